This design comes from an exercise in tuning for small area on the open sky130 flow, not from production work.
Where RTL was checked, it was by simulation tests only, not by an equivalence proof against the original.
The runs stand in the order in which they began. Some may have run side by side, so a run need not build on the results above it, and the first need not be the original design.
Not every run is shown, and edits may drop behaviour that the tests do not exercise.
Function not checked in run 5: the RTL went through the layout flow alone.
No activity file was given, so power comes from the tool's default toggle rates.

File: design.v
`timescale 1ns / 1ps
`default_nettype none
module rv32i_alu (
    i_clk,
    i_rst_n,
    i_alu,
    i_rs1_addr,
    i_rs1,
    i_rs2,
    i_imm,
    i_funct3,
    i_opcode,
    i_exception,
    i_pc,
    i_rd_addr,
    i_ce,
    i_stall,
    i_force_stall,
    i_flush,
    o_rs1_addr,
    o_rs1,
    o_rs2,
    o_imm,
    o_funct3,
    o_opcode,
    o_exception,
    o_y,
    o_pc,
    o_next_pc,
    o_change_pc,
    o_wr_rd,
    o_rd_addr,
    o_rd,
    o_rd_valid,
    o_stall_from_alu,
    o_ce,
    o_stall,
    o_flush
);
    input logic i_clk, i_rst_n;
    input logic [14-1:0] i_alu;   
    input logic [4:0] i_rs1_addr;   
    input logic [31:0] i_rs1;   
    input logic [31:0] i_rs2;   
    input logic [31:0] i_imm;   
    input logic [2:0] i_funct3;   
    input logic [11-1:0] i_opcode;   
    input logic [4-1:0] i_exception;   
    input logic [31:0] i_pc;   
    input logic [4:0] i_rd_addr;   
    input logic i_ce;   
    input logic i_stall;   
    input logic i_force_stall;   
    input logic i_flush;   
    output logic [4:0] o_rs1_addr;   
    output logic [31:0] o_rs1;   
    output logic [31:0] o_rs2;   
    output logic [11:0] o_imm;   
    output logic [2:0] o_funct3;   
    output logic [11-1:0] o_opcode;   
    output logic [4-1:0] o_exception;   
    output logic [31:0] o_y;   
    output logic [31:0] o_pc;   
    output logic [31:0] o_next_pc;   
    output logic o_change_pc;   
    output logic o_wr_rd;   
    output logic [4:0] o_rd_addr;   
    output logic [31:0] o_rd;   
    output logic o_rd_valid;   
    output logic o_stall_from_alu;  
    output logic o_ce;   
    output logic o_stall;   
    output logic o_flush;   
    logic alu_add;
    logic alu_sub;
    logic alu_slt;
    logic alu_sltu;
    logic alu_xor;
    logic alu_or;
    logic alu_and;
    logic alu_sll;
    logic alu_srl;
    logic alu_sra;
    logic alu_eq;
    logic alu_neq;
    logic alu_ge;
    logic alu_geu;
    logic opcode_rtype;
    logic opcode_itype;
    logic opcode_load;
    logic opcode_store;
    logic opcode_branch;
    logic opcode_jal;
    logic opcode_jalr;
    logic opcode_lui;
    logic opcode_auipc;
    logic opcode_system;
    logic opcode_fence;
    logic [31:0] a;   
    logic [31:0] b;   
    logic [31:0] y_d;   
    logic [31:0] rd_d;   
    logic wr_rd_d;   
    logic rd_valid_d;   
    logic [31:0] a_pc;
    logic [31:0] sum;
    logic stall_bit;
    always_ff @(posedge i_clk, negedge i_rst_n) begin
        if (!i_rst_n) begin
            o_exception      <= 0;
            o_ce             <= 0;
            o_stall_from_alu <= 0;
        end else begin
            if (i_ce && !stall_bit) begin   
                o_opcode <= i_opcode;
                o_exception <= i_exception;
                o_y <= y_d;
                o_rs1_addr <= i_rs1_addr;
                o_rs1 <= i_rs1;
                o_rs2 <= i_rs2;
                o_rd_addr <= i_rd_addr;
                o_imm <= i_imm[11:0];
                o_funct3 <= i_funct3;
                o_rd <= rd_d;
                o_rd_valid <= rd_valid_d;
                o_wr_rd <= wr_rd_d;
                o_stall_from_alu <= i_opcode[3] || i_opcode[2];  
                o_pc <= i_pc;   
            end
            if(i_flush && !stall_bit) begin  
                o_ce <= 0;
            end else if (!stall_bit) begin   
                o_ce <= i_ce;
            end else if (stall_bit && !i_stall)
                o_ce <= 0;   
        end
    end
    always_comb begin
        y_d = 0;
        a   = (opcode_jal || opcode_auipc) ? i_pc : i_rs1;   
        b   = (opcode_rtype || opcode_branch) ? i_rs2 : i_imm;   
        if (alu_add) y_d = a + b;
        if (alu_sub) y_d = a - b;
        if (alu_slt || alu_sltu) begin
            y_d = {31'b0, (a < b)};
            if (alu_slt) y_d = (a[31] ^ b[31]) ? {31'b0, a[31]} : y_d;
        end
        if (alu_xor) y_d = a ^ b;
        if (alu_or) y_d = a | b;
        if (alu_and) y_d = a & b;
        if (alu_sll) y_d = a << b[4:0];
        if (alu_srl) y_d = a >> b[4:0];
        if (alu_sra) y_d = $signed(a) >>> b[4:0];
        if (alu_eq || alu_neq) begin
            y_d = {31'b0, (a == b)};
            if (alu_neq) y_d = {31'b0, !y_d[0]};
        end
        if (alu_ge || alu_geu) begin
            y_d = {31'b0, (a >= b)};
            if (alu_ge) y_d = (a[31] ^ b[31]) ? {31'b0, b[31]} : y_d;
        end
    end
    always_comb begin
        o_flush = i_flush;   
        rd_d = 0;
        rd_valid_d = 0;
        o_change_pc = 0;
        o_next_pc = 0;
        wr_rd_d = 0;
        a_pc = i_pc;
        if (!i_flush) begin
            if (opcode_rtype || opcode_itype) rd_d = y_d;
            if (opcode_branch && y_d[0]) begin
                o_next_pc = sum;   
                o_change_pc = i_ce;   
                o_flush = i_ce;
            end
            if (opcode_jal || opcode_jalr) begin
                if (opcode_jalr) a_pc = i_rs1;
                o_next_pc = sum;   
                o_change_pc = i_ce;   
                o_flush = i_ce;
                rd_d = i_pc + 4;   
            end
        end
        if (opcode_lui) rd_d = i_imm;
        if (opcode_auipc) rd_d = sum;
        if (opcode_branch || opcode_store || (opcode_system && i_funct3 == 0) || opcode_fence)
            wr_rd_d = 0;   
        else
            wr_rd_d = 1;  
        if (opcode_load || (opcode_system && i_funct3 != 0))
            rd_valid_d = 0;   
        else rd_valid_d = 1;
        o_stall = (i_stall || i_force_stall) && !i_flush;   
    end
    assign sum = a_pc + i_imm;   
    assign stall_bit = o_stall || i_stall;
    assign alu_add = i_alu[0];
    assign alu_sub = i_alu[1];
    assign alu_slt = i_alu[2];
    assign alu_sltu = i_alu[3];
    assign alu_xor = i_alu[4];
    assign alu_or = i_alu[5];
    assign alu_and = i_alu[6];
    assign alu_sll = i_alu[7];
    assign alu_srl = i_alu[8];
    assign alu_sra = i_alu[9];
    assign alu_eq = i_alu[10];
    assign alu_neq = i_alu[11];
    assign alu_ge = i_alu[12];
    assign alu_geu = i_alu[13];
    assign opcode_rtype = i_opcode[0];
    assign opcode_itype = i_opcode[1];
    assign opcode_load = i_opcode[2];
    assign opcode_store = i_opcode[3];
    assign opcode_branch = i_opcode[4];
    assign opcode_jal = i_opcode[5];
    assign opcode_jalr = i_opcode[6];
    assign opcode_lui = i_opcode[7];
    assign opcode_auipc = i_opcode[8];
    assign opcode_system = i_opcode[9];
    assign opcode_fence = i_opcode[10];
endmodule
File: run.sh
#!/bin/bash
# synth_recipe.tcl (not shown) runs the flow's synth.tcl, then flattens the netlist and writes it again
# the make line also repeats each setting of config.mk as NAME=value (left out here)
make -C /OpenROAD-flow-scripts/flow DESIGN_CONFIG=/design/flow/config.mk WORK_HOME=/design/flow/orfs CLKGATE_MAP_FILE= SYNTH_SCRIPT=/design/flow/synth_recipe.tcl finish
File: config.mk
export PLATFORM = sky130hd
export DESIGN_NAME = rv32i_alu
export DESIGN_NICKNAME = rv32i_alu
export VERILOG_FILES = /design/flow/design.v
export SDC_FILE = /design/flow/constraint.sdc
export NUM_CORES = 4
export LEC_CHECK = 0
export CAP_MARGIN = 20
export CORE_MARGIN = 2
export CORE_UTILIZATION = 40
export SLEW_MARGIN = 20
File: constraint.sdc
create_clock -name core_clock -period 9.0 [get_ports {i_clk}]
set_input_delay 1.8000 -clock core_clock [delete_from_list [all_inputs] [get_ports {i_clk}]]
set_output_delay 1.8000 -clock core_clock [all_outputs]
set_load 0.01 [all_outputs]
==> results of run 1 <==
==> flip-flops by register name, summed over array words and instances (netlist names), 3 cells and up <==
name,count
o_imm,12
o_opcode,11
o_funct3,3
o_rs1,32
o_rd_addr,5
o_rs2,32
o_rd,32
o_rs1_addr,5
o_pc,32
o_y,32
o_exception,4
==> metrics by stage <==
step                total power [uW]  area [sq um]  TNS [ns]  setup WS (ns)  util, %
floorplan                       2130         21300         0          0.736        -
global placement                2960         26900         0          0.143     51.3
detailed placement              2950         26900         0         0.0143     51.3
CTS                             3790         27600         0         0.0219     52.5
global route                    3970         27700  -0.00467       -0.00467     52.6
finish                          3870         27700         0          0.225     52.6
==> cells in the final DEF (no fill, tap or decap), drive strengths merged, types with 18 or more instances in the layout <==
| cell type | count |
|---|---|
| o21ai | 139 |
| buf | 181 |
| o21a | 34 |
| a21oi | 194 |
| edfxtp | 198 |
| inv | 137 |
| clkbuf | 27 |
| a211oi | 40 |
| mux2i | 129 |
| clkdlybuf4s50 | 410 |
| nor2 | 264 |
| a221oi | 33 |
| o211ai | 42 |
| and2 | 18 |
| nand2 | 187 |
| a21o | 32 |
| xor2 | 31 |
| ha | 129 |
| nor3 | 72 |
| a211o | 18 |
| o31ai | 28 |
| xnor2 | 46 |
| nor2b | 30 |
| nand3 | 55 |
| nand4 | 28 |
| o21bai | 18 |
| a31oi | 36 |
| nor4 | 19 |
| mux2 | 110 |
==> power groups by stage <==
stage / combinational [uW] / sequential [uW] / clock (uW)
finish: 1920 / 1100 / 840
global route: 1990 / 1110 / 874
CTS: 1840 / 1100 / 845
detailed placement: 1830 / 1130 / 0
global placement: 1830 / 1120 / 0
floorplan: 983 / 1150 / 0
==> repair_timing <==
action / CTS / global route
resized for setup: 0 / 5
buffers inserted: 0 / 5
gates cloned: 0 / 1
endpoints found under the setup margin: 1 / 34
pin swaps: 1 / 3
==> kinds of logic (layout without fill, tap and decap cells) <==
family,after synthesis,in the layout
AOI/OAI and AO/OA,780,780
xor gates and xnor gates,77,77
adders and majority gates,130,130
buffers and inverters,298,767
DFF,204,204
muxes,251,251
other,0,2
and+or+nand+nor,761,762
==> worst paths after layout <==
kind / cells past startpoint / slack, ns / start / endpoint
setup / recovery: 19 / 0.22 / i_opcode[4] / o_next_pc[4]
hold reg to reg: 2 / 0.49 / o_ce / o_ce
min in group asynchronous: 1 / 1.54 / i_rst_n / o_exception[3]
hold / removal: 2 / 0.49 / o_ce / o_ce
max in group asynchronous: 1 / 7.21 / i_rst_n / o_ce
setup reg to reg: 1 / 8.23 / o_exception[0] / o_exception[0]
==> layout make-up <==
| class | instances | area share [%] |
|---|---|---|
| multi-input combinational | 2000 | 50.8 |
| sequential | 204 | 22.0 |
| timing repair buffer | 592 | 19.9 |
| tap | 688 | 3.11 |
| clock buffer | 27 | 2.09 |
| inverter | 137 | 1.86 |
| clock inverter | 11 | 0.208 |
| antenna | 2 | 0.0181 |
==> worst max-delay path, cell delays in order <==
cell and delay (ns):
clkdlybuf4s50_1 0.44, buf_4 0.22, nor2_2 0.26, buf_4 0.23
mux2i_4 0.44, ha_1 0.40, inv_1 0.13, or4_1 0.71
nor4_2 0.24, buf_4 0.20, nor3b_1 0.05, a2111oi_1 0.36
inv_1 0.13, a211oi_2 0.24, nor3_4 0.07, buf_12 0.16
buf_12 0.16, nor2_1 0.15, clkdlybuf4s50_1 0.55
==> layer usage <==
metal | vias up | global-route usage, % | share of wire [%]
met5 | - | 0 | 0.052
met4 | 10 | 21.9 | 6.4
met3 | 402 | 9.68 | 12
met2 | 1890 | 67.5 | 44
met1 | 11800 | 54.8 | 38
li1 | 10300 | - | -
==> impl_metrics.py, run 1 <==
metrics = {
    "status": {
        "outcome": "finished clean",
    },
    "synth": {
        "yosys_warnings": 1,
        "synth_area_sq_um": 21300,
        "synth_simple_gate_area_share_pct": 16.8,
        "netlist_instances": 2501,
        "yosys_most_used_dff": "edfxtp_1",
        "syn_area_per_cell_sq_um": 8.50,
        "synthXorXnorAreaFrac_pct": 3.17,
        "synth_compound_area_share_pct": 24.8,
        "synth_edf_count": 198,
        "synthMuxAreaShare_pct": 13.2,
        "yosysTopAreaCellShare_pct": 28.0,
        "synth_area_leaders": "edfxtp_1, ha_1, mux2i_1",
        "synth_top_family_by_area": "compound AO/OA/AOI/OAI gates",
        "synth.distinct_cells": 92,
        "synth_seq_area_share_pct": 28.7,
        "synth-adder-area-share_pct": 7.69,
        "ys_seq_elements": 204,
        "synth_commonest_cells": "nor2_1, edfxtp_1, a21oi_1, nand2_1, o21ai_0",
        "syn_nets": 2807,
        "synthArstFlopShare_pct": 2.94,
        "yosysMostFrequentCell": "nor2_1",
        "yosysTopAreaCell": "edfxtp_1",
    },
    "power": {
        "seqPwrFrac_pct": 28.6,
        "peakVddDrop_mv": 0.0985,
        "internal_power_uw": 2260,
        "pwr_density_cell_nw_per_um2": 140,
        "p_comb_share_pct": 49.7,
        "p_leak_uw": 0.0106,
        "power_switching_uw": 1600,
        "switching_share_pct": 41.5,
        "pwr-share-clk_pct": 21.7,
    },
    "placed_design": {
        "place.port_buffers": 414,
        "place_congestion": 1.10,
        "post-dp-hpwl_mm": 99.7,
        "place_inst": 3615,
    },
    "global_route": {
        "grt_pass1_vias": 22800,
        "antenna_found_initial": 12,
        "grt_overflow": 0,
        "grt_usage_pct": 42.8,
        "grt_first_pass_wirelength_mm": 168,
        "grt_max_degree": 81,
    },
    "routing": {
        "wl_per_cell_um": 33.6,
        "drt-total-wl_mm": 123,
        "vias": 24400,
        "postRouteAntennaNets": 0,
        "firstDrtPassIters": 8,
        "first_iter_violations": 3543,
        "routed_via_density": 6.66,
        "drc": 0,
    },
    "setup_path": {
        "crit_path_end_kind": "primary output",
        "crit_path_start_kind": "input pin",
        "required_ns": 7.20,
        "crit_arrival_ns": 6.98,
        "crit_fanout": 27,
        "critPathKind": "input pin to primary output",
    },
    "final_layout": {
        "stdcell_count": 3661,
        "n_fill_cell": 4942,
        "nets": 3262,
        "seqCellArea_sq_um": 6100,
        "multiInputGateArea_sq_um": 14100,
        "drive_gt1_share_pct": 12.9,
        "syn2layout_area_growth_pct": 30.1,
    },
    "sta": {
        "setup_viol": 0,
        "fmax_mhz": 114,
        "tightest_slew_ns": 1.19,
        "hold_ws_ns": 0.489,
        "skew_ns": 0,
        "min_period_over_period_pct": 97.5,
        "hold_viol_final": 0,
        "fin_crit_ns": 8.78,
        "slew_headroom_pct": 20.2,
        "drv_slew": 0,
    },
    "cts": {
        "cts_tree": "done",
        "cts.sinks": 204,
        "hold_buffers": 0,
        "clkLatencyLatePin_ns": 0.52,
        "cts_max_level": 1,
        "cts_buffer_depth": 3,
        "cts_buffers": 21,
        "cts-root-buf": "clkbuf_16",
        "cts.clk_slew.worst_paths_ns": 0.06,
    },
    "flow_run": {
        "drv_cap": 0,
    },
    "floorplanning": {
        "start_util_pct": 40.5,
        "die_h_um": 235,
        "rows": 84,
        "chipWidth_um": 235,
        "dieArea_sq_um": 55000,
        "io_pins": 415,
        "core_area_sq_um": 52600,
    },
    "worst_hold_path": {
        "hold_class": "flip-flop to flip-flop",
    },
}
==> run 2: changes to the inputs <==
==> design.v (replaced) <==
`timescale 1ns / 1ps
`default_nettype none
module rv32i_alu (
    input  logic                        i_clk,
    input  logic                        i_rst_n,
    input  logic [14-1:0]       i_alu,
    input  logic [4:0]                  i_rs1_addr,
    input  logic [31:0]                 i_rs1,
    input  logic [31:0]                 i_rs2,
    input  logic [31:0]                 i_imm,
    input  logic [2:0]                  i_funct3,
    input  logic [11-1:0]    i_opcode,
    input  logic [4-1:0] i_exception,
    input  logic [31:0]                 i_pc,
    input  logic [4:0]                  i_rd_addr,
    input  logic                        i_ce,
    input  logic                        i_stall,
    input  logic                        i_force_stall,
    input  logic                        i_flush,
    output logic [4:0]                  o_rs1_addr,
    output logic [31:0]                 o_rs1,
    output logic [31:0]                 o_rs2,
    output logic [11:0]                 o_imm,
    output logic [2:0]                  o_funct3,
    output logic [11-1:0]    o_opcode,
    output logic [4-1:0] o_exception,
    output logic [31:0]                 o_y,
    output logic [31:0]                 o_pc,
    output logic [31:0]                 o_next_pc,
    output logic                        o_change_pc,
    output logic                        o_wr_rd,
    output logic [4:0]                  o_rd_addr,
    output logic [31:0]                 o_rd,
    output logic                        o_rd_valid,
    output logic                        o_stall_from_alu,
    output logic                        o_ce,
    output logic                        o_stall,
    output logic                        o_flush
);
    logic op_rtype, op_itype, op_load, op_store, op_branch, op_jal, op_jalr;
    logic op_lui, op_auipc, op_system, op_fence;
    assign op_rtype  = i_opcode[0];
    assign op_itype  = i_opcode[1];
    assign op_load   = i_opcode[2];
    assign op_store  = i_opcode[3];
    assign op_branch = i_opcode[4];
    assign op_jal    = i_opcode[5];
    assign op_jalr   = i_opcode[6];
    assign op_lui    = i_opcode[7];
    assign op_auipc  = i_opcode[8];
    assign op_system = i_opcode[9];
    assign op_fence  = i_opcode[10];
    logic [31:0] a, b;
    assign a = (op_jal | op_auipc) ? i_pc : i_rs1;
    assign b = (op_rtype | op_branch) ? i_rs2 : i_imm;
    logic        do_sub;
    logic [31:0] bx, sum;
    logic        cout;
    assign do_sub = i_alu[1] | i_alu[2] | i_alu[3] | i_alu[12] | i_alu[13];
    assign bx = b ^ {32{do_sub}};
    logic [31:0] a_p, a_g; logic [32:0] a_c;
    assign a_p = a ^ bx; assign a_g = a & bx; assign a_c[0] = do_sub;
    logic a_G0, a_P0; assign a_G0 = (a_g[3] | (a_p[3] & (a_g[2] | (a_p[2] & (a_g[1] | (a_p[1] & a_g[0])))))); assign a_P0 = (a_p[3] & (a_p[2] & (a_p[1] & a_p[0])));
    assign sum[0] = a_p[0] ^ a_c[0];
    assign a_c[1] = a_g[0] | (a_p[0] & a_c[0]);
    assign sum[1] = a_p[1] ^ a_c[1];
    assign a_c[2] = a_g[1] | (a_p[1] & a_c[1]);
    assign sum[2] = a_p[2] ^ a_c[2];
    assign a_c[3] = a_g[2] | (a_p[2] & a_c[2]);
    assign sum[3] = a_p[3] ^ a_c[3];
    assign a_c[4] = a_G0 | (a_P0 & a_c[0]);
    logic a_G1, a_P1; assign a_G1 = (a_g[7] | (a_p[7] & (a_g[6] | (a_p[6] & (a_g[5] | (a_p[5] & a_g[4])))))); assign a_P1 = (a_p[7] & (a_p[6] & (a_p[5] & a_p[4])));
    assign sum[4] = a_p[4] ^ a_c[4];
    assign a_c[5] = a_g[4] | (a_p[4] & a_c[4]);
    assign sum[5] = a_p[5] ^ a_c[5];
    assign a_c[6] = a_g[5] | (a_p[5] & a_c[5]);
    assign sum[6] = a_p[6] ^ a_c[6];
    assign a_c[7] = a_g[6] | (a_p[6] & a_c[6]);
    assign sum[7] = a_p[7] ^ a_c[7];
    assign a_c[8] = a_G1 | (a_P1 & a_c[4]);
    logic a_G2, a_P2; assign a_G2 = (a_g[11] | (a_p[11] & (a_g[10] | (a_p[10] & (a_g[9] | (a_p[9] & a_g[8])))))); assign a_P2 = (a_p[11] & (a_p[10] & (a_p[9] & a_p[8])));
    assign sum[8] = a_p[8] ^ a_c[8];
    assign a_c[9] = a_g[8] | (a_p[8] & a_c[8]);
    assign sum[9] = a_p[9] ^ a_c[9];
    assign a_c[10] = a_g[9] | (a_p[9] & a_c[9]);
    assign sum[10] = a_p[10] ^ a_c[10];
    assign a_c[11] = a_g[10] | (a_p[10] & a_c[10]);
    assign sum[11] = a_p[11] ^ a_c[11];
    assign a_c[12] = a_G2 | (a_P2 & a_c[8]);
    logic a_G3, a_P3; assign a_G3 = (a_g[15] | (a_p[15] & (a_g[14] | (a_p[14] & (a_g[13] | (a_p[13] & a_g[12])))))); assign a_P3 = (a_p[15] & (a_p[14] & (a_p[13] & a_p[12])));
    assign sum[12] = a_p[12] ^ a_c[12];
    assign a_c[13] = a_g[12] | (a_p[12] & a_c[12]);
    assign sum[13] = a_p[13] ^ a_c[13];
    assign a_c[14] = a_g[13] | (a_p[13] & a_c[13]);
    assign sum[14] = a_p[14] ^ a_c[14];
    assign a_c[15] = a_g[14] | (a_p[14] & a_c[14]);
    assign sum[15] = a_p[15] ^ a_c[15];
    assign a_c[16] = a_G3 | (a_P3 & a_c[12]);
    logic a_G4, a_P4; assign a_G4 = (a_g[19] | (a_p[19] & (a_g[18] | (a_p[18] & (a_g[17] | (a_p[17] & a_g[16])))))); assign a_P4 = (a_p[19] & (a_p[18] & (a_p[17] & a_p[16])));
    assign sum[16] = a_p[16] ^ a_c[16];
    assign a_c[17] = a_g[16] | (a_p[16] & a_c[16]);
    assign sum[17] = a_p[17] ^ a_c[17];
    assign a_c[18] = a_g[17] | (a_p[17] & a_c[17]);
    assign sum[18] = a_p[18] ^ a_c[18];
    assign a_c[19] = a_g[18] | (a_p[18] & a_c[18]);
    assign sum[19] = a_p[19] ^ a_c[19];
    assign a_c[20] = a_G4 | (a_P4 & a_c[16]);
    logic a_G5, a_P5; assign a_G5 = (a_g[23] | (a_p[23] & (a_g[22] | (a_p[22] & (a_g[21] | (a_p[21] & a_g[20])))))); assign a_P5 = (a_p[23] & (a_p[22] & (a_p[21] & a_p[20])));
    assign sum[20] = a_p[20] ^ a_c[20];
    assign a_c[21] = a_g[20] | (a_p[20] & a_c[20]);
    assign sum[21] = a_p[21] ^ a_c[21];
    assign a_c[22] = a_g[21] | (a_p[21] & a_c[21]);
    assign sum[22] = a_p[22] ^ a_c[22];
    assign a_c[23] = a_g[22] | (a_p[22] & a_c[22]);
    assign sum[23] = a_p[23] ^ a_c[23];
    assign a_c[24] = a_G5 | (a_P5 & a_c[20]);
    logic a_G6, a_P6; assign a_G6 = (a_g[27] | (a_p[27] & (a_g[26] | (a_p[26] & (a_g[25] | (a_p[25] & a_g[24])))))); assign a_P6 = (a_p[27] & (a_p[26] & (a_p[25] & a_p[24])));
    assign sum[24] = a_p[24] ^ a_c[24];
    assign a_c[25] = a_g[24] | (a_p[24] & a_c[24]);
    assign sum[25] = a_p[25] ^ a_c[25];
    assign a_c[26] = a_g[25] | (a_p[25] & a_c[25]);
    assign sum[26] = a_p[26] ^ a_c[26];
    assign a_c[27] = a_g[26] | (a_p[26] & a_c[26]);
    assign sum[27] = a_p[27] ^ a_c[27];
    assign a_c[28] = a_G6 | (a_P6 & a_c[24]);
    logic a_G7, a_P7; assign a_G7 = (a_g[31] | (a_p[31] & (a_g[30] | (a_p[30] & (a_g[29] | (a_p[29] & a_g[28])))))); assign a_P7 = (a_p[31] & (a_p[30] & (a_p[29] & a_p[28])));
    assign sum[28] = a_p[28] ^ a_c[28];
    assign a_c[29] = a_g[28] | (a_p[28] & a_c[28]);
    assign sum[29] = a_p[29] ^ a_c[29];
    assign a_c[30] = a_g[29] | (a_p[29] & a_c[29]);
    assign sum[30] = a_p[30] ^ a_c[30];
    assign a_c[31] = a_g[30] | (a_p[30] & a_c[30]);
    assign sum[31] = a_p[31] ^ a_c[31];
    assign a_c[32] = a_G7 | (a_P7 & a_c[28]);
    assign cout = a_c[32];
    logic ltu, lt, eq;
    assign ltu = ~cout;
    assign lt  = (a[31] ^ b[31]) ? a[31] : ltu;
    assign eq  = ~|a_p;   
    logic [31:0] a_rev, sh_in, sh_out, sh_rev;
    logic        fill;
    always_comb for (int i = 0; i < 32; i++) a_rev[i] = a[31-i];
    assign sh_in  = i_alu[7] ? a_rev : a;
    assign fill   = i_alu[9] & a[31];
    assign sh_out = 32'($signed({fill, sh_in}) >>> b[4:0]);
    always_comb for (int i = 0; i < 32; i++) sh_rev[i] = sh_out[31-i];
    logic cmp;
    assign cmp = (i_alu[2] & lt) | (i_alu[3] & ltu) | (i_alu[12] & ~lt) |
                 (i_alu[13] & ~ltu) | (i_alu[10] & eq) | (i_alu[11] & ~eq);
    logic [31:0] y;
    assign y = ({32{i_alu[0] | i_alu[1]}} & sum) |
               ({32{i_alu[4] | i_alu[5]}} & a_p) |
               ({32{i_alu[6] | i_alu[5]}} & a_g) |
               ({32{i_alu[7]}} & sh_rev) |
               ({32{i_alu[8] | i_alu[9]}} & sh_out) |
               {31'b0, cmp};
    logic [31:0] ta, target;
    assign ta = op_jalr ? i_rs1 : i_pc;
    logic [31:0] t_p, t_g; logic [32:0] t_c;
    assign t_p = ta ^ i_imm; assign t_g = ta & i_imm; assign t_c[0] = 1'b0;
    logic t_G0, t_P0; assign t_G0 = (t_g[3] | (t_p[3] & (t_g[2] | (t_p[2] & (t_g[1] | (t_p[1] & t_g[0])))))); assign t_P0 = (t_p[3] & (t_p[2] & (t_p[1] & t_p[0])));
    assign target[0] = t_p[0] ^ t_c[0];
    assign t_c[1] = t_g[0] | (t_p[0] & t_c[0]);
    assign target[1] = t_p[1] ^ t_c[1];
    assign t_c[2] = t_g[1] | (t_p[1] & t_c[1]);
    assign target[2] = t_p[2] ^ t_c[2];
    assign t_c[3] = t_g[2] | (t_p[2] & t_c[2]);
    assign target[3] = t_p[3] ^ t_c[3];
    assign t_c[4] = t_G0 | (t_P0 & t_c[0]);
    logic t_G1, t_P1; assign t_G1 = (t_g[7] | (t_p[7] & (t_g[6] | (t_p[6] & (t_g[5] | (t_p[5] & t_g[4])))))); assign t_P1 = (t_p[7] & (t_p[6] & (t_p[5] & t_p[4])));
    assign target[4] = t_p[4] ^ t_c[4];
    assign t_c[5] = t_g[4] | (t_p[4] & t_c[4]);
    assign target[5] = t_p[5] ^ t_c[5];
    assign t_c[6] = t_g[5] | (t_p[5] & t_c[5]);
    assign target[6] = t_p[6] ^ t_c[6];
    assign t_c[7] = t_g[6] | (t_p[6] & t_c[6]);
    assign target[7] = t_p[7] ^ t_c[7];
    assign t_c[8] = t_G1 | (t_P1 & t_c[4]);
    logic t_G2, t_P2; assign t_G2 = (t_g[11] | (t_p[11] & (t_g[10] | (t_p[10] & (t_g[9] | (t_p[9] & t_g[8])))))); assign t_P2 = (t_p[11] & (t_p[10] & (t_p[9] & t_p[8])));
    assign target[8] = t_p[8] ^ t_c[8];
    assign t_c[9] = t_g[8] | (t_p[8] & t_c[8]);
    assign target[9] = t_p[9] ^ t_c[9];
    assign t_c[10] = t_g[9] | (t_p[9] & t_c[9]);
    assign target[10] = t_p[10] ^ t_c[10];
    assign t_c[11] = t_g[10] | (t_p[10] & t_c[10]);
    assign target[11] = t_p[11] ^ t_c[11];
    assign t_c[12] = t_G2 | (t_P2 & t_c[8]);
    logic t_G3, t_P3; assign t_G3 = (t_g[15] | (t_p[15] & (t_g[14] | (t_p[14] & (t_g[13] | (t_p[13] & t_g[12])))))); assign t_P3 = (t_p[15] & (t_p[14] & (t_p[13] & t_p[12])));
    assign target[12] = t_p[12] ^ t_c[12];
    assign t_c[13] = t_g[12] | (t_p[12] & t_c[12]);
    assign target[13] = t_p[13] ^ t_c[13];
    assign t_c[14] = t_g[13] | (t_p[13] & t_c[13]);
    assign target[14] = t_p[14] ^ t_c[14];
    assign t_c[15] = t_g[14] | (t_p[14] & t_c[14]);
    assign target[15] = t_p[15] ^ t_c[15];
    assign t_c[16] = t_G3 | (t_P3 & t_c[12]);
    logic t_G4, t_P4; assign t_G4 = (t_g[19] | (t_p[19] & (t_g[18] | (t_p[18] & (t_g[17] | (t_p[17] & t_g[16])))))); assign t_P4 = (t_p[19] & (t_p[18] & (t_p[17] & t_p[16])));
    assign target[16] = t_p[16] ^ t_c[16];
    assign t_c[17] = t_g[16] | (t_p[16] & t_c[16]);
    assign target[17] = t_p[17] ^ t_c[17];
    assign t_c[18] = t_g[17] | (t_p[17] & t_c[17]);
    assign target[18] = t_p[18] ^ t_c[18];
    assign t_c[19] = t_g[18] | (t_p[18] & t_c[18]);
    assign target[19] = t_p[19] ^ t_c[19];
    assign t_c[20] = t_G4 | (t_P4 & t_c[16]);
    logic t_G5, t_P5; assign t_G5 = (t_g[23] | (t_p[23] & (t_g[22] | (t_p[22] & (t_g[21] | (t_p[21] & t_g[20])))))); assign t_P5 = (t_p[23] & (t_p[22] & (t_p[21] & t_p[20])));
    assign target[20] = t_p[20] ^ t_c[20];
    assign t_c[21] = t_g[20] | (t_p[20] & t_c[20]);
    assign target[21] = t_p[21] ^ t_c[21];
    assign t_c[22] = t_g[21] | (t_p[21] & t_c[21]);
    assign target[22] = t_p[22] ^ t_c[22];
    assign t_c[23] = t_g[22] | (t_p[22] & t_c[22]);
    assign target[23] = t_p[23] ^ t_c[23];
    assign t_c[24] = t_G5 | (t_P5 & t_c[20]);
    logic t_G6, t_P6; assign t_G6 = (t_g[27] | (t_p[27] & (t_g[26] | (t_p[26] & (t_g[25] | (t_p[25] & t_g[24])))))); assign t_P6 = (t_p[27] & (t_p[26] & (t_p[25] & t_p[24])));
    assign target[24] = t_p[24] ^ t_c[24];
    assign t_c[25] = t_g[24] | (t_p[24] & t_c[24]);
    assign target[25] = t_p[25] ^ t_c[25];
    assign t_c[26] = t_g[25] | (t_p[25] & t_c[25]);
    assign target[26] = t_p[26] ^ t_c[26];
    assign t_c[27] = t_g[26] | (t_p[26] & t_c[26]);
    assign target[27] = t_p[27] ^ t_c[27];
    assign t_c[28] = t_G6 | (t_P6 & t_c[24]);
    logic t_G7, t_P7; assign t_G7 = (t_g[31] | (t_p[31] & (t_g[30] | (t_p[30] & (t_g[29] | (t_p[29] & t_g[28])))))); assign t_P7 = (t_p[31] & (t_p[30] & (t_p[29] & t_p[28])));
    assign target[28] = t_p[28] ^ t_c[28];
    assign t_c[29] = t_g[28] | (t_p[28] & t_c[28]);
    assign target[29] = t_p[29] ^ t_c[29];
    assign t_c[30] = t_g[29] | (t_p[29] & t_c[29]);
    assign target[30] = t_p[30] ^ t_c[30];
    assign t_c[31] = t_g[30] | (t_p[30] & t_c[30]);
    assign target[31] = t_p[31] ^ t_c[31];
    assign t_c[32] = t_G7 | (t_P7 & t_c[28]);
    logic take;
    assign take = ~i_flush & ((op_branch & y[0]) | op_jal | op_jalr);
    assign o_next_pc   = take ? target : 32'b0;
    assign o_change_pc = take & i_ce;
    assign o_flush     = i_flush | (take & i_ce);
    assign o_stall     = (i_stall | i_force_stall) & ~i_flush;
    logic [31:0] pc4, ic;
    assign pc4[1:0] = i_pc[1:0];
    assign ic[2] = 1'b1;
    for (genvar i = 2; i < 32; i++) begin : g_inc
        assign pc4[i] = i_pc[i] ^ ic[i];
        if (i < 31) assign ic[i+1] = ic[i] & i_pc[i];
    end
    logic [31:0] rd;
    always_comb begin
        rd = 32'b0;
        if (~i_flush & (op_rtype | op_itype)) rd = y;
        if (~i_flush & (op_jal | op_jalr)) rd = pc4;
        if (op_lui) rd = i_imm;
        if (op_auipc) rd = target;
    end
    logic stall, capture;
    assign stall   = i_stall | o_stall;
    assign capture = i_ce & ~stall;
    always_ff @(posedge i_clk, negedge i_rst_n) begin
        if (!i_rst_n) begin
            o_exception      <= 0;
            o_ce             <= 0;
            o_stall_from_alu <= 0;
        end else begin
            if (capture) begin
                o_exception      <= i_exception;
                o_stall_from_alu <= op_store | op_load;
            end
            if (!stall) o_ce <= i_ce & ~i_flush;
            else if (!i_stall) o_ce <= 0;
        end
    end
    always_ff @(posedge i_clk) begin
        if (i_rst_n && capture) begin
            o_opcode   <= i_opcode;
            o_y        <= y;
            o_rs1_addr <= i_rs1_addr;
            o_rs1      <= i_rs1;
            o_rs2      <= i_rs2;
            o_rd_addr  <= i_rd_addr;
            o_imm      <= i_imm[11:0];
            o_funct3   <= i_funct3;
            o_rd       <= rd;
            o_pc       <= i_pc;
        end
    end
    assign o_wr_rd    = ~(o_opcode[4] | o_opcode[3] | o_opcode[10] |
                          (o_opcode[9] & (o_funct3 == 3'd0)));
    assign o_rd_valid = ~(o_opcode[2] | (o_opcode[9] & (o_funct3 != 3'd0)));
endmodule
==> run 2 against run 1 <==
Setup slack worse by 0.037 ns. Cell count down 29%. Sequential share of layout area up 4.5 points. Sequential power about the same. Fmax down 0.42%. Worst hold slack better by 0.012 ns. Final area down 18%.
==> impl_metrics.py, run 2 <==
metrics = {
    "status": {
        "outcome": "finished clean",
    },
    "setup_path": {
        "required_ns": 7.20,
        "crit_fanout": 2,
        "r2r_cells": 1,
        "critPathKind": "input pin to primary output",
        "crit_path_start_kind": "input pin",
        "crit_arrival_ns": 7.01,
        "crit_path_end_kind": "primary output",
    },
    "global_route": {
        "grt_first_pass_wirelength_mm": 113,
        "grt_pass1_vias": 15900,
        "antenna_found_initial": 5,
        "grt_usage_pct": 37.6,
        "grt_overflow": 0,
        "grt_max_degree": 180,
    },
    "cts": {
        "cts-root-buf": "clkbuf_16",
        "clkLatencyLatePin_ns": 0.54,
        "cts.sinks": 202,
        "cts_buffers": 24,
        "cts.clk_slew.worst_paths_ns": 0.06,
        "cts_buffer_depth": 3,
        "hold_buffers": 0,
        "cts_tree": "done",
        "cts_max_level": 1,
    },
    "synth": {
        "synth_seq_area_share_pct": 37.0,
        "yosys_warnings": 1,
        "synth_commonest_cells": "edfxtp_1, nand2_1, nor2_1, a21oi_1, mux2i_1",
        "yosysMostFrequentCell": "edfxtp_1",
        "syn_nets": 1864,
        "netlist_instances": 1556,
        "syn_area_per_cell_sq_um": 10.5,
        "yosys_most_used_dff": "edfxtp_1",
        "synth_area_sq_um": 16300,
        "synth.distinct_cells": 75,
        "ys_seq_elements": 202,
        "yosysTopAreaCellShare_pct": 36.1,
        "yosysTopAreaCell": "edfxtp_1",
        "synth_area_leaders": "edfxtp_1, ha_1, fa_1",
        "synth_edf_count": 196,
        "synthArstFlopShare_pct": 2.97,
    },
    "placed_design": {
        "place_congestion": 1.07,
        "post-dp-hpwl_mm": 65.7,
        "place.port_buffers": 414,
        "place_inst": 2552,
        "pre_cts_ws_ns": -0.863,
    },
    "final_layout": {
        "n_fill_cell": 3564,
        "stdcell_count": 2602,
        "final_util_pct": 56.9,
        "syn2layout_area_growth_pct": 39.7,
        "layout_common_cells": "clkdlybuf4s50_1, edfxtp_1, buf_4, nand2_1, nor2_1",
        "seqCellArea_sq_um": 6040,
        "multiInputGateArea_sq_um": 9740,
        "nets": 2366,
        "drive_gt1_share_pct": 16.6,
        "final_common_cell": "clkdlybuf4s50_1",
    },
    "worst_hold_path": {
        "holdPathStages": 2,
        "hold_class": "flip-flop to flip-flop",
    },
    "sta": {
        "skew_ns": 0,
        "fin_crit_ns": 8.81,
        "drv_slew": 0,
        "min_period_over_period_pct": 97.9,
        "tightest_slew_ns": 1.23,
        "hold_viol_final": 0,
        "slew_headroom_pct": 17.6,
        "setup_ws_ns": 0.188,
        "setup_viol": 0,
        "fmax_mhz": 113,
    },
    "routing": {
        "drt-total-wl_mm": 80.4,
        "firstDrtPassIters": 9,
        "wl_per_cell_um": 30.9,
        "postRouteAntennaNets": 0,
        "routed_via_density": 6.27,
        "drc": 0,
        "vias": 16300,
        "first_iter_violations": 2185,
    },
    "floorplanning": {
        "io_pins": 415,
        "die_h_um": 206,
        "core_area_sq_um": 40000,
        "dieArea_sq_um": 42400,
        "rows": 73,
        "chipWidth_um": 206,
        "start_util_pct": 40.8,
    },
    "power": {
        "pwr_density_cell_nw_per_um2": 154,
        "p_leak_uw": 0.00892,
        "peakVddDrop_mv": 0.159,
    },
    "flow_run": {
        "drv_cap": 0,
    },
}
[run 2: cell types whose count changed after synthesis, sizes merged, moves of 44 or more]
cell,previous run,this run
mux2,110,53
clkbuf,113,65
fa,1,47
nor3,72,20
inv,135,61
nand2,187,130
ha,129,85
o21ai,139,79
nor2,263,128
a21oi,194,95
[run 2: routing by layer]
layer	track usage, %	up-vias	part of all wire (%)
met1	48.4	8012	38
met3	8.34	177	11
met5	0	-	0
li1	-	6987	-
met4	18.2	0	5.5
met2	60.0	1147	45
[run 2: worst paths after layout]
check | slack [ns] | startpoint | endpoint
setup / recovery | 0.19 | i_pc[0] | o_next_pc[31]
hold / removal | 0.50 | o_ce | o_ce
setup reg to reg | 8.23 | o_exception[2] | o_exception[2]
hold reg to reg | 0.50 | o_ce | o_ce
max in group asynchronous | 7.23 | i_rst_n | o_stall_from_alu
min in group asynchronous | 1.52 | i_rst_n | o_exception[1]
[run 2: critical path, cell delays in order]
cell,delay (ns)
clkdlybuf4s50_1,0.42
mux2_2,0.27
ha_1,0.18
inv_1,0.08
fa_1,0.16
inv_1,0.06
fa_2,0.36
fa_2,0.35
a21o_1,0.20
a21o_1,0.17
a21o_1,0.17
a21o_1,0.21
a31o_2,0.28
nand3_2,0.09
a31oi_4,0.09
a41oi_2,0.18
buf_4,0.15
o31ai_2,0.09
fa_2,0.37
fa_2,0.36
fa_2,0.36
xnor2_2,0.16
xnor2_2,0.15
nor2b_1,0.14
buf_2,0.15
[run 2: what timing repair did]
| action | 4_1_cts | 5_1_grt |
|---|---|---|
| endpoints found under the setup margin | 12 | 11 |
| gates cloned | 0 | 0 |
| setup buffers | 2 | 3 |
| pin swaps | 5 | 5 |
| hold endpoints to repair | 0 | 0 |
| gates resized for setup | 27 | 10 |
[run 2: area by class of cell]
class | count | share of cell area (%)
multi-input cells | 1197 | 42.7
flip-flops and latches | 202 | 26.5
repair buffers | 572 | 23.6
well taps | 525 | 2.88
clock buffers | 25 | 2.65
inverters | 61 | 1.01
clock inverters | 15 | 0.577
diodes | 5 | 0.0549
[run 2: cell families (layout without fill, tap and decap cells)]
kind of cell / Yosys count / in the layout / share of synthesized area [%]
AO/OA/AOI/OAI: 422 / 422 / 17.9
AND/OR/NAND/NOR: 410 / 410 / 11.6
flip-flops: 202 / 202 / 37.0
multiplexers: 188 / 188 / 14.7
buffers and inverters: 157 / 673 / 4.01
adder cells (fa/ha/maj): 134 / 134 / 12.4
XOR/XNOR: 43 / 43 / 2.31
other: 0 / 5 / 0
[run 2: where the power goes]
part	total, uW	leakage [uW]	internal (uW)	switching (uW)
clock	924	0.000363	518	406
combinational	1470	0.00665	612	860
sequential	1110	0.00191	1090	13.1
total	3500	0.00892	2220	1280
[run 2: stage by stage]
step	hold slack [ns]	power, uW	setup TNS, ns	area (sq um)
6_report	0.500	3500	0	22800
5_1_grt	0.527	3630	-0.00477	22800
4_1_cts	0.501	3470	0	22700
3_5_place_dp	0.486	2540	-4.74	21900
3_3_place_gp	0.471	2540	-4.51	21900
2_1_floorplan	0.514	1840	0	16300
==> run 3: changes to the inputs <==
==> flow/run.sh (new file) <==
#!/bin/bash
# The standard layout (standard.sh: standard synthesis, ORFS from floorplan to finish),
# with one change: the buffer that global placement puts on every input and output port is
# sky130_fd_sc_hd__buf_1 instead of the one OpenROAD picks by default.
set -euo pipefail
cd "$(dirname "$0")/.."
bash standard.sh "BUFFER_PORTS_ARGS=-buffer_cell sky130_fd_sc_hd__buf_1" finish > flow_make.log 2>&1
==> standard.sh (new file) <==
#!/bin/bash
# synth_recipe.tcl (not shown) runs the flow's synth.tcl, then flattens the netlist and writes it again
# the make line also repeats each setting of config.mk as NAME=value (left out here)
make -C /OpenROAD-flow-scripts/flow DESIGN_CONFIG=/design/flow/config.mk WORK_HOME=/design/flow/orfs CLKGATE_MAP_FILE= SYNTH_SCRIPT=/design/flow/synth_recipe.tcl "${@:-finish}"
removed: run.sh
==> run 3 against run 2 <==
Still clean on timing, DRC and antenna. Clock skew stayed put. Wire length is 3.0% lower. Sequential cell count stayed put. Sequential power hardly changed. Sequential share of layout area is 4.4 points higher. Via count is 2.6% lower. Non-clock buffer count is 76 lower. Clock power is 4.7% lower. Global-route usage is 1.3 points lower. Register-to-register slack better by 0.02 ns. Fmax is 0.71% higher. Critical endpoint unchanged.
==> impl_metrics.py, run 3 <==
metrics = {
    "status": {
        "outcome": "finished clean",
    },
    "global_route": {
        "use_met2_pct": 57.9,
        "antenna_found_initial": 3,
        "grt_first_pass_wirelength_mm": 110,
        "grt_pass1_vias": 15500,
        "use_met3_pct": 7.76,
        "grt_overflow": 0,
        "grt_max_degree": 80,
        "met1_usage_pct": 46.6,
        "grt-busiest-layer": "met2",
        "grt_usage_pct": 36.2,
    },
    "sta": {
        "tightest_slew_ns": 1.04,
        "drv_slew": 0,
        "skew_ns": 0,
        "slew_headroom_pct": 30.6,
        "fmax_mhz": 114,
        "hold_viol_final": 0,
        "rsz0062_at_grt": "no",
        "setup_viol": 0,
        "fin_crit_ns": 8.75,
        "setup_ws_ns": 0.250,
        "min_period_over_period_pct": 97.2,
    },
    "setup_path": {
        "crit_path_top_delay_cell": "fa_1",
        "cp_num_buf_inv": 5,
        "crit_fanout": 2,
        "slowest_delay_ns": 0.42,
        "crit_arrival_ns": 6.95,
        "crit_family": "adder cells",
        "crit_path_end_kind": "primary output",
        "crit_path_start_kind": "input pin",
        "required_ns": 7.20,
        "critPathKind": "input pin to primary output",
    },
    "cts": {
        "cts_tree": "done",
        "cts_max_level": 1,
        "cts.clk_slew.worst_paths_ns": 0.06,
        "clkLatencyLatePin_ns": 0.53,
        "cts_buffer_depth": 3,
        "hold_buffers": 0,
        "cts_buffers": 22,
        "cts.sinks": 202,
        "cts-root-buf": "clkbuf_16",
    },
    "synth": {
        "synth_commonest_cells": "edfxtp_1, nand2_1, nor2_1, a21oi_1, mux2i_1",
        "synth.distinct_cells": 75,
        "synth_area_leaders": "edfxtp_1, ha_1, fa_1",
        "syn_nets": 1864,
        "netlist_instances": 1556,
        "synth_seq_area_share_pct": 37.0,
        "yosys_warnings": 1,
        "syn_area_per_cell_sq_um": 10.5,
        "ys_seq_elements": 202,
        "synth_area_sq_um": 16300,
        "yosys_most_used_dff": "edfxtp_1",
        "yosysTopAreaCell": "edfxtp_1",
        "synth_edf_count": 196,
        "yosysTopAreaCellShare_pct": 36.1,
        "yosysMostFrequentCell": "edfxtp_1",
        "synthArstFlopShare_pct": 2.97,
    },
    "routing": {
        "wl_per_cell_um": 30.9,
        "first_iter_violations": 1792,
        "routed_via_density": 6.30,
        "drt-total-wl_mm": 78.0,
        "postRouteAntennaNets": 0,
        "drc": 0,
        "vias": 15900,
        "firstDrtPassIters": 8,
    },
    "floorplanning": {
        "dieArea_sq_um": 42400,
        "io_pins": 415,
        "core_area_sq_um": 40000,
        "rows": 73,
        "start_util_pct": 40.8,
        "chipWidth_um": 206,
        "die_h_um": 206,
    },
    "final_layout": {
        "syn2layout_area_growth_pct": 19.8,
        "layout_common_cells": "buf_1, edfxtp_1, nand2_1, nor2_1, a21oi_1",
        "final_util_pct": 48.8,
        "nets": 2288,
        "drive_gt1_share_pct": 12.9,
        "final_common_cell": "buf_1",
    },
    "flow_run": {
        "drv_cap": 0,
    },
    "placed_design": {
        "place_congestion": 1.02,
        "pre_cts_ws_ns": -0.0507,
        "post-dp-hpwl_mm": 63.3,
        "place.port_buffers": 414,
    },
    "power": {
        "p_leak_uw": 0.00740,
        "peakVddDrop_mv": 0.135,
        "total_power_uw": 3280,
        "pwr_density_cell_nw_per_um2": 168,
    },
    "worst_hold_path": {
        "hold_class": "flip-flop to flip-flop",
    },
}
run 3: power by group:
part	leakage (uW)	switching [uW]	internal [uW]	total, uW
sequential	0.00191	13.1	1090	1110
clock	0.000335	391	490	881
combinational	0.00516	841	448	1290
run 3: worst paths after layout:
check | start | to | slack (ns) | depth (start not counted)
setup / recovery | i_opcode[6] | o_next_pc[31] | 0.25 | 25
hold / removal | o_stall_from_alu | o_stall_from_alu | 0.48 | 2
setup reg to reg | o_exception[1] | o_exception[1] | 8.25 | 1
hold reg to reg | o_stall_from_alu | o_stall_from_alu | 0.48 | 2
max in group asynchronous | i_rst_n | o_stall_from_alu | 7.58 | 1
min in group asynchronous | i_rst_n | o_exception[3] | 1.15 | 1
run 3: final cells by class:
class	instances	area (sq um)
fillers	3889	20500
flip-flops and latches	202	6040
well taps	525	657
multi-input cells	1197	9710
clock buffers	27	579
clock inverters	13	119
repair buffers	496	2200
inverters	61	229
diodes	2	5.00
run 3: metal layers:
metal | up-vias | routed length, um
met1 | 7879 | 30000
li1 | 6812 | -
met3 | 200 | 7990
met4 | 6 | 4540
met5 | - | 49
met2 | 1002 | 35400
run 3: cells by family after synthesis:
family | Yosys count | share of synthesized area (%)
compound gates | 422 | 17.9
buf+inv | 157 | 4.01
fa+ha+maj | 134 | 12.4
simple gates | 410 | 11.6
flops | 202 | 37.0
mux | 188 | 14.7
xor+xnor | 43 | 2.31
run 3: per-stage QoR:
step	area, sq um	TNS [ns]	hold slack, ns	cells
after floorplan	16300	0	0.514	1556
final	19500	0	0.484	2523
after global routing	19500	0	0.519	2522
after detailed placement	18800	-0.0507	0.476	2480
after global placement	18800	0	0.472	2480
after CTS	19500	0	0.489	2521
run 3: repair_timing:
item,in CTS,in global routing
buffers inserted,1,0
gates cloned,0,0
gates resized for setup,1,10
setup endpoints to repair,1,3
pin swaps,2,1
hold endpoints to repair,0,0
==> run 4: changes to the inputs <==
--- a/design.v
+++ b/design.v
@@ -156,5 +156,5 @@
                {31'b0, cmp};
     logic [31:0] ta, target;
-    assign ta = op_jalr ? i_rs1 : i_pc;
+    assign ta = op_jalr ? i_rs1 : (op_lui ? 32'b0 : i_pc);
     logic [31:0] t_p, t_g; logic [32:0] t_c;
     assign t_p = ta ^ i_imm; assign t_g = ta & i_imm; assign t_c[0] = 1'b0;
@@ -249,6 +249,5 @@
         if (~i_flush & (op_rtype | op_itype)) rd = y;
         if (~i_flush & (op_jal | op_jalr)) rd = pc4;
-        if (op_lui) rd = i_imm;
-        if (op_auipc) rd = target;
+        if (op_lui | op_auipc) rd = target;
     end
     logic stall, capture;
--- a/config.mk
+++ b/config.mk
@@ -6,6 +6,9 @@
 export NUM_CORES = 4
 export LEC_CHECK = 0
+export ABC_AREA = 1
 export CAP_MARGIN = 20
 export CORE_MARGIN = 2
 export CORE_UTILIZATION = 40
+export CTS_CLUSTER_DIAMETER = 150
+export CTS_CLUSTER_SIZE = 25
 export SLEW_MARGIN = 20
==> run 4 against run 3 <==
First-iteration DRC count down 20%. Non-clock buffer count decreased by 47. Count of clock-buffer cells in the layout shrank 11. Clock skew unchanged. Setup slack improved by 0.046 ns. Die area shrank 8.1%. Sequential share of layout area grew 3.8 points. Critical path depth decreased by 1. Power shrank 18%. Critical endpoint unchanged. Largest cell class unchanged.
==> impl_metrics.py, run 4 <==
metrics = {
    "sta": {
        "tightest_slew_ns": 1.03,
        "slew_headroom_pct": 31.0,
        "hold_viol_final": 0,
        "rsz0062_at_grt": "no",
        "skew_ns": 0,
        "fmax_mhz": 115,
        "tns_ns": 0,
        "min_period_over_period_pct": 96.7,
        "hold_ws_ns": 0.482,
        "fin_crit_ns": 8.70,
        "setup_viol": 0,
        "drv_slew": 0,
    },
    "flow_run": {
        "drv_cap": 0,
    },
    "power": {
        "p_leak_uw": 0.00704,
        "switching_share_pct": 37.2,
        "p_comb_share_pct": 37.0,
        "seqPwrFrac_pct": 41.2,
        "pwr_density_cell_nw_per_um2": 154,
        "pwr-share-clk_pct": 21.8,
        "peakVddDrop_mv": 0.103,
        "power_switching_uw": 999,
        "internal_power_uw": 1680,
    },
    "setup_path": {
        "r2r_cells": 2,
        "critPathKind": "input pin to primary output",
        "rr_endpoint": "o_ce",
        "crit_path_start_kind": "input pin",
        "crit_end": "o_next_pc[31]",
        "setup.worst_path.start": "i_opcode[7]",
        "required_ns": 7.20,
        "crit_arrival_ns": 6.90,
        "crit_path_end_kind": "primary output",
        "crit_fanout": 7,
        "reg2reg_from": "o_ce",
        "reg2reg_slack_ns": 8.32,
    },
    "final_layout": {
        "nets": 2427,
        "final_common_cell": "buf_1",
        "final_util_pct": 47.4,
        "layout_common_cells": "buf_1, nand2_1, inv_1, edfxtp_1, o21ai_0",
        "syn2layout_area_growth_pct": 16.1,
        "design_area_sq_um": 17400,
        "drive_gt1_share_pct": 5.94,
    },
    "synth": {
        "yosys_most_used_dff": "edfxtp_1",
        "synth_commonest_cells": "nand2_1, inv_1, edfxtp_1, o21ai_0, nand3_1",
        "synth_area_leaders": "edfxtp_1, nand2_1, ha_1",
        "synthArstFlopShare_pct": 2.97,
        "synth_area_sq_um": 15000,
        "netlist_instances": 1745,
        "synth_edf_count": 196,
        "ys_seq_elements": 202,
        "yosysTopAreaCell": "edfxtp_1",
        "syn_area_per_cell_sq_um": 8.58,
        "yosys_warnings": 1,
        "syn_nets": 2053,
        "yosysMostFrequentCell": "nand2_1",
        "synth.distinct_cells": 57,
        "yosysTopAreaCellShare_pct": 39.3,
        "synth_seq_area_share_pct": 40.3,
    },
    "cts": {
        "cts_buffers": 12,
        "cts.clk_slew.worst_paths_ns": 0.07,
        "cts_buffer_depth": 3,
        "cts_max_level": 1,
        "cts_tree": "done",
        "post-cts-setup-buffer-count": 0,
        "cts.sinks": 202,
        "cts-root-buf": "clkbuf_16",
        "hold_buffers": 0,
        "clkLatencyLatePin_ns": 0.48,
    },
    "global_route": {
        "grt_pass1_vias": 13400,
        "use_met3_pct": 5.04,
        "grt_first_pass_wirelength_mm": 84.0,
        "antenna_found_initial": 4,
        "grt-busiest-layer": "met2",
        "grt_usage_pct": 29.1,
        "use_met2_pct": 46.8,
        "grt_max_degree": 79,
        "grt_overflow": 0,
        "met1_usage_pct": 40.2,
    },
    "routing": {
        "first_iter_violations": 1433,
        "drt-total-wl_mm": 58.7,
        "postRouteAntennaNets": 0,
        "wl_per_cell_um": 22.6,
        "firstDrtPassIters": 6,
        "routed_via_density": 5.55,
        "drc": 0,
        "vias": 14400,
    },
    "floorplanning": {
        "core_area_sq_um": 36700,
        "die_h_um": 197,
        "chipWidth_um": 197,
        "dieArea_sq_um": 39000,
        "start_util_pct": 40.8,
        "io_pins": 415,
        "rows": 70,
    },
    "placed_design": {
        "place.port_buffers": 414,
        "placed_cell_area_sq_um": 17000,
        "post-dp-hpwl_mm": 47.6,
        "place_congestion": 0.969,
    },
    "status": {
        "outcome": "finished clean",
    },
    "worst_hold_path": {
        "hold_class": "flip-flop to flip-flop",
    },
}
[run 4: kinds of logic (layout without fill, tap and decap cells)]
logic type | count (synthesis) | in the layout | synth area share (%)
and+or+nand+nor | 592 | 592 | 16.4
AOI/OAI and AO/OA | 450 | 450 | 18.0
buffers and inverters | 307 | 684 | 8.21
DFF | 202 | 202 | 40.3
adders and majority gates | 132 | 132 | 13.4
xor gates and xnor gates | 48 | 48 | 2.81
muxes | 14 | 14 | 0.936
other | 0 | 3 | 0
[run 4: critical path: stages]
cell and delay (ns):
clkbuf_2 0.22, o31ai_1 0.31, ha_1 0.23, fa_1 0.18, inv_1 0.05, fa_1 0.41
fa_1 0.44, nand3b_1 0.18, nand3_1 0.14, a221o_1 0.21, nand3_1 0.08, nand2_1 0.09
nand3_1 0.07, nand3_1 0.11, nand3_1 0.08, nand3_1 0.18, a31oi_1 0.16, fa_1 0.44
fa_1 0.43, fa_1 0.41, xor2_1 0.16, xor2_1 0.19, a21oi_2 0.11, buf_1 0.19
[run 4: how the worst min path moves through the flow]
stage                         from        endpoint  slack [ns]  cells after the start
floorplan           o_exception[0]  o_exception[0]        0.51                      2
global placement    o_exception[2]  o_exception[2]        0.45                      2
detailed placement  o_exception[3]  o_exception[3]        0.46                      2
CTS                 o_exception[3]  o_exception[3]        0.48                      2
global route        o_exception[2]  o_exception[2]        0.51                      2
finish              o_exception[0]  o_exception[0]        0.48                      2
[run 4: area by class of cell]
class	instances	area, sq um
Fill cell	3678	19300
Multi-Input combinational cell	1236	7720
Sequential cell	202	6040
Timing Repair Buffer	449	1840
Inverter	218	818
Tap cell	468	586
Clock buffer	16	337
Clock inverter	1	30.0
Antenna cell	3	7.51
[run 4: power by group through the flow]
stage                     combinational [uW]  sequential (uW)  clock [uW]
after global routing                    1090             1110         620
after detailed placement                 973             1130           0
final                                    993             1100         585
after global placement                   965             1130           0
after CTS                                978             1110         596
after floorplan                          600             1150           0
[run 4: repair_timing]
action | CTS | global route
endpoints found under the hold margin | 0 | 0
gates resized for setup | 0 | 1
endpoints found under the setup margin | 0 | 1
[run 4: routing by layer]
layer  wire, um  part of all wire [%]
met2      26900                    46
met4       1550                   2.6
met5         26                 0.044
met1      24700                    42
met3       5550                   9.4
[run 4: stage by stage]
stage                     power (uW)  setup WS [ns]  instances
after floorplan                 1750          0.832       1745
after global placement          2090          0.301       2572
after detailed placement        2100          0.196       2572
after CTS                       2680          0.210       2589
after global routing            2820         0.0571       2591
final                           2680          0.297       2593
==> run 5: changes to the inputs <==
--- a/design.v
+++ b/design.v
@@ -69,5 +69,4 @@
     assign a_c[3] = a_g[2] | (a_p[2] & a_c[2]);
     assign sum[3] = a_p[3] ^ a_c[3];
-    assign a_c[4] = a_G0 | (a_P0 & a_c[0]);
     logic a_G1, a_P1; assign a_G1 = (a_g[7] | (a_p[7] & (a_g[6] | (a_p[6] & (a_g[5] | (a_p[5] & a_g[4])))))); assign a_P1 = (a_p[7] & (a_p[6] & (a_p[5] & a_p[4])));
     assign sum[4] = a_p[4] ^ a_c[4];
@@ -78,5 +77,4 @@
     assign a_c[7] = a_g[6] | (a_p[6] & a_c[6]);
     assign sum[7] = a_p[7] ^ a_c[7];
-    assign a_c[8] = a_G1 | (a_P1 & a_c[4]);
     logic a_G2, a_P2; assign a_G2 = (a_g[11] | (a_p[11] & (a_g[10] | (a_p[10] & (a_g[9] | (a_p[9] & a_g[8])))))); assign a_P2 = (a_p[11] & (a_p[10] & (a_p[9] & a_p[8])));
     assign sum[8] = a_p[8] ^ a_c[8];
@@ -87,5 +85,4 @@
     assign a_c[11] = a_g[10] | (a_p[10] & a_c[10]);
     assign sum[11] = a_p[11] ^ a_c[11];
-    assign a_c[12] = a_G2 | (a_P2 & a_c[8]);
     logic a_G3, a_P3; assign a_G3 = (a_g[15] | (a_p[15] & (a_g[14] | (a_p[14] & (a_g[13] | (a_p[13] & a_g[12])))))); assign a_P3 = (a_p[15] & (a_p[14] & (a_p[13] & a_p[12])));
     assign sum[12] = a_p[12] ^ a_c[12];
@@ -96,5 +93,4 @@
     assign a_c[15] = a_g[14] | (a_p[14] & a_c[14]);
     assign sum[15] = a_p[15] ^ a_c[15];
-    assign a_c[16] = a_G3 | (a_P3 & a_c[12]);
     logic a_G4, a_P4; assign a_G4 = (a_g[19] | (a_p[19] & (a_g[18] | (a_p[18] & (a_g[17] | (a_p[17] & a_g[16])))))); assign a_P4 = (a_p[19] & (a_p[18] & (a_p[17] & a_p[16])));
     assign sum[16] = a_p[16] ^ a_c[16];
@@ -105,5 +101,4 @@
     assign a_c[19] = a_g[18] | (a_p[18] & a_c[18]);
     assign sum[19] = a_p[19] ^ a_c[19];
-    assign a_c[20] = a_G4 | (a_P4 & a_c[16]);
     logic a_G5, a_P5; assign a_G5 = (a_g[23] | (a_p[23] & (a_g[22] | (a_p[22] & (a_g[21] | (a_p[21] & a_g[20])))))); assign a_P5 = (a_p[23] & (a_p[22] & (a_p[21] & a_p[20])));
     assign sum[20] = a_p[20] ^ a_c[20];
@@ -114,5 +109,4 @@
     assign a_c[23] = a_g[22] | (a_p[22] & a_c[22]);
     assign sum[23] = a_p[23] ^ a_c[23];
-    assign a_c[24] = a_G5 | (a_P5 & a_c[20]);
     logic a_G6, a_P6; assign a_G6 = (a_g[27] | (a_p[27] & (a_g[26] | (a_p[26] & (a_g[25] | (a_p[25] & a_g[24])))))); assign a_P6 = (a_p[27] & (a_p[26] & (a_p[25] & a_p[24])));
     assign sum[24] = a_p[24] ^ a_c[24];
@@ -123,5 +117,4 @@
     assign a_c[27] = a_g[26] | (a_p[26] & a_c[26]);
     assign sum[27] = a_p[27] ^ a_c[27];
-    assign a_c[28] = a_G6 | (a_P6 & a_c[24]);
     logic a_G7, a_P7; assign a_G7 = (a_g[31] | (a_p[31] & (a_g[30] | (a_p[30] & (a_g[29] | (a_p[29] & a_g[28])))))); assign a_P7 = (a_p[31] & (a_p[30] & (a_p[29] & a_p[28])));
     assign sum[28] = a_p[28] ^ a_c[28];
@@ -132,5 +125,40 @@
     assign a_c[31] = a_g[30] | (a_p[30] & a_c[30]);
     assign sum[31] = a_p[31] ^ a_c[31];
-    assign a_c[32] = a_G7 | (a_P7 & a_c[28]);
+    logic a_X0; assign a_X0 = a_G0 | (a_P0 & a_c[0]);
+    logic a_G1_0; assign a_G1_0 = a_G1 | (a_P1 & a_X0);
+    logic a_G2_0; assign a_G2_0 = a_G2 | (a_P2 & a_G1);
+    logic a_P2_0; assign a_P2_0 = a_P2 & a_P1;
+    logic a_G3_0; assign a_G3_0 = a_G3 | (a_P3 & a_G2);
+    logic a_P3_0; assign a_P3_0 = a_P3 & a_P2;
+    logic a_G4_0; assign a_G4_0 = a_G4 | (a_P4 & a_G3);
+    logic a_P4_0; assign a_P4_0 = a_P4 & a_P3;
+    logic a_G5_0; assign a_G5_0 = a_G5 | (a_P5 & a_G4);
+    logic a_P5_0; assign a_P5_0 = a_P5 & a_P4;
+    logic a_G6_0; assign a_G6_0 = a_G6 | (a_P6 & a_G5);
+    logic a_P6_0; assign a_P6_0 = a_P6 & a_P5;
+    logic a_G7_0; assign a_G7_0 = a_G7 | (a_P7 & a_G6);
+    logic a_P7_0; assign a_P7_0 = a_P7 & a_P6;
+    logic a_G2_1; assign a_G2_1 = a_G2_0 | (a_P2_0 & a_X0);
+    logic a_G3_1; assign a_G3_1 = a_G3_0 | (a_P3_0 & a_G1_0);
+    logic a_G4_1; assign a_G4_1 = a_G4_0 | (a_P4_0 & a_G2_0);
+    logic a_P4_1; assign a_P4_1 = a_P4_0 & a_P2_0;
+    logic a_G5_1; assign a_G5_1 = a_G5_0 | (a_P5_0 & a_G3_0);
+    logic a_P5_1; assign a_P5_1 = a_P5_0 & a_P3_0;
+    logic a_G6_1; assign a_G6_1 = a_G6_0 | (a_P6_0 & a_G4_0);
+    logic a_P6_1; assign a_P6_1 = a_P6_0 & a_P4_0;
+    logic a_G7_1; assign a_G7_1 = a_G7_0 | (a_P7_0 & a_G5_0);
+    logic a_P7_1; assign a_P7_1 = a_P7_0 & a_P5_0;
+    logic a_G4_2; assign a_G4_2 = a_G4_1 | (a_P4_1 & a_X0);
+    logic a_G5_2; assign a_G5_2 = a_G5_1 | (a_P5_1 & a_G1_0);
+    logic a_G6_2; assign a_G6_2 = a_G6_1 | (a_P6_1 & a_G2_1);
+    logic a_G7_2; assign a_G7_2 = a_G7_1 | (a_P7_1 & a_G3_1);
+    assign a_c[4] = a_X0;
+    assign a_c[8] = a_G1_0;
+    assign a_c[12] = a_G2_1;
+    assign a_c[16] = a_G3_1;
+    assign a_c[20] = a_G4_2;
+    assign a_c[24] = a_G5_2;
+    assign a_c[28] = a_G6_2;
+    assign a_c[32] = a_G7_2;
     assign cout = a_c[32];
     logic ltu, lt, eq;
@@ -148,11 +176,24 @@
     assign cmp = (i_alu[2] & lt) | (i_alu[3] & ltu) | (i_alu[12] & ~lt) |
                  (i_alu[13] & ~ltu) | (i_alu[10] & eq) | (i_alu[11] & ~eq);
-    logic [31:0] y;
-    assign y = ({32{i_alu[0] | i_alu[1]}} & sum) |
-               ({32{i_alu[4] | i_alu[5]}} & a_p) |
-               ({32{i_alu[6] | i_alu[5]}} & a_g) |
-               ({32{i_alu[7]}} & sh_rev) |
-               ({32{i_alu[8] | i_alu[9]}} & sh_out) |
-               {31'b0, cmp};
+    logic stall, capture, cap;
+    assign stall   = i_stall | o_stall;
+    assign capture = i_ce & ~stall;
+    assign cap     = i_rst_n & capture;
+    logic s_sum, s_p, s_g, s_sll, s_sr;
+    assign s_sum = i_alu[0] | i_alu[1];
+    assign s_p   = i_alu[4] | i_alu[5];
+    assign s_g   = i_alu[6] | i_alu[5];
+    assign s_sll = i_alu[7];
+    assign s_sr  = i_alu[8] | i_alu[9];
+    logic [31:0] yc;
+    assign yc = ({32{cap & s_sum}} & sum) |
+                ({32{cap & s_p}} & a_p) |
+                ({32{cap & s_g}} & a_g) |
+                ({32{cap & s_sll}} & sh_rev) |
+                ({32{cap & s_sr}} & sh_out) |
+                {31'b0, cap & cmp};
+    logic y0;
+    assign y0 = (s_sum & sum[0]) | (s_p & a_p[0]) | (s_g & a_g[0]) | (s_sll & sh_rev[0]) |
+                (s_sr & sh_out[0]) | cmp;
     logic [31:0] ta, target;
     assign ta = op_jalr ? i_rs1 : (op_lui ? 32'b0 : i_pc);
@@ -167,5 +208,4 @@
     assign t_c[3] = t_g[2] | (t_p[2] & t_c[2]);
     assign target[3] = t_p[3] ^ t_c[3];
-    assign t_c[4] = t_G0 | (t_P0 & t_c[0]);
     logic t_G1, t_P1; assign t_G1 = (t_g[7] | (t_p[7] & (t_g[6] | (t_p[6] & (t_g[5] | (t_p[5] & t_g[4])))))); assign t_P1 = (t_p[7] & (t_p[6] & (t_p[5] & t_p[4])));
     assign target[4] = t_p[4] ^ t_c[4];
@@ -176,5 +216,4 @@
     assign t_c[7] = t_g[6] | (t_p[6] & t_c[6]);
     assign target[7] = t_p[7] ^ t_c[7];
-    assign t_c[8] = t_G1 | (t_P1 & t_c[4]);
     logic t_G2, t_P2; assign t_G2 = (t_g[11] | (t_p[11] & (t_g[10] | (t_p[10] & (t_g[9] | (t_p[9] & t_g[8])))))); assign t_P2 = (t_p[11] & (t_p[10] & (t_p[9] & t_p[8])));
     assign target[8] = t_p[8] ^ t_c[8];
@@ -185,5 +224,4 @@
     assign t_c[11] = t_g[10] | (t_p[10] & t_c[10]);
     assign target[11] = t_p[11] ^ t_c[11];
-    assign t_c[12] = t_G2 | (t_P2 & t_c[8]);
     logic t_G3, t_P3; assign t_G3 = (t_g[15] | (t_p[15] & (t_g[14] | (t_p[14] & (t_g[13] | (t_p[13] & t_g[12])))))); assign t_P3 = (t_p[15] & (t_p[14] & (t_p[13] & t_p[12])));
     assign target[12] = t_p[12] ^ t_c[12];
@@ -194,5 +232,4 @@
     assign t_c[15] = t_g[14] | (t_p[14] & t_c[14]);
     assign target[15] = t_p[15] ^ t_c[15];
-    assign t_c[16] = t_G3 | (t_P3 & t_c[12]);
     logic t_G4, t_P4; assign t_G4 = (t_g[19] | (t_p[19] & (t_g[18] | (t_p[18] & (t_g[17] | (t_p[17] & t_g[16])))))); assign t_P4 = (t_p[19] & (t_p[18] & (t_p[17] & t_p[16])));
     assign target[16] = t_p[16] ^ t_c[16];
@@ -203,5 +240,4 @@
     assign t_c[19] = t_g[18] | (t_p[18] & t_c[18]);
     assign target[19] = t_p[19] ^ t_c[19];
-    assign t_c[20] = t_G4 | (t_P4 & t_c[16]);
     logic t_G5, t_P5; assign t_G5 = (t_g[23] | (t_p[23] & (t_g[22] | (t_p[22] & (t_g[21] | (t_p[21] & t_g[20])))))); assign t_P5 = (t_p[23] & (t_p[22] & (t_p[21] & t_p[20])));
     assign target[20] = t_p[20] ^ t_c[20];
@@ -212,5 +248,4 @@
     assign t_c[23] = t_g[22] | (t_p[22] & t_c[22]);
     assign target[23] = t_p[23] ^ t_c[23];
-    assign t_c[24] = t_G5 | (t_P5 & t_c[20]);
     logic t_G6, t_P6; assign t_G6 = (t_g[27] | (t_p[27] & (t_g[26] | (t_p[26] & (t_g[25] | (t_p[25] & t_g[24])))))); assign t_P6 = (t_p[27] & (t_p[26] & (t_p[25] & t_p[24])));
     assign target[24] = t_p[24] ^ t_c[24];
@@ -221,5 +256,4 @@
     assign t_c[27] = t_g[26] | (t_p[26] & t_c[26]);
     assign target[27] = t_p[27] ^ t_c[27];
-    assign t_c[28] = t_G6 | (t_P6 & t_c[24]);
     logic t_G7, t_P7; assign t_G7 = (t_g[31] | (t_p[31] & (t_g[30] | (t_p[30] & (t_g[29] | (t_p[29] & t_g[28])))))); assign t_P7 = (t_p[31] & (t_p[30] & (t_p[29] & t_p[28])));
     assign target[28] = t_p[28] ^ t_c[28];
@@ -230,7 +264,42 @@
     assign t_c[31] = t_g[30] | (t_p[30] & t_c[30]);
     assign target[31] = t_p[31] ^ t_c[31];
-    assign t_c[32] = t_G7 | (t_P7 & t_c[28]);
+    logic t_X0; assign t_X0 = t_G0 | (t_P0 & t_c[0]);
+    logic t_G1_0; assign t_G1_0 = t_G1 | (t_P1 & t_X0);
+    logic t_G2_0; assign t_G2_0 = t_G2 | (t_P2 & t_G1);
+    logic t_P2_0; assign t_P2_0 = t_P2 & t_P1;
+    logic t_G3_0; assign t_G3_0 = t_G3 | (t_P3 & t_G2);
+    logic t_P3_0; assign t_P3_0 = t_P3 & t_P2;
+    logic t_G4_0; assign t_G4_0 = t_G4 | (t_P4 & t_G3);
+    logic t_P4_0; assign t_P4_0 = t_P4 & t_P3;
+    logic t_G5_0; assign t_G5_0 = t_G5 | (t_P5 & t_G4);
+    logic t_P5_0; assign t_P5_0 = t_P5 & t_P4;
+    logic t_G6_0; assign t_G6_0 = t_G6 | (t_P6 & t_G5);
+    logic t_P6_0; assign t_P6_0 = t_P6 & t_P5;
+    logic t_G7_0; assign t_G7_0 = t_G7 | (t_P7 & t_G6);
+    logic t_P7_0; assign t_P7_0 = t_P7 & t_P6;
+    logic t_G2_1; assign t_G2_1 = t_G2_0 | (t_P2_0 & t_X0);
+    logic t_G3_1; assign t_G3_1 = t_G3_0 | (t_P3_0 & t_G1_0);
+    logic t_G4_1; assign t_G4_1 = t_G4_0 | (t_P4_0 & t_G2_0);
+    logic t_P4_1; assign t_P4_1 = t_P4_0 & t_P2_0;
+    logic t_G5_1; assign t_G5_1 = t_G5_0 | (t_P5_0 & t_G3_0);
+    logic t_P5_1; assign t_P5_1 = t_P5_0 & t_P3_0;
+    logic t_G6_1; assign t_G6_1 = t_G6_0 | (t_P6_0 & t_G4_0);
+    logic t_P6_1; assign t_P6_1 = t_P6_0 & t_P4_0;
+    logic t_G7_1; assign t_G7_1 = t_G7_0 | (t_P7_0 & t_G5_0);
+    logic t_P7_1; assign t_P7_1 = t_P7_0 & t_P5_0;
+    logic t_G4_2; assign t_G4_2 = t_G4_1 | (t_P4_1 & t_X0);
+    logic t_G5_2; assign t_G5_2 = t_G5_1 | (t_P5_1 & t_G1_0);
+    logic t_G6_2; assign t_G6_2 = t_G6_1 | (t_P6_1 & t_G2_1);
+    logic t_G7_2; assign t_G7_2 = t_G7_1 | (t_P7_1 & t_G3_1);
+    assign t_c[4] = t_X0;
+    assign t_c[8] = t_G1_0;
+    assign t_c[12] = t_G2_1;
+    assign t_c[16] = t_G3_1;
+    assign t_c[20] = t_G4_2;
+    assign t_c[24] = t_G5_2;
+    assign t_c[28] = t_G6_2;
+    assign t_c[32] = t_G7_2;
     logic take;
-    assign take = ~i_flush & ((op_branch & y[0]) | op_jal | op_jalr);
+    assign take = ~i_flush & ((op_branch & y0) | op_jal | op_jalr);
     assign o_next_pc   = take ? target : 32'b0;
     assign o_change_pc = take & i_ce;
@@ -244,14 +313,12 @@
         if (i < 31) assign ic[i+1] = ic[i] & i_pc[i];
     end
-    logic [31:0] rd;
-    always_comb begin
-        rd = 32'b0;
-        if (~i_flush & (op_rtype | op_itype)) rd = y;
-        if (~i_flush & (op_jal | op_jalr)) rd = pc4;
-        if (op_lui | op_auipc) rd = target;
-    end
-    logic stall, capture;
-    assign stall   = i_stall | o_stall;
-    assign capture = i_ce & ~stall;
+    logic s_rdy, s_rdt, s_rdp;
+    assign s_rdy = ~i_flush & (op_rtype | op_itype);
+    assign s_rdt = op_lui | op_auipc;
+    assign s_rdp = ~i_flush & (op_jal | op_jalr);
+    logic [31:0] y_d, rd_d;
+    assign y_d  = yc | ({32{~cap}} & o_y);
+    assign rd_d = ({32{s_rdy}} & yc) | ({32{cap & s_rdt}} & target) |
+                  ({32{cap & s_rdp}} & pc4) | ({32{~cap}} & o_rd);
     always_ff @(posedge i_clk, negedge i_rst_n) begin
         if (!i_rst_n) begin
@@ -271,5 +338,4 @@
         if (i_rst_n && capture) begin
             o_opcode   <= i_opcode;
-            o_y        <= y;
             o_rs1_addr <= i_rs1_addr;
             o_rs1      <= i_rs1;
@@ -278,8 +344,11 @@
             o_imm      <= i_imm[11:0];
             o_funct3   <= i_funct3;
-            o_rd       <= rd;
             o_pc       <= i_pc;
         end
     end
+    always_ff @(posedge i_clk) begin
+        o_y  <= y_d;
+        o_rd <= rd_d;
+    end
     assign o_wr_rd    = ~(o_opcode[4] | o_opcode[3] | o_opcode[10] |
                           (o_opcode[9] & (o_funct3 == 3'd0)));
==> flow/run.sh (replaced) <==
#!/bin/bash
# The standard layout (standard.sh), with two changes:
#  - synthesis runs flow/synth.tcl: the standard synthesis script with an area-oriented ABC script;
#  - the buffer that global placement puts on every input and output port is
#    sky130_fd_sc_hd__buf_1 instead of the one OpenROAD picks by default.
# The make output goes to flow_make.log; each ORFS step logs to orfs/logs/.
set -euo pipefail
cd "$(dirname "$0")/.."
bash standard.sh "SYNTH_SCRIPT=$PWD/flow/synth.tcl" \
  "BUFFER_PORTS_ARGS=-buffer_cell sky130_fd_sc_hd__buf_1" finish > flow_make.log 2>&1
==> flow/area.abc (new file) <==
strash
dch
amap
topo
stime -c
buffer -c
upsize -c
dnsize -c
==> flow/synth.tcl (new file) <==
# The standard synthesis script (synth_recipe.tcl in the work folder), with one change: the
# ABC pass maps the logic with flow/area.abc, an area-oriented script, instead of ORFS's own.
# Flip-flops are mapped before ABC runs, so the registers are those of the standard synthesis.
set my_flow_dir [file dirname [file normalize [info script]]]
proc abc {args} {
  set i [lsearch -exact $args -script]
  if {$i >= 0} { lset args [expr {$i + 1}] [file join $::my_flow_dir area.abc] }
  yosys abc {*}$args
}
source [file join [file dirname $my_flow_dir] synth_recipe.tcl]
==> run 5 against run 4 <==
Synthesized area is 10% lower. Final area is 7.4% lower. Critical path depth increased by 4. Critical path type unchanged. Largest cell class unchanged. Largest power group unchanged. Highest routed layer unchanged.
==> impl_metrics.py, run 5 <==
metrics = {
    "routing": {
        "drc": 0,
        "drt-total-wl_mm": 50.8,
        "wl_per_cell_um": 22.9,
        "routed_via_density": 5.86,
        "first_iter_violations": 1320,
        "postRouteAntennaNets": 0,
        "vias": 13000,
        "firstDrtPassIters": 7,
    },
    "cts": {
        "clkLatencyLatePin_ns": 0.48,
        "cts.clk_slew.worst_paths_ns": 0.10,
        "cts_buffer_depth": 3,
        "cts.sinks": 202,
        "cts_tree": "done",
        "cts_buffers": 12,
        "cts_max_level": 1,
        "cts-root-buf": "clkbuf_16",
    },
    "global_route": {
        "antenna_found_initial": 2,
        "grt_pass1_vias": 12500,
        "grt_usage_pct": 27.9,
        "grt_first_pass_wirelength_mm": 75.9,
        "grt_overflow": 0,
        "grt_max_degree": 66,
    },
    "power": {
        "p_leak_uw": 0.00622,
        "power_switching_uw": 1030,
        "switching_share_pct": 36.6,
        "pwr-share-clk_pct": 21.3,
        "internal_power_uw": 1780,
        "total_power_uw": 2810,
        "pwr_density_cell_nw_per_um2": 175,
        "seqPwrFrac_pct": 41.9,
        "p_comb_share_pct": 36.9,
        "peakVddDrop_mv": 0.102,
    },
    "worst_hold_path": {
        "hold_class": "flip-flop to flip-flop",
    },
    "synth": {
        "yosysTopAreaCellShare_pct": 29.6,
        "synth_area_leaders": "edfxtp_1, dfxtp_1, ha_1",
        "yosysMostFrequentCell": "inv_1",
        "syn_nets": 1678,
        "synth_seq_area_share_pct": 40.2,
        "syn_area_per_cell_sq_um": 9.78,
        "synth.distinct_cells": 52,
        "yosysTopAreaCell": "edfxtp_1",
        "ys_seq_elements": 202,
        "yosys_warnings": 1,
        "synthArstFlopShare_pct": 2.97,
        "synth_edf_count": 132,
        "synth_area_sq_um": 13400,
        "yosys_most_used_dff": "edfxtp_1",
        "synth_commonest_cells": "inv_1, o22ai_1, edfxtp_1, nor2_1, o21ai_0",
        "netlist_instances": 1370,
    },
    "floorplanning": {
        "rows": 67,
        "chipWidth_um": 187,
        "core_area_sq_um": 33300,
        "die_h_um": 187,
        "io_pins": 415,
        "start_util_pct": 40.3,
        "dieArea_sq_um": 35000,
    },
    "sta": {
        "hold_viol_final": 0,
        "fin_crit_ns": 8.78,
        "setup_viol": 0,
        "slew_headroom_pct": 18.0,
        "min_period_over_period_pct": 97.6,
        "tightest_slew_ns": 1.23,
        "fmax_mhz": 114,
        "skew_ns": 0,
        "drv_slew": 0,
    },
    "placed_design": {
        "post-dp-hpwl_mm": 39.9,
        "place.port_buffers": 414,
        "placed_cell_area_sq_um": 15700,
        "place_congestion": 0.943,
    },
    "final_layout": {
        "syn2layout_area_growth_pct": 20.0,
        "layout_common_cells": "buf_1, inv_1, o22ai_1, edfxtp_1, nor2_1",
        "final_common_cell": "buf_1",
        "drive_gt1_share_pct": 8.61,
        "seqCellArea_sq_um": 5400,
        "nets": 2068,
        "design_area_sq_um": 16100,
        "multiInputGateArea_sq_um": 7110,
        "n_fill_cell": 3277,
    },
    "setup_path": {
        "crit_arrival_ns": 6.98,
        "crit_path_end_kind": "primary output",
        "slowest_delay_ns": 0.53,
        "cp_common_cell": "inv_1",
        "crit_path_top_delay_cell": "fa_2",
        "crit_fanout": 4,
        "required_ns": 7.20,
        "critPathKind": "input pin to primary output",
        "crit_path_start_kind": "input pin",
    },
    "flow_run": {
        "drv_cap": 0,
    },
    "status": {
        "outcome": "finished clean",
    },
}
## run 5: cell types whose count changed after synthesis, moves of 50 or more
cell / delta
nor2_1: +59
nand3_1: -88
edfxtp_1: -64
nand2_1: -358
inv_1: -50
dfxtp_1: +64
o22ai_1: +134
o22a_1: +76
o21ai_0: -88
## run 5: logic make-up after synthesis
kind of cell,count (synthesis),share of synthesized area (%)
AO/OA/AOI/OAI,563,30.6
buffers and inverters,261,7.40
AND/OR/NAND/NOR,212,6.79
flip-flops,202,40.2
adder cells (fa/ha/maj),132,15.0
## run 5: path summary, 6_finish.rpt
path | startpoint | to | slack (ns) | depth (start not counted)
max | i_opcode[6] | o_next_pc[30] | 0.22 | 28
min | o_y[20] | o_y[20] | 0.48 | 2
max reg2reg | o_rd[21] | o_rd[21] | 8.26 | 1
min reg2reg | o_y[20] | o_y[20] | 0.48 | 2
max in group asynchronous | i_rst_n | o_exception[1] | 7.54 | 1
min in group asynchronous | i_rst_n | o_exception[2] | 1.19 | 1
## run 5: final cells by class
cell class,instances,area share (%)
well taps,448,3.48
diodes,1,0.0156
repair buffers,472,12.6
inverters,165,3.88
flip-flops and latches,202,33.5
multi-input cells,907,44.2
clock inverters,1,0.187
clock buffers,19,2.16
## run 5: worst max-delay path, delay by kind of cell
kind / cells / cell delay, ns
AO/OA/AOI/OAI: 12 / 1.90
adder cells (fa/ha/maj): 7 / 2.41
buffers and inverters: 8 / 0.78
AND/OR/NAND/NOR: 1 / 0.09
## run 5: what timing repair did
| item | CTS | global route |
|---|---|---|
| pin swaps | 1 | 4 |
| gates cloned | 0 | 0 |
| resized for setup | 11 | 11 |
| setup endpoints to repair | 6 | 6 |
| setup buffers | 0 | 1 |
| hold buffers | 0 | 0 |
## run 5: through the flow
stage	setup slack [ns]	hold WS, ns	TNS, ns	instances	util [%]
after floorplan	0.0386	0.489	0	1370	-
after global placement	-0.327	0.455	-1.30	2193	47.0
after detailed placement	-0.382	0.458	-1.61	2193	47.0
after CTS	0.0676	0.477	0	2213	48.2
after global routing	-0.0150	0.492	-0.0217	2215	48.4
final	0.215	0.479	0	2215	48.4
## run 5: layer usage
metal  share of wire (%)  vias to the layer above  global-route usage [%]  wire, um
li1                    -                     6043                       -         -
met1                  43                     6262                    37.4     21600
met2                  47                      579                    45.4     23700
met3                 7.4                       87                    5.20      3770
met4                 3.3                        2                    9.77      1660
met5               0.026                        -                       0        13
## run 5: power by group through the flow
stage,clock network (uW),registers [uW],logic [uW]
2_1_floorplan,0,1250,565
3_3_place_gp,0,1190,1010
3_5_place_dp,0,1200,1010
4_1_cts,611,1180,1020
5_1_grt,637,1190,1130
6_report,599,1180,1040
==> run 6: changes to the inputs <==
--- a/design.v
+++ b/design.v
@@ -321,4 +321,10 @@
     assign rd_d = ({32{s_rdy}} & yc) | ({32{cap & s_rdt}} & target) |
                   ({32{cap & s_rdp}} & pc4) | ({32{~cap}} & o_rd);
+    logic [3:0] op_enc, op_code;
+    always_comb begin
+        op_enc = 4'd0;
+        for (int j = 0; j < 11; j++) op_enc = op_enc | (i_opcode[j] ? 4'(j + 1) : 4'd0);
+    end
+    always_comb for (int j = 0; j < 11; j++) o_opcode[j] = (op_code == 4'(j + 1));
     always_ff @(posedge i_clk, negedge i_rst_n) begin
         if (!i_rst_n) begin
@@ -337,5 +343,5 @@
     always_ff @(posedge i_clk) begin
         if (i_rst_n && capture) begin
-            o_opcode   <= i_opcode;
+            op_code    <= op_enc;
             o_rs1_addr <= i_rs1_addr;
             o_rs1      <= i_rs1;
==> run 6 against run 5 <==
Setup slack lost 0.041 ns. Sequential cell count down 7. Wire length grew 9.9%. Critical endpoint is now o_next_pc[26]. Synthesized area shrank 0.67%. Sequential share of layout area fell by 1.4 points. Via count increased by 4.4%. Still clean on timing, DRC and antenna. Die area is 0.66% lower. Power up 6.9%. Non-clock buffer count fell by 6. Critical path type unchanged. Final area rose by 0.29%.
==> impl_metrics.py, run 6 <==
metrics = {
    "status": {
        "outcome": "finished clean",
    },
    "power": {
        "peakVddDrop_mv": 0.114,
        "seqPwrFrac_pct": 38.0,
        "p_comb_share_pct": 35.8,
        "internal_power_uw": 1880,
        "pwr_density_cell_nw_per_um2": 186,
        "pwr-share-clk_pct": 26.3,
        "p_leak_uw": 0.00626,
        "switching_share_pct": 37.6,
        "power_switching_uw": 1130,
    },
    "placed_design": {
        "place_congestion": 0.975,
        "place_inst": 2204,
        "place.port_buffers": 414,
        "post-dp-hpwl_mm": 44.2,
    },
    "sta": {
        "fmax_mhz": 113,
        "rsz0062_at_grt": "yes",
        "fin_crit_ns": 8.83,
        "hold_viol_final": 0,
        "tightest_slew_ns": 1.11,
        "setup_viol": 0,
        "slew_headroom_pct": 25.4,
        "drv_slew": 0,
        "skew_ns": 0,
        "min_period_over_period_pct": 98.1,
        "tns_ns": 0,
    },
    "setup_path": {
        "crit_arrival_ns": 7.03,
        "r2r_cells": 1,
        "required_ns": 7.20,
        "rr_endpoint": "o_rd[24]",
        "crit_path_end_kind": "primary output",
        "crit_path_start_kind": "input pin",
        "reg2reg_from": "o_rd[24]",
        "critPathKind": "input pin to primary output",
        "reg2reg_slack_ns": 8.25,
        "crit_fanout": 4,
    },
    "worst_hold_path": {
        "min_to": "o_y[17]",
        "hold_class": "flip-flop to flip-flop",
        "hp-start": "o_y[17]",
        "holdPathStages": 2,
    },
    "routing": {
        "first_iter_violations": 1539,
        "vias": 13500,
        "routed_via_density": 6.06,
        "firstDrtPassIters": 6,
        "drc": 0,
        "wl_per_cell_um": 25.0,
        "postRouteAntennaNets": 0,
        "drt-total-wl_mm": 55.8,
    },
    "final_layout": {
        "syn2layout_area_growth_pct": 21.2,
        "final_util_pct": 49.5,
        "drive_gt1_share_pct": 9.08,
        "n_fill_cell": 3120,
        "stdcell_count": 2237,
        "nets": 2090,
        "final_common_cell": "buf_1",
        "layout_common_cells": "buf_1, inv_1, o22ai_1, nor2_1, edfxtp_1",
        "num_antenna_cells": 0,
    },
    "floorplanning": {
        "core_area_sq_um": 32600,
        "dieArea_sq_um": 34800,
        "start_util_pct": 40.8,
        "chipWidth_um": 186,
        "die_h_um": 186,
        "io_pins": 415,
        "rows": 66,
    },
    "flow_run": {
        "drv_cap": 0,
    },
    "synth": {
        "synth.distinct_cells": 53,
        "syn_nets": 1700,
        "synth_area_sq_um": 13300,
        "yosys_warnings": 1,
        "yosysMostFrequentCell": "inv_1",
        "yosysTopAreaCellShare_pct": 28.2,
        "ys_seq_elements": 195,
        "syn_area_per_cell_sq_um": 9.57,
        "synth_edf_count": 125,
        "synth_seq_area_share_pct": 38.9,
        "synth_area_leaders": "edfxtp_1, dfxtp_1, ha_1",
        "synthArstFlopShare_pct": 3.08,
        "yosysTopAreaCell": "edfxtp_1",
        "yosys_most_used_dff": "edfxtp_1",
        "synth_commonest_cells": "inv_1, o22ai_1, nor2_1, edfxtp_1, o21ai_0",
        "netlist_instances": 1392,
    },
    "cts": {
        "cts_buffer_depth": 2,
        "cts-root-buf": "clkbuf_16",
        "cts.clk_slew.worst_paths_ns": 0.08,
        "cts_buffers": 17,
        "cts.sinks": 195,
        "cts_tree": "done",
        "cts_max_level": 4,
        "clkLatencyLatePin_ns": 0.45,
    },
    "global_route": {
        "grt_first_pass_wirelength_mm": 82.2,
        "antenna_found_initial": 1,
        "grt_usage_pct": 31.1,
        "grt_pass1_vias": 12800,
        "grt_overflow": 0,
        "grt_max_degree": 86,
    },
}
-- run 6: cell types whose count changed after synthesis, sizes merged, moves of 4 or more --
cell    change
buf         +4
clkbuf      -5
edfxtp      -7
nor2       +11
nor3        +4
o221a       -4
o22ai       +6
or2         +5
-- run 6: timing repair --
| action | CTS | global route |
|---|---|---|
| hold buffers | 0 | 0 |
| pin swaps | 1 | 4 |
| setup endpoints to repair | 6 | 6 |
| setup buffers | 0 | 1 |
| gates resized for setup | 11 | 10 |
-- run 6: worst max path at each step --
stage	start	to	slack, ns
detailed placement	i_opcode[7]	o_next_pc[31]	-0.27
floorplan	i_opcode[7]	o_next_pc[27]	0.05
global route	i_opcode[6]	o_next_pc[26]	-0.01
finish	i_opcode[6]	o_next_pc[26]	0.17
CTS	i_opcode[6]	o_next_pc[27]	0.03
global placement	i_opcode[7]	o_next_pc[31]	-0.25
-- run 6: kinds of logic after synthesis --
logic type / Yosys count / share of synthesized area, %
adders and majority gates: 132 / 15.1
DFF: 195 / 38.9
AOI/OAI and AO/OA: 563 / 30.7
buffers and inverters: 262 / 7.56
and+or+nand+nor: 240 / 7.79
-- run 6: cell type report --
class                   count  area [sq um]  area share, %
clock buffers              19           453           2.81
clock inverters            13           139          0.861
inverters                 167           632           3.92
multi-input cells         935          7190           44.5
flip-flops and latches    195          5180           32.1
well taps                 442           553           3.43
repair buffers            466          1990           12.3
-- run 6: critical path: stages --
cell	delay, ns
clkbuf_2	0.14
inv_1	0.07
a32o_1	0.26
ha_1	0.18
inv_1	0.08
fa_1	0.17
inv_1	0.06
fa_2	0.37
fa_2	0.41
a21o_1	0.19
a21oi_2	0.14
o21bai_1	0.08
a21o_1	0.19
a21oi_1	0.15
o21bai_1	0.08
a21oi_1	0.15
o21bai_1	0.09
a311oi_1	0.24
buf_4	0.17
o21ai_1	0.13
inv_1	0.13
o21ai_1	0.10
fa_2	0.40
fa_2	0.38
fa_2	0.54
inv_1	0.05
nor2_1	0.10
buf_1	0.17
-- run 6: power by group through the flow --
stage | sequential [uW] | combinational (uW) | clock [uW]
after global placement | 1160 | 1040 | 0
after CTS | 1140 | 1050 | 795
after global routing | 1150 | 1160 | 826
after detailed placement | 1160 | 1050 | 0
after floorplan | 1210 | 565 | 0
final | 1140 | 1070 | 789
-- run 6: routing by layer --
metal | vias up | share of wire, % | global-route usage (%)
met5 | - | 0 | 0
met4 | 0 | 3.3 | 10.9
met3 | 100 | 9.3 | 6.23
met2 | 774 | 46 | 49.6
met1 | 6557 | 41 | 42.3
li1 | 6118 | - | -
-- run 6: stage by stage --
stage	instance area [sq um]	hold WS, ns	setup WS [ns]	power, uW
floorplan	13300	0.489	0.0494	1780
global placement	15500	0.456	-0.247	2190
detailed placement	15500	0.458	-0.269	2200
CTS	16100	0.472	0.0308	2990
global route	16100	0.485	-0.0131	3140
finish	16100	0.470	0.174	3000
==> run 7: changes to the inputs <==
==> flow/area.abc (replaced) <==
strash
dch -f
amap
topo
stime -c
buffer -c
upsize -c
dnsize -c
--- a/config.mk
+++ b/config.mk
@@ -10,5 +10,4 @@
 export CORE_MARGIN = 2
 export CORE_UTILIZATION = 40
-export CTS_CLUSTER_DIAMETER = 150
-export CTS_CLUSTER_SIZE = 25
+export CTS_BUF_LIST = sky130_fd_sc_hd__clkbuf_8
 export SLEW_MARGIN = 20
==> run 7 against run 6 <==
Cell count down 0.45%. Sequential power is essentially flat. Count of clock-buffer cells in the layout is the same. Final area shrank 0.79%. Sequential share of layout area rose by 0.26 points. Clock power is 27% lower. Sequential cell count unchanged. Fmax rose by 0.65%. Via count fell by 1.5%. Non-clock buffer count grew 20. Largest power group unchanged.
==> impl_metrics.py, run 7 <==
metrics = {
    "status": {
        "outcome": "finished clean",
    },
    "setup_path": {
        "crit_arrival_ns": 6.97,
        "cp_num_buf_inv": 6,
        "crit_path_end_kind": "primary output",
        "critPathKind": "input pin to primary output",
        "crit_path_top_delay_cell": "fa_1",
        "crit_path_start_kind": "input pin",
        "cp_common_cell": "fa_2",
        "crit_fanout": 4,
        "required_ns": 7.20,
        "crit_family": "adder cells",
        "slowest_delay_ns": 0.40,
    },
    "synth": {
        "syn_nets": 1670,
        "yosysTopAreaCell": "edfxtp_1",
        "synth_edf_count": 125,
        "yosys_warnings": 1,
        "synth_seq_area_share_pct": 39.3,
        "yosys_most_used_dff": "edfxtp_1",
        "synth_commonest_cells": "o22ai_1, inv_1, edfxtp_1, nor2_1, clkbuf_1",
        "ys_seq_elements": 195,
        "synthArstFlopShare_pct": 3.08,
        "synth_area_leaders": "edfxtp_1, dfxtp_1, o22ai_1",
        "synth_area_sq_um": 13200,
        "syn_area_per_cell_sq_um": 9.70,
        "synth.distinct_cells": 54,
        "netlist_instances": 1362,
        "yosysTopAreaCellShare_pct": 28.4,
        "yosysMostFrequentCell": "o22ai_1",
    },
    "flow_run": {
        "drv_cap": 0,
    },
    "global_route": {
        "grt_first_pass_wirelength_mm": 77.1,
        "grt_usage_pct": 30.1,
        "grt_max_degree": 85,
        "antenna_found_initial": 1,
        "grt_pass1_vias": 12600,
        "grt_overflow": 0,
    },
    "cts": {
        "cts_max_level": 4,
        "hold_buffers": 0,
        "cts_buffers": 17,
        "cts.clk_slew.worst_paths_ns": 0.09,
        "cts_tree": "done",
        "cts.sinks": 195,
        "cts-root-buf": "clkbuf_8",
        "cts_buffer_depth": 2,
        "clkLatencyLatePin_ns": 0.51,
    },
    "floorplanning": {
        "rows": 66,
        "chipWidth_um": 186,
        "die_h_um": 186,
        "core_area_sq_um": 32500,
        "io_pins": 415,
        "start_util_pct": 40.6,
        "dieArea_sq_um": 34500,
    },
    "final_layout": {
        "n_fill_cell": 3178,
        "final_util_pct": 49.2,
        "num_antenna_cells": 0,
        "nets": 2080,
        "drive_gt1_share_pct": 9.58,
        "layout_common_cells": "buf_1, o22ai_1, inv_1, edfxtp_1, nor2_1",
        "syn2layout_area_growth_pct": 21.2,
        "design_area_sq_um": 16000,
        "final_common_cell": "buf_1",
    },
    "sta": {
        "drv_slew": 0,
        "fin_crit_ns": 8.77,
        "skew_ns": 0,
        "slew_headroom_pct": 29.1,
        "min_period_over_period_pct": 97.4,
        "tightest_slew_ns": 1.06,
        "setup_ws_ns": 0.232,
        "hold_viol_final": 0,
        "setup_viol": 0,
        "fmax_mhz": 114,
    },
    "routing": {
        "drt-total-wl_mm": 53.4,
        "wl_per_cell_um": 24.0,
        "drc": 0,
        "vias": 13300,
        "postRouteAntennaNets": 0,
        "firstDrtPassIters": 5,
        "routed_via_density": 5.99,
        "first_iter_violations": 1274,
    },
    "power": {
        "peakVddDrop_mv": 0.0853,
        "p_leak_uw": 0.00615,
        "pwr_density_cell_nw_per_um2": 174,
    },
    "placed_design": {
        "place.port_buffers": 414,
        "pre_cts_ws_ns": -0.469,
        "placed_cell_area_sq_um": 15500,
        "post-dp-hpwl_mm": 41.3,
        "place_congestion": 0.971,
    },
    "worst_hold_path": {
        "hold_class": "flip-flop to flip-flop",
    },
}
run 7: final cells by class:
class / instances / area (sq um) / area share [%]
clock buffer: 19 / 262 / 1.63
clock inverter: 13 / 110 / 0.688
timing repair buffer: 486 / 2120 / 13.2
tap: 442 / 553 / 3.45
sequential: 195 / 5180 / 32.4
inverter: 159 / 602 / 3.76
multi-input combinational: 913 / 7180 / 44.9
run 7: stage by stage:
step	total power, uW	TNS [ns]	std cells	hold WS [ns]
after floorplan	1790	0	1362	0.488
after global placement	2200	-0.828	2191	0.454
after detailed placement	2200	-1.66	2191	0.460
after CTS	2770	0	2223	0.477
after global routing	2930	-0.000930	2227	0.498
final	2790	0	2227	0.473
run 7: worst min-delay path: cells and delay by family, from the launching register on:
family,cells,cell delay [ns]
flip-flops,1,0.32
AO/OA/AOI/OAI,1,0.07
buffers and inverters,1,0.04
run 7: repair_timing:
item,CTS,global route
resized for setup,10,16
setup buffers,0,4
hold endpoints to repair,0,0
pin swaps,1,9
endpoints found under the setup margin,6,34
run 7: layer usage:
layer | track usage, % | vias to the layer above | wire length, um
met4 | 8.85 | 0 | 1340
met5 | 0 | - | 0
met2 | 49.0 | 667 | 25000
li1 | - | 6085 | -
met3 | 5.32 | 81 | 4300
met1 | 41.0 | 6509 | 22800
run 7: final timing paths:
path,from,end,slack [ns],cells past startpoint
max,i_opcode[7],o_next_pc[31],0.23,29
min,o_y[13],o_y[13],0.47,2
max reg2reg,o_rd[16],o_rd[16],8.26,1
min reg2reg,o_y[13],o_y[13],0.47,2
max in group asynchronous,i_rst_n,o_stall_from_alu,7.60,1
min in group asynchronous,i_rst_n,o_exception[3],1.14,1
run 7: kinds of logic after synthesis:
family,Yosys count,share of synthesized area (%)
xor gates and xnor gates,5,0.332
AOI/OAI and AO/OA,554,30.7
buffers and inverters,254,7.31
and+or+nand+nor,222,7.23
adders and majority gates,132,15.2
DFF,195,39.3
run 7: report_power, final:
group,switching (uW),internal (uW)
clock network,343,234
logic,669,402
registers,62.9,1080
==> run 8: changes to the inputs <==
--- a/flow/run.sh
+++ b/flow/run.sh
@@ -1,5 +1,6 @@
 #!/bin/bash
 # The standard layout (standard.sh), with two changes:
-#  - synthesis runs flow/synth.tcl: the standard synthesis script with an area-oriented ABC script;
+#  - synthesis runs flow/synth.tcl: the standard synthesis script without extract_fa and with an
+#    area-oriented ABC script;
 #  - the buffer that global placement puts on every input and output port is
 #    sky130_fd_sc_hd__buf_1 instead of the one OpenROAD picks by default.
==> flow/area.abc (replaced) <==
strash
dch
amap
topo
stime -c
buffer -c
upsize -c
dnsize -c
==> flow/synth.tcl (replaced) <==
# The standard synthesis script (synth_recipe.tcl in the work folder), with two changes to the
# mapping of the logic: Yosys's extract_fa pass is skipped, so ABC maps the adders together with
# the rest of the logic, and the ABC pass uses flow/area.abc, an area-oriented script, instead of
# ORFS's own. Flip-flops are mapped before ABC runs and extract_fa never touches them, so the
# registers (names, count and cell types) are those of the standard synthesis.
set my_flow_dir [file dirname [file normalize [info script]]]
proc extract_fa {args} { puts "extract_fa skipped by flow/synth.tcl" }
proc abc {args} {
  set i [lsearch -exact $args -script]
  if {$i >= 0} { lset args [expr {$i + 1}] [file join $::my_flow_dir area.abc] }
  yosys abc {*}$args
}
source [file join [file dirname $my_flow_dir] synth_recipe.tcl]
==> run 8 against run 7 <==
Worst hold slack improved by 0.00075 ns. Register-to-register slack barely moved. Power fell by 5.8%. Die area fell by 2.6%. Setup slack improved by 0.16 ns. Global-route usage rose by 0.45 points. Cell count rose by 7.6%. First-iteration DRC count rose by 29%. Final area fell by 5.1%. Sequential power barely moved. Critical path type unchanged. Largest cell class unchanged.
==> impl_metrics.py, run 8 <==
metrics = {
    "setup_path": {
        "crit_fanout": 34,
        "crit_path_end_kind": "primary output",
        "required_ns": 7.20,
        "critPathKind": "input pin to primary output",
        "slowest_delay_ns": 0.40,
        "crit_path_top_delay_cell": "a221oi_2",
        "cp_num_buf_inv": 10,
        "crit_family": "compound AO/OA/AOI/OAI gates",
        "crit_path_start_kind": "input pin",
        "crit_arrival_ns": 6.81,
    },
    "flow_run": {
        "drv_cap": 0,
    },
    "synth": {
        "synth_seq_area_share_pct": 40.3,
        "synth_area_sq_um": 12900,
        "yosysTopAreaCellShare_pct": 29.2,
        "synth_edf_count": 125,
        "yosysTopAreaCell": "edfxtp_1",
        "yosys_warnings": 1,
        "synth.distinct_cells": 61,
        "synth_commonest_cells": "nor2_1, o22ai_1, o21ai_0, edfxtp_1",
        "synthArstFlopShare_pct": 3.08,
        "yosys_most_used_dff": "edfxtp_1",
        "synth_area_leaders": "edfxtp_1, dfxtp_1, nor2_1",
        "yosysMostFrequentCell": "nor2_1",
        "syn_nets": 1786,
        "netlist_instances": 1610,
        "ys_seq_elements": 195,
        "syn_area_per_cell_sq_um": 7.98,
    },
    "sta": {
        "fin_crit_ns": 8.61,
        "tightest_slew_ns": 1.11,
        "hold_viol_final": 0,
        "drv_slew": 0,
        "slew_headroom_pct": 25.1,
        "min_period_over_period_pct": 95.6,
        "skew_ns": 0,
        "setup_viol": 0,
        "tns_ns": 0,
        "rsz0062_at_grt": "no",
        "fmax_mhz": 116,
    },
    "placed_design": {
        "post-dp-hpwl_mm": 42.6,
        "place.port_buffers": 414,
        "place_congestion": 1.01,
        "placed_cell_area_sq_um": 14800,
    },
    "global_route": {
        "antenna_found_initial": 0,
        "grt_usage_pct": 30.6,
        "grt_pass1_vias": 12700,
        "grt_max_degree": 90,
        "grt_overflow": 0,
        "grt_first_pass_wirelength_mm": 77.4,
    },
    "power": {
        "peakVddDrop_mv": 0.0913,
        "total_power_uw": 2630,
        "p_leak_uw": 0.00544,
        "pwr_density_cell_nw_per_um2": 173,
    },
    "floorplanning": {
        "die_h_um": 183,
        "rows": 65,
        "chipWidth_um": 183,
        "io_pins": 415,
        "core_area_sq_um": 31600,
        "start_util_pct": 40.6,
        "dieArea_sq_um": 33600,
    },
    "final_layout": {
        "n_fill_cell": 3265,
        "final_util_pct": 48.0,
        "seqCellArea_sq_um": 5180,
        "num_antenna_cells": 0,
        "syn2layout_area_growth_pct": 18.2,
        "nets": 2157,
        "multiInputGateArea_sq_um": 6830,
        "final_common_cell": "buf_1",
        "layout_common_cells": "buf_1, nor2_1, o22ai_1, o21ai_0, edfxtp_1",
        "design_area_sq_um": 15200,
        "drive_gt1_share_pct": 6.37,
    },
    "cts": {
        "cts-root-buf": "clkbuf_8",
        "cts_max_level": 4,
        "cts_buffers": 17,
        "cts.clk_slew.worst_paths_ns": 0.09,
        "post-cts-setup-buffer-count": 0,
        "clkLatencyLatePin_ns": 0.50,
        "cts_buffer_depth": 2,
        "cts.sinks": 195,
        "cts_tree": "done",
    },
    "routing": {
        "postRouteAntennaNets": 0,
        "first_iter_violations": 1641,
        "wl_per_cell_um": 22.3,
        "firstDrtPassIters": 6,
        "drt-total-wl_mm": 53.3,
        "vias": 14500,
        "drc": 0,
        "routed_via_density": 6.04,
    },
    "worst_hold_path": {
        "hold_class": "flip-flop to flip-flop",
    },
    "status": {
        "outcome": "finished clean",
    },
}
run 8: metal layers:
layer / up-vias / GRT usage [%] / part of all wire [%] / routed length (um)
met5: - / 0 / 0 / 0
met4: 0 / 8.10 / 2.1 / 1140
met3: 76 / 5.32 / 9.4 / 5010
met2: 777 / 49.6 / 46 / 24600
met1: 6781 / 42.1 / 42 / 22600
li1: 6839 / - / - / -
run 8: kinds of logic (layout without fill, tap and decap cells):
group | Yosys count | in the layout | synth area share (%)
simple gates | 514 | 514 | 17.0
flops | 195 | 195 | 40.3
buf+inv | 224 | 608 | 6.89
compound gates | 677 | 677 | 35.7
run 8: repair_timing:
| action | CTS | global route |
|---|---|---|
| hold buffers | 0 | 0 |
| endpoints found under the setup margin | 0 | 30 |
| gates resized for setup | 0 | 1 |
run 8: cell type report:
type / count / share of cell area, %
Timing Repair Buffer: 449 / 12.0
Sequential cell: 195 / 34.1
Multi-Input combinational cell: 1191 / 45.0
Inverter: 127 / 3.19
Clock inverter: 15 / 0.807
Clock buffer: 17 / 1.54
Tap cell: 402 / 3.31
run 8: per-stage QoR:
step                hold slack (ns)  cells  worst slack, ns
floorplan                     0.489   1610             1.74
global placement              0.456   2364            0.561
detailed placement            0.457   2364            0.485
CTS                           0.478   2396            0.472
global route                  0.490   2396           0.0105
finish                        0.474   2396            0.392
run 8: report_power, final:
group | total, uW | internal (uW) | switching (uW)
Clock | 544 | 216 | 327
Sequential | 1130 | 1070 | 57.0
Combinational | 957 | 316 | 641
run 8: path summary, 6_finish.rpt:
path,cells after the start,to,slack [ns],startpoint
max,31,o_next_pc[21],0.39,i_opcode[4]
min,2,o_y[12],0.47,o_y[12]
max reg2reg,1,o_rd[11],8.26,o_rd[11]
min reg2reg,2,o_y[12],0.47,o_y[12]
max in group asynchronous,1,o_ce,7.57,i_rst_n
min in group asynchronous,1,o_exception[1],1.17,i_rst_n
==> run 9: changes to the inputs <==
--- a/design.v
+++ b/design.v
@@ -61,5 +61,5 @@
     logic [31:0] a_p, a_g; logic [32:0] a_c;
     assign a_p = a ^ bx; assign a_g = a & bx; assign a_c[0] = do_sub;
-    logic a_G0, a_P0; assign a_G0 = (a_g[3] | (a_p[3] & (a_g[2] | (a_p[2] & (a_g[1] | (a_p[1] & a_g[0])))))); assign a_P0 = (a_p[3] & (a_p[2] & (a_p[1] & a_p[0])));
+    logic a_G0, a_P0; assign a_G0 = (a_g[7] | (a_p[7] & (a_g[6] | (a_p[6] & (a_g[5] | (a_p[5] & (a_g[4] | (a_p[4] & (a_g[3] | (a_p[3] & (a_g[2] | (a_p[2] & (a_g[1] | (a_p[1] & a_g[0])))))))))))))); assign a_P0 = (a_p[7] & (a_p[6] & (a_p[5] & (a_p[4] & (a_p[3] & (a_p[2] & (a_p[1] & a_p[0])))))));
     assign sum[0] = a_p[0] ^ a_c[0];
     assign a_c[1] = a_g[0] | (a_p[0] & a_c[0]);
@@ -69,5 +69,5 @@
     assign a_c[3] = a_g[2] | (a_p[2] & a_c[2]);
     assign sum[3] = a_p[3] ^ a_c[3];
-    logic a_G1, a_P1; assign a_G1 = (a_g[7] | (a_p[7] & (a_g[6] | (a_p[6] & (a_g[5] | (a_p[5] & a_g[4])))))); assign a_P1 = (a_p[7] & (a_p[6] & (a_p[5] & a_p[4])));
+    assign a_c[4] = a_g[3] | (a_p[3] & a_c[3]);
     assign sum[4] = a_p[4] ^ a_c[4];
     assign a_c[5] = a_g[4] | (a_p[4] & a_c[4]);
@@ -77,5 +77,5 @@
     assign a_c[7] = a_g[6] | (a_p[6] & a_c[6]);
     assign sum[7] = a_p[7] ^ a_c[7];
-    logic a_G2, a_P2; assign a_G2 = (a_g[11] | (a_p[11] & (a_g[10] | (a_p[10] & (a_g[9] | (a_p[9] & a_g[8])))))); assign a_P2 = (a_p[11] & (a_p[10] & (a_p[9] & a_p[8])));
+    logic a_G1, a_P1; assign a_G1 = (a_g[15] | (a_p[15] & (a_g[14] | (a_p[14] & (a_g[13] | (a_p[13] & (a_g[12] | (a_p[12] & (a_g[11] | (a_p[11] & (a_g[10] | (a_p[10] & (a_g[9] | (a_p[9] & a_g[8])))))))))))))); assign a_P1 = (a_p[15] & (a_p[14] & (a_p[13] & (a_p[12] & (a_p[11] & (a_p[10] & (a_p[9] & a_p[8])))))));
     assign sum[8] = a_p[8] ^ a_c[8];
     assign a_c[9] = a_g[8] | (a_p[8] & a_c[8]);
@@ -85,5 +85,5 @@
     assign a_c[11] = a_g[10] | (a_p[10] & a_c[10]);
     assign sum[11] = a_p[11] ^ a_c[11];
-    logic a_G3, a_P3; assign a_G3 = (a_g[15] | (a_p[15] & (a_g[14] | (a_p[14] & (a_g[13] | (a_p[13] & a_g[12])))))); assign a_P3 = (a_p[15] & (a_p[14] & (a_p[13] & a_p[12])));
+    assign a_c[12] = a_g[11] | (a_p[11] & a_c[11]);
     assign sum[12] = a_p[12] ^ a_c[12];
     assign a_c[13] = a_g[12] | (a_p[12] & a_c[12]);
@@ -93,5 +93,5 @@
     assign a_c[15] = a_g[14] | (a_p[14] & a_c[14]);
     assign sum[15] = a_p[15] ^ a_c[15];
-    logic a_G4, a_P4; assign a_G4 = (a_g[19] | (a_p[19] & (a_g[18] | (a_p[18] & (a_g[17] | (a_p[17] & a_g[16])))))); assign a_P4 = (a_p[19] & (a_p[18] & (a_p[17] & a_p[16])));
+    logic a_G2, a_P2; assign a_G2 = (a_g[23] | (a_p[23] & (a_g[22] | (a_p[22] & (a_g[21] | (a_p[21] & (a_g[20] | (a_p[20] & (a_g[19] | (a_p[19] & (a_g[18] | (a_p[18] & (a_g[17] | (a_p[17] & a_g[16])))))))))))))); assign a_P2 = (a_p[23] & (a_p[22] & (a_p[21] & (a_p[20] & (a_p[19] & (a_p[18] & (a_p[17] & a_p[16])))))));
     assign sum[16] = a_p[16] ^ a_c[16];
     assign a_c[17] = a_g[16] | (a_p[16] & a_c[16]);
@@ -101,5 +101,5 @@
     assign a_c[19] = a_g[18] | (a_p[18] & a_c[18]);
     assign sum[19] = a_p[19] ^ a_c[19];
-    logic a_G5, a_P5; assign a_G5 = (a_g[23] | (a_p[23] & (a_g[22] | (a_p[22] & (a_g[21] | (a_p[21] & a_g[20])))))); assign a_P5 = (a_p[23] & (a_p[22] & (a_p[21] & a_p[20])));
+    assign a_c[20] = a_g[19] | (a_p[19] & a_c[19]);
     assign sum[20] = a_p[20] ^ a_c[20];
     assign a_c[21] = a_g[20] | (a_p[20] & a_c[20]);
@@ -109,5 +109,5 @@
     assign a_c[23] = a_g[22] | (a_p[22] & a_c[22]);
     assign sum[23] = a_p[23] ^ a_c[23];
-    logic a_G6, a_P6; assign a_G6 = (a_g[27] | (a_p[27] & (a_g[26] | (a_p[26] & (a_g[25] | (a_p[25] & a_g[24])))))); assign a_P6 = (a_p[27] & (a_p[26] & (a_p[25] & a_p[24])));
+    logic a_G3, a_P3; assign a_G3 = (a_g[31] | (a_p[31] & (a_g[30] | (a_p[30] & (a_g[29] | (a_p[29] & (a_g[28] | (a_p[28] & (a_g[27] | (a_p[27] & (a_g[26] | (a_p[26] & (a_g[25] | (a_p[25] & a_g[24])))))))))))))); assign a_P3 = (a_p[31] & (a_p[30] & (a_p[29] & (a_p[28] & (a_p[27] & (a_p[26] & (a_p[25] & a_p[24])))))));
     assign sum[24] = a_p[24] ^ a_c[24];
     assign a_c[25] = a_g[24] | (a_p[24] & a_c[24]);
@@ -117,5 +117,5 @@
     assign a_c[27] = a_g[26] | (a_p[26] & a_c[26]);
     assign sum[27] = a_p[27] ^ a_c[27];
-    logic a_G7, a_P7; assign a_G7 = (a_g[31] | (a_p[31] & (a_g[30] | (a_p[30] & (a_g[29] | (a_p[29] & a_g[28])))))); assign a_P7 = (a_p[31] & (a_p[30] & (a_p[29] & a_p[28])));
+    assign a_c[28] = a_g[27] | (a_p[27] & a_c[27]);
     assign sum[28] = a_p[28] ^ a_c[28];
     assign a_c[29] = a_g[28] | (a_p[28] & a_c[28]);
@@ -131,34 +131,10 @@
     logic a_G3_0; assign a_G3_0 = a_G3 | (a_P3 & a_G2);
     logic a_P3_0; assign a_P3_0 = a_P3 & a_P2;
-    logic a_G4_0; assign a_G4_0 = a_G4 | (a_P4 & a_G3);
-    logic a_P4_0; assign a_P4_0 = a_P4 & a_P3;
-    logic a_G5_0; assign a_G5_0 = a_G5 | (a_P5 & a_G4);
-    logic a_P5_0; assign a_P5_0 = a_P5 & a_P4;
-    logic a_G6_0; assign a_G6_0 = a_G6 | (a_P6 & a_G5);
-    logic a_P6_0; assign a_P6_0 = a_P6 & a_P5;
-    logic a_G7_0; assign a_G7_0 = a_G7 | (a_P7 & a_G6);
-    logic a_P7_0; assign a_P7_0 = a_P7 & a_P6;
     logic a_G2_1; assign a_G2_1 = a_G2_0 | (a_P2_0 & a_X0);
     logic a_G3_1; assign a_G3_1 = a_G3_0 | (a_P3_0 & a_G1_0);
-    logic a_G4_1; assign a_G4_1 = a_G4_0 | (a_P4_0 & a_G2_0);
-    logic a_P4_1; assign a_P4_1 = a_P4_0 & a_P2_0;
-    logic a_G5_1; assign a_G5_1 = a_G5_0 | (a_P5_0 & a_G3_0);
-    logic a_P5_1; assign a_P5_1 = a_P5_0 & a_P3_0;
-    logic a_G6_1; assign a_G6_1 = a_G6_0 | (a_P6_0 & a_G4_0);
-    logic a_P6_1; assign a_P6_1 = a_P6_0 & a_P4_0;
-    logic a_G7_1; assign a_G7_1 = a_G7_0 | (a_P7_0 & a_G5_0);
-    logic a_P7_1; assign a_P7_1 = a_P7_0 & a_P5_0;
-    logic a_G4_2; assign a_G4_2 = a_G4_1 | (a_P4_1 & a_X0);
-    logic a_G5_2; assign a_G5_2 = a_G5_1 | (a_P5_1 & a_G1_0);
-    logic a_G6_2; assign a_G6_2 = a_G6_1 | (a_P6_1 & a_G2_1);
-    logic a_G7_2; assign a_G7_2 = a_G7_1 | (a_P7_1 & a_G3_1);
-    assign a_c[4] = a_X0;
-    assign a_c[8] = a_G1_0;
-    assign a_c[12] = a_G2_1;
-    assign a_c[16] = a_G3_1;
-    assign a_c[20] = a_G4_2;
-    assign a_c[24] = a_G5_2;
-    assign a_c[28] = a_G6_2;
-    assign a_c[32] = a_G7_2;
+    assign a_c[8] = a_X0;
+    assign a_c[16] = a_G1_0;
+    assign a_c[24] = a_G2_1;
+    assign a_c[32] = a_G3_1;
     assign cout = a_c[32];
     logic ltu, lt, eq;
==> flow/area.abc (replaced) <==
strash
dch -f
amap
topo
stime -c
buffer -c
dnsize -c
==> run 9 against run 8 <==
Synthesized area decreased by 2.6%. Final area increased by 1.3%. Clock skew unchanged. Critical path type unchanged. Highest routed layer unchanged. Clock power increased by 2%. First-iteration DRC count increased by 13%. Still clean.
==> impl_metrics.py, run 9 <==
metrics = {
    "synth": {
        "synth_commonest_cells": "nor2_1, o21ai_0, nand2_1, a21oi_1",
        "yosys_warnings": 1,
        "yosysTopAreaCell": "edfxtp_1",
        "synth.distinct_cells": 45,
        "yosysMostFrequentCell": "nor2_1",
        "synth_area_leaders": "edfxtp_1, dfxtp_1, nor2_1",
        "synth_seq_area_share_pct": 41.4,
        "syn_area_per_cell_sq_um": 7.94,
        "synth_edf_count": 125,
        "yosysTopAreaCellShare_pct": 30.0,
        "netlist_instances": 1576,
        "synthArstFlopShare_pct": 3.08,
        "syn_nets": 1752,
        "yosys_most_used_dff": "edfxtp_1",
        "synth_area_sq_um": 12500,
        "ys_seq_elements": 195,
    },
    "sta": {
        "min_period_over_period_pct": 97.2,
        "fmax_mhz": 114,
        "fin_crit_ns": 8.75,
        "drv_slew": 0,
        "skew_ns": 0,
        "hold_viol_final": 0,
        "hold_ws_ns": 0.476,
        "setup_viol": 0,
        "setup_ws_ns": 0.248,
        "slew_headroom_pct": 21.8,
        "tightest_slew_ns": 1.17,
    },
    "placed_design": {
        "place.port_buffers": 414,
        "post-dp-hpwl_mm": 44.3,
        "place_congestion": 0.990,
        "pre_cts_ws_ns": 0.115,
    },
    "cts": {
        "cts.clk_slew.worst_paths_ns": 0.09,
        "cts_buffers": 17,
        "cts.sinks": 195,
        "cts_tree": "done",
        "hold_buffers": 0,
        "cts_max_level": 4,
        "cts-root-buf": "clkbuf_8",
        "clkLatencyLatePin_ns": 0.51,
        "cts_buffer_depth": 2,
    },
    "final_layout": {
        "nets": 2167,
        "n_fill_cell": 3120,
        "drive_gt1_share_pct": 7.58,
        "final_common_cell": "buf_1",
        "layout_common_cells": "buf_1, nor2_1, nand2_1, o21ai_0, a21oi_1",
        "syn2layout_area_growth_pct": 23.0,
    },
    "routing": {
        "postRouteAntennaNets": 0,
        "drc": 0,
        "routed_via_density": 6.12,
        "top_layer": "met4",
        "wl_met2_mm": 26.0,
        "wl_per_cell_um": 23.9,
        "route.met3.wl_mm": 5.51,
        "met1_length_mm": 23.7,
        "first_iter_violations": 1848,
        "vias": 14700,
        "drt-total-wl_mm": 57.3,
        "firstDrtPassIters": 6,
    },
    "global_route": {
        "grt_max_degree": 82,
        "antenna_found_initial": 1,
        "grt_first_pass_wirelength_mm": 82.8,
        "grt_usage_pct": 33.2,
        "grt_overflow": 0,
        "grt_pass1_vias": 13400,
    },
    "status": {
        "outcome": "finished clean",
    },
    "power": {
        "p_leak_uw": 0.00559,
        "pwr_density_cell_nw_per_um2": 175,
        "peakVddDrop_mv": 0.0955,
        "total_power_uw": 2690,
    },
    "floorplanning": {
        "die_h_um": 181,
        "core_area_sq_um": 30700,
        "dieArea_sq_um": 32700,
        "io_pins": 415,
        "start_util_pct": 40.8,
        "rows": 64,
        "chipWidth_um": 181,
    },
    "flow_run": {
        "drv_cap": 0,
    },
    "setup_path": {
        "crit_family": "compound AO/OA/AOI/OAI gates",
        "crit_path_end_kind": "primary output",
        "required_ns": 7.20,
        "cp_num_buf_inv": 5,
        "crit_fanout": 8,
        "crit_arrival_ns": 6.95,
        "crit_path_start_kind": "input pin",
        "critPathKind": "input pin to primary output",
        "slowest_delay_ns": 0.53,
        "crit_path_top_delay_cell": "or4_1",
    },
    "worst_hold_path": {
        "hold_class": "flip-flop to flip-flop",
    },
}
[run 9: changes by cell type after synthesis, moves of 13 or more]
cell / before / now
a32oi_1: 0 / 24
a2111oi_0: 1 / 19
nand2_1: 110 / 169
buf_2: 13 / 0
o22ai_1: 152 / 125
a211oi_1: 34 / 7
a21oi_1: 117 / 136
clkbuf_1: 74 / 89
nor2_1: 301 / 236
o21ai_0: 142 / 171
[run 9: timing repair]
item,CTS,global route
buffers inserted,0,2
resized for setup,0,28
setup endpoints to repair,0,34
[run 9: worst paths after layout]
path | from | end | slack, ns | depth (start not counted)
setup / recovery | i_opcode[5] | o_next_pc[11] | 0.25 | 29
hold / removal | o_y[18] | o_y[18] | 0.48 | 2
setup reg to reg | o_rd[10] | o_rd[10] | 8.24 | 2
max in group asynchronous | i_rst_n | o_exception[0] | 7.57 | 1
min in group asynchronous | i_rst_n | o_stall_from_alu | 1.16 | 1
hold reg to reg | o_y[18] | o_y[18] | 0.48 | 2
[run 9: cell families after synthesis]
kind of cell | share of synthesized area (%)
buffers and inverters | 6.21
AOI/OAI and AO/OA | 36.4
xor gates and xnor gates | 0.0700
and+or+nand+nor | 15.8
DFF | 41.4
[run 9: report_power, final]
group	internal (uW)	switching, uW
sequential	1070	62.7
clock	207	349
combinational	339	660
[run 9: layout make-up]
cell class	count	area [sq um]	area share, %
repair buffers	491	2220	14.5
clock inverters	14	120	0.780
inverters	112	425	2.76
diodes	1	2.50	0.0163
flip-flops and latches	195	5180	33.7
clock buffers	18	248	1.61
well taps	396	495	3.22
multi-input cells	1174	6690	43.5
[run 9: layer usage]
| metal | vias up | track usage, % |
|---|---|---|
| met5 | - | 0 |
| li1 | 6815 | - |
| met3 | 97 | 6.03 |
| met2 | 839 | 53.3 |
| met4 | 0 | 12.2 |
| met1 | 6945 | 44.8 |
[run 9: tightest hold or removal path, delay by kind of cell, from the launching register on]
| family | cells | cell delay (ns) |
|---|---|---|
| buf+inv | 1 | 0.04 |
| flops | 1 | 0.32 |
| compound gates | 1 | 0.07 |
[run 9: metrics by stage]
step	instances	TNS, ns	util [%]	instance area, sq um
3_5_place_dp	2363	0	48.4	14800
6_report	2401	0	50.2	15400
5_1_grt	2401	-0.00565	50.2	15400
4_1_cts	2395	0	49.6	15200
2_1_floorplan	1576	0	-	12500
3_3_place_gp	2363	0	48.4	14800
==> run 10: changes to the inputs <==
==> design.v: back to that of run 6 <==
==> run 10 against run 9 <==
First-iteration DRC count is 17% lower. Sequential power is essentially flat. Final area down 1.3%. Clock skew is the same. Register-to-register slack about the same. Cell count rose by 0.96%. Core utilization down 1.7 points. Die area grew 1.1%. Power decreased by 0.93%. Fmax increased by 1.7%. Largest cell class unchanged.
==> impl_metrics.py, run 10 <==
metrics = {
    "sta": {
        "slew_headroom_pct": 19.1,
        "tightest_slew_ns": 1.20,
        "hold_ws_ns": 0.472,
        "fin_crit_ns": 8.61,
        "rsz0062_at_grt": "no",
        "tns_ns": 0,
        "setup_viol": 0,
        "min_period_over_period_pct": 95.7,
        "fmax_mhz": 116,
        "drv_slew": 0,
        "hold_viol_final": 0,
        "skew_ns": 0,
    },
    "routing": {
        "routed_via_density": 6.02,
        "wl_met2_mm": 24.2,
        "first_iter_violations": 1534,
        "postRouteAntennaNets": 0,
        "met1_length_mm": 23.6,
        "drt-total-wl_mm": 53.5,
        "firstDrtPassIters": 6,
        "route.met3.wl_mm": 4.70,
        "drc": 0,
        "vias": 14600,
        "wl_per_cell_um": 22.1,
        "top_layer": "met4",
    },
    "synth": {
        "yosys_most_used_dff": "edfxtp_1",
        "synth_area_sq_um": 12600,
        "synth_seq_area_share_pct": 41.0,
        "synthArstFlopShare_pct": 3.08,
        "netlist_instances": 1632,
        "yosysTopAreaCell": "edfxtp_1",
        "yosysMostFrequentCell": "nor2_1",
        "synth_edf_count": 125,
        "yosys_warnings": 1,
        "synth.distinct_cells": 46,
        "synth_area_leaders": "edfxtp_1, dfxtp_1, o22ai_1",
        "syn_area_per_cell_sq_um": 7.75,
        "synth_commonest_cells": "nor2_1, o22ai_1, inv_1, o21ai_0, nand2_1",
        "syn_nets": 1808,
        "ys_seq_elements": 195,
        "yosysTopAreaCellShare_pct": 29.7,
    },
    "flow_run": {
        "drv_cap": 0,
    },
    "global_route": {
        "grt_first_pass_wirelength_mm": 78.9,
        "antenna_found_initial": 0,
        "grt_overflow": 0,
        "grt_pass1_vias": 12800,
        "grt_max_degree": 68,
        "grt_usage_pct": 31.1,
    },
    "final_layout": {
        "final_common_cell": "buf_1",
        "layout_common_cells": "buf_1, nor2_1, o22ai_1, inv_1, o21ai_0",
        "syn2layout_area_growth_pct": 20.1,
        "num_antenna_cells": 0,
        "drive_gt1_share_pct": 5.04,
        "n_fill_cell": 3220,
        "nets": 2186,
    },
    "cts": {
        "cts_max_level": 4,
        "clkLatencyLatePin_ns": 0.51,
        "cts_tree": "done",
        "cts_buffer_depth": 2,
        "post-cts-setup-buffer-count": 0,
        "hold_buffers": 0,
        "cts-root-buf": "clkbuf_8",
        "cts_buffers": 17,
        "cts.sinks": 195,
        "cts.clk_slew.worst_paths_ns": 0.09,
    },
    "status": {
        "outcome": "finished clean",
    },
    "setup_path": {
        "required_ns": 7.20,
        "crit_arrival_ns": 6.81,
        "critPathKind": "input pin to primary output",
        "crit_fanout": 31,
        "crit_path_end_kind": "primary output",
        "crit_path_start_kind": "input pin",
        "reg2reg_slack_ns": 8.25,
    },
    "power": {
        "p_leak_uw": 0.00562,
        "total_power_uw": 2670,
        "peakVddDrop_mv": 0.0867,
        "pwr_density_cell_nw_per_um2": 175,
    },
    "placed_design": {
        "place_congestion": 0.958,
        "place.port_buffers": 414,
        "post-dp-hpwl_mm": 41.9,
    },
    "floorplanning": {
        "core_area_sq_um": 31300,
        "rows": 65,
        "chipWidth_um": 182,
        "die_h_um": 182,
        "dieArea_sq_um": 33100,
        "io_pins": 415,
        "start_util_pct": 40.4,
    },
    "worst_hold_path": {
        "hold_class": "flip-flop to flip-flop",
    },
}
-- run 10: area by class of cell --
| cell class | instances | area (sq um) | area share (%) |
|---|---|---|---|
| clock inverter | 13 | 138 | 0.906 |
| timing repair buffer | 457 | 1890 | 12.4 |
| multi-input combinational | 1170 | 6590 | 43.4 |
| inverter | 169 | 639 | 4.21 |
| tap | 402 | 503 | 3.31 |
| clock buffer | 18 | 248 | 1.63 |
| sequential | 195 | 5180 | 34.1 |
-- run 10: power breakdown --
part	internal, uW	total [uW]	switching (uW)
clock	253	588	335
combinational	308	952	644
sequential	1070	1130	53.5
total	1630	2670	1030
-- run 10: kinds of logic (layout without fill, tap and decap cells) --
kind of cell	Yosys count	after routing	synth area share (%)
and+or+nand+nor	494	494	16.3
DFF	195	195	41.0
buffers and inverters	267	657	7.92
AOI/OAI and AO/OA	676	676	34.7
-- run 10: stage by stage --
step / utilization [%] / area, sq um / std cells / worst slack [ns]
after global routing: 48.5 / 15200 / 2424 / 0.000469
final: 48.5 / 15200 / 2424 / 0.391
after detailed placement: 47.1 / 14800 / 2393 / -0.0246
after global placement: 47.1 / 14800 / 2393 / 0.258
after CTS: 48.4 / 15100 / 2424 / 0.0860
after floorplan: - / 12600 / 1632 / 0.879
-- run 10: critical path, stage by stage --
cell and delay (ns):
buf_1 0.15, nor2_4 0.26, clkinv_1 0.18, buf_4 0.29
o22ai_2 0.18, inv_1 0.08, o22ai_1 0.20, nand2_1 0.10
o21ai_0 0.18, nor2b_1 0.12, a21oi_1 0.25, o21ai_1 0.18
a311oi_2 0.35, buf_4 0.18, o221ai_1 0.13, inv_1 0.14
o21a_1 0.19, nor3_2 0.07, a221oi_2 0.31, inv_1 0.09
o22ai_1 0.13, o211ai_1 0.13, a221oi_2 0.34, nor2b_1 0.10
o21ai_2 0.18, buf_8 0.23, nor2_1 0.09, buf_1 0.15
-- run 10: final timing paths --
check                                       to        start  cells after the start
worst max-delay path             o_next_pc[10]  i_opcode[4]                     28
worst min-delay path                    o_y[3]       o_y[3]                      2
worst max register to register        o_rd[30]     o_rd[30]                      2
worst min register to register          o_y[3]       o_y[3]                      2
max in group asynchronous       o_exception[0]      i_rst_n                      1
min in group asynchronous                 o_ce      i_rst_n                      1
-- run 10: metal layers --
| layer | track usage [%] | vias to the layer above |
|---|---|---|
| met3 | 4.19 | 61 |
| met4 | 7.90 | 0 |
| met5 | 0 | - |
| li1 | - | 6870 |
| met1 | 45.2 | 6885 |
| met2 | 48.8 | 770 |
-- run 10: repair_timing --
action / in CTS / in global routing
pin swaps: 0 / 0
gates resized for setup: 1 / 11
setup endpoints to repair: 10 / 34
==> run 11: changes to the inputs <==
--- a/design.v
+++ b/design.v
@@ -61,5 +61,5 @@
     logic [31:0] a_p, a_g; logic [32:0] a_c;
     assign a_p = a ^ bx; assign a_g = a & bx; assign a_c[0] = do_sub;
-    logic a_G0, a_P0; assign a_G0 = (a_g[3] | (a_p[3] & (a_g[2] | (a_p[2] & (a_g[1] | (a_p[1] & a_g[0])))))); assign a_P0 = (a_p[3] & (a_p[2] & (a_p[1] & a_p[0])));
+    logic a_G0, a_P0; assign a_G0 = (a_g[7] | (a_p[7] & (a_g[6] | (a_p[6] & (a_g[5] | (a_p[5] & (a_g[4] | (a_p[4] & (a_g[3] | (a_p[3] & (a_g[2] | (a_p[2] & (a_g[1] | (a_p[1] & a_g[0])))))))))))))); assign a_P0 = (a_p[7] & (a_p[6] & (a_p[5] & (a_p[4] & (a_p[3] & (a_p[2] & (a_p[1] & a_p[0])))))));
     assign sum[0] = a_p[0] ^ a_c[0];
     assign a_c[1] = a_g[0] | (a_p[0] & a_c[0]);
@@ -69,5 +69,5 @@
     assign a_c[3] = a_g[2] | (a_p[2] & a_c[2]);
     assign sum[3] = a_p[3] ^ a_c[3];
-    logic a_G1, a_P1; assign a_G1 = (a_g[7] | (a_p[7] & (a_g[6] | (a_p[6] & (a_g[5] | (a_p[5] & a_g[4])))))); assign a_P1 = (a_p[7] & (a_p[6] & (a_p[5] & a_p[4])));
+    assign a_c[4] = a_g[3] | (a_p[3] & a_c[3]);
     assign sum[4] = a_p[4] ^ a_c[4];
     assign a_c[5] = a_g[4] | (a_p[4] & a_c[4]);
@@ -77,5 +77,6 @@
     assign a_c[7] = a_g[6] | (a_p[6] & a_c[6]);
     assign sum[7] = a_p[7] ^ a_c[7];
-    logic a_G2, a_P2; assign a_G2 = (a_g[11] | (a_p[11] & (a_g[10] | (a_p[10] & (a_g[9] | (a_p[9] & a_g[8])))))); assign a_P2 = (a_p[11] & (a_p[10] & (a_p[9] & a_p[8])));
+    assign a_c[8] = a_G0 | (a_P0 & a_c[0]);
+    logic a_G1, a_P1; assign a_G1 = (a_g[15] | (a_p[15] & (a_g[14] | (a_p[14] & (a_g[13] | (a_p[13] & (a_g[12] | (a_p[12] & (a_g[11] | (a_p[11] & (a_g[10] | (a_p[10] & (a_g[9] | (a_p[9] & a_g[8])))))))))))))); assign a_P1 = (a_p[15] & (a_p[14] & (a_p[13] & (a_p[12] & (a_p[11] & (a_p[10] & (a_p[9] & a_p[8])))))));
     assign sum[8] = a_p[8] ^ a_c[8];
     assign a_c[9] = a_g[8] | (a_p[8] & a_c[8]);
@@ -85,5 +86,5 @@
     assign a_c[11] = a_g[10] | (a_p[10] & a_c[10]);
     assign sum[11] = a_p[11] ^ a_c[11];
-    logic a_G3, a_P3; assign a_G3 = (a_g[15] | (a_p[15] & (a_g[14] | (a_p[14] & (a_g[13] | (a_p[13] & a_g[12])))))); assign a_P3 = (a_p[15] & (a_p[14] & (a_p[13] & a_p[12])));
+    assign a_c[12] = a_g[11] | (a_p[11] & a_c[11]);
     assign sum[12] = a_p[12] ^ a_c[12];
     assign a_c[13] = a_g[12] | (a_p[12] & a_c[12]);
@@ -93,5 +94,6 @@
     assign a_c[15] = a_g[14] | (a_p[14] & a_c[14]);
     assign sum[15] = a_p[15] ^ a_c[15];
-    logic a_G4, a_P4; assign a_G4 = (a_g[19] | (a_p[19] & (a_g[18] | (a_p[18] & (a_g[17] | (a_p[17] & a_g[16])))))); assign a_P4 = (a_p[19] & (a_p[18] & (a_p[17] & a_p[16])));
+    assign a_c[16] = a_G1 | (a_P1 & a_c[8]);
+    logic a_G2, a_P2; assign a_G2 = (a_g[23] | (a_p[23] & (a_g[22] | (a_p[22] & (a_g[21] | (a_p[21] & (a_g[20] | (a_p[20] & (a_g[19] | (a_p[19] & (a_g[18] | (a_p[18] & (a_g[17] | (a_p[17] & a_g[16])))))))))))))); assign a_P2 = (a_p[23] & (a_p[22] & (a_p[21] & (a_p[20] & (a_p[19] & (a_p[18] & (a_p[17] & a_p[16])))))));
     assign sum[16] = a_p[16] ^ a_c[16];
     assign a_c[17] = a_g[16] | (a_p[16] & a_c[16]);
@@ -101,5 +103,5 @@
     assign a_c[19] = a_g[18] | (a_p[18] & a_c[18]);
     assign sum[19] = a_p[19] ^ a_c[19];
-    logic a_G5, a_P5; assign a_G5 = (a_g[23] | (a_p[23] & (a_g[22] | (a_p[22] & (a_g[21] | (a_p[21] & a_g[20])))))); assign a_P5 = (a_p[23] & (a_p[22] & (a_p[21] & a_p[20])));
+    assign a_c[20] = a_g[19] | (a_p[19] & a_c[19]);
     assign sum[20] = a_p[20] ^ a_c[20];
     assign a_c[21] = a_g[20] | (a_p[20] & a_c[20]);
@@ -109,5 +111,6 @@
     assign a_c[23] = a_g[22] | (a_p[22] & a_c[22]);
     assign sum[23] = a_p[23] ^ a_c[23];
-    logic a_G6, a_P6; assign a_G6 = (a_g[27] | (a_p[27] & (a_g[26] | (a_p[26] & (a_g[25] | (a_p[25] & a_g[24])))))); assign a_P6 = (a_p[27] & (a_p[26] & (a_p[25] & a_p[24])));
+    assign a_c[24] = a_G2 | (a_P2 & a_c[16]);
+    logic a_G3, a_P3; assign a_G3 = (a_g[31] | (a_p[31] & (a_g[30] | (a_p[30] & (a_g[29] | (a_p[29] & (a_g[28] | (a_p[28] & (a_g[27] | (a_p[27] & (a_g[26] | (a_p[26] & (a_g[25] | (a_p[25] & a_g[24])))))))))))))); assign a_P3 = (a_p[31] & (a_p[30] & (a_p[29] & (a_p[28] & (a_p[27] & (a_p[26] & (a_p[25] & a_p[24])))))));
     assign sum[24] = a_p[24] ^ a_c[24];
     assign a_c[25] = a_g[24] | (a_p[24] & a_c[24]);
@@ -117,5 +120,5 @@
     assign a_c[27] = a_g[26] | (a_p[26] & a_c[26]);
     assign sum[27] = a_p[27] ^ a_c[27];
-    logic a_G7, a_P7; assign a_G7 = (a_g[31] | (a_p[31] & (a_g[30] | (a_p[30] & (a_g[29] | (a_p[29] & a_g[28])))))); assign a_P7 = (a_p[31] & (a_p[30] & (a_p[29] & a_p[28])));
+    assign a_c[28] = a_g[27] | (a_p[27] & a_c[27]);
     assign sum[28] = a_p[28] ^ a_c[28];
     assign a_c[29] = a_g[28] | (a_p[28] & a_c[28]);
@@ -125,40 +128,5 @@
     assign a_c[31] = a_g[30] | (a_p[30] & a_c[30]);
     assign sum[31] = a_p[31] ^ a_c[31];
-    logic a_X0; assign a_X0 = a_G0 | (a_P0 & a_c[0]);
-    logic a_G1_0; assign a_G1_0 = a_G1 | (a_P1 & a_X0);
-    logic a_G2_0; assign a_G2_0 = a_G2 | (a_P2 & a_G1);
-    logic a_P2_0; assign a_P2_0 = a_P2 & a_P1;
-    logic a_G3_0; assign a_G3_0 = a_G3 | (a_P3 & a_G2);
-    logic a_P3_0; assign a_P3_0 = a_P3 & a_P2;
-    logic a_G4_0; assign a_G4_0 = a_G4 | (a_P4 & a_G3);
-    logic a_P4_0; assign a_P4_0 = a_P4 & a_P3;
-    logic a_G5_0; assign a_G5_0 = a_G5 | (a_P5 & a_G4);
-    logic a_P5_0; assign a_P5_0 = a_P5 & a_P4;
-    logic a_G6_0; assign a_G6_0 = a_G6 | (a_P6 & a_G5);
-    logic a_P6_0; assign a_P6_0 = a_P6 & a_P5;
-    logic a_G7_0; assign a_G7_0 = a_G7 | (a_P7 & a_G6);
-    logic a_P7_0; assign a_P7_0 = a_P7 & a_P6;
-    logic a_G2_1; assign a_G2_1 = a_G2_0 | (a_P2_0 & a_X0);
-    logic a_G3_1; assign a_G3_1 = a_G3_0 | (a_P3_0 & a_G1_0);
-    logic a_G4_1; assign a_G4_1 = a_G4_0 | (a_P4_0 & a_G2_0);
-    logic a_P4_1; assign a_P4_1 = a_P4_0 & a_P2_0;
-    logic a_G5_1; assign a_G5_1 = a_G5_0 | (a_P5_0 & a_G3_0);
-    logic a_P5_1; assign a_P5_1 = a_P5_0 & a_P3_0;
-    logic a_G6_1; assign a_G6_1 = a_G6_0 | (a_P6_0 & a_G4_0);
-    logic a_P6_1; assign a_P6_1 = a_P6_0 & a_P4_0;
-    logic a_G7_1; assign a_G7_1 = a_G7_0 | (a_P7_0 & a_G5_0);
-    logic a_P7_1; assign a_P7_1 = a_P7_0 & a_P5_0;
-    logic a_G4_2; assign a_G4_2 = a_G4_1 | (a_P4_1 & a_X0);
-    logic a_G5_2; assign a_G5_2 = a_G5_1 | (a_P5_1 & a_G1_0);
-    logic a_G6_2; assign a_G6_2 = a_G6_1 | (a_P6_1 & a_G2_1);
-    logic a_G7_2; assign a_G7_2 = a_G7_1 | (a_P7_1 & a_G3_1);
-    assign a_c[4] = a_X0;
-    assign a_c[8] = a_G1_0;
-    assign a_c[12] = a_G2_1;
-    assign a_c[16] = a_G3_1;
-    assign a_c[20] = a_G4_2;
-    assign a_c[24] = a_G5_2;
-    assign a_c[28] = a_G6_2;
-    assign a_c[32] = a_G7_2;
+    assign a_c[32] = a_G3 | (a_P3 & a_c[24]);
     assign cout = a_c[32];
     logic ltu, lt, eq;
@@ -200,5 +168,5 @@
     logic [31:0] t_p, t_g; logic [32:0] t_c;
     assign t_p = ta ^ i_imm; assign t_g = ta & i_imm; assign t_c[0] = 1'b0;
-    logic t_G0, t_P0; assign t_G0 = (t_g[3] | (t_p[3] & (t_g[2] | (t_p[2] & (t_g[1] | (t_p[1] & t_g[0])))))); assign t_P0 = (t_p[3] & (t_p[2] & (t_p[1] & t_p[0])));
+    logic t_G0, t_P0; assign t_G0 = (t_g[7] | (t_p[7] & (t_g[6] | (t_p[6] & (t_g[5] | (t_p[5] & (t_g[4] | (t_p[4] & (t_g[3] | (t_p[3] & (t_g[2] | (t_p[2] & (t_g[1] | (t_p[1] & t_g[0])))))))))))))); assign t_P0 = (t_p[7] & (t_p[6] & (t_p[5] & (t_p[4] & (t_p[3] & (t_p[2] & (t_p[1] & t_p[0])))))));
     assign target[0] = t_p[0] ^ t_c[0];
     assign t_c[1] = t_g[0] | (t_p[0] & t_c[0]);
@@ -208,5 +176,5 @@
     assign t_c[3] = t_g[2] | (t_p[2] & t_c[2]);
     assign target[3] = t_p[3] ^ t_c[3];
-    logic t_G1, t_P1; assign t_G1 = (t_g[7] | (t_p[7] & (t_g[6] | (t_p[6] & (t_g[5] | (t_p[5] & t_g[4])))))); assign t_P1 = (t_p[7] & (t_p[6] & (t_p[5] & t_p[4])));
+    assign t_c[4] = t_g[3] | (t_p[3] & t_c[3]);
     assign target[4] = t_p[4] ^ t_c[4];
     assign t_c[5] = t_g[4] | (t_p[4] & t_c[4]);
@@ -216,5 +184,5 @@
     assign t_c[7] = t_g[6] | (t_p[6] & t_c[6]);
     assign target[7] = t_p[7] ^ t_c[7];
-    logic t_G2, t_P2; assign t_G2 = (t_g[11] | (t_p[11] & (t_g[10] | (t_p[10] & (t_g[9] | (t_p[9] & t_g[8])))))); assign t_P2 = (t_p[11] & (t_p[10] & (t_p[9] & t_p[8])));
+    logic t_G1, t_P1; assign t_G1 = (t_g[15] | (t_p[15] & (t_g[14] | (t_p[14] & (t_g[13] | (t_p[13] & (t_g[12] | (t_p[12] & (t_g[11] | (t_p[11] & (t_g[10] | (t_p[10] & (t_g[9] | (t_p[9] & t_g[8])))))))))))))); assign t_P1 = (t_p[15] & (t_p[14] & (t_p[13] & (t_p[12] & (t_p[11] & (t_p[10] & (t_p[9] & t_p[8])))))));
     assign target[8] = t_p[8] ^ t_c[8];
     assign t_c[9] = t_g[8] | (t_p[8] & t_c[8]);
@@ -224,5 +192,5 @@
     assign t_c[11] = t_g[10] | (t_p[10] & t_c[10]);
     assign target[11] = t_p[11] ^ t_c[11];
-    logic t_G3, t_P3; assign t_G3 = (t_g[15] | (t_p[15] & (t_g[14] | (t_p[14] & (t_g[13] | (t_p[13] & t_g[12])))))); assign t_P3 = (t_p[15] & (t_p[14] & (t_p[13] & t_p[12])));
+    assign t_c[12] = t_g[11] | (t_p[11] & t_c[11]);
     assign target[12] = t_p[12] ^ t_c[12];
     assign t_c[13] = t_g[12] | (t_p[12] & t_c[12]);
@@ -232,5 +200,5 @@
     assign t_c[15] = t_g[14] | (t_p[14] & t_c[14]);
     assign target[15] = t_p[15] ^ t_c[15];
-    logic t_G4, t_P4; assign t_G4 = (t_g[19] | (t_p[19] & (t_g[18] | (t_p[18] & (t_g[17] | (t_p[17] & t_g[16])))))); assign t_P4 = (t_p[19] & (t_p[18] & (t_p[17] & t_p[16])));
+    logic t_G2, t_P2; assign t_G2 = (t_g[23] | (t_p[23] & (t_g[22] | (t_p[22] & (t_g[21] | (t_p[21] & (t_g[20] | (t_p[20] & (t_g[19] | (t_p[19] & (t_g[18] | (t_p[18] & (t_g[17] | (t_p[17] & t_g[16])))))))))))))); assign t_P2 = (t_p[23] & (t_p[22] & (t_p[21] & (t_p[20] & (t_p[19] & (t_p[18] & (t_p[17] & t_p[16])))))));
     assign target[16] = t_p[16] ^ t_c[16];
     assign t_c[17] = t_g[16] | (t_p[16] & t_c[16]);
@@ -240,5 +208,5 @@
     assign t_c[19] = t_g[18] | (t_p[18] & t_c[18]);
     assign target[19] = t_p[19] ^ t_c[19];
-    logic t_G5, t_P5; assign t_G5 = (t_g[23] | (t_p[23] & (t_g[22] | (t_p[22] & (t_g[21] | (t_p[21] & t_g[20])))))); assign t_P5 = (t_p[23] & (t_p[22] & (t_p[21] & t_p[20])));
+    assign t_c[20] = t_g[19] | (t_p[19] & t_c[19]);
     assign target[20] = t_p[20] ^ t_c[20];
     assign t_c[21] = t_g[20] | (t_p[20] & t_c[20]);
@@ -248,5 +216,5 @@
     assign t_c[23] = t_g[22] | (t_p[22] & t_c[22]);
     assign target[23] = t_p[23] ^ t_c[23];
-    logic t_G6, t_P6; assign t_G6 = (t_g[27] | (t_p[27] & (t_g[26] | (t_p[26] & (t_g[25] | (t_p[25] & t_g[24])))))); assign t_P6 = (t_p[27] & (t_p[26] & (t_p[25] & t_p[24])));
+    logic t_G3, t_P3; assign t_G3 = (t_g[31] | (t_p[31] & (t_g[30] | (t_p[30] & (t_g[29] | (t_p[29] & (t_g[28] | (t_p[28] & (t_g[27] | (t_p[27] & (t_g[26] | (t_p[26] & (t_g[25] | (t_p[25] & t_g[24])))))))))))))); assign t_P3 = (t_p[31] & (t_p[30] & (t_p[29] & (t_p[28] & (t_p[27] & (t_p[26] & (t_p[25] & t_p[24])))))));
     assign target[24] = t_p[24] ^ t_c[24];
     assign t_c[25] = t_g[24] | (t_p[24] & t_c[24]);
@@ -256,5 +224,5 @@
     assign t_c[27] = t_g[26] | (t_p[26] & t_c[26]);
     assign target[27] = t_p[27] ^ t_c[27];
-    logic t_G7, t_P7; assign t_G7 = (t_g[31] | (t_p[31] & (t_g[30] | (t_p[30] & (t_g[29] | (t_p[29] & t_g[28])))))); assign t_P7 = (t_p[31] & (t_p[30] & (t_p[29] & t_p[28])));
+    assign t_c[28] = t_g[27] | (t_p[27] & t_c[27]);
     assign target[28] = t_p[28] ^ t_c[28];
     assign t_c[29] = t_g[28] | (t_p[28] & t_c[28]);
@@ -270,34 +238,10 @@
     logic t_G3_0; assign t_G3_0 = t_G3 | (t_P3 & t_G2);
     logic t_P3_0; assign t_P3_0 = t_P3 & t_P2;
-    logic t_G4_0; assign t_G4_0 = t_G4 | (t_P4 & t_G3);
-    logic t_P4_0; assign t_P4_0 = t_P4 & t_P3;
-    logic t_G5_0; assign t_G5_0 = t_G5 | (t_P5 & t_G4);
-    logic t_P5_0; assign t_P5_0 = t_P5 & t_P4;
-    logic t_G6_0; assign t_G6_0 = t_G6 | (t_P6 & t_G5);
-    logic t_P6_0; assign t_P6_0 = t_P6 & t_P5;
-    logic t_G7_0; assign t_G7_0 = t_G7 | (t_P7 & t_G6);
-    logic t_P7_0; assign t_P7_0 = t_P7 & t_P6;
     logic t_G2_1; assign t_G2_1 = t_G2_0 | (t_P2_0 & t_X0);
     logic t_G3_1; assign t_G3_1 = t_G3_0 | (t_P3_0 & t_G1_0);
-    logic t_G4_1; assign t_G4_1 = t_G4_0 | (t_P4_0 & t_G2_0);
-    logic t_P4_1; assign t_P4_1 = t_P4_0 & t_P2_0;
-    logic t_G5_1; assign t_G5_1 = t_G5_0 | (t_P5_0 & t_G3_0);
-    logic t_P5_1; assign t_P5_1 = t_P5_0 & t_P3_0;
-    logic t_G6_1; assign t_G6_1 = t_G6_0 | (t_P6_0 & t_G4_0);
-    logic t_P6_1; assign t_P6_1 = t_P6_0 & t_P4_0;
-    logic t_G7_1; assign t_G7_1 = t_G7_0 | (t_P7_0 & t_G5_0);
-    logic t_P7_1; assign t_P7_1 = t_P7_0 & t_P5_0;
-    logic t_G4_2; assign t_G4_2 = t_G4_1 | (t_P4_1 & t_X0);
-    logic t_G5_2; assign t_G5_2 = t_G5_1 | (t_P5_1 & t_G1_0);
-    logic t_G6_2; assign t_G6_2 = t_G6_1 | (t_P6_1 & t_G2_1);
-    logic t_G7_2; assign t_G7_2 = t_G7_1 | (t_P7_1 & t_G3_1);
-    assign t_c[4] = t_X0;
-    assign t_c[8] = t_G1_0;
-    assign t_c[12] = t_G2_1;
-    assign t_c[16] = t_G3_1;
-    assign t_c[20] = t_G4_2;
-    assign t_c[24] = t_G5_2;
-    assign t_c[28] = t_G6_2;
-    assign t_c[32] = t_G7_2;
+    assign t_c[8] = t_X0;
+    assign t_c[16] = t_G1_0;
+    assign t_c[24] = t_G2_1;
+    assign t_c[32] = t_G3_1;
     logic take;
     assign take = ~i_flush & ((op_branch & y0) | op_jal | op_jalr);
==> run 11 against run 10 <==
Highest routed layer unchanged. Largest power group unchanged. Power up 1.5%. Largest cell class unchanged. Critical path depth up 7. Critical endpoint is now o_next_pc[16]. Synthesized area down 0.46%.
==> impl_metrics.py, run 11 <==
metrics = {
    "status": {
        "outcome": "finished clean",
    },
    "synth": {
        "yosys_most_used_dff": "edfxtp_1",
        "synth_area_sq_um": 12600,
        "netlist_instances": 1613,
        "synth_edf_count": 125,
        "syn_area_per_cell_sq_um": 7.81,
        "ys_seq_elements": 195,
        "synth_commonest_cells": "nor2_1, o22ai_1, inv_1, nand2_1, o21ai_0",
        "syn_nets": 1789,
        "synth_seq_area_share_pct": 41.2,
        "synth_area_leaders": "edfxtp_1, dfxtp_1, nor2_1",
        "synthArstFlopShare_pct": 3.08,
        "yosys_warnings": 1,
        "synth.distinct_cells": 45,
        "yosysTopAreaCell": "edfxtp_1",
        "yosysTopAreaCellShare_pct": 29.8,
        "yosysMostFrequentCell": "nor2_1",
    },
    "cts": {
        "cts_max_level": 4,
        "cts_buffer_depth": 2,
        "hold_buffers": 0,
        "cts.clk_slew.worst_paths_ns": 0.10,
        "clkLatencyLatePin_ns": 0.50,
        "cts_buffers": 17,
        "cts_tree": "done",
        "cts.sinks": 195,
        "cts-root-buf": "clkbuf_8",
    },
    "global_route": {
        "grt_first_pass_wirelength_mm": 81.7,
        "use_met3_pct": 5.58,
        "grt_pass1_vias": 13400,
        "use_met2_pct": 51.7,
        "antenna_found_initial": 0,
        "grt_overflow": 0,
        "grt-busiest-layer": "met2",
        "grt_usage_pct": 32.6,
        "met1_usage_pct": 44.9,
        "grt_max_degree": 105,
    },
    "routing": {
        "first_iter_violations": 1697,
        "postRouteAntennaNets": 0,
        "drt-total-wl_mm": 56.6,
        "drc": 0,
        "wl_per_cell_um": 23.1,
        "vias": 14700,
        "routed_via_density": 5.99,
        "firstDrtPassIters": 8,
    },
    "sta": {
        "tightest_slew_ns": 1.27,
        "drv_slew": 0,
        "fmax_mhz": 115,
        "slew_headroom_pct": 13.0,
        "skew_ns": 0,
        "setup_ws_ns": 0.275,
        "min_period_over_period_pct": 96.9,
        "fin_crit_ns": 8.72,
        "hold_viol_final": 0,
        "setup_viol": 0,
    },
    "placed_design": {
        "place_inst": 2409,
        "post-dp-hpwl_mm": 44.1,
        "place_congestion": 0.981,
        "place.port_buffers": 414,
        "pre_cts_ws_ns": -0.0423,
    },
    "setup_path": {
        "reg2reg_slack_ns": 8.24,
        "critPathKind": "input pin to primary output",
        "slowest_delay_ns": 0.32,
        "crit_path_end_kind": "primary output",
        "cp_common_cell": "o21ai_1",
        "crit_fanout": 23,
        "r2r_cells": 2,
        "crit_path_top_delay_cell": "o31a_1",
        "rr_endpoint": "o_rd[27]",
        "crit_arrival_ns": 6.92,
        "reg2reg_from": "o_rd[27]",
        "required_ns": 7.20,
        "crit_path_start_kind": "input pin",
    },
    "power": {
        "seqPwrFrac_pct": 41.8,
        "pwr_density_cell_nw_per_um2": 172,
        "internal_power_uw": 1650,
        "p_leak_uw": 0.00590,
        "power_switching_uw": 1060,
        "p_comb_share_pct": 37.8,
        "switching_share_pct": 39.0,
        "peakVddDrop_mv": 0.0939,
        "pwr-share-clk_pct": 20.4,
    },
    "floorplanning": {
        "rows": 64,
        "io_pins": 415,
        "chipWidth_um": 181,
        "start_util_pct": 40.8,
        "core_area_sq_um": 30800,
        "dieArea_sq_um": 32900,
        "die_h_um": 181,
    },
    "worst_hold_path": {
        "min_to": "o_y[31]",
        "hp-start": "o_y[31]",
        "holdPathStages": 2,
        "hold_class": "flip-flop to flip-flop",
    },
    "final_layout": {
        "final_common_cell": "buf_1",
        "drive_gt1_share_pct": 8.47,
        "layout_common_cells": "buf_1, nor2_1, inv_1, o22ai_1, nand2_1",
        "stdcell_count": 2451,
        "seqCellArea_sq_um": 5180,
        "syn2layout_area_growth_pct": 24.6,
        "multiInputGateArea_sq_um": 6720,
        "nets": 2218,
        "n_fill_cell": 3102,
        "num_antenna_cells": 0,
    },
    "flow_run": {
        "drv_cap": 0,
    },
}
[run 11: worst max-delay path by stage]
| stage | cells after the start | to | startpoint | slack (ns) |
|---|---|---|---|---|
| after floorplan | 32 | o_next_pc[10] | i_opcode[4] | 0.25 |
| after global placement | 35 | o_next_pc[8] | i_opcode[0] | 0.12 |
| after detailed placement | 35 | o_next_pc[8] | i_opcode[0] | -0.04 |
| after CTS | 35 | o_next_pc[8] | i_opcode[0] | 0.005 |
| after global routing | 35 | o_next_pc[16] | i_alu[2] | -0.11 |
| final | 35 | o_next_pc[16] | i_alu[2] | 0.28 |
[run 11: layout make-up]
cell class / instances / area share (%)
multi-input combinational: 1173 / 42.8
sequential: 195 / 33.0
timing repair buffer: 506 / 15.1
inverter: 149 / 3.60
tap: 396 / 3.16
clock buffer: 18 / 1.58
clock inverter: 14 / 0.718
[run 11: logic make-up after synthesis]
family | share of synthesized area (%)
AO/OA/AOI/OAI | 35.0
AND/OR/NAND/NOR | 16.6
buffers and inverters | 7.30
flip-flops | 41.2
[run 11: per-stage QoR]
stage	total power (uW)	cell area [sq um]	utilization, %	hold WS, ns	setup TNS (ns)
finish	2710	15700	50.9	0.476	0
floorplan	1710	12600	-	0.489	0
CTS	2660	15300	49.7	0.476	0
detailed placement	2110	15000	48.6	0.457	-0.399
global placement	2110	15000	48.6	0.457	0
global route	2840	15700	50.9	0.497	-2.98
[run 11: worst max-delay path: cells and delay by family]
family	cells	cell delay (ns)
buffers and inverters	10	1.39
and+or+nand+nor	8	1.24
AOI/OAI and AO/OA	17	2.48
[run 11: power by group through the flow]
| stage | clock network (uW) | logic (uW) | registers [uW] |
|---|---|---|---|
| 4_1_cts | 562 | 968 | 1130 |
| 3_5_place_dp | 0 | 962 | 1150 |
| 2_1_floorplan | 0 | 509 | 1200 |
| 5_1_grt | 591 | 1100 | 1140 |
| 3_3_place_gp | 0 | 964 | 1140 |
| 6_report | 552 | 1020 | 1130 |
[run 11: per-layer routing]
layer	up-vias	share of wire, %	routed length, um
met2	815	46	25800
met3	81	9.0	5090
met5	-	0	0
met1	6888	43	24100
li1	6901	-	-
met4	0	2.8	1570
[run 11: repair_timing]
action	in CTS	in global routing
resized for setup	1	57
setup endpoints to repair	31	34
pin swaps	0	11
gates cloned	0	4
buffers inserted	0	6

-- port drivers added, routing unchanged --
Ports are ideal in the flow. The routed layouts listed here were re-timed in OpenROAD.
Step 1: set_driving_cell puts a clkbuf_16 on i_clk and a buf_2 on each other input, an assumption about the parent block.
Step 2 also shifts input and output timing later by t, the mid clock arrival at the registers, as if the neighbouring blocks saw the same clock.
Three values: no drivers, after step 1, after step 2; two values: the first two.
| run | t (ns) | setup slack, ns | clock arrival spread, ns | worst register clock-pin slew, ns | pins driven straight from the clock port |
|---|---|---|---|---|---|
| run 1 | 0.572 | 0.225 / 0.181 / 0.181 | 0.019 / 0.020 | 0.07 / 0.07 | 1 |
| run 2 | 0.607 | 0.188 / 0.162 / 0.162 | 0.028 / 0.028 | 0.07 / 0.07 | 1 |
| run 3 | 0.607 | 0.250 / 0.198 / 0.198 | 0.045 / 0.045 | 0.07 / 0.07 | 1 |
| run 4 | 0.522 | 0.297 / 0.256 / 0.256 | 0.031 / 0.031 | 0.11 / 0.11 | 1 |
| run 5 | 0.524 | 0.215 / 0.076 / 0.076 | 0.031 / 0.031 | 0.11 / 0.11 | 1 |
| run 6 | 0.506 | 0.174 / 0.137 / 0.137 | 0.015 / 0.015 | 0.08 / 0.08 | 1 |
| run 7 | 0.553 | 0.232 / 0.186 / 0.186 | 0.020 / 0.020 | 0.11 / 0.11 | 1 |
| run 8 | 0.549 | 0.392 / 0.349 / 0.349 | 0.028 / 0.028 | 0.11 / 0.11 | 1 |
| run 9 | 0.566 | 0.248 / 0.205 / 0.205 | 0.025 / 0.024 | 0.12 / 0.12 | 1 |
| run 10 | 0.555 | 0.391 / 0.368 / 0.368 | 0.016 / 0.016 | 0.11 / 0.11 | 1 |
| run 11 | 0.556 | 0.275 / 0.252 / 0.252 | 0.023 / 0.023 | 0.11 / 0.11 | 1 |
After both steps setup and hold are still met in every run listed. The setup slack of run 5, which loses most, moves by -0.139 ns with the drivers and by -0.139 ns with both steps.
